This is an optimization exercise on Yosys and OpenROAD, whose aim is small area, a short achievable clock period and few clock cycles per item, not a production implementation. At most, simulation tests tie the RTL to the original design; equivalence was not proved. The runs stand in the order in which they began. Some may have run side by side, so a run need not build on the results above it, and the first need not be the original design. Not every run is shown, and edits may drop behaviour that the tests do not exercise. For run 2, only the layout was checked, not whether the RTL still works. Power and IR drop assume default switching activity.

===== flow/config.mk =====
export PLATFORM = sky130hd
export DESIGN_NAME = idct_top
export DESIGN_NICKNAME = idct_top
export VERILOG_FILES = /design/flow/design.v
export SDC_FILE = /design/flow/constraint.sdc
export NUM_CORES = 4
export LEC_CHECK = 0
export CAP_MARGIN = 20
export CORE_MARGIN = 2
export CORE_UTILIZATION = 40
export PLACE_DENSITY = 0.6
export SLEW_MARGIN = 20

===== flow/constraint.sdc =====
create_clock -name core_clock -period 12.0 [get_ports {clk}]
set_input_delay 2.4000 -clock core_clock [delete_from_list [all_inputs] [get_ports {clk}]]
set_output_delay 2.4000 -clock core_clock [all_outputs]
set_load 0.01 [all_outputs]

===== flow/design.v =====
`timescale 1ns / 1ps
module weight_matrix (
    input wire [2:0] row,
    input wire [2:0] col,
    output reg signed [15:0] weight
);
    always @(*) begin
        case ({row, col})
            6'd0: weight = 16'sd181;
            6'd1: weight = 16'sd181;
            6'd2: weight = 16'sd181;
            6'd3: weight = 16'sd181;
            6'd4: weight = 16'sd181;
            6'd5: weight = 16'sd181;
            6'd6: weight = 16'sd181;
            6'd7: weight = 16'sd181;
            6'd8: weight = 16'sd251;
            6'd9: weight = 16'sd213;
            6'd10: weight = 16'sd142;
            6'd11: weight = 16'sd50;
            6'd12: weight = -16'sd50;
            6'd13: weight = -16'sd142;
            6'd14: weight = -16'sd213;
            6'd15: weight = -16'sd251;
            6'd16: weight = 16'sd236;
            6'd17: weight = 16'sd98;
            6'd18: weight = -16'sd98;
            6'd19: weight = -16'sd236;
            6'd20: weight = -16'sd236;
            6'd21: weight = -16'sd98;
            6'd22: weight = 16'sd98;
            6'd23: weight = 16'sd236;
            6'd24: weight = 16'sd213;
            6'd25: weight = -16'sd50;
            6'd26: weight = -16'sd251;
            6'd27: weight = -16'sd142;
            6'd28: weight = 16'sd142;
            6'd29: weight = 16'sd251;
            6'd30: weight = 16'sd50;
            6'd31: weight = -16'sd213;
            6'd32: weight = 16'sd181;
            6'd33: weight = -16'sd181;
            6'd34: weight = -16'sd181;
            6'd35: weight = 16'sd181;
            6'd36: weight = 16'sd181;
            6'd37: weight = -16'sd181;
            6'd38: weight = -16'sd181;
            6'd39: weight = 16'sd181;
            6'd40: weight = 16'sd142;
            6'd41: weight = -16'sd251;
            6'd42: weight = 16'sd50;
            6'd43: weight = 16'sd213;
            6'd44: weight = -16'sd213;
            6'd45: weight = -16'sd50;
            6'd46: weight = 16'sd251;
            6'd47: weight = -16'sd142;
            6'd48: weight = 16'sd98;
            6'd49: weight = -16'sd236;
            6'd50: weight = 16'sd236;
            6'd51: weight = -16'sd98;
            6'd52: weight = -16'sd98;
            6'd53: weight = 16'sd236;
            6'd54: weight = -16'sd236;
            6'd55: weight = 16'sd98;
            6'd56: weight = 16'sd50;
            6'd57: weight = -16'sd142;
            6'd58: weight = 16'sd213;
            6'd59: weight = -16'sd251;
            6'd60: weight = 16'sd251;
            6'd61: weight = -16'sd213;
            6'd62: weight = 16'sd142;
            6'd63: weight = -16'sd50;
            default: weight = 16'sd0;
        endcase
    end
endmodule
`timescale 1ns / 1ps
module mac_unit (
    input clk,
    input rst,
    input enable,
    input clear,
    input signed [15:0] data,
    input signed [15:0] weight,
    output signed [31:0] sum,
    output reg signed [31:0] mac_out
);
    wire signed [31:0] product = data * weight;
    assign sum = (clear ? 32'sd0 : mac_out) + product;
    always @(posedge clk or posedge rst) begin
        if (rst)
            mac_out <= 0;
        else if (enable)
            mac_out <= sum;
    end
endmodule
`timescale 1ns / 1ps
module row_buffer (
    input clk,
    input write_enable,
    input [5:0] wr_index,
    input signed [15:0] data_in,
    input [5:0] rd_index,
    output signed [15:0] data_out
);
    reg signed [15:0] buffer [0:63];
    always @(posedge clk) begin
        if (write_enable)
            buffer[wr_index] <= data_in;
    end
    assign data_out = buffer[rd_index];
endmodule
`timescale 1ns / 1ps
module output_scaler (
    input signed [31:0] idct_value,
    output reg [7:0] pixel_out
);
    reg signed [22:0] temp;
    always @(*) begin
        temp = {idct_value[31], idct_value[31:10]} + 23'sd128;
        if (temp < 0)
            pixel_out = 8'd0;
        else if (temp > 23'sd255)
            pixel_out = 8'd255;
        else
            pixel_out = temp[7:0];
    end
endmodule
`timescale 1ns / 1ps
module idct_fsm (
    input wire clk, rst, in_valid,
    output wire in_ready,
    output wire load_we,
    output wire row_phase,
    output wire col_phase,
    output wire [2:0] outer,
    output wire [2:0] inner,
    output wire [2:0] k,
    output wire [5:0] load_idx
);
    localparam LOAD = 2'd0,
               ROW  = 2'd1,
               COL  = 2'd2;
    reg [1:0] state;
    reg [8:0] cnt;
    assign in_ready  = (state == LOAD);
    assign load_we   = in_ready & in_valid;
    assign row_phase = (state == ROW);
    assign col_phase = (state == COL);
    assign outer     = cnt[8:6];
    assign inner     = cnt[5:3];
    assign k         = cnt[2:0];
    assign load_idx  = cnt[5:0];
    always @(posedge clk or posedge rst) begin
        if (rst) begin
            state <= LOAD;
            cnt   <= 9'd0;
        end else begin
            case (state)
                LOAD: if (in_valid) begin
                    if (cnt[5:0] == 6'd63) begin
                        state <= ROW;
                        cnt   <= 9'd0;
                    end else
                        cnt <= cnt + 9'd1;
                end
                ROW: begin
                    if (cnt == 9'd511) state <= COL;
                    cnt <= cnt + 9'd1;
                end
                COL: begin
                    if (cnt == 9'd511) state <= LOAD;
                    cnt <= cnt + 9'd1;
                end
                default: begin
                    state <= LOAD;
                    cnt   <= 9'd0;
                end
            endcase
        end
    end
endmodule
`timescale 1ns / 1ps
module idct_top (
    input clk,
    input rst,
    input in_valid,
    input signed [15:0] F_in,
    output in_ready,
    output reg [7:0] idct_out,
    output reg out_valid
);
    wire load_we, row_phase, col_phase;
    wire [2:0] outer, inner, k;
    wire [5:0] load_idx;
    wire signed [15:0] weight;
    wire signed [15:0] coef_data;
    wire signed [15:0] row_buffer_data;
    wire signed [31:0] mac_sum;
    wire signed [31:0] mac_result;
    wire [7:0] pixel;
    idct_fsm fsm (
        .clk(clk),
        .rst(rst),
        .in_valid(in_valid),
        .in_ready(in_ready),
        .load_we(load_we),
        .row_phase(row_phase),
        .col_phase(col_phase),
        .outer(outer),
        .inner(inner),
        .k(k),
        .load_idx(load_idx)
    );
    row_buffer coef_buf (
        .clk(clk),
        .write_enable(load_we),
        .wr_index(load_idx),
        .data_in(F_in),
        .rd_index({outer, k}),           
        .data_out(coef_data)
    );
    weight_matrix weight_table (
        .row(k),
        .col(row_phase ? inner : outer),
        .weight(weight)
    );
    mac_unit mac (
        .clk(clk),
        .rst(rst),
        .enable(row_phase | col_phase),
        .clear(k == 3'd0),
        .data(col_phase ? row_buffer_data : coef_data),
        .weight(weight),
        .sum(mac_sum),
        .mac_out(mac_result)
    );
    row_buffer row_buf (
        .clk(clk),
        .write_enable(row_phase && k == 3'd7),
        .wr_index({outer, inner}),       
        .data_in(mac_sum[23:8]),
        .rd_index({k, inner}),           
        .data_out(row_buffer_data)
    );
    output_scaler scaler (
        .idct_value(mac_sum),
        .pixel_out(pixel)
    );
    always @(posedge clk or posedge rst) begin
        if (rst)
            out_valid <= 1'b0;
        else
            out_valid <= col_phase && k == 3'd7;
    end
    always @(posedge clk) begin
        if (col_phase && k == 3'd7)
            idct_out <= pixel;
    end
endmodule

===== flow/run.sh =====
#!/bin/bash
# synth_recipe.tcl (not shown) runs the flow's synth.tcl, then flattens the netlist and writes it again
# the make line also repeats each setting of config.mk as NAME=value (left out here)
make -C /OpenROAD-flow-scripts/flow DESIGN_CONFIG=/design/flow/config.mk WORK_HOME=/design/flow/orfs CLKGATE_MAP_FILE= SYNTH_SCRIPT=/design/flow/synth_recipe.tcl finish

==> summary.txt, run 1 <==
Max clock buf depth - 3
layout net count - 6273
headroom to the max-slew limit - 23.9%
Final Non-Filler Cells - 9001
Die W - 477 um
Vias - 54187
RSZ-0062 raised after global routing - false
routed vias/inst - 6.02
most common flop cell mapped by yosys - edfxtp_1
max layer used - met5
DR DRC count - 0
clock latency (worst-skew pair) - 0.89 ns
synthesized flop and latch total - 2100
Post-Synthesis Cells - 5657
period utilization - 96.7%
Post-CTS Hold Buffers - 0
Synth Area in Compound Gates - 11.4%
Crit. End Element - flip-flop
post-synth cell types - 95
core footprint - 0.222 mm2
Inst Count DP - 8619
status - finished clean
largest net degree at the start of global routing - 71
fin worst setup slack - 0.400 ns
commonest non-fill, non-tap cell in the layout - edfxtp_1
WL final - 272000 um
largest family of logic cells by synthesized area - compound AO/OA/AOI/OAI gates
CP required - 12.56 ns
WP data arrival - 12.16 ns
number of DRC violations after detailed-routing iteration 0 - 7740
htree depth - 4
Worst R2R Setup Slack - 0.40 ns
Area Overhead vs Synth - 13.5%
pin slew with the least headroom to its limit - 1.13 ns
Synth Area in Simple Gates - 4.51%
wire length on met3 - 27200 um
skew final - 0.0702 ns
vias in the first global route - 52662
TritonRoute pass-1 iters - 6
Setup Viol. Count Final - 0
I/O pins - 29
TritonCTS buffer count - 203
Initial Util - 40.3%
CP max stage cell - nor3_4
IO Port Bufs - 28
post-layout min period - 11.60 ns
worst min path class - reg -> reg
post-synthesis mux area share - 2.17%
f_max - 86.2 MHz
Final Hold Fails - 0
die area - 0.228 mm2
met2 WL - 125000 um
Worst-path clk slew - 0.06 ns
WL per Instance - 30.3 um
sequential fraction of the synthesis area - 70.2%
most used cell, CP - fa_1
Post-Place Worst Slack - -0.271 ns
count of pins over their slew limit - 0
Worst setup SP type - flip-flop
Root Buffer - clkbuf_16
CTS tree - built
Net Count, Synth - 6078
asr flop ratio synth - 2.10%
max cap viols - 0
Rows - 173
clock sinks - 2100
Adder-Cell Fraction of Synth Area - 7.97%
max incr delay on CP - 0.82 ns
post-route met1 wirelength - 110000 um
most frequent cells in the layout - edfxtp_1 (2056), a22oi_1 (591), inv_1 (397), nor2_1 (282), fa_1 (279)
CP Class - reg -> reg
DRT antenna net count - 0
Max Fanout on Critical Path - 36
synth warn - 6
mapped cell area - 0.0895 mm2
HPWL after detailed placement - 167000 um
Post-synth EDFFs - 2056
Total GRT Usage - 23.4%
post-synthesis xor/xnor area fraction - 0.531%
antenna violations before repair - 16
final estimated routing congestion in global placement - 0.913
Remaining Overflow, GRT - 0
ratio of cells with drive above 1 in the final layout - 13.7%
average cell area after synthesis - 15.8 um2
die height - 477 um
first-pass GRT wire length - 389000 um
-- worst paths after layout --
kind                       depth (start not counted)                        start                     endpoint
min reg2reg                                        1  mac.mac_out[10]$_DFFE_PP0N_  mac.mac_out[10]$_DFFE_PP0N_
min in group asynchronous                          3                          rst  mac.mac_out[24]$_DFFE_PP0N_
max                                               31       fsm.cnt[5]$_DFFE_PP0N_    idct_out[7]$_SDFFCE_PN0P_
max reg2reg                                       31       fsm.cnt[5]$_DFFE_PP0N_    idct_out[7]$_SDFFCE_PN0P_
max in group asynchronous                          3                          rst       fsm.cnt[0]$_DFFE_PP0N_
min                                                1  mac.mac_out[10]$_DFFE_PP0N_  mac.mac_out[10]$_DFFE_PP0N_
-- logic make-up (layout without fill, tap and decap cells) --
| group | Yosys count | count (layout) |
|---|---|---|
| mux | 159 | 159 |
| fa+ha+maj | 403 | 403 |
| xor+xnor | 49 | 49 |
| buf+inv | 733 | 1097 |
| simple gates | 830 | 831 |
| compound gates | 1383 | 1383 |
| other cells | 0 | 4 |
| flops | 2100 | 2100 |
-- critical path, delay by kind of cell, from the launching register on --
kind	cells	cell delay, ns
fa+ha+maj	7	3.32
compound gates	12	3.70
buf+inv	4	0.81
xor+xnor	1	0.22
simple gates	7	2.47
flops	1	0.69
-- final cells by class --
type	count	area, um2
fill	19081	121000
sequential	2100	62900
multi-input combinational	2825	24300
clock buffer	251	5330
tap	2975	3720
timing repair buffer	315	2730
inverter	407	1530
clock inverter	124	1130
antenna	4	10.0
-- per-stage QoR --
step	hold WS (ns)	utilization [%]	setup TNS, ns	instance area, um2
5_1_grt	0.512	45.7	0	102000
4_1_cts	0.499	45.7	0	102000
6_report	0.498	45.7	0	102000
2_1_floorplan	0.472	-	0	89500
3_5_place_dp	0.487	42.8	-1.98	95100
3_3_place_gp	0.480	42.7	-1.56	94900
-- synthesized netlist by cell type, drive strengths merged (18+ instances only) --
library cell	n	share of area, %
nor2b	18	0.13
mux4	20	0.50
a21oi	140	0.79
o211ai	34	0.30
and2	52	0.36
a22oi	591	5.0
or2	21	0.15
ha	123	1.7
inv	406	1.7
o21ai	90	0.50
xnor2	32	0.31
a22o	123	1.2
buf	140	0.71
nand3	41	0.24
mux2i	67	0.76
nand2b	30	0.21
nor3	29	0.17
clkbuf	186	0.78
nand4	100	0.70
a41oi	18	0.18
nor2	336	1.4
a221oi	168	1.6
fa	279	6.2
a31oi	92	0.64
mux2	72	0.91
dfrtp	44	1.2
nand2	135	0.57
edfxtp	2056	69
-- routing by layer --
layer  global-route usage, %  vias up
met5                       0        -
met1                    33.2    28107
met2                    36.2     3110
met3                    4.27      498
met4                    8.78        2
li1                        -    22470
-- registers in the layout, indices dropped and copies added (netlist names) --
name             flops
coef_buf.buffer   1024
row_buf.buffer    1024
mac.mac_out         32
fsm.cnt              9
idct_out             8
fsm.state            2
out_valid            1
-- repair_timing --
action / in CTS / in global routing
setup endpoints to repair: 8 / 8
resized for setup: 2 / 10
pin swaps: 0 / 1
gates cloned: 0 / 1
setup buffers: 0 / 1
Testbench counts, summed over its fixed seeds: cycles 104,456, blocks 96.
Power of run 1 is left out: the tool's default activity adds up to more than one toggle a clock period on the data nets, which glitch-free logic cannot reach.
==> run 2, diff against run 1 <==
==> flow/design.v (replaced) <==
`timescale 1ns / 1ps
module weight_matrix (
    input  wire [2:0] k,
    output reg  [7:0] neg,       
    output reg  [2:0] sel0, sel1, sel2, sel3
);
    always @(*) begin
        case (k)
            3'd0: begin sel0 = 3'd0; sel1 = 3'd0; sel2 = 3'd0; sel3 = 3'd0; neg = 8'b00000000; end
            3'd1: begin sel0 = 3'd1; sel1 = 3'd2; sel2 = 3'd3; sel3 = 3'd4; neg = 8'b11110000; end
            3'd2: begin sel0 = 3'd5; sel1 = 3'd6; sel2 = 3'd6; sel3 = 3'd5; neg = 8'b00111100; end
            3'd3: begin sel0 = 3'd2; sel1 = 3'd4; sel2 = 3'd1; sel3 = 3'd3; neg = 8'b10001110; end
            3'd4: begin sel0 = 3'd0; sel1 = 3'd0; sel2 = 3'd0; sel3 = 3'd0; neg = 8'b01100110; end
            3'd5: begin sel0 = 3'd3; sel1 = 3'd1; sel2 = 3'd4; sel3 = 3'd2; neg = 8'b10110010; end
            3'd6: begin sel0 = 3'd6; sel1 = 3'd5; sel2 = 3'd5; sel3 = 3'd6; neg = 8'b01011010; end
            default: begin sel0 = 3'd4; sel1 = 3'd3; sel2 = 3'd2; sel3 = 3'd1; neg = 8'b10101010; end
        endcase
    end
endmodule
`timescale 1ns / 1ps
module mac_unit #(
    parameter AW = 24
) (
    input clk,
    input rst,
    input in_v,
    input [2:0] k,
    input signed [15:0] x,
    output reg done,
    output [8*AW-1:0] acc_flat
);
    wire [7:0] neg;
    wire [2:0] sel0, sel1, sel2, sel3;
    weight_matrix wm (.k(k), .neg(neg), .sel0(sel0), .sel1(sel1), .sel2(sel2), .sel3(sel3));
    wire signed [23:0] X   = x;
    wire signed [23:0] x3  = X + (X <<< 1);
    wire signed [23:0] x5  = X + (X <<< 2);
    wire signed [23:0] x9  = X + (X <<< 3);
    wire signed [23:0] x45 = x5 + (x5 <<< 3);
    wire signed [23:0] m50  = (x3 <<< 4) + (X <<< 1);
    wire signed [23:0] m98  = (x3 <<< 5) + (X <<< 1);
    wire signed [23:0] m142 = (x9 <<< 4) - (X <<< 1);
    wire signed [23:0] m181 = (x45 <<< 2) + X;
    wire signed [23:0] m213 = m181 + (X <<< 5);
    wire signed [23:0] m236 = ((X <<< 6) - x5) <<< 2;
    wire signed [23:0] m251 = (X <<< 8) - x5;
    function signed [23:0] pick;
        input [2:0] s;
        begin
            case (s)
                3'd0: pick = m181;
                3'd1: pick = m251;
                3'd2: pick = m213;
                3'd3: pick = m142;
                3'd4: pick = m50;
                3'd5: pick = m236;
                default: pick = m98;
            endcase
        end
    endfunction
    reg signed [23:0] p0, p1, p2, p3;
    reg [7:0] neg1;
    reg clr1, last1, v1;
    always @(posedge clk) begin
        p0 <= pick(sel0);
        p1 <= pick(sel1);
        p2 <= pick(sel2);
        p3 <= pick(sel3);
        neg1  <= neg;
        clr1  <= (k == 3'd0);
        last1 <= (k == 3'd7);
    end
    always @(posedge clk or posedge rst) begin
        if (rst) begin
            v1   <= 1'b0;
            done <= 1'b0;
        end else begin
            v1   <= in_v;
            done <= v1 & last1;
        end
    end
    wire signed [23:0] pl [0:7];
    assign pl[0] = p0; assign pl[1] = p1; assign pl[2] = p2; assign pl[3] = p3;
    assign pl[4] = p3; assign pl[5] = p2; assign pl[6] = p1; assign pl[7] = p0;
    genvar g;
    generate
        for (g = 0; g < 8; g = g + 1) begin : lane
            reg signed [AW-1:0] acc;
            wire signed [AW-1:0] pe = pl[g];
            wire signed [AW-1:0] base = clr1 ? {AW{1'b0}} : acc;
            always @(posedge clk)
                acc <= neg1[g] ? base - pe : base + pe;
            assign acc_flat[AW*g +: AW] = acc;
        end
    endgenerate
endmodule
`timescale 1ns / 1ps
module row_buffer #(
    parameter W = 16
) (
    input clk,
    input write_enable,
    input [5:0] wr_index,
    input [W-1:0] data_in,
    input [5:0] rd_index,
    output [W-1:0] data_out
);
    reg [W-1:0] buffer [0:63];
    always @(posedge clk) begin
        if (write_enable)
            buffer[wr_index] <= data_in;
    end
    assign data_out = buffer[rd_index];
endmodule
`timescale 1ns / 1ps
module output_scaler (
    input signed [26:0] idct_value,
    output [7:0] pixel_out
);
    wire in_range = (idct_value[26:17] == {10{idct_value[17]}});
    assign pixel_out = in_range ? {~idct_value[17], idct_value[16:10]}
                                : {8{~idct_value[26]}};
endmodule
`timescale 1ns / 1ps
module idct_fsm (
    input clk,
    input rst,
    input start,
    output reg busy,
    output reg [5:0] cnt
);
    always @(posedge clk or posedge rst) begin
        if (rst) begin
            busy <= 1'b0;
            cnt  <= 6'd0;
        end else if (start) begin
            busy <= 1'b1;
            cnt  <= 6'd0;
        end else if (busy) begin
            cnt <= cnt + 6'd1;
            if (cnt == 6'd63) busy <= 1'b0;
        end
    end
endmodule
`timescale 1ns / 1ps
module idct_top (
    input clk,
    input rst,
    input in_valid,
    input signed [15:0] F_in,
    output in_ready,
    output reg [7:0] idct_out,
    output reg out_valid
);
    reg rdy, iv;
    reg signed [15:0] fd;
    reg [5:0] idx;                       
    assign in_ready = rdy;
    always @(posedge clk or posedge rst) begin
        if (rst) begin
            rdy <= 1'b0;
            iv  <= 1'b0;
            idx <= 6'd0;
        end else begin
            rdy <= 1'b1;
            iv  <= in_valid & rdy;
            if (iv) idx <= idx + 6'd1;
        end
    end
    always @(posedge clk) fd <= (in_valid & rdy) ? F_in : 16'sd0;
    wire rdone;
    wire [8*24-1:0] racc;
    mac_unit #(.AW(24)) row_mac (
        .clk(clk), .rst(rst), .in_v(iv), .k(idx[2:0]), .x(fd),
        .done(rdone), .acc_flat(racc)
    );
    reg [127:0] gsr;
    reg g_act, gwm;
    reg [2:0] gsc, gsu, rowc;
    integer i;
    always @(posedge clk) begin
        if (rdone) begin
            for (i = 0; i < 8; i = i + 1)
                gsr[16*i +: 16] <= racc[24*i + 8 +: 16];
        end else
            gsr <= gsr >> 16;
    end
    always @(posedge clk or posedge rst) begin
        if (rst) begin
            g_act <= 1'b0;
            gwm   <= 1'b0;
            gsc   <= 3'd0;
            gsu   <= 3'd0;
            rowc  <= 3'd0;
        end else begin
            if (g_act && gsc == 3'd7 && gsu == 3'd7) gwm <= ~gwm;
            if (rdone) begin
                g_act <= 1'b1;
                gsc   <= 3'd0;
                gsu   <= rowc;
                rowc  <= rowc + 3'd1;
            end else if (g_act) begin
                gsc <= gsc + 3'd1;
                if (gsc == 3'd7) g_act <= 1'b0;
            end
        end
    end
    wire r_act;
    wire [5:0] rc;
    reg grm;
    wire [15:0] gdata;
    idct_fsm rseq (.clk(clk), .rst(rst), .start(iv && idx == 6'd63), .busy(r_act), .cnt(rc));
    row_buffer #(.W(16)) gbuf (
        .clk(clk),
        .write_enable(g_act),
        .wr_index(gwm ? {gsc, gsu} : {gsu, gsc}),
        .data_in(gsr[15:0]),
        .rd_index(grm ? {rc[5:3], rc[2:0]} : {rc[2:0], rc[5:3]}),
        .data_out(gdata)
    );
    reg signed [15:0] gr;
    reg [2:0] gk;
    reg gv;
    always @(posedge clk or posedge rst) begin
        if (rst) begin
            grm <= 1'b0;
            gv  <= 1'b0;
        end else begin
            if (iv && idx == 6'd63) grm <= gwm;
            gv <= r_act;
        end
    end
    always @(posedge clk) begin
        gr <= gdata;
        gk <= rc[2:0];
    end
    wire cdone;
    wire [8*27-1:0] cacc;
    mac_unit #(.AW(27)) col_mac (
        .clk(clk), .rst(rst), .in_v(gv), .k(gk), .x(gr),
        .done(cdone), .acc_flat(cacc)
    );
    wire [63:0] pix;
    genvar g;
    generate
        for (g = 0; g < 8; g = g + 1) begin : sc
            output_scaler os (.idct_value(cacc[27*g +: 27]), .pixel_out(pix[8*g +: 8]));
        end
    endgenerate
    reg [63:0] psr;
    reg p_act, pwm;
    reg [2:0] psc, psy, colc;
    always @(posedge clk) begin
        if (cdone) psr <= pix;
        else       psr <= psr >> 8;
    end
    always @(posedge clk or posedge rst) begin
        if (rst) begin
            p_act <= 1'b0;
            pwm   <= 1'b0;
            psc   <= 3'd0;
            psy   <= 3'd0;
            colc  <= 3'd0;
        end else begin
            if (p_act && psc == 3'd7 && psy == 3'd7) pwm <= ~pwm;
            if (cdone) begin
                p_act <= 1'b1;
                psc   <= 3'd0;
                psy   <= colc;
                colc  <= colc + 3'd1;
            end else if (p_act) begin
                psc <= psc + 3'd1;
                if (psc == 3'd7) p_act <= 1'b0;
            end
        end
    end
    wire o_act;
    wire [5:0] oc;
    reg prm;
    wire [7:0] pdata;
    wire ostart = r_act && rc == 6'd60;
    idct_fsm oseq (.clk(clk), .rst(rst), .start(ostart), .busy(o_act), .cnt(oc));
    row_buffer #(.W(8)) pbuf (
        .clk(clk),
        .write_enable(p_act),
        .wr_index(pwm ? {psy, psc} : {psc, psy}),
        .data_in(psr[7:0]),
        .rd_index(prm ? {oc[2:0], oc[5:3]} : oc),
        .data_out(pdata)
    );
    always @(posedge clk or posedge rst) begin
        if (rst) begin
            prm       <= 1'b0;
            out_valid <= 1'b0;
        end else begin
            if (ostart) prm <= pwm;
            out_valid <= o_act;
        end
    end
    always @(posedge clk) idct_out <= pdata;
endmodule
==> summary.txt, run 2 <==
status - finished clean
CTS tree - built
asr flop ratio synth - 2.13%
Final Hold Fails - 0
headroom to the max-slew limit - 17.2%
GR peak layer - met2
count of pins over their slew limit - 0
Worst R2R Setup Slack - 2.88 ns
FF-to-FF End - col_mac.p1[22]$_DFF_P_
Worst setup SP type - flip-flop
Crit. End Element - flip-flop
Max Fanout on Critical Path - 20
post-route cell area - 0.146 mm2
commonest non-fill, non-tap cell in the layout - edfxtp_1
pin slew with the least headroom to its limit - 1.24 ns
WP data arrival - 9.88 ns
most common flop cell mapped by yosys - edfxtp_1
TritonRoute pass-1 iters - 6
Die W - 577 um
final estimated routing congestion in global placement - 0.947
routed vias/inst - 5.75
DRT antenna net count - 0
IO Port Bufs - 28
max cap viols - 0
met3 GRT Util - 3.81%
post-synth top area cell - edfxtp_1
CP max stage cell - dfxtp_1
Post-Place Worst Slack - 2.94 ns
Yosys top cell area share - 35.2%
Total GRT Usage - 22.7%
mapped cell area - 0.131 mm2
Worst-path clk slew - 0.06 ns
r2r startpoint - gr[2]$_DFF_P_
min-delay src - gv$_DFF_PP0_
CP Class - reg -> reg
largest net degree at the start of global routing - 133
Post-CTS Hold Buffers - 0
antenna violations before repair - 23
clock sinks - 2441
die area - 0.333 mm2
cell area after placement - 0.137 mm2
RSZ-0062 raised after global routing - false
WL per Instance - 23.7 um
Post-Synthesis Cells - 11678
fin worst setup slack - 2.88 ns
WL final - 387000 um
Rows - 210
Initial Util - 40.1%
Max clock buf depth - 4
Remaining Overflow, GRT - 0
DR DRC count - 0
CP required - 12.76 ns
Final Non-Filler Cells - 16282
htree depth - 5
Inst Count DP - 15781
I/O pins - 29
r2r worst-path depth - 31
Hold Path Depth - 0
HPWL after detailed placement - 270000 um
postcts setup bufs - 0
Vias - 93600
most frequent cell after synthesis - edfxtp_1
met2 GRT Util - 36.5%
Reg with most FFs - gbuf.buffer
GR Util met1 - 30.9%
layout net count - 12506
TritonCTS buffer count - 273
Largest regs - gbuf.buffer: 1024 flops, pbuf.buffer: 512 flops, col_mac.lane.acc: 216 flops
most frequent cells in the layout - edfxtp_1 (1536), nor2_1 (1134), dfxtp_1 (824), xnor2_1 (812), a21oi_1 (803)
average cell area after synthesis - 11.2 um2
worst min path class - reg -> reg
post-synth cell types - 103
total negative setup slack - 0 ns
top cells by count, synth - edfxtp_1 (1536), nor2_1 (1144), dfxtp_1 (853)
Net Count, Synth - 12472
sequential fraction of the synthesis area - 49.2%
max incr delay on CP - 0.90 ns
number of DRC violations after detailed-routing iteration 0 - 8130
core footprint - 0.327 mm2
first-pass GRT wire length - 579000 um
synthesized flop and latch total - 2441
Post-synth EDFFs - 1536
skew final - 0.0619 ns
synth warn - 7
ratio of cells with drive above 1 in the final layout - 10.9%
die height - 577 um
Area Overhead vs Synth - 11.4%
leading post-synthesis cells by cell area - edfxtp_1 (35%), dfxtp_1 (13%), ha_1 (7.1%)
Setup Viol. Count Final - 0
Hold Path End - col_mac.v1$_DFF_PP0_
period utilization - 76.0%
vias in the first global route - 92263
f_max - 110 MHz
post-CTS sizing - 0
Root Buffer - clkbuf_16
max FFs per register - 1024
clock latency (worst-skew pair) - 0.92 ns
post-layout min period - 9.12 ns
## run 2: cell types whose count changed after synthesis, sizes merged, moves of 320 or more
cell    before   now
dfxtp        0   853
nor2       336  1144
xnor2       32   813
a21oi      140   804
ha         123   745
nand2      135   721
a22oi      591    27
edfxtp    2056  1536
nor2b       18   483
mux4        20   392
o21ai       90   410
## run 2: final cells by class
type / instances / area, um2
clock inverter: 139 / 1570
clock buffer: 354 / 7490
sequential: 2441 / 64600
fill: 29827 / 181000
antenna: 6 / 15.0
tap: 4346 / 5440
timing repair buffer: 232 / 1900
multi-input combinational: 8438 / 63900
inverter: 326 / 1220
## run 2: logic make-up after synthesis
group,after synthesis,share of synthesized area [%]
other,1,0.00286
XOR/XNOR,1022,6.86
flip-flops,2441,49.2
buffers and inverters,799,2.29
adder cells (fa/ha/maj),794,7.71
multiplexers,594,8.40
AND/OR/NAND/NOR,3451,12.7
AO/OA/AOI/OAI,2576,12.9
## run 2: worst max path at each step
stage,startpoint,end,slack (ns),depth (start not counted)
after floorplan,gr[1]$_DFF_P_,col_mac.p0[22]$_DFF_P_,4.33,31
after CTS,gr[2]$_DFF_P_,col_mac.p1[22]$_DFF_P_,2.91,31
after global routing,gr[2]$_DFF_P_,col_mac.p1[22]$_DFF_P_,2.15,31
after detailed placement,gr[2]$_DFF_P_,col_mac.p1[22]$_DFF_P_,2.94,31
after global placement,gr[2]$_DFF_P_,col_mac.p1[22]$_DFF_P_,2.85,32
final,gr[2]$_DFF_P_,col_mac.p1[22]$_DFF_P_,2.88,31
## run 2: metrics by stage
step                      hold WS, ns  util, %
final                           0.348     44.7
after global routing            0.370     44.7
after CTS                       0.350     44.7
after detailed placement        0.336     41.9
after global placement          0.334     41.9
after floorplan                 0.331        -
## run 2: worst max-delay path, delay by kind of cell (launching register included)
kind                     cells  cell delay (ns)
adder cells (fa/ha/maj)      5             1.67
multiplexers                 1             0.47
buffers and inverters        2             0.16
AO/OA/AOI/OAI               14             3.66
XOR/XNOR                     4             1.14
AND/OR/NAND/NOR              5             1.03
flip-flops                   1             0.90
## run 2: per-layer routing
| layer | wire, um | vias up |
|---|---|---|
| li1 | - | 43362 |
| met1 | 169000 | 46395 |
| met2 | 177000 | 3147 |
| met3 | 27000 | 686 |
| met4 | 14200 | 10 |
| met5 | 66 | - |
Power of run 2 is not shown: the default activity estimate is doubtful for this run.
==> run 3, diff against run 2 <==
--- a/flow/design.v
+++ b/flow/design.v
@@ -34,7 +34,17 @@
     weight_matrix wm (.k(k), .neg(neg), .sel0(sel0), .sel1(sel1), .sel2(sel2), .sel3(sel3));
-    wire signed [23:0] X   = x;
-    wire signed [23:0] x3  = X + (X <<< 1);
-    wire signed [23:0] x5  = X + (X <<< 2);
-    wire signed [23:0] x9  = X + (X <<< 3);
-    wire signed [23:0] x45 = x5 + (x5 <<< 3);
+    reg signed [23:0] X, x3, x5, x9, x11, x13;
+    reg [2:0] sel0a, sel1a, sel2a, sel3a, ka;
+    reg [7:0] nega;
+    reg va;
+    always @(posedge clk) begin
+        X   <= x;
+        x3  <= x + (x <<< 1);
+        x5  <= x + (x <<< 2);
+        x9  <= x + (x <<< 3);
+        x11 <= x + (x <<< 1) + (x <<< 3);
+        x13 <= x + (x <<< 2) + (x <<< 3);
+        sel0a <= sel0; sel1a <= sel1; sel2a <= sel2; sel3a <= sel3;
+        nega  <= neg;
+        ka    <= k;
+    end
     wire signed [23:0] m50  = (x3 <<< 4) + (X <<< 1);
@@ -42,5 +52,5 @@
     wire signed [23:0] m142 = (x9 <<< 4) - (X <<< 1);
-    wire signed [23:0] m181 = (x45 <<< 2) + X;
-    wire signed [23:0] m213 = m181 + (X <<< 5);
-    wire signed [23:0] m236 = ((X <<< 6) - x5) <<< 2;
+    wire signed [23:0] m181 = (x11 <<< 4) + x5;
+    wire signed [23:0] m213 = (x13 <<< 4) + x5;
+    wire signed [23:0] m236 = (X <<< 8) - (x5 <<< 2);
     wire signed [23:0] m251 = (X <<< 8) - x5;
@@ -64,9 +74,9 @@
     always @(posedge clk) begin
-        p0 <= pick(sel0);
-        p1 <= pick(sel1);
-        p2 <= pick(sel2);
-        p3 <= pick(sel3);
-        neg1  <= neg;
-        clr1  <= (k == 3'd0);
-        last1 <= (k == 3'd7);
+        p0 <= pick(sel0a);
+        p1 <= pick(sel1a);
+        p2 <= pick(sel2a);
+        p3 <= pick(sel3a);
+        neg1  <= nega;
+        clr1  <= (ka == 3'd0);
+        last1 <= (ka == 3'd7);
     end
@@ -74,2 +84,3 @@
         if (rst) begin
+            va   <= 1'b0;
             v1   <= 1'b0;
@@ -77,3 +88,4 @@
         end else begin
-            v1   <= in_v;
+            va   <= in_v;
+            v1   <= va;
             done <= v1 & last1;
@@ -280,3 +292,3 @@
     wire [7:0] pdata;
-    wire ostart = r_act && rc == 6'd60;
+    wire ostart = r_act && rc == 6'd61;
     idct_fsm oseq (.clk(clk), .rst(rst), .start(ostart), .busy(o_act), .cnt(oc));
==> summary.txt, run 3 <==
status - finished clean
Root Buffer - clkbuf_16
Rows - 217
Largest regs - gbuf.buffer: 1024 flops, pbuf.buffer: 512 flops, col_mac.lane.acc: 216 flops
average cell area after synthesis - 11.3 um2
leading post-synthesis cells by cell area - edfxtp_1 (33%), dfxtp_1 (16%), mux4_2 (7.1%)
post-synth top area cell - edfxtp_1
die area - 0.354 mm2
most common flop cell mapped by yosys - edfxtp_1
post-layout min period - 5.44 ns
antenna violations before repair - 22
routed vias/inst - 5.63
Initial Util - 40.1%
FF+latch area - 0.0693 mm2
Yosys top cell area share - 33.0%
Crit. End Element - flip-flop
Worst setup SP type - flip-flop
Reg with most FFs - gbuf.buffer
clock network power share - 21.0%
HPWL after detailed placement - 260000 um
total negative setup slack - 0 ns
Vias - 97088
number of DRC violations after detailed-routing iteration 0 - 9171
max cap viols - 0
most frequent cell after synthesis - edfxtp_1
TritonCTS buffer count - 295
f_max - 184 MHz
Area Overhead vs Synth - 11.1%
htree depth - 5
Post-Synthesis Cells - 12413
Max Fanout on Critical Path - 6
Total GRT Usage - 20.9%
Final Hold Fails - 0
most frequent cells in the layout - edfxtp_1 (1536), nor2_1 (1121), dfxtp_1 (1042), a21oi_1 (885), xnor2_1 (813)
Post-CTS Hold Buffers - 0
period utilization - 45.4%
postcts setup bufs - 0
ratio of cells with drive above 1 in the final layout - 11.1%
Die W - 595 um
RSZ-0062 raised after global routing - false
Max clock buf depth - 4
layout net count - 13240
Sequential Power Share - 30.9%
final core area utilization - 44.6%
mapped cell area - 0.140 mm2
PwrDens - 280 mW/mm2
switching part of the total - 40.6%
Setup Viol. Count Final - 0
WP data arrival - 6.17 ns
worst vdd ir - 144 uV
max FFs per register - 1024
commonest non-fill, non-tap cell in the layout - edfxtp_1
total design power - 43.4 mW
Comb pwr share - 48.0%
largest net degree at the start of global routing - 98
first-pass GRT wire length - 575000 um
post-synth cell types - 105
sequential fraction of the synthesis area - 49.5%
CP Class - reg -> reg
vias in the first global route - 93898
Worst-path clk slew - 0.06 ns
asr flop ratio synth - 2.02%
IO Port Bufs - 28
Net Count, Synth - 13248
TritonRoute pass-1 iters - 6
CTS tree - built
Internal Dissipation - 25.8 mW
core footprint - 0.349 mm2
post-CTS sizing - 0
DRT antenna net count - 0
WL per Instance - 22.1 um
Inst Count DP - 16704
synth warn - 7
skew final - 0.0909 ns
clock latency (worst-skew pair) - 0.92 ns
DR DRC count - 0
worst min path class - reg -> reg
Post-synth EDFFs - 1536
Remaining Overflow, GRT - 0
Multi-input gate area - 0.0676 mm2
pin slew with the least headroom to its limit - 1.10 ns
final estimated routing congestion in global placement - 0.943
count of pins over their slew limit - 0
Static Leakage - 59.9 nW
cell area after placement - 0.146 mm2
I/O pins - 29
Switch Pwr - 17.6 mW
clock sinks - 2675
CP required - 12.73 ns
post-route cell area - 0.155 mm2
# fillers - 32193
Final Non-Filler Cells - 17259
die height - 595 um
headroom to the max-slew limit - 26.7%
synthesized flop and latch total - 2675
WL final - 381000 um
top cells by count, synth - edfxtp_1 (1536), nor2_1 (1121), dfxtp_1 (1085)
==> run 3: logic make-up after synthesis <==
logic type,synth area share [%]
buffers and inverters,2.36
adders and majority gates,7.48
xor gates and xnor gates,6.62
and+or+nand+nor,12.0
AOI/OAI and AO/OA,12.8
DFF,49.5
other,0.00268
muxes,9.27
==> run 3: power groups by stage <==
| stage | Clock [mW] | Sequential [mW] | Combinational [mW] |
|---|---|---|---|
| after CTS | 9.34 | 13.4 | 20.6 |
| after detailed placement | 0 | 13.6 | 20.4 |
| after floorplan | 0 | 13.1 | 15.1 |
| final | 9.13 | 13.4 | 20.9 |
| after global routing | 9.68 | 13.6 | 22.9 |
| after global placement | 0 | 13.6 | 20.3 |
==> run 3: area by class of cell <==
class | count | area share [%]
Sequential cell | 2675 | 44.6
Multi-Input combinational cell | 8878 | 43.5
Clock buffer | 385 | 5.18
Tap cell | 4599 | 3.70
Timing Repair Buffer | 219 | 1.16
Clock inverter | 155 | 1.08
Inverter | 336 | 0.812
Antenna cell | 12 | 0.0193
==> run 3: path summary, 6_finish.rpt <==
kind                                         startpoint                               to  slack, ns  depth (start not counted)
worst max-delay path              col_mac.p1[0]$_DFF_P_  col_mac.lane[6].acc[26]$_DFF_P_       6.56                         20
worst min-delay path            row_mac.nega[3]$_DFF_P_          row_mac.neg1[3]$_DFF_P_       0.32                          0
worst max register to register    col_mac.p1[0]$_DFF_P_  col_mac.lane[6].acc[26]$_DFF_P_       6.56                         20
worst min register to register  row_mac.nega[3]$_DFF_P_          row_mac.neg1[3]$_DFF_P_       0.32                          0
max in group asynchronous                           rst           col_mac.done$_DFF_PP0_       9.09                          3
min in group asynchronous                           rst               psy[2]$_DFFE_PP0P_       1.72                          2
==> run 3: worst max-delay path, cell delays in order, from the launching register on <==
cell,delay [ns]
dfxtp_1,0.36
inv_1,0.08
ha_1,0.23
nand2_1,0.07
nor3_1,0.29
nor3b_1,0.57
nand2_1,0.18
nor2_1,0.24
nor2_1,0.09
xnor2_1,0.18
ha_1,0.32
and3_1,0.20
nand4_1,0.19
or3_1,0.38
o21ai_0,0.29
nor4b_1,0.10
nor3_1,0.38
a41oi_1,0.21
a2111oi_0,0.60
a311oi_1,0.21
xnor2_1,0.16
==> run 3: through the flow <==
stage,worst slack [ns],hold slack [ns]
4_1_cts,6.53,0.324
5_1_grt,6.03,0.331
3_3_place_gp,6.62,0.310
3_5_place_dp,6.58,0.313
6_report,6.56,0.322
2_1_floorplan,7.60,0.310
==> run 3: routing by layer <==
| metal | track usage, % | up-vias | share of wire, % |
|---|---|---|---|
| met3 | 2.71 | 682 | 6.3 |
| li1 | - | 45971 | - |
| met1 | 29.0 | 47310 | 44 |
| met5 | 0 | - | 0.016 |
| met4 | 8.17 | 8 | 4.1 |
| met2 | 33.2 | 3117 | 45 |
Testbench counts for the RTL of run 3, summed over its fixed seeds: cycles 7,168, blocks 96.
==> run 4, diff against run 3 <==
--- a/flow/design.v
+++ b/flow/design.v
@@ -101,5 +101,5 @@
             wire signed [AW-1:0] pe = pl[g];
-            wire signed [AW-1:0] base = clr1 ? {AW{1'b0}} : acc;
+            wire signed [AW-1:0] pn = pe ^ {AW{neg1[g]}};
             always @(posedge clk)
-                acc <= neg1[g] ? base - pe : base + pe;
+                acc <= clr1 ? pe : acc + pn + neg1[g];
             assign acc_flat[AW*g +: AW] = acc;
@@ -135,2 +135,24 @@
 endmodule
+module perm_stage #(
+    parameter W = 8,
+    parameter A = 3,
+    parameter B = 0
+) (
+    input clk,
+    input [5:0] pos,
+    input [W-1:0] din,
+    output [W-1:0] dout
+);
+    localparam L = (1 << A) - (1 << B);
+    reg [W-1:0] dl [0:L-1];
+    wire s = pos[A] & ~pos[B];
+    wire [W-1:0] tail = dl[L-1];
+    integer i;
+    assign dout = s ? din : tail;
+    always @(posedge clk) begin
+        dl[0] <= s ? tail : din;
+        for (i = 1; i < L; i = i + 1)
+            dl[i] <= dl[i-1];
+    end
+endmodule
 `timescale 1ns / 1ps
@@ -166,6 +188,12 @@
 );
-    reg rdy, iv;
+    reg rdy, iv, t63;
     reg signed [15:0] fd;
-    reg [5:0] idx;                       
+    reg [2:0] idx;                       
+    reg [5:0] cnt;
+    reg [6:0] age;
     assign in_ready = rdy;
+    wire take = in_valid & rdy;
+    wire [5:0] cnt_n = take ? cnt + 6'd1 : cnt;
+    wire [6:0] age_n = (take && cnt == 6'd63) ? 7'd1 : (age == 7'd127 ? age : age + 7'd1);
+    wire last_ok = (age_n == 7'd64) || (age_n >= 7'd114);
     always @(posedge clk or posedge rst) begin
@@ -174,10 +202,17 @@
             iv  <= 1'b0;
-            idx <= 6'd0;
+            t63 <= 1'b0;
+            cnt <= 6'd0;
+            age <= 7'd127;
         end else begin
-            rdy <= 1'b1;
-            iv  <= in_valid & rdy;
-            if (iv) idx <= idx + 6'd1;
+            rdy <= ~(cnt_n == 6'd63 && !last_ok);
+            iv  <= take;
+            t63 <= take && cnt == 6'd63;
+            cnt <= cnt_n;
+            age <= age_n;
         end
     end
-    always @(posedge clk) fd <= (in_valid & rdy) ? F_in : 16'sd0;
+    always @(posedge clk) begin
+        fd  <= take ? F_in : 16'sd0;
+        idx <= cnt[2:0];
+    end
     wire rdone;
@@ -185,3 +220,3 @@
     mac_unit #(.AW(24)) row_mac (
-        .clk(clk), .rst(rst), .in_v(iv), .k(idx[2:0]), .x(fd),
+        .clk(clk), .rst(rst), .in_v(iv), .k(idx), .x(fd),
         .done(rdone), .acc_flat(racc)
@@ -223,3 +258,3 @@
     wire [15:0] gdata;
-    idct_fsm rseq (.clk(clk), .rst(rst), .start(iv && idx == 6'd63), .busy(r_act), .cnt(rc));
+    idct_fsm rseq (.clk(clk), .rst(rst), .start(t63), .busy(r_act), .cnt(rc));
     row_buffer #(.W(16)) gbuf (
@@ -240,3 +275,3 @@
         end else begin
-            if (iv && idx == 6'd63) grm <= gwm;
+            if (t63) grm <= gwm;
             gv <= r_act;
@@ -262,4 +297,3 @@
     reg [63:0] psr;
-    reg p_act, pwm;
-    reg [2:0] psc, psy, colc;
+    reg [2:0] colc;
     always @(posedge clk) begin
@@ -268,42 +302,24 @@
     end
+    reg [5:0] pc;
+    reg pend, o_act;
+    wire load0 = cdone && colc == 3'd0;
+    wire [5:0] pc2 = pc - 6'd7;
+    wire [5:0] pc3 = pc - 6'd21;
+    wire [7:0] q1, q2, q3;
+    perm_stage #(.W(8), .A(3), .B(0)) ps1 (.clk(clk), .pos(pc),  .din(psr[7:0]), .dout(q1));
+    perm_stage #(.W(8), .A(4), .B(1)) ps2 (.clk(clk), .pos(pc2), .din(q1),       .dout(q2));
+    perm_stage #(.W(8), .A(5), .B(2)) ps3 (.clk(clk), .pos(pc3), .din(q2),       .dout(q3));
     always @(posedge clk or posedge rst) begin
         if (rst) begin
-            p_act <= 1'b0;
-            pwm   <= 1'b0;
-            psc   <= 3'd0;
-            psy   <= 3'd0;
-            colc  <= 3'd0;
-        end else begin
-            if (p_act && psc == 3'd7 && psy == 3'd7) pwm <= ~pwm;
-            if (cdone) begin
-                p_act <= 1'b1;
-                psc   <= 3'd0;
-                psy   <= colc;
-                colc  <= colc + 3'd1;
-            end else if (p_act) begin
-                psc <= psc + 3'd1;
-                if (psc == 3'd7) p_act <= 1'b0;
-            end
-        end
-    end
-    wire o_act;
-    wire [5:0] oc;
-    reg prm;
-    wire [7:0] pdata;
-    wire ostart = r_act && rc == 6'd61;
-    idct_fsm oseq (.clk(clk), .rst(rst), .start(ostart), .busy(o_act), .cnt(oc));
-    row_buffer #(.W(8)) pbuf (
-        .clk(clk),
-        .write_enable(p_act),
-        .wr_index(pwm ? {psy, psc} : {psc, psy}),
-        .data_in(psr[7:0]),
-        .rd_index(prm ? {oc[2:0], oc[5:3]} : oc),
-        .data_out(pdata)
-    );
-    always @(posedge clk or posedge rst) begin
-        if (rst) begin
-            prm       <= 1'b0;
+            colc      <= 3'd0;
+            pc        <= 6'd0;
+            pend      <= 1'b0;
+            o_act     <= 1'b0;
             out_valid <= 1'b0;
         end else begin
-            if (ostart) prm <= pwm;
+            if (cdone) colc <= colc + 3'd1;
+            pc <= load0 ? 6'd0 : pc + 6'd1;
+            if (pc == 6'd48) o_act <= pend;
+            if (load0) pend <= 1'b1;
+            else if (pc == 6'd48) pend <= 1'b0;
             out_valid <= o_act;
@@ -311,3 +327,3 @@
     end
-    always @(posedge clk) idct_out <= pdata;
+    always @(posedge clk) idct_out <= q3;
 endmodule
==> summary.txt, run 4 <==
max cap viols - 0
Initial Util - 40.1%
Setup Viol. Count Final - 0
vias in the first global route - 92960
htree depth - 5
synth warn - 12
ratio of cells with drive above 1 in the final layout - 11.0%
DRT antenna net count - 0
most used cell, CP - o21ai_0
Vias - 94933
r2r startpoint - gr[1]$_DFF_P_
Post-Synthesis Cells - 11920
Worst R2R Setup Slack - 7.02 ns
TritonCTS buffer count - 290
max incr delay on CP - 0.68 ns
average cell area after synthesis - 10.8 um2
Hold Path End - ps3.dl[20][6]$_DFF_P_
sequential fraction of the synthesis area - 48.0%
Area Overhead vs Synth - 11.6%
Hold Path Depth - 0
final estimated routing congestion in global placement - 0.964
TritonRoute pass-1 iters - 7
Yosys top cell area share - 23.9%
Remaining Overflow, GRT - 0
period utilization - 41.5%
max FFs per register - 1024
Die W - 571 um
I/O pins - 29
worst min path class - reg -> reg
leading post-synthesis cells by cell area - edfxtp_1 (24%), dfxtp_1 (23%), ha_1 (7.4%)
min-delay src - ps3.dl[19][6]$_DFF_P_
f_max - 201 MHz
WP data arrival - 5.73 ns
Net Count, Synth - 12730
Max Fanout on Critical Path - 11
post-layout min period - 4.98 ns
routed vias/inst - 5.78
Crit path max-delay family - compound AO/OA/AOI/OAI gates
most common flop cell mapped by yosys - dfxtp_1
top cells by count, synth - dfxtp_1 (1480), edfxtp_1 (1024), nand2_1 (904)
skew final - 0.0908 ns
count of pins over their slew limit - 0
number of DRC violations after detailed-routing iteration 0 - 8801
Worst setup SP type - flip-flop
clock sinks - 2558
IO Port Bufs - 28
ordered list of cells on the worst path - ha_1 -> inv_1 -> fa_1 -> nor2b_1 -> o21ai_0 -> a21boi_0 -> o21ai_0 -> a21boi_0 -> nor2_1 -> ha_1 -> inv_1 -> o21bai_1 -> a21oi_1 -> o21ai_0 -> a211o_1 -> a2111oi_0 -> or3_1 -> o311ai_0
CP required - 12.75 ns
Largest regs - gbuf.buffer: 1024 flops, ps3.dl: 224 flops, col_mac.lane.acc: 216 flops
CTS tree - built
Reg with most FFs - gbuf.buffer
Multi-input gate area - 0.0637 mm2
first-pass GRT wire length - 567000 um
post-synth top area cell - edfxtp_1
most frequent cell after synthesis - dfxtp_1
headroom to the max-slew limit - 17.6%
Root Buffer - clkbuf_16
post-CTS sizing - 0
antenna violations before repair - 18
commonest non-fill, non-tap cell in the layout - dfxtp_1
post-synth cell types - 112
asr flop ratio synth - 2.11%
HPWL after detailed placement - 263000 um
FF-to-FF End - col_mac.x11[17]$_DFF_P_
final hold slack - 0.317 ns
WL per Instance - 22.9 um
Crit. End Element - flip-flop
WL final - 377000 um
RSZ-0062 raised after global routing - false
largest net degree at the start of global routing - 179
CP max stage cell - dfxtp_1
Total GRT Usage - 22.5%
clock latency (worst-skew pair) - 0.93 ns
status - finished clean
Post-synth EDFFs - 1024
synthesized flop and latch total - 2558
layout net count - 12702
total negative setup slack - 0 ns
Max clock buf depth - 4
worst path bufs/invs - 2
Worst-path clk slew - 0.06 ns
# fillers - 29734
DR DRC count - 0
pin slew with the least headroom to its limit - 1.22 ns
postcts setup bufs - 0
Post-CTS Hold Buffers - 0
r2r worst-path depth - 18
die area - 0.326 mm2
Final Hold Fails - 0
most frequent cells in the layout - dfxtp_1 (1448), edfxtp_1 (1024), nand2_1 (904), o21ai_0 (852), a21oi_1 (814)
die height - 571 um
CP Class - reg -> reg
mapped cell area - 0.129 mm2
core footprint - 0.321 mm2
Rows - 208
FF+latch area - 0.0618 mm2
run 4: stage by stage:
step	utilization (%)	cells	worst slack, ns	instance area, um2
2_1_floorplan	-	11920	8.01	129000
3_3_place_gp	41.7	15904	6.83	134000
3_5_place_dp	41.7	15904	6.78	134000
4_1_cts	44.8	16427	7.05	143000
5_1_grt	44.8	16431	6.66	144000
6_report	44.8	16434	7.02	144000
run 4: cell type report:
type,instances,share of cell area [%]
antenna,6,0.0105
sequential,2558,43.1
tap,4305,3.75
multi-input combinational,8502,44.4
clock inverter,129,1.04
inverter,343,0.898
clock buffer,394,5.72
timing repair buffer,197,1.13
run 4: routing by layer:
layer	GRT usage [%]	vias up	wire, um
met5	0	-	49
met4	9.51	8	16900
met3	3.29	700	24500
met2	36.1	3276	171000
met1	30.3	46566	164000
li1	-	44383	-
run 4: logic make-up after synthesis:
logic type               Yosys count  synth area share, %
adder cells (fa/ha/maj)          791                 7.89
flip-flops                      2558                 48.0
AO/OA/AOI/OAI                   3277                 16.4
buffers and inverters            860                 2.57
AND/OR/NAND/NOR                 2821                 10.3
multiplexers                     649                 8.31
XOR/XNOR                         964                 6.56
run 4: worst max path at each step:
stage | startpoint | endpoint | slack (ns) | cells after the start
detailed placement | in_valid | rdy$_DFF_PP0_ | 6.78 | 10
finish | gr[1]$_DFF_P_ | col_mac.x11[17]$_DFF_P_ | 7.02 | 18
global placement | in_valid | rdy$_DFF_PP0_ | 6.83 | 10
CTS | gr[1]$_DFF_P_ | col_mac.x11[17]$_DFF_P_ | 7.05 | 18
floorplan | in_valid | rdy$_DFF_PP0_ | 8.01 | 10
global route | gr[1]$_DFF_P_ | col_mac.x11[17]$_DFF_P_ | 6.66 | 18
run 4: worst register-to-register path, stage by stage, from the launching register on:
cell and delay [ns]:
dfxtp_1 0.68, ha_1 0.29, inv_1 0.07, fa_1 0.42, nor2b_1 0.13, o21ai_0 0.12, a21boi_0 0.28, o21ai_0 0.17
a21boi_0 0.42, nor2_1 0.14, ha_1 0.34, inv_1 0.07, o21bai_1 0.10, a21oi_1 0.25, o21ai_0 0.16, a211o_1 0.34
a2111oi_0 0.53, or3_1 0.23, o311ai_0 0.13
Testbench counts for the RTL of run 4, summed over its fixed seeds: cycles 7,160, blocks 96.
Power of run 4 is not shown: the default activity estimate is doubtful for this run.
==> run 5, diff against run 4 <==
--- a/flow/design.v
+++ b/flow/design.v
@@ -197,3 +197,4 @@
     wire [6:0] age_n = (take && cnt == 6'd63) ? 7'd1 : (age == 7'd127 ? age : age + 7'd1);
-    wire last_ok = (age_n == 7'd64) || (age_n >= 7'd114);
+    wire next_last = take ? (cnt == 6'd62) : (cnt == 6'd63);
+    wire last_ok = (age == 7'd63) || (age >= 7'd113);
     always @(posedge clk or posedge rst) begin
@@ -206,3 +207,3 @@
         end else begin
-            rdy <= ~(cnt_n == 6'd63 && !last_ok);
+            rdy <= ~(next_last && !last_ok);
             iv  <= take;
==> summary.txt, run 5 <==
post-synth top area cell - edfxtp_1
die area - 0.318 mm2
final core area utilization - 44.8%
antenna violations before repair - 15
postcts setup bufs - 0
commonest non-fill, non-tap cell in the layout - dfxtp_1
most frequent cell after synthesis - dfxtp_1
max incr delay on CP - 1.04 ns
Worst-path clk slew - 0.06 ns
Die W - 564 um
layout net count - 12245
asr flop ratio synth - 2.11%
CP max stage cell - a211oi_1
Vias - 89966
Final Hold Fails - 0
Total GRT Usage - 22.0%
r2r startpoint - grm$_DFFE_PP0P_
CP required - 12.74 ns
synth warn - 12
mapped cell area - 0.125 mm2
most common flop cell mapped by yosys - dfxtp_1
die height - 564 um
htree depth - 5
critical path depth in cells - 9
core footprint - 0.312 mm2
pin slew with the least headroom to its limit - 1.26 ns
source of the critical timing path - grm$_DFFE_PP0P_
WL per Instance - 22.7 um
CP Class - reg -> reg
largest net degree at the start of global routing - 203
final estimated routing congestion in global placement - 0.975
IO Port Bufs - 28
top cells by count, synth - dfxtp_1 (1480), edfxtp_1 (1024), o21ai_0 (867)
Largest regs - gbuf.buffer: 1024 flops, ps3.dl: 224 flops, col_mac.lane.acc: 216 flops
TritonCTS buffer count - 284
number of DRC violations after detailed-routing iteration 0 - 8294
Remaining Overflow, GRT - 0
Area Overhead vs Synth - 11.6%
WL final - 359000 um
vias in the first global route - 88180
Hold Path Depth - 0
r2r worst-path depth - 9
Reg with most FFs - gbuf.buffer
# fillers - 28736
Crit path max-delay family - compound AO/OA/AOI/OAI gates
CP Capture Point - gr[8]$_DFF_P_
TritonRoute pass-1 iters - 7
Crit. End Element - flip-flop
clock sinks - 2558
period utilization - 42.8%
CTS tree - built
post-CTS sizing - 0
Post-Synthesis Cells - 11434
Net Count, Synth - 12246
I/O pins - 29
DR DRC count - 0
post-synth cell types - 109
Initial Util - 40.2%
Worst R2R Setup Slack - 6.87 ns
Max clock buf depth - 4
average cell area after synthesis - 11.0 um2
final hold slack - 0.302 ns
ordered list of cells on the worst path - mux2i_4 -> buf_12 -> buf_4 -> mux4_2 -> and2_1 -> a211oi_1 -> a31oi_1 -> a211oi_1 -> a21oi_1
HPWL after detailed placement - 248000 um
count of pins over their slew limit - 0
max cap viols - 0
total negative setup slack - 0 ns
RSZ-0062 raised after global routing - false
routed vias/inst - 5.69
Post-Place Worst Slack - 6.89 ns
Post-CTS Hold Buffers - 0
Max Fanout on Critical Path - 83
max FFs per register - 1024
post-layout min period - 5.13 ns
most used cell, CP - a211oi_1
status - finished clean
clock latency (worst-skew pair) - 0.92 ns
synthesized flop and latch total - 2558
Post-synth EDFFs - 1024
DRT antenna net count - 0
ratio of cells with drive above 1 in the final layout - 10.9%
worst path bufs/invs - 2
f_max - 195 MHz
Root Buffer - clkbuf_16
most frequent cells in the layout - dfxtp_1 (1444), edfxtp_1 (1024), o21ai_0 (867), nand2_1 (861), a21oi_1 (838)
first-pass GRT wire length - 541000 um
leading post-synthesis cells by cell area - edfxtp_1 (25%), dfxtp_1 (24%), ha_1 (7.6%)
fin worst setup slack - 6.87 ns
skew final - 0.0834 ns
WP data arrival - 5.87 ns
worst min path class - reg -> reg
headroom to the max-slew limit - 15.6%
Worst setup SP type - flip-flop
FF-to-FF End - gr[8]$_DFF_P_
Setup Viol. Count Final - 0
Rows - 205
Yosys top cell area share - 24.5%
sequential fraction of the synthesis area - 49.3%
==> run 5: area by class of cell <==
class	instances	area (um2)	share of cell area, %
Antenna cell	8	20.0	0.0143
Clock buffer	367	7830	5.60
Clock inverter	146	1640	1.17
Inverter	312	1170	0.838
Multi-Input combinational cell	8073	60600	43.3
Sequential cell	2558	61800	44.2
Tap cell	4140	5180	3.70
Timing Repair Buffer	204	1650	1.18
==> run 5: through the flow <==
step | cells | area [um2]
floorplan | 11434 | 125000
global placement | 15286 | 130000
detailed placement | 15286 | 130000
CTS | 15799 | 140000
global route | 15802 | 140000
finish | 15808 | 140000
==> run 5: logic make-up (layout without fill, tap and decap cells) <==
logic type / after synthesis / after routing / synth area share, %
multiplexers: 579 / 579 / 7.73
AND/OR/NAND/NOR: 2475 / 2475 / 9.06
buffers and inverters: 803 / 1029 / 2.50
AO/OA/AOI/OAI: 3165 / 3165 / 15.9
XOR/XNOR: 1061 / 1061 / 7.43
other: 0 / 8 / 0
flip-flops: 2558 / 2558 / 49.3
adder cells (fa/ha/maj): 793 / 793 / 8.12
==> run 5: how the worst min path moves through the flow <==
stage	start	to	slack (ns)
6_report	ps1.dl[0][5]$_DFF_P_	ps1.dl[1][5]$_DFF_P_	0.30
5_1_grt	ps1.dl[0][5]$_DFF_P_	ps1.dl[1][5]$_DFF_P_	0.30
4_1_cts	ps1.dl[0][5]$_DFF_P_	ps1.dl[1][5]$_DFF_P_	0.30
3_5_place_dp	ps1.dl[5][0]$_DFF_P_	ps1.dl[6][0]$_DFF_P_	0.31
3_3_place_gp	ps2.dl[8][1]$_DFF_P_	ps2.dl[9][1]$_DFF_P_	0.31
2_1_floorplan	col_mac.nega[1]$_DFF_P_	col_mac.neg1[1]$_DFF_P_	0.31
==> run 5: layer usage <==
layer,GRT usage (%),share of wire (%),vias to the layer above
met3,3.78,6.9,636
met5,0,0.025,-
met4,8.69,4.2,8
met2,34.8,45,3035
li1,-,-,42172
met1,29.9,44,44115
==> run 5: worst reg2reg max path: cells and delay by family (launching register included) <==
family                 cells  cell delay (ns)
and+or+nand+nor            1             0.17
muxes                      2             0.99
DFF                        1             0.80
buffers and inverters      2             1.53
AOI/OAI and AO/OA          4             1.52
Testbench counts for the RTL of run 5, summed over its fixed seeds: cycles 7,160, blocks 96.
Power of run 5 is left out: the tool's default activity adds up to more than one toggle a clock period on the data nets, which glitch-free logic cannot reach.
==> run 6, diff against run 5 <==
--- a/flow/config.mk
+++ b/flow/config.mk
@@ -9,4 +9,6 @@
 export CORE_MARGIN = 2
-export CORE_UTILIZATION = 40
-export PLACE_DENSITY = 0.6
+export CORE_UTILIZATION = 55
+export CTS_CLUSTER_DIAMETER = 60
+export CTS_CLUSTER_SIZE = 24
+export PLACE_DENSITY = 0.75
 export SLEW_MARGIN = 20
==> summary.txt, run 6 <==
status - finished clean
asr flop ratio synth - 2.11%
largest net degree at the start of global routing - 245
I/O pins - 29
post-synth cell types - 109
die area - 0.232 mm2
WL final - 345000 um
TritonCTS buffer count - 174
Initial Util - 55.2%
ratio of cells with drive above 1 in the final layout - 9.62%
Largest regs - gbuf.buffer: 1024 flops, ps3.dl: 224 flops, col_mac.lane.acc: 216 flops
RSZ-0062 raised after global routing - false
Post-Synthesis Cells - 11434
antenna violations before repair - 13
top cells by count, synth - dfxtp_1 (1480), edfxtp_1 (1024), o21ai_0 (867)
WL per Instance - 23.9 um
Worst R2R Setup Slack - 7.19 ns
synthesized flop and latch total - 2558
sequential fraction of the synthesis area - 49.3%
headroom to the max-slew limit - 17.8%
max FFs per register - 1024
CP required - 12.80 ns
Post-CTS Hold Buffers - 0
period utilization - 40.1%
Setup Viol. Count Final - 0
Yosys top cell area share - 24.5%
Multi-input gate area - 0.0607 mm2
mapped cell area - 0.125 mm2
Die W - 481 um
commonest non-fill, non-tap cell in the layout - dfxtp_1
leading post-synthesis cells by cell area - edfxtp_1 (25%), dfxtp_1 (24%), ha_1 (7.6%)
most used cell, CP - a21oi_1
number of DRC violations after detailed-routing iteration 0 - 10059
Worst-path clk slew - 0.09 ns
most frequent cell after synthesis - dfxtp_1
Crit. End Element - flip-flop
skew final - 0.0708 ns
vias in the first global route - 87089
most common flop cell mapped by yosys - dfxtp_1
Rows - 175
r2r worst-path depth - 9
WP data arrival - 5.62 ns
max cap viols - 0
Remaining Overflow, GRT - 0
synth warn - 12
r2r startpoint - grm$_DFFE_PP0P_
critical path depth in cells - 9
Post-synth EDFFs - 1024
CP Capture Point - gr[12]$_DFF_P_
worst min path class - reg -> reg
FF-to-FF End - gr[12]$_DFF_P_
final estimated routing congestion in global placement - 1.00
ordered list of cells on the worst path - mux2i_4 -> buf_4 -> buf_12 -> mux4_2 -> and2_1 -> a211oi_1 -> a311oi_1 -> a21oi_1 -> a21oi_1
Vias - 90348
postcts setup bufs - 0
FF+latch area - 0.0618 mm2
CP max stage cell - a311oi_1
post-synth top area cell - edfxtp_1
first-pass GRT wire length - 523000 um
clock sinks - 2558
post-layout min period - 4.81 ns
die height - 481 um
IO Port Bufs - 28
most frequent cells in the layout - dfxtp_1 (1445), edfxtp_1 (1024), o21ai_0 (867), nand2_1 (861), a21oi_1 (838)
count of pins over their slew limit - 0
CTS tree - built
pin slew with the least headroom to its limit - 1.22 ns
Max Fanout on Critical Path - 156
DR DRC count - 0
DRT antenna net count - 0
post-CTS sizing - 0
layout net count - 12110
core footprint - 0.227 mm2
Area Overhead vs Synth - 7.84%
Reg with most FFs - gbuf.buffer
Crit path max-delay family - compound AO/OA/AOI/OAI gates
# fillers - 17844
source of the critical timing path - grm$_DFFE_PP0P_
Total GRT Usage - 29.2%
worst path bufs/invs - 2
Final Hold Fails - 0
routed vias/inst - 6.26
Net Count, Synth - 12246
clock latency (worst-skew pair) - 0.88 ns
Root Buffer - clkbuf_16
f_max - 208 MHz
htree depth - 4
Worst setup SP type - flip-flop
TritonRoute pass-1 iters - 7
CP Class - reg -> reg
max incr delay on CP - 0.99 ns
Max clock buf depth - 3
average cell area after synthesis - 11.0 um2
total negative setup slack - 0 ns
HPWL after detailed placement - 242000 um
## run 6: cell count changes in the layout (fill, tap and decap cells not counted), sizes merged
cell | before | now
clkinv | 95 | 45
inv | 335 | 365
diode | 8 | 5
clkinvlp | 10 | 9
bufinv | 18 | 10
clkbuf | 368 | 190
buf | 175 | 151
## run 6: kinds of logic after synthesis
group	count (synthesis)	synth area share, %
compound gates	3165	15.9
mux	579	7.73
flops	2558	49.3
buf+inv	803	2.50
xor+xnor	1061	7.43
simple gates	2475	9.06
fa+ha+maj	793	8.12
## run 6: layout make-up
class / count / area share [%]
Antenna cell: 5 / 0.00926
Clock buffer: 190 / 3.27
Clock inverter: 117 / 1.36
Inverter: 312 / 0.866
Multi-Input combinational cell: 8073 / 44.9
Sequential cell: 2558 / 45.7
Tap cell: 3009 / 2.79
Timing Repair Buffer: 179 / 1.09
## run 6: worst register-to-register path, delay by kind of cell, from the launching register on
kind / cells / cell delay, ns
AOI/OAI and AO/OA: 4 / 1.61
buffers and inverters: 2 / 1.30
and+or+nand+nor: 1 / 0.14
DFF: 1 / 0.84
muxes: 2 / 0.85
## run 6: worst min-delay path by stage
stage	to	slack (ns)	cells after the start	from
global placement	ps3.dl[21][6]$_DFF_P_	0.31	0	ps3.dl[20][6]$_DFF_P_
detailed placement	col_mac.neg1[1]$_DFF_P_	0.31	0	col_mac.nega[1]$_DFF_P_
global route	ps3.dl[19][4]$_DFF_P_	0.32	0	ps3.dl[18][4]$_DFF_P_
floorplan	col_mac.neg1[1]$_DFF_P_	0.31	0	col_mac.nega[1]$_DFF_P_
CTS	ps3.dl[18][3]$_DFF_P_	0.32	0	ps3.dl[17][3]$_DFF_P_
finish	ps3.dl[18][3]$_DFF_P_	0.31	0	ps3.dl[17][3]$_DFF_P_
## run 6: layer usage
metal / vias up / global-route usage [%] / wire (um)
met5: - / 0 / 48
met2: 3983 / 46.1 / 155000
met1: 43881 / 40.2 / 144000
li1: 41781 / - / -
met4: 8 / 12.4 / 16500
met3: 695 / 4.49 / 28900
## run 6: metrics by stage
step	instances	utilization, %	hold slack [ns]	setup WS, ns	area [um2]
6_report	14443	59.5	0.306	7.19	135000
5_1_grt	14440	59.5	0.318	6.98	135000
4_1_cts	14438	59.5	0.321	7.24	135000
3_5_place_dp	14131	56.8	0.312	7.24	129000
3_3_place_gp	14130	56.7	0.310	7.18	129000
2_1_floorplan	11434	-	0.310	7.97	125000
Power of run 6 is left out for the same reason.
==> run 7, diff against run 6 <==
==> flow/flow/run.sh (new file) <==
#!/bin/bash
# The standard layout (standard.sh: standard synthesis, floorplan, place, CTS, route),
# with ORFS's timing repair asked for setup slack of at least SETUP_MARGIN ns against the
# 12 ns clock, so that it sizes and buffers the design for a shorter achieved period.
# The clock, the I/O delays and every other constraint are the standard flow's own.
set -euo pipefail
SETUP_MARGIN=7.5
bash standard.sh SETUP_SLACK_MARGIN=$SETUP_MARGIN finish > standard.log 2>&1
==> flow/standard.sh (new file) <==
#!/bin/bash
# synth_recipe.tcl (not shown) runs the flow's synth.tcl, then flattens the netlist and writes it again
# the make line also repeats each setting of config.mk as NAME=value (left out here)
make -C /OpenROAD-flow-scripts/flow DESIGN_CONFIG=/design/flow/config.mk WORK_HOME=/design/flow/orfs CLKGATE_MAP_FILE= SYNTH_SCRIPT=/design/flow/synth_recipe.tcl "${@:-finish}"
--- a/flow/config.mk
+++ b/flow/config.mk
@@ -9,6 +9,4 @@
 export CORE_MARGIN = 2
-export CORE_UTILIZATION = 55
-export CTS_CLUSTER_DIAMETER = 60
-export CTS_CLUSTER_SIZE = 24
-export PLACE_DENSITY = 0.75
+export CORE_UTILIZATION = 40
+export PLACE_DENSITY = 0.6
 export SLEW_MARGIN = 20
removed: flow/run.sh
==> summary.txt, run 7 <==
count of pins over their slew limit - 0
Root Buffer - clkbuf_16
CTS tree - built
WL per Instance - 22.7 um
Multi-input gate area - 0.0607 mm2
Total GRT Usage - 22.0%
Post-synth EDFFs - 1024
clock sinks - 2558
Reg with most FFs - gbuf.buffer
Post-Synthesis Cells - 11434
sequential fraction of the synthesis area - 49.3%
max cap viols - 0
Worst-path clk slew - 0.06 ns
met3 GRT Util - 3.78%
Largest regs - gbuf.buffer: 1024 flops, ps3.dl: 224 flops, col_mac.lane.acc: 216 flops
Net Count, Synth - 12246
Crit path max-delay family - compound AO/OA/AOI/OAI gates
Die W - 564 um
synthesized flop and latch total - 2558
commonest non-fill, non-tap cell in the layout - dfxtp_1
Rows - 205
antenna violations before repair - 15
IO Port Bufs - 28
CP Class - reg -> reg
htree depth - 5
WL final - 360000 um
headroom to the max-slew limit - 15.2%
post-synth cell types - 109
post-synth top area cell - edfxtp_1
ratio of cells with drive above 1 in the final layout - 11.3%
f_max - 228 MHz
TritonRoute pass-1 iters - 9
Remaining Overflow, GRT - 0
Crit. End Element - flip-flop
CP required - 12.75 ns
pin slew with the least headroom to its limit - 1.27 ns
Initial Util - 40.2%
synth warn - 12
status - finished clean
core footprint - 0.312 mm2
number of DRC violations after detailed-routing iteration 0 - 8412
final hold slack - 0.301 ns
Area Overhead vs Synth - 11.8%
RSZ-0062 raised after global routing - false
final estimated routing congestion in global placement - 0.975
Worst setup SP type - flip-flop
DR DRC count - 0
mapped cell area - 0.125 mm2
worst min path class - reg -> reg
Max clock buf depth - 4
layout net count - 12250
HPWL after detailed placement - 248000 um
Final Hold Fails - 0
I/O pins - 29
leading post-synthesis cells by cell area - edfxtp_1 (25%), dfxtp_1 (24%), ha_1 (7.6%)
vias in the first global route - 88200
die height - 564 um
Vias - 90014
max FFs per register - 1024
worst path bufs/invs - 2
routed vias/inst - 5.69
CP max stage cell - o211ai_1
clock latency (worst-skew pair) - 0.92 ns
max incr delay on CP - 0.59 ns
most common flop cell mapped by yosys - dfxtp_1
GR peak layer - met2
average cell area after synthesis - 11.0 um2
Setup Viol. Count Final - 0
asr flop ratio synth - 2.11%
period utilization - 36.5%
# fillers - 28702
Yosys top cell area share - 24.5%
DRT antenna net count - 0
Max Fanout on Critical Path - 7
ordered list of cells on the worst path - buf_4 -> inv_1 -> ha_1 -> nor4b_2 -> o22ai_1 -> o211ai_1 -> nand2_1 -> o31ai_1 -> a221oi_1 -> xnor2_1 -> a21oi_1 -> a2bb2oi_1 -> a311oi_1
most frequent cell after synthesis - dfxtp_1
TritonCTS buffer count - 284
die area - 0.318 mm2
WP data arrival - 5.13 ns
Post-CTS Hold Buffers - 0
most frequent cells in the layout - dfxtp_1 (1433), edfxtp_1 (1024), o21ai_0 (864), nand2_1 (861), a21oi_1 (826)
total negative setup slack - 0 ns
post-layout min period - 4.38 ns
top cells by count, synth - dfxtp_1 (1480), edfxtp_1 (1024), o21ai_0 (867)
met2 GRT Util - 34.9%
FF+latch area - 0.0618 mm2
first-pass GRT wire length - 541000 um
largest net degree at the start of global routing - 203
skew final - 0.0820 ns
GR Util met1 - 30.0%
## run 7: cell counts after synthesis
No cell type changed its count.
## run 7: cells by family (layout without fill, tap and decap cells)
logic type | after synthesis | count (layout) | share of synthesized area [%]
buffers and inverters | 803 | 1034 | 2.50
adder cells (fa/ha/maj) | 793 | 793 | 8.12
flip-flops | 2558 | 2558 | 49.3
XOR/XNOR | 1061 | 1061 | 7.43
AO/OA/AOI/OAI | 3165 | 3165 | 15.9
AND/OR/NAND/NOR | 2475 | 2475 | 9.06
other | 0 | 6 | 0
multiplexers | 579 | 579 | 7.73
## run 7: per-stage QoR
step	cells	util, %	setup WS [ns]	instance area, um2
after global placement	15286	41.8	6.93	130000
after global routing	15807	44.9	7.48	140000
final	15811	44.9	7.62	140000
after floorplan	11434	-	7.97	125000
after CTS	15799	44.9	7.44	140000
after detailed placement	15286	41.8	6.89	130000
## run 7: layout make-up
| class | instances | area share [%] |
|---|---|---|
| Antenna cell | 6 | 0.0107 |
| Clock buffer | 367 | 5.59 |
| Clock inverter | 146 | 1.17 |
| Inverter | 312 | 0.837 |
| Multi-Input combinational cell | 8073 | 43.3 |
| Sequential cell | 2558 | 44.1 |
| Tap cell | 4140 | 3.70 |
| Timing Repair Buffer | 209 | 1.23 |
## run 7: final timing paths
kind | startpoint | slack (ns) | depth (start not counted) | to
max | col_mac.X[3]$_DFF_P_ | 7.62 | 13 | col_mac.p1[22]$_DFF_P_
max reg2reg | col_mac.X[3]$_DFF_P_ | 7.62 | 13 | col_mac.p1[22]$_DFF_P_
max in group asynchronous | rst | 8.80 | 3 | col_mac.done$_DFF_PP0_
min in group asynchronous | rst | 2.40 | 3 | rowc[1]$_DFFE_PP0P_
min reg2reg | ps1.dl[2][7]$_DFF_P_ | 0.30 | 0 | ps1.dl[3][7]$_DFF_P_
min | ps1.dl[2][7]$_DFF_P_ | 0.30 | 0 | ps1.dl[3][7]$_DFF_P_
## run 7: what timing repair did
| item | in CTS | in global routing |
|---|---|---|
| pin swaps | 0 | 1 |
| buffers inserted | 0 | 5 |
| gates cloned | 0 | 0 |
| resized for setup | 21 | 39 |
| endpoints found under the setup margin | 25 | 39 |
## run 7: layer usage
metal  up-vias  wire length, um
li1      42213                -
met1     44024           157000
met2      3144           162000
met3       625            25800
met4         8            14800
met5         -              117
Power of run 7 is left out for the same reason.
==> run 8, diff against run 7 <==
==> flow/run.sh (new file) <==
#!/bin/bash
# synth_recipe.tcl (not shown) runs the flow's synth.tcl, then flattens the netlist and writes it again
# the make line also repeats each setting of config.mk as NAME=value (left out here)
make -C /OpenROAD-flow-scripts/flow DESIGN_CONFIG=/design/flow/config.mk WORK_HOME=/design/flow/orfs CLKGATE_MAP_FILE= SYNTH_SCRIPT=/design/flow/synth_recipe.tcl finish
--- a/flow/config.mk
+++ b/flow/config.mk
@@ -9,4 +9,6 @@
 export CORE_MARGIN = 2
-export CORE_UTILIZATION = 40
-export PLACE_DENSITY = 0.6
+export CORE_UTILIZATION = 65
+export CTS_CLUSTER_DIAMETER = 60
+export CTS_CLUSTER_SIZE = 30
+export PLACE_DENSITY = 0.85
 export SLEW_MARGIN = 20
removed: flow/flow/run.sh
removed: flow/standard.sh
==> summary.txt, run 8 <==
ratio of cells with drive above 1 in the final layout - 9.34%
most used cell, CP - a21oi_1
antenna violations before repair - 24
WP data arrival - 5.99 ns
mapped cell area - 0.125 mm2
synth warn - 12
IO Port Bufs - 28
synthesized flop and latch total - 2558
status - finished clean
Net Count, Synth - 12246
number of DRC violations after detailed-routing iteration 0 - 11236
CP Class - reg -> reg
DRT antenna net count - 0
ordered list of cells on the worst path - mux2i_4 -> buf_12 -> mux4_2 -> and2_1 -> a211oi_1 -> a31oi_1 -> a21oi_1 -> a21oi_1
Reg with most FFs - gbuf.buffer
total negative setup slack - 0 ns
post-route cell area - 0.134 mm2
r2r startpoint - grm$_DFFE_PP0P_
core footprint - 0.192 mm2
CP max stage cell - mux2i_4
top cells by count, synth - dfxtp_1 (1480), edfxtp_1 (1024), o21ai_0 (867)
Inst Count DP - 13643
headroom to the max-slew limit - 19.3%
Setup Viol. Count Final - 0
f_max - 191 MHz
die height - 443 um
Worst setup SP type - flip-flop
most frequent cell after synthesis - dfxtp_1
WL per Instance - 26.1 um
postcts setup bufs - 0
Final Non-Filler Cells - 13935
vias in the first global route - 91207
leading post-synthesis cells by cell area - edfxtp_1 (25%), dfxtp_1 (24%), ha_1 (7.6%)
Area Overhead vs Synth - 6.85%
Initial Util - 65.2%
clock sinks - 2558
cell area after placement - 0.128 mm2
average cell area after synthesis - 11.0 um2
post-layout min period - 5.24 ns
Max Fanout on Critical Path - 90
post-synth top area cell - edfxtp_1
# fillers - 13130
TritonCTS buffer count - 151
Crit. End Element - flip-flop
layout net count - 12085
count of pins over their slew limit - 0
DR DRC count - 0
FF-to-FF End - gr[3]$_DFF_P_
Final Hold Fails - 0
TritonRoute pass-1 iters - 11
die area - 0.196 mm2
Die W - 443 um
asr flop ratio synth - 2.11%
post-synth cell types - 109
post-CTS sizing - 0
period utilization - 43.7%
htree depth - 4
I/O pins - 29
final estimated routing congestion in global placement - 1.05
clock latency (worst-skew pair) - 0.89 ns
first-pass GRT wire length - 546000 um
CP Capture Point - gr[3]$_DFF_P_
RSZ-0062 raised after global routing - false
max cap viols - 0
commonest non-fill, non-tap cell in the layout - dfxtp_1
Rows - 161
WL final - 363000 um
Largest regs - gbuf.buffer: 1024 flops, ps3.dl: 224 flops, col_mac.lane.acc: 216 flops
max incr delay on CP - 0.98 ns
routed vias/inst - 6.66
FF+latch area - 0.0618 mm2
Post-CTS Hold Buffers - 0
Post-Synthesis Cells - 11434
pin slew with the least headroom to its limit - 1.20 ns
Remaining Overflow, GRT - 0
max FFs per register - 1024
most common flop cell mapped by yosys - dfxtp_1
worst min path class - reg -> reg
skew final - 0.0655 ns
CP required - 12.74 ns
Multi-input gate area - 0.0607 mm2
sequential fraction of the synthesis area - 49.3%
most frequent cells in the layout - dfxtp_1 (1446), edfxtp_1 (1024), o21ai_0 (867), nand2_1 (861), a21oi_1 (838)
Total GRT Usage - 36.2%
Root Buffer - clkbuf_16
Post-synth EDFFs - 1024
Worst-path clk slew - 0.11 ns
HPWL after detailed placement - 245000 um
critical path depth in cells - 8
worst path bufs/invs - 1
Yosys top cell area share - 24.5%
largest net degree at the start of global routing - 197
r2r worst-path depth - 8
Max clock buf depth - 3
Worst R2R Setup Slack - 6.76 ns
Vias - 92874
source of the critical timing path - grm$_DFFE_PP0P_
CTS tree - built
Crit path max-delay family - compound AO/OA/AOI/OAI gates
run 8: cell counts after synthesis:
No cell type changed its count.
run 8: worst min-delay path by stage:
stage	start	end	slack, ns	depth (start not counted)
detailed placement	ps3.dl[2][3]$_DFF_P_	ps3.dl[3][3]$_DFF_P_	0.31	0
finish	ps3.dl[12][2]$_DFF_P_	ps3.dl[13][2]$_DFF_P_	0.31	0
global placement	ps3.dl[11][5]$_DFF_P_	ps3.dl[12][5]$_DFF_P_	0.31	0
global route	ps3.dl[9][0]$_DFF_P_	ps3.dl[10][0]$_DFF_P_	0.32	0
floorplan	col_mac.nega[1]$_DFF_P_	col_mac.neg1[1]$_DFF_P_	0.31	0
CTS	ps3.dl[12][4]$_DFF_P_	ps3.dl[13][4]$_DFF_P_	0.31	0
run 8: cells by family (layout without fill, tap and decap cells):
logic type / count (synthesis) / count (layout) / share of synthesized area, %
AOI/OAI and AO/OA: 3165 / 3165 / 15.9
DFF: 2558 / 2558 / 49.3
and+or+nand+nor: 2475 / 2475 / 9.06
xor gates and xnor gates: 1061 / 1061 / 7.43
buffers and inverters: 803 / 764 / 2.50
adders and majority gates: 793 / 793 / 8.12
muxes: 579 / 579 / 7.73
other: 0 / 14 / 0
run 8: cell type report:
| cell class | count | share of cell area (%) |
|---|---|---|
| sequential | 2558 | 46.2 |
| multi-input combinational | 8073 | 45.3 |
| clock buffer | 168 | 2.95 |
| tap | 2526 | 2.36 |
| clock inverter | 107 | 1.22 |
| timing repair buffer | 177 | 1.12 |
| inverter | 312 | 0.874 |
| antenna | 14 | 0.0262 |
run 8: routing by layer:
| metal | global-route usage [%] | wire length, um | vias up |
|---|---|---|---|
| li1 | - | - | 41645 |
| met1 | 45.8 | 136000 | 44630 |
| met2 | 58.1 | 166000 | 5323 |
| met3 | 6.79 | 35400 | 1272 |
| met4 | 21.8 | 25600 | 4 |
| met5 | 0 | 27 | - |
run 8: metrics by stage:
step | setup WS, ns | util, % | hold slack [ns]
after floorplan | 7.97 | - | 0.310
after global placement | 7.00 | 66.7 | 0.310
after detailed placement | 6.87 | 66.7 | 0.312
after CTS | 6.70 | 69.6 | 0.314
after global routing | 6.56 | 69.7 | 0.321
final | 6.76 | 69.7 | 0.312
Power of run 8 is left out for the same reason.
==> run 9, diff against run 8 <==
--- a/flow/design.v
+++ b/flow/design.v
@@ -265,5 +265,8 @@
         .data_in(gsr[15:0]),
-        .rd_index(grm ? {rc[5:3], rc[2:0]} : {rc[2:0], rc[5:3]}),
+        .rd_index(ra),
         .data_out(gdata)
     );
+    reg [5:0] ra;
+    reg [2:0] rak;
+    reg rav;
     reg signed [15:0] gr;
@@ -274,2 +277,3 @@
             grm <= 1'b0;
+            rav <= 1'b0;
             gv  <= 1'b0;
@@ -277,3 +281,4 @@
             if (t63) grm <= gwm;
-            gv <= r_act;
+            rav <= r_act;
+            gv  <= rav;
         end
@@ -281,4 +286,6 @@
     always @(posedge clk) begin
-        gr <= gdata;
-        gk <= rc[2:0];
+        ra  <= grm ? {rc[5:3], rc[2:0]} : {rc[2:0], rc[5:3]};
+        rak <= rc[2:0];
+        gr  <= gdata;
+        gk  <= rak;
     end
==> flow/flow/run.sh (new file) <==
#!/bin/bash
# The standard layout (standard.sh: standard synthesis, floorplan, place, CTS, route),
# with ORFS's timing repair asked for setup slack of at least SETUP_MARGIN ns against the
# 12 ns clock, so that it sizes and buffers the design for a shorter achieved period.
# The clock, the I/O delays and every other constraint are the standard flow's own.
set -euo pipefail
SETUP_MARGIN=8.0
bash standard.sh SETUP_SLACK_MARGIN=$SETUP_MARGIN finish > standard.log 2>&1
==> flow/standard.sh (new file) <==
#!/bin/bash
# synth_recipe.tcl (not shown) runs the flow's synth.tcl, then flattens the netlist and writes it again
# the make line also repeats each setting of config.mk as NAME=value (left out here)
make -C /OpenROAD-flow-scripts/flow DESIGN_CONFIG=/design/flow/config.mk WORK_HOME=/design/flow/orfs CLKGATE_MAP_FILE= SYNTH_SCRIPT=/design/flow/synth_recipe.tcl "${@:-finish}"
--- a/flow/config.mk
+++ b/flow/config.mk
@@ -9,6 +9,6 @@
 export CORE_MARGIN = 2
-export CORE_UTILIZATION = 65
+export CORE_UTILIZATION = 55
 export CTS_CLUSTER_DIAMETER = 60
-export CTS_CLUSTER_SIZE = 30
-export PLACE_DENSITY = 0.85
+export CTS_CLUSTER_SIZE = 24
+export PLACE_DENSITY = 0.75
 export SLEW_MARGIN = 20
removed: flow/run.sh
==> summary.txt, run 9 <==
post-layout min period - 3.96 ns
Final Hold Fails - 0
Synth Area in Compound Gates - 15.4%
max incr delay on CP - 0.43 ns
Net Count, Synth - 12105
worst min path class - reg -> reg
status - finished clean
core footprint - 0.228 mm2
TritonRoute pass-1 iters - 9
CTS tree - built
CP required - 12.71 ns
f_max - 252 MHz
ratio of cells with drive above 1 in the final layout - 11.2%
Vias - 91994
Max clock buf depth - 3
Post-Place Worst Slack - 7.26 ns
top cells by count, synth - dfxtp_1 (1489), edfxtp_1 (1024), o21ai_0 (846)
HPWL after detailed placement - 247000 um
number of DRC violations after detailed-routing iteration 0 - 10853
Adder-Cell Fraction of Synth Area - 8.07%
most common flop cell mapped by yosys - dfxtp_1
Crit path max-delay family - compound AO/OA/AOI/OAI gates
layout net count - 12014
max FFs per register - 1024
largest net degree at the start of global routing - 122
most frequent cell after synthesis - dfxtp_1
most frequent cells in the layout - dfxtp_1 (1437), edfxtp_1 (1024), o21ai_0 (839), nand2_1 (794), a21oi_1 (772)
pin slew with the least headroom to its limit - 1.26 ns
Die W - 483 um
Post-CTS Hold Buffers - 0
RSZ-0062 raised after global routing - true
Post-synth EDFFs - 1024
ordered list of cells on the worst path - ha_1 -> fa_1 -> xor2_1 -> ha_1 -> fa_1 -> a21o_1 -> a21oi_1 -> o21bai_1 -> a21oi_1 -> o21bai_1 -> a21oi_2 -> o211ai_1 -> a31o_2 -> a21oi_1 -> xnor2_1
Rows - 175
Remaining Overflow, GRT - 0
Area Overhead vs Synth - 8.26%
Setup Viol. Count Final - 0
skew final - 0.0839 ns
htree depth - 4
WL final - 358000 um
count of pins over their slew limit - 0
post-synthesis mux area share - 9.17%
clock sinks - 2568
DRT antenna net count - 0
TritonCTS buffer count - 169
Crit. End Element - flip-flop
Largest regs - gbuf.buffer: 1024 flops, ps3.dl: 224 flops, col_mac.lane.acc: 216 flops
post-synth top area cell - edfxtp_1
vias in the first global route - 88239
period utilization - 33.0%
total negative setup slack - 0 ns
max cap viols - 0
die area - 0.233 mm2
first-pass GRT wire length - 536000 um
CP Class - reg -> reg
Total GRT Usage - 30.0%
post-synthesis xor/xnor area fraction - 7.07%
WL per Instance - 25.0 um
DR DRC count - 0
Post-Synthesis Cells - 11293
leading post-synthesis cells by cell area - edfxtp_1 (24%), dfxtp_1 (24%), ha_1 (7.5%)
synthesized flop and latch total - 2568
clock latency (worst-skew pair) - 0.88 ns
worst path bufs/invs - 0
most used cell, CP - a21oi_1
Reg with most FFs - gbuf.buffer
Worst setup SP type - flip-flop
Worst-path clk slew - 0.09 ns
IO Port Bufs - 28
Synth Area in Simple Gates - 8.91%
sequential fraction of the synthesis area - 49.1%
largest family of logic cells by synthesized area - compound AO/OA/AOI/OAI gates
post-synth cell types - 98
fin worst setup slack - 8.04 ns
Max Fanout on Critical Path - 6
synth warn - 12
headroom to the max-slew limit - 15.6%
final estimated routing congestion in global placement - 0.994
asr flop ratio synth - 2.14%
average cell area after synthesis - 11.2 um2
die height - 483 um
WP data arrival - 4.67 ns
antenna violations before repair - 17
Initial Util - 55.4%
Root Buffer - clkbuf_16
commonest non-fill, non-tap cell in the layout - dfxtp_1
routed vias/inst - 6.41
Yosys top cell area share - 24.4%
CP max stage cell - fa_1
mapped cell area - 0.126 mm2
I/O pins - 29
==> run 9: layout make-up <==
cell class              instances  area [um2]
repair buffers                204        1690
flip-flops and latches       2568       62100
clock buffers                 199        4420
inverters                     301        1130
fillers                     17885       91200
well taps                    3009        3760
diodes                          5        12.5
clock inverters               106        1610
multi-input cells            7958       61800
==> run 9: logic make-up after synthesis <==
| kind of cell | Yosys count |
|---|---|
| fa+ha+maj | 793 |
| flops | 2568 |
| xor+xnor | 1018 |
| buf+inv | 767 |
| simple gates | 2430 |
| mux | 663 |
| compound gates | 3054 |
==> run 9: stage by stage <==
stage / utilization, % / instance area [um2] / std cells / hold slack, ns
floorplan: - / 126000 / 11293 / 0.310
global placement: 57.0 / 130000 / 14025 / 0.310
detailed placement: 57.0 / 130000 / 14026 / 0.312
CTS: 59.7 / 136000 / 14332 / 0.309
global route: 59.9 / 137000 / 14346 / 0.315
finish: 60.0 / 137000 / 14350 / 0.296
==> run 9: worst paths after layout <==
check	end	slack (ns)	startpoint	cells past startpoint
worst min register to register	ps3.dl[21][4]$_DFF_P_	0.30	ps3.dl[20][4]$_DFF_P_	0
max in group asynchronous	row_mac.done$_DFF_PP0_	9.09	rst	3
min in group asynchronous	pc[0]$_DFF_PP0_	2.11	rst	3
worst min-delay path	ps3.dl[21][4]$_DFF_P_	0.30	ps3.dl[20][4]$_DFF_P_	0
worst max-delay path	col_mac.x11[17]$_DFF_P_	8.04	gr[0]$_DFF_P_	15
worst max register to register	col_mac.x11[17]$_DFF_P_	8.04	gr[0]$_DFF_P_	15
==> run 9: worst register-to-register path, delay by kind of cell, from the launching register on <==
kind / cells / cell delay [ns]
flip-flops: 1 / 0.38
AO/OA/AOI/OAI: 9 / 1.81
XOR/XNOR: 2 / 0.29
adder cells (fa/ha/maj): 4 / 1.35
==> run 9: what timing repair did <==
action | 4_1_cts | 5_1_grt
pin swaps | 0 | 16
hold endpoints to repair | 0 | 0
gates resized for setup | 52 | 97
endpoints found under the setup margin | 79 | 91
setup buffers | 1 | 11
cloned | 0 | 0
==> run 9: per-layer routing <==
metal,global-route usage (%),vias to the layer above,share of wire (%)
met2,47.1,4665,45
met4,14.2,10,5.6
met1,40.1,44488,40
li1,-,41813,-
met3,5.89,1018,9.8
met5,0,-,0.018
Testbench counts for the RTL of run 9, summed over its fixed seeds: cycles 7,168, blocks 96.
Power of run 9 is not shown: the default activity estimate is doubtful for this run.
==> run 10, diff against run 9 <==
--- a/flow/flow/run.sh
+++ b/flow/flow/run.sh
@@ -6,3 +6,3 @@
 set -euo pipefail
-SETUP_MARGIN=8.0
+SETUP_MARGIN=8.5
 bash standard.sh SETUP_SLACK_MARGIN=$SETUP_MARGIN finish > standard.log 2>&1
==> summary.txt, run 10 <==
status - finished clean
synthesized flop and latch total - 2568
Root Buffer - clkbuf_16
sequential fraction of the synthesis area - 49.1%
commonest non-fill, non-tap cell in the layout - dfxtp_1
post-synthesis xor/xnor area fraction - 7.07%
worst min path class - reg -> reg
IO Port Bufs - 28
# fillers - 17087
Initial Util - 55.4%
Yosys top cell area share - 24.4%
Net Count, Synth - 12105
first-pass GRT wire length - 545000 um
DRT antenna net count - 0
leading post-synthesis cells by cell area - edfxtp_1 (24%), dfxtp_1 (24%), ha_1 (7.5%)
average cell area after synthesis - 11.2 um2
clock sinks - 2568
Area Overhead vs Synth - 12.3%
routed vias/inst - 6.42
Post-synth EDFFs - 1024
synth warn - 12
mapped cell area - 0.126 mm2
layout net count - 12260
CP Class - reg -> out
HPWL after detailed placement - 244000 um
WP data arrival - 1.42 ns
TritonCTS buffer count - 169
skew final - 0.0804 ns
number of DRC violations after detailed-routing iteration 0 - 10825
Largest regs - gbuf.buffer: 1024 flops, ps3.dl: 224 flops, col_mac.lane.acc: 216 flops
RSZ-0062 raised after global routing - true
total negative setup slack - 0 ns
Total GRT Usage - 30.5%
ratio of cells with drive above 1 in the final layout - 16.5%
TritonRoute pass-1 iters - 8
Worst setup SP type - flip-flop
CP required - 9.60 ns
DR DRC count - 0
Worst-path clk slew - 0.09 ns
FF+latch area - 0.0622 mm2
most frequent cells in the layout - dfxtp_1 (1389), edfxtp_1 (1024), o21ai_0 (790), nand2_1 (788), a21oi_1 (726)
Rows - 175
I/O pins - 29
die height - 483 um
Remaining Overflow, GRT - 0
period utilization - 31.8%
die area - 0.233 mm2
Reg with most FFs - gbuf.buffer
post-synth top area cell - edfxtp_1
vias in the first global route - 90157
post-synthesis mux area share - 9.17%
antenna violations before repair - 22
asr flop ratio synth - 2.14%
largest net degree at the start of global routing - 117
CP max stage cell - dfrtp_1
most common flop cell mapped by yosys - dfxtp_1
clock latency (worst-skew pair) - 0.90 ns
WL final - 371000 um
pin slew with the least headroom to its limit - 1.21 ns
Synth Area in Compound Gates - 15.4%
fin worst setup slack - 8.18 ns
max incr delay on CP - 0.44 ns
core footprint - 0.228 mm2
max FFs per register - 1024
top cells by count, synth - dfxtp_1 (1489), edfxtp_1 (1024), o21ai_0 (846)
most frequent cell after synthesis - dfxtp_1
WL per Instance - 25.4 um
ordered list of cells on the worst path - buf_6
Crit path max-delay family - flip-flops
Vias - 93743
post-synth cell types - 98
Post-Synthesis Cells - 11293
cell area after placement - 0.130 mm2
Crit. End Element - output pin
CTS tree - built
htree depth - 4
Post-CTS Hold Buffers - 0
post-route cell area - 0.142 mm2
Adder-Cell Fraction of Synth Area - 8.07%
f_max - 262 MHz
count of pins over their slew limit - 0
largest family of logic cells by synthesized area - compound AO/OA/AOI/OAI gates
Final Hold Fails - 0
final estimated routing congestion in global placement - 1.06
Synth Area in Simple Gates - 8.91%
headroom to the max-slew limit - 19.3%
worst path bufs/invs - 1
Max clock buf depth - 3
Max Fanout on Critical Path - 1
max cap viols - 0
Multi-input gate area - 0.0643 mm2
Die W - 483 um
Setup Viol. Count Final - 0
Post-Place Worst Slack - 7.49 ns
post-layout min period - 3.82 ns
run 10: cell count changes in the layout (fill, tap and decap cells not counted), moves of 44 or more:
cell,before,now
o21ai_0,839,790
buf_4,161,362
dfxtp_1,1437,1389
xnor2_1,434,390
a21oi_1,772,726
ha_1,755,708
run 10: final timing paths:
check | from | end | slack (ns) | cells after the start
worst min-delay path | ps1.dl[4][2]$_DFF_P_ | ps1.dl[5][2]$_DFF_P_ | 0.29 | 0
worst max register to register | gr[2]$_DFF_P_ | col_mac.x11[17]$_DFF_P_ | 8.19 | 18
min in group asynchronous | rst | iv$_DFF_PP0_ | 2.13 | 3
worst max-delay path | out_valid$_DFF_PP0_ | out_valid | 8.18 | 1
max in group asynchronous | rst | col_mac.done$_DFF_PP0_ | 9.12 | 3
worst min register to register | ps1.dl[4][2]$_DFF_P_ | ps1.dl[5][2]$_DFF_P_ | 0.29 | 0
run 10: stage by stage:
| stage | hold WS (ns) | utilization (%) | std cells |
|---|---|---|---|
| detailed placement | 0.312 | 57.0 | 14012 |
| global route | 0.279 | 62.2 | 14589 |
| finish | 0.288 | 62.2 | 14593 |
| global placement | 0.310 | 56.9 | 14009 |
| CTS | 0.278 | 61.0 | 14464 |
| floorplan | 0.310 | - | 11293 |
run 10: layout make-up:
type | instances | share of cell area (%)
diodes | 5 | 0.00884
clock buffers | 197 | 3.12
clock inverters | 105 | 1.14
inverters | 301 | 0.809
multi-input cells | 7958 | 45.4
flip-flops and latches | 2568 | 43.9
well taps | 3009 | 2.66
repair buffers | 450 | 2.93
run 10: per-layer routing:
| layer | global-route usage (%) | vias to the layer above | part of all wire [%] |
|---|---|---|---|
| li1 | - | 42310 | - |
| met1 | 40.4 | 45557 | 39 |
| met2 | 48.5 | 4816 | 46 |
| met3 | 5.59 | 1040 | 9.4 |
| met4 | 14.6 | 20 | 5.6 |
| met5 | 0 | - | 0.036 |
run 10: repair_timing:
item / 4_1_cts / 5_1_grt
gates resized for setup: 460 / 343
pin swaps: 167 / 229
cloned: 7 / 7
buffers inserted: 143 / 115
endpoints found under the setup margin: 247 / 235
run 10: cells by family after synthesis:
logic type	count (synthesis)
flip-flops	2568
adder cells (fa/ha/maj)	793
AND/OR/NAND/NOR	2430
XOR/XNOR	1018
multiplexers	663
AO/OA/AOI/OAI	3054
buffers and inverters	767
Power of run 10 is not shown: the default activity estimate is doubtful for this run.
==> run 11, diff against run 10 <==
--- a/flow/config.mk
+++ b/flow/config.mk
@@ -9,6 +9,6 @@
 export CORE_MARGIN = 2
-export CORE_UTILIZATION = 55
+export CORE_UTILIZATION = 62
 export CTS_CLUSTER_DIAMETER = 60
 export CTS_CLUSTER_SIZE = 24
-export PLACE_DENSITY = 0.75
+export PLACE_DENSITY = 0.8
 export SLEW_MARGIN = 20
==> summary.txt, run 11 <==
DRT antenna net count - 0
WL final - 392000 um
status - finished clean
post-layout min period - 3.90 ns
post-synthesis mux area share - 9.17%
CP max stage cell - dfxtp_4
leading post-synthesis cells by cell area - edfxtp_1 (24%), dfxtp_1 (24%), ha_1 (7.5%)
HPWL after detailed placement - 250000 um
Worst setup SP type - flip-flop
Setup Viol. Count Final - 0
ordered list of cells on the worst path - buf_6 -> ha_4 -> a21o_1 -> a21oi_4 -> o21bai_1 -> a21oi_2 -> xnor2_1 -> ha_2 -> inv_1 -> o21bai_1 -> a21oi_2 -> o21bai_1 -> a21oi_4 -> o211ai_1 -> a31o_2 -> a21oi_2 -> xnor2_1
Synth Area in Compound Gates - 15.4%
clock sinks - 2568
Post-Synthesis Cells - 11293
headroom to the max-slew limit - 14.0%
average cell area after synthesis - 11.2 um2
Total GRT Usage - 36.3%
Vias - 96178
RSZ-0062 raised after global routing - true
f_max - 256 MHz
Rows - 165
WL per Instance - 27.5 um
count of pins over their slew limit - 0
Initial Util - 62.4%
Final Hold Fails - 0
Remaining Overflow, GRT - 0
Max Fanout on Critical Path - 4
max incr delay on CP - 0.48 ns
post-synth top area cell - edfxtp_1
core footprint - 0.202 mm2
Largest regs - gbuf.buffer: 1024 flops, ps3.dl: 224 flops, col_mac.lane.acc: 216 flops
synth warn - 12
final estimated routing congestion in global placement - 1.03
asr flop ratio synth - 2.14%
Crit. End Element - flip-flop
CTS tree - built
Worst-path clk slew - 0.11 ns
max FFs per register - 1024
total negative setup slack - 0 ns
pin slew with the least headroom to its limit - 1.28 ns
Die W - 455 um
post-synthesis xor/xnor area fraction - 7.07%
mapped cell area - 0.126 mm2
Yosys top cell area share - 24.4%
Synth Area in Simple Gates - 8.91%
Post-synth EDFFs - 1024
commonest non-fill, non-tap cell in the layout - dfxtp_1
routed vias/inst - 6.75
largest net degree at the start of global routing - 242
sequential fraction of the synthesis area - 49.1%
most frequent cell after synthesis - dfxtp_1
DR DRC count - 0
first-pass GRT wire length - 569000 um
CP required - 12.78 ns
Adder-Cell Fraction of Synth Area - 8.07%
synthesized flop and latch total - 2568
die height - 455 um
vias in the first global route - 92222
ratio of cells with drive above 1 in the final layout - 16.5%
number of DRC violations after detailed-routing iteration 0 - 12826
Area Overhead vs Synth - 11.9%
IO Port Bufs - 28
Root Buffer - clkbuf_16
TritonCTS buffer count - 168
die area - 0.207 mm2
most common flop cell mapped by yosys - dfxtp_1
top cells by count, synth - dfxtp_1 (1489), edfxtp_1 (1024), o21ai_0 (846)
post-synth cell types - 98
worst min path class - reg -> reg
clock latency (worst-skew pair) - 0.91 ns
largest family of logic cells by synthesized area - compound AO/OA/AOI/OAI gates
layout net count - 12236
Max clock buf depth - 3
max cap viols - 0
I/O pins - 29
WP data arrival - 4.68 ns
htree depth - 4
period utilization - 32.5%
antenna violations before repair - 39
Net Count, Synth - 12105
most frequent cells in the layout - dfxtp_1 (1392), edfxtp_1 (1024), nand2_1 (789), o21ai_0 (775), a21oi_1 (721)
TritonRoute pass-1 iters - 11
CP Class - reg -> reg
Reg with most FFs - gbuf.buffer
skew final - 0.0972 ns
[run 11: cell types whose count changed in the layout (fill, tap and decap cells not counted), sizes merged]
cell / delta
buf: -20
bufbuf: -2
bufinv: -2
clkbuf: -2
clkdlybuf4s18: +1
clkinv: -5
clkinvlp: +2
diode: +12
inv: +6
[run 11: final timing paths]
kind,startpoint,endpoint,slack (ns),cells after the start
min reg2reg,ps2.dl[6][2]$_DFF_P_,ps2.dl[7][2]$_DFF_P_,0.32,0
min,ps2.dl[6][2]$_DFF_P_,ps2.dl[7][2]$_DFF_P_,0.32,0
max,gr[3]$_DFF_P_,col_mac.x13[17]$_DFF_P_,8.10,17
min in group asynchronous,rst,pend$_DFFE_PP0P_,2.21,3
max reg2reg,gr[3]$_DFF_P_,col_mac.x13[17]$_DFF_P_,8.10,17
max in group asynchronous,rst,row_mac.done$_DFF_PP0_,8.87,3
[run 11: repair_timing]
| item | in CTS | in global routing |
|---|---|---|
| gates resized for setup | 448 | 400 |
| endpoints found under the hold margin | 0 | 0 |
| setup buffers | 124 | 135 |
| hold buffers | 0 | 0 |
| setup endpoints to repair | 323 | 387 |
| pin swaps | 157 | 219 |
| gates cloned | 4 | 6 |
[run 11: routing by layer]
layer,GRT usage (%),vias to the layer above,share of wire (%)
met5,0,-,0.088
met4,21.9,38,7.5
met3,8.18,1611,11
met2,56.8,6038,45
met1,46.1,46229,37
li1,-,42262,-
[run 11: metrics by stage]
step	std cells	cell area (um2)	hold WS (ns)	setup WS [ns]	util (%)
final	14246	141000	0.321	8.10	69.8
after global routing	14231	141000	0.307	8.03	69.8
after CTS	14085	138000	0.307	8.15	68.2
after detailed placement	13654	129000	0.312	7.49	63.9
after global placement	13654	129000	0.310	7.48	63.9
after floorplan	11293	126000	0.310	8.42	-
[run 11: kinds of logic after synthesis]
kind of cell             Yosys count
AO/OA/AOI/OAI                   3054
flip-flops                      2568
AND/OR/NAND/NOR                 2430
XOR/XNOR                        1018
adder cells (fa/ha/maj)          793
buffers and inverters            767
multiplexers                     663
[run 11: final cells by class]
| cell class | instances | area, um2 |
|---|---|---|
| well taps | 2672 | 3340 |
| flip-flops and latches | 2568 | 62200 |
| multi-input cells | 7958 | 64500 |
| fillers | 13436 | 61100 |
| inverters | 301 | 1140 |
| diodes | 17 | 42.5 |
| clock inverters | 106 | 1420 |
| clock buffers | 197 | 4420 |
| repair buffers | 427 | 4000 |
[run 11: critical path: cells and delay by family (launching register included)]
family	cells	cell delay (ns)
buffers and inverters	2	0.20
DFF	1	0.48
xor gates and xnor gates	2	0.29
AOI/OAI and AO/OA	11	2.20
adders and majority gates	2	0.60
Power of run 11 is not shown: the default activity estimate is doubtful for this run.
==> run 12, diff against run 11 <==
--- a/flow/flow/run.sh
+++ b/flow/flow/run.sh
@@ -6,3 +6,3 @@
 set -euo pipefail
-SETUP_MARGIN=8.5
+SETUP_MARGIN=9.0
 bash standard.sh SETUP_SLACK_MARGIN=$SETUP_MARGIN finish > standard.log 2>&1
--- a/flow/config.mk
+++ b/flow/config.mk
@@ -9,6 +9,6 @@
 export CORE_MARGIN = 2
-export CORE_UTILIZATION = 62
+export CORE_UTILIZATION = 55
 export CTS_CLUSTER_DIAMETER = 60
 export CTS_CLUSTER_SIZE = 24
-export PLACE_DENSITY = 0.8
+export PLACE_DENSITY = 0.75
 export SLEW_MARGIN = 20
==> summary.txt, run 12 <==
most common flop cell mapped by yosys - dfxtp_1
clock latency (worst-skew pair) - 0.91 ns
Remaining Overflow, GRT - 0
TritonRoute pass-1 iters - 9
worst min path class - reg -> reg
post-layout min period - 3.89 ns
f_max - 257 MHz
mapped cell area - 0.126 mm2
Crit. End Element - output pin
HPWL after detailed placement - 253000 um
worst path bufs/invs - 1
post-synth cell types - 98
RSZ-0062 raised after global routing - true
Final Hold Fails - 0
period utilization - 32.4%
Worst-path clk slew - 0.08 ns
count of pins over their slew limit - 0
Net Count, Synth - 12105
largest net degree at the start of global routing - 88
WP data arrival - 1.49 ns
total negative setup slack - 0 ns
Crit path max-delay family - flip-flops
final estimated routing congestion in global placement - 1.04
Area Overhead vs Synth - 20.1%
Max Fanout on Critical Path - 1
# fillers - 16048
first-pass GRT wire length - 577000 um
Largest regs - gbuf.buffer: 1024 flops, ps3.dl: 224 flops, col_mac.lane.acc: 216 flops
vias in the first global route - 93386
Setup Viol. Count Final - 0
Rows - 175
Initial Util - 55.4%
top cells by count, synth - dfxtp_1 (1489), edfxtp_1 (1024), o21ai_0 (846)
ratio of cells with drive above 1 in the final layout - 25.8%
DRT antenna net count - 0
skew final - 0.0620 ns
Die W - 483 um
antenna violations before repair - 20
die area - 0.233 mm2
Post-Synthesis Cells - 11293
IO Port Bufs - 28
Vias - 96874
CTS tree - built
sequential fraction of the synthesis area - 49.1%
CP max stage cell - dfrtp_2
headroom to the max-slew limit - 22.1%
most frequent cells in the layout - dfxtp_1 (1358), edfxtp_1 (1024), nand2_1 (773), buf_4 (692), nor2_1 (642)
Post-synth EDFFs - 1024
I/O pins - 29
Max clock buf depth - 3
asr flop ratio synth - 2.14%
synth warn - 12
Reg with most FFs - gbuf.buffer
DR DRC count - 0
max FFs per register - 1024
max incr delay on CP - 0.47 ns
synthesized flop and latch total - 2568
routed vias/inst - 6.42
clock sinks - 2568
commonest non-fill, non-tap cell in the layout - dfxtp_1
pin slew with the least headroom to its limit - 1.16 ns
Worst setup SP type - flip-flop
post-synth top area cell - edfxtp_1
status - finished clean
TritonCTS buffer count - 175
die height - 483 um
leading post-synthesis cells by cell area - edfxtp_1 (24%), dfxtp_1 (24%), ha_1 (7.5%)
Root Buffer - clkbuf_16
core footprint - 0.228 mm2
htree depth - 4
max cap viols - 0
Yosys top cell area share - 24.4%
layout net count - 12739
CP required - 9.60 ns
ordered list of cells on the worst path - buf_6
WL per Instance - 26.2 um
average cell area after synthesis - 11.2 um2
CP Class - reg -> out
number of DRC violations after detailed-routing iteration 0 - 10786
Total GRT Usage - 32.5%
most frequent cell after synthesis - dfxtp_1
WL final - 396000 um
-- run 12: cell counts after synthesis --
No cell type changed its count.
-- run 12: kinds of logic (layout without fill, tap and decap cells) --
logic type | count (synthesis) | after routing | share of synthesized area [%]
AOI/OAI and AO/OA | 3054 | 3054 | 15.4
xor gates and xnor gates | 1018 | 1018 | 7.07
adders and majority gates | 793 | 793 | 8.07
other | 0 | 8 | 0
muxes | 663 | 663 | 9.17
buffers and inverters | 767 | 1540 | 2.29
DFF | 2568 | 2568 | 49.1
and+or+nand+nor | 2430 | 2430 | 8.91
-- run 12: cell type report --
cell class / instances / area, um2 / share of cell area (%)
sequential: 2568 / 62300 / 41.1
inverter: 301 / 1150 / 0.757
multi-input combinational: 7958 / 69500 / 45.8
tap: 3009 / 3760 / 2.49
timing repair buffer: 923 / 8620 / 5.69
clock buffer: 207 / 4680 / 3.09
antenna: 8 / 20.0 / 0.0132
clock inverter: 109 / 1500 / 0.992
-- run 12: what timing repair did --
action | in CTS | in global routing
hold buffers | 0 | 0
cloned | 20 | 3
resized for setup | 1134 | 866
endpoints found under the setup margin | 460 | 382
buffers inserted | 436 | 280
pin swaps | 573 | 700
-- run 12: layer usage --
layer,GRT usage [%],part of all wire (%)
met5,0,0.022
met4,15.3,5.6
met3,5.66,9.2
met2,52.6,47
met1,42.4,39
-- run 12: path summary, 6_finish.rpt --
| kind | cells after the start | slack (ns) | to | start |
|---|---|---|---|---|
| min in group asynchronous | 3 | 2.06 | iv$_DFF_PP0_ | rst |
| max in group asynchronous | 3 | 9.32 | col_mac.done$_DFF_PP0_ | rst |
| setup / recovery | 1 | 8.11 | out_valid | out_valid$_DFF_PP0_ |
| hold / removal | 0 | 0.31 | col_mac.neg1[7]$_DFF_P_ | col_mac.nega[7]$_DFF_P_ |
| setup reg to reg | 17 | 8.22 | col_mac.x13[16]$_DFF_P_ | gr[2]$_DFF_P_ |
| hold reg to reg | 0 | 0.31 | col_mac.neg1[7]$_DFF_P_ | col_mac.nega[7]$_DFF_P_ |
-- run 12: metrics by stage --
step | worst slack, ns | util (%) | hold slack, ns | cell area (um2) | cells
detailed placement | 7.35 | 57.2 | 0.312 | 130000 | 14020
CTS | 8.04 | 63.8 | 0.297 | 145000 | 14792
global route | 8.06 | 66.5 | 0.309 | 151000 | 15076
global placement | 7.48 | 57.2 | 0.310 | 130000 | 14020
floorplan | 8.61 | - | 0.310 | 127000 | 11293
finish | 8.11 | 66.5 | 0.308 | 151000 | 15083
Power of run 12 is not shown: the default activity estimate is doubtful for this run.
==> run 13, diff against run 12 <==
--- a/flow/flow/run.sh
+++ b/flow/flow/run.sh
@@ -6,3 +6,3 @@
 set -euo pipefail
-SETUP_MARGIN=9.0
+SETUP_MARGIN=8.5
 bash standard.sh SETUP_SLACK_MARGIN=$SETUP_MARGIN finish > standard.log 2>&1
--- a/flow/config.mk
+++ b/flow/config.mk
@@ -14 +14,2 @@
 export SLEW_MARGIN = 20
+export TNS_END_PERCENT = 20
==> summary.txt, run 13 <==
Post-CTS Hold Buffers - 0
mapped cell area - 0.126 mm2
WL per Instance - 25.3 um
largest net degree at the start of global routing - 219
Area Overhead vs Synth - 11.0%
DRT antenna net count - 0
Root Buffer - clkbuf_16
antenna violations before repair - 17
Max Fanout on Critical Path - 1
post-synth top area cell - edfxtp_1
WP data arrival - 1.42 ns
most frequent cells in the layout - dfxtp_1 (1399), edfxtp_1 (1024), o21ai_0 (803), nand2_1 (792), a21oi_1 (732)
Rows - 175
Setup Viol. Count Final - 0
Synth Area in Simple Gates - 8.91%
CP Class - reg -> out
status - finished clean
f_max - 262 MHz
Worst-path clk slew - 0.09 ns
max cap viols - 0
vias in the first global route - 89783
average cell area after synthesis - 11.2 um2
HPWL after detailed placement - 250000 um
RSZ-0062 raised after global routing - true
core footprint - 0.228 mm2
sequential fraction of the synthesis area - 49.1%
Crit path max-delay family - flip-flops
headroom to the max-slew limit - 11.9%
max FFs per register - 1024
Worst setup SP type - flip-flop
TritonRoute pass-1 iters - 9
IO Port Bufs - 28
I/O pins - 29
clock latency (worst-skew pair) - 0.87 ns
most common flop cell mapped by yosys - dfxtp_1
worst path bufs/invs - 1
DR DRC count - 0
Net Count, Synth - 12105
max incr delay on CP - 0.42 ns
Remaining Overflow, GRT - 0
commonest non-fill, non-tap cell in the layout - dfxtp_1
post-synthesis xor/xnor area fraction - 7.07%
period utilization - 31.9%
Reg with most FFs - gbuf.buffer
post-route met1 wirelength - 147000 um
skew final - 0.0654 ns
Total GRT Usage - 30.5%
ordered list of cells on the worst path - buf_6
leading post-synthesis cells by cell area - edfxtp_1 (24%), dfxtp_1 (24%), ha_1 (7.5%)
CP required - 9.60 ns
die area - 0.233 mm2
WL final - 367000 um
Post-Synthesis Cells - 11293
post-synth cell types - 98
first-pass GRT wire length - 544000 um
layout net count - 12167
Synth Area in Compound Gates - 15.4%
TritonCTS buffer count - 170
Initial Util - 55.4%
Post-synth EDFFs - 1024
met2 WL - 169000 um
Max clock buf depth - 3
CP max stage cell - dfrtp_1
top cells by count, synth - dfxtp_1 (1489), edfxtp_1 (1024), o21ai_0 (846)
Crit. End Element - output pin
post-synthesis mux area share - 9.17%
clock sinks - 2568
ratio of cells with drive above 1 in the final layout - 14.9%
max layer used - met5
Final Hold Fails - 0
Adder-Cell Fraction of Synth Area - 8.07%
number of DRC violations after detailed-routing iteration 0 - 10465
largest family of logic cells by synthesized area - compound AO/OA/AOI/OAI gates
total negative setup slack - 0 ns
Inst Count DP - 14012
synthesized flop and latch total - 2568
asr flop ratio synth - 2.14%
Final Non-Filler Cells - 14503
routed vias/inst - 6.39
final estimated routing congestion in global placement - 0.992
most frequent cell after synthesis - dfxtp_1
die height - 483 um
Yosys top cell area share - 24.4%
Largest regs - gbuf.buffer: 1024 flops, ps3.dl: 224 flops, col_mac.lane.acc: 216 flops
Vias - 92745
synth warn - 12
count of pins over their slew limit - 0
post-layout min period - 3.82 ns
htree depth - 4
worst min path class - reg -> reg
Die W - 483 um
wire length on met3 - 32000 um
pin slew with the least headroom to its limit - 1.31 ns
CTS tree - built
run 13: changes by cell type in the layout (fill, tap and decap cells not counted), sizes merged:
cell / before / now
diode: 8 / 6
buf: 887 / 330
clkbuf: 211 / 205
bufbuf: 15 / 2
clkdlybuf4s50: 17 / 18
inv: 334 / 341
clkinv: 61 / 51
run 13: kinds of logic after synthesis:
logic type	count (synthesis)
buffers and inverters	767
flip-flops	2568
adder cells (fa/ha/maj)	793
multiplexers	663
AO/OA/AOI/OAI	3054
AND/OR/NAND/NOR	2430
XOR/XNOR	1018
run 13: cell type report:
type	instances	area, um2
multi-input combinational	7958	63700
tap	3009	3760
clock buffer	199	4400
clock inverter	106	1550
timing repair buffer	356	3220
inverter	301	1140
fill	17442	87800
sequential	2568	62200
antenna	6	15.0
run 13: per-layer routing:
| layer | vias up | GRT usage, % |
|---|---|---|
| met1 | 45270 | 40.6 |
| met3 | 897 | 5.12 |
| met4 | 6 | 14.1 |
| met2 | 4463 | 48.7 |
| met5 | - | 0 |
| li1 | 42109 | - |
run 13: path summary, 6_finish.rpt:
check                                       from                       to  cells past startpoint  slack [ns]
hold / removal             ps3.dl[23][3]$_DFF_P_    ps3.dl[24][3]$_DFF_P_                      0        0.31
min in group asynchronous                    rst       cnt[1]$_DFFE_PP0P_                      3        2.14
setup / recovery             out_valid$_DFF_PP0_                out_valid                      1        8.18
max in group asynchronous                    rst   col_mac.done$_DFF_PP0_                      3        9.12
hold reg to reg            ps3.dl[23][3]$_DFF_P_    ps3.dl[24][3]$_DFF_P_                      0        0.31
setup reg to reg                   gr[0]$_DFF_P_  col_mac.x13[17]$_DFF_P_                     18        8.24
run 13: stage by stage:
stage               hold slack, ns  util, %  cell area (um2)  setup WS [ns]
finish                       0.315     61.5           140000           8.18
global route                 0.322     61.5           140000           8.09
CTS                          0.320     60.4           138000           8.12
detailed placement           0.312     56.9           130000           7.40
global placement             0.310     56.9           130000           7.40
floorplan                    0.310        -           126000           8.29
run 13: what timing repair did:
action	4_1_cts	5_1_grt
pin swaps	124	123
endpoints found under the setup margin	303	337
setup buffers	94	77
resized for setup	322	341
cloned	2	6
Power of run 13 is not shown: the default activity estimate is doubtful for this run.
==> run 14, diff against run 13 <==
--- a/flow/config.mk
+++ b/flow/config.mk
@@ -14,2 +14,2 @@
 export SLEW_MARGIN = 20
-export TNS_END_PERCENT = 20
+export TNS_END_PERCENT = 5
==> summary.txt, run 14 <==
CP required - 9.60 ns
clock latency (worst-skew pair) - 0.87 ns
max cap viols - 0
Yosys top cell area share - 24.4%
Post-Synthesis Cells - 11293
htree depth - 4
Net Count, Synth - 12105
Max Fanout on Critical Path - 1
number of DRC violations after detailed-routing iteration 0 - 10789
WP data arrival - 1.42 ns
Largest regs - gbuf.buffer: 1024 flops, ps3.dl: 224 flops, col_mac.lane.acc: 216 flops
TritonCTS buffer count - 170
DRT antenna net count - 0
top cells by count, synth - dfxtp_1 (1489), edfxtp_1 (1024), o21ai_0 (846)
total negative setup slack - 0 ns
Post-synth EDFFs - 1024
CTS tree - built
WL per Instance - 25.4 um
layout net count - 12074
f_max - 262 MHz
worst min path class - reg -> reg
post-layout min period - 3.82 ns
ratio of cells with drive above 1 in the final layout - 13.2%
Post-CTS Hold Buffers - 0
most frequent cell after synthesis - dfxtp_1
Worst-path clk slew - 0.09 ns
headroom to the max-slew limit - 7.82%
clock sinks - 2568
skew final - 0.0599 ns
leading post-synthesis cells by cell area - edfxtp_1 (24%), dfxtp_1 (24%), ha_1 (7.5%)
routed vias/inst - 6.41
asr flop ratio synth - 2.14%
Vias - 92338
sequential fraction of the synthesis area - 49.1%
Initial Util - 55.4%
status - finished clean
synth warn - 12
Area Overhead vs Synth - 9.58%
RSZ-0062 raised after global routing - true
period utilization - 31.9%
die height - 483 um
most frequent cells in the layout - dfxtp_1 (1418), edfxtp_1 (1024), o21ai_0 (820), nand2_1 (794), a21oi_1 (743)
max incr delay on CP - 0.42 ns
HPWL after detailed placement - 250000 um
Crit path max-delay family - flip-flops
Reg with most FFs - gbuf.buffer
first-pass GRT wire length - 539000 um
Setup Viol. Count Final - 0
CP max stage cell - dfrtp_1
IO Port Bufs - 28
worst path bufs/invs - 1
Max clock buf depth - 3
final estimated routing congestion in global placement - 0.992
Rows - 175
count of pins over their slew limit - 0
Crit. End Element - output pin
DR DRC count - 0
vias in the first global route - 88728
core footprint - 0.228 mm2
largest net degree at the start of global routing - 219
most common flop cell mapped by yosys - dfxtp_1
commonest non-fill, non-tap cell in the layout - dfxtp_1
Die W - 483 um
Total GRT Usage - 30.1%
Worst R2R Setup Slack - 8.22 ns
pin slew with the least headroom to its limit - 1.37 ns
mapped cell area - 0.126 mm2
post-synth top area cell - edfxtp_1
Worst setup SP type - flip-flop
antenna violations before repair - 18
die area - 0.233 mm2
WL final - 366000 um
I/O pins - 29
post-synth cell types - 98
CP Class - reg -> out
max FFs per register - 1024
synthesized flop and latch total - 2568
ordered list of cells on the worst path - buf_6
Final Hold Fails - 0
TritonRoute pass-1 iters - 7
Root Buffer - clkbuf_16
Remaining Overflow, GRT - 0
average cell area after synthesis - 11.2 um2
==> run 14: cell families (layout without fill, tap and decap cells) <==
group	count (synthesis)	in the layout	synth area share [%]
XOR/XNOR	1018	1018	7.07
multiplexers	663	663	9.17
AO/OA/AOI/OAI	3054	3054	15.4
AND/OR/NAND/NOR	2430	2430	8.91
buffers and inverters	767	869	2.29
flip-flops	2568	2568	49.1
adder cells (fa/ha/maj)	793	793	8.07
other	0	6	0
==> run 14: worst paths after layout <==
check,startpoint,endpoint,cells after the start
setup / recovery,out_valid$_DFF_PP0_,out_valid,1
hold / removal,ps3.dl[23][3]$_DFF_P_,ps3.dl[24][3]$_DFF_P_,0
setup reg to reg,gwm$_DFFE_PP0P_,gbuf.buffer[49][1]$_DFFE_PP_,4
hold reg to reg,ps3.dl[23][3]$_DFF_P_,ps3.dl[24][3]$_DFF_P_,0
max in group asynchronous,rst,col_mac.done$_DFF_PP0_,3
min in group asynchronous,rst,cnt[1]$_DFFE_PP0P_,3
==> run 14: per-layer routing <==
metal / up-vias / part of all wire, % / global-route usage (%)
met5: - / 0.026 / 0
met4: 12 / 5.2 / 13.5
met3: 916 / 8.8 / 4.86
li1: 41902 / - / -
met2: 4545 / 46 / 48.0
met1: 44963 / 40 / 40.7
==> run 14: metrics by stage <==
step / setup WS (ns) / util, % / area (um2) / std cells / hold slack [ns]
finish: 8.18 / 60.7 / 138000 / 14410 / 0.313
global route: 8.10 / 60.7 / 138000 / 14407 / 0.322
CTS: 8.12 / 59.8 / 136000 / 14330 / 0.320
detailed placement: 7.40 / 56.9 / 130000 / 14012 / 0.312
global placement: 7.40 / 56.9 / 130000 / 14012 / 0.310
floorplan: 8.29 / - / 126000 / 11293 / 0.310
==> run 14: final cells by class <==
| type | instances | area [um2] |
|---|---|---|
| Antenna cell | 6 | 15.0 |
| Multi-Input combinational cell | 7958 | 62900 |
| Inverter | 301 | 1140 |
| Clock buffer | 199 | 4400 |
| Clock inverter | 106 | 1550 |
| Tap cell | 3009 | 3760 |
| Sequential cell | 2568 | 62100 |
| Fill cell | 17662 | 89500 |
| Timing Repair Buffer | 263 | 2270 |
==> run 14: what timing repair did <==
action,in CTS,in global routing
resized for setup,146,293
buffers inserted,12,71
cloned,1,2
endpoints found under the setup margin,303,357
pin swaps,8,113
Power of run 14 is not shown: the default activity estimate is doubtful for this run.
==> run 15, diff against run 14 <==
--- a/flow/flow/run.sh
+++ b/flow/flow/run.sh
@@ -6,3 +6,3 @@
 set -euo pipefail
-SETUP_MARGIN=8.5
+SETUP_MARGIN=8.7
 bash standard.sh SETUP_SLACK_MARGIN=$SETUP_MARGIN finish > standard.log 2>&1
--- a/flow/config.mk
+++ b/flow/config.mk
@@ -14,2 +14,2 @@
 export SLEW_MARGIN = 20
-export TNS_END_PERCENT = 5
+export TNS_END_PERCENT = 20
==> summary.txt, run 15 <==
status - finished clean
Setup Viol. Count Final - 0
commonest non-fill, non-tap cell in the layout - dfxtp_1
CP required - 9.60 ns
max FFs per register - 1024
Area Overhead vs Synth - 12.2%
most frequent cells in the layout - dfxtp_1 (1388), edfxtp_1 (1024), nand2_1 (792), o21ai_0 (786)
Remaining Overflow, GRT - 0
worst min path class - reg -> reg
critical path depth in cells - 1
post-layout min period - 3.88 ns
# fillers - 17140
Net Count, Synth - 12105
Reg with most FFs - gbuf.buffer
TritonRoute pass-1 iters - 9
die area - 0.233 mm2
Root Buffer - clkbuf_16
layout net count - 12251
htree depth - 4
max cap viols - 0
headroom to the max-slew limit - 12.9%
first-pass GRT wire length - 548000 um
DRT antenna net count - 0
DR DRC count - 0
most common flop cell mapped by yosys - dfxtp_1
Post-Synthesis Cells - 11293
ratio of cells with drive above 1 in the final layout - 16.3%
number of DRC violations after detailed-routing iteration 0 - 10485
I/O pins - 29
die height - 483 um
Die W - 483 um
total negative setup slack - 0 ns
r2r worst-path depth - 19
CTS tree - built
CP max stage cell - dfrtp_1
synthesized flop and latch total - 2568
routed vias/inst - 6.42
Total GRT Usage - 30.8%
ordered list of cells on the worst path - buf_6
mapped cell area - 0.126 mm2
Final Hold Fails - 0
Worst-path clk slew - 0.09 ns
Crit path max-delay family - flip-flops
pin slew with the least headroom to its limit - 1.30 ns
Yosys top cell area share - 24.4%
largest net degree at the start of global routing - 202
asr flop ratio synth - 2.14%
top cells by count, synth - dfxtp_1 (1489), edfxtp_1 (1024), o21ai_0 (846)
WL per Instance - 25.7 um
most frequent cell after synthesis - dfxtp_1
RSZ-0062 raised after global routing - true
clock sinks - 2568
max incr delay on CP - 0.45 ns
Worst setup SP type - flip-flop
core footprint - 0.228 mm2
Crit. End Element - output pin
sequential fraction of the synthesis area - 49.1%
average cell area after synthesis - 11.2 um2
WL final - 375000 um
Post-synth EDFFs - 1024
CP Class - reg -> out
Largest regs - gbuf.buffer: 1024 flops, ps3.dl: 224 flops, col_mac.lane.acc: 216 flops
Vias - 93572
Hold Path Depth - 0
Initial Util - 55.4%
post-synth top area cell - edfxtp_1
clock latency (worst-skew pair) - 0.90 ns
HPWL after detailed placement - 249000 um
vias in the first global route - 89060
Worst R2R Setup Slack - 8.16 ns
count of pins over their slew limit - 0
Max clock buf depth - 3
Post-CTS Hold Buffers - 0
final estimated routing congestion in global placement - 1.02
Max Fanout on Critical Path - 1
post-synth cell types - 98
antenna violations before repair - 15
period utilization - 32.4%
Rows - 175
IO Port Bufs - 28
worst path bufs/invs - 1
skew final - 0.0831 ns
synth warn - 12
TritonCTS buffer count - 169
WP data arrival - 1.48 ns
f_max - 257 MHz
leading post-synthesis cells by cell area - edfxtp_1 (24%), dfxtp_1 (24%), ha_1 (7.5%)
-- run 15: final timing paths --
kind | end | startpoint
hold / removal | ps2.dl[10][0]$_DFF_P_ | ps2.dl[9][0]$_DFF_P_
setup reg to reg | col_mac.x11[17]$_DFF_P_ | gr[1]$_DFF_P_
min in group asynchronous | gsu[0]$_DFFE_PP0P_ | rst
max in group asynchronous | col_mac.done$_DFF_PP0_ | rst
setup / recovery | out_valid | out_valid$_DFF_PP0_
hold reg to reg | ps2.dl[10][0]$_DFF_P_ | ps2.dl[9][0]$_DFF_P_
-- run 15: stage by stage --
step	util (%)	setup WS [ns]	area [um2]	instances	hold WS [ns]
global placement	56.9	7.58	130000	14005	0.310
floorplan	-	8.29	126000	11293	0.310
global route	62.1	8.01	141000	14577	0.305
detailed placement	57.0	7.58	130000	14006	0.312
finish	62.1	8.12	141000	14584	0.307
CTS	60.5	8.08	138000	14408	0.304
-- run 15: cell type report --
class / count / area [um2] / area share [%]
multi-input combinational: 7958 / 64200 / 45.4
sequential: 2568 / 62200 / 44.0
clock buffer: 191 / 4400 / 3.11
timing repair buffer: 441 / 4070 / 2.88
tap: 3009 / 3760 / 2.66
clock inverter: 107 / 1600 / 1.13
inverter: 301 / 1150 / 0.810
antenna: 9 / 22.5 / 0.0159
-- run 15: repair_timing --
action	4_1_cts	5_1_grt
cloned	2	15
endpoints found under the setup margin	319	349
setup buffers	102	151
gates resized for setup	357	442
endpoints found under the hold margin	0	0
pin swaps	118	210
-- run 15: logic make-up after synthesis --
logic type                 after synthesis  share of synthesized area (%)
AOI/OAI and AO/OA                     3054                           15.4
DFF                                   2568                           49.1
and+or+nand+nor                       2430                           8.91
xor gates and xnor gates              1018                           7.07
adders and majority gates              793                           8.07
buffers and inverters                  767                           2.29
muxes                                  663                           9.17
-- run 15: layer usage --
| layer | part of all wire [%] | vias to the layer above | global-route usage [%] |
|---|---|---|---|
| li1 | - | 42256 | - |
| met1 | 40 | 45536 | 40.7 |
| met2 | 46 | 4785 | 49.1 |
| met3 | 9.2 | 989 | 5.67 |
| met4 | 5.5 | 6 | 14.8 |
| met5 | 0.0083 | - | 0 |
-- run 15: worst register-to-register path, delay by kind of cell, from the launching register on --
family	cells	cell delay (ns)
compound gates	11	1.81
fa+ha+maj	2	0.77
buf+inv	4	0.47
flops	1	0.44
xor+xnor	2	0.19
Power of run 15 is not shown: the default activity estimate is doubtful for this run.
==> run 16, diff against run 15 <==
--- a/flow/flow/run.sh
+++ b/flow/flow/run.sh
@@ -6,3 +6,3 @@
 set -euo pipefail
-SETUP_MARGIN=8.7
+SETUP_MARGIN=8.3
 bash standard.sh SETUP_SLACK_MARGIN=$SETUP_MARGIN finish > standard.log 2>&1
--- a/flow/config.mk
+++ b/flow/config.mk
@@ -14,2 +14,2 @@
 export SLEW_MARGIN = 20
-export TNS_END_PERCENT = 20
+export TNS_END_PERCENT = 5
==> summary.txt, run 16 <==
die height - 483 um
critical path depth in cells - 10
most used cell, CP - a21oi_1
leading post-synthesis cells by cell area - edfxtp_1 (24%), dfxtp_1 (24%), ha_1 (7.5%)
fin worst setup slack - 8.07 ns
core footprint - 0.228 mm2
max incr delay on CP - 0.86 ns
CP required - 12.68 ns
Root Buffer - clkbuf_16
WL final - 367000 um
# fillers - 17866
post-layout min period - 3.93 ns
Rows - 175
Post-synth EDFFs - 1024
asr flop ratio synth - 2.14%
Largest regs - gbuf.buffer: 1024 flops, ps3.dl: 224 flops, col_mac.lane.acc: 216 flops
CP Class - reg -> reg
max cap viols - 0
Reg with most FFs - gbuf.buffer
Post-CTS Hold Buffers - 0
Post-Place Worst Slack - 7.55 ns
r2r worst-path depth - 10
post-synthesis xor/xnor area fraction - 7.07%
skew final - 0.0605 ns
Net Count, Synth - 12105
post-synth top area cell - edfxtp_1
mapped cell area - 0.126 mm2
status - finished clean
RSZ-0062 raised after global routing - true
ratio of cells with drive above 1 in the final layout - 12.6%
IO Port Bufs - 28
final core area utilization - 60.4%
CTS tree - built
DRT antenna net count - 0
Synth Area in Compound Gates - 15.4%
Synth Area in Simple Gates - 8.91%
TritonCTS buffer count - 170
headroom to the max-slew limit - 17.9%
Vias - 91970
number of DRC violations after detailed-routing iteration 0 - 9408
most common flop cell mapped by yosys - dfxtp_1
Worst setup SP type - flip-flop
Remaining Overflow, GRT - 0
pin slew with the least headroom to its limit - 1.22 ns
antenna violations before repair - 18
post-synth cell types - 98
clock latency (worst-skew pair) - 0.87 ns
Hold Path Depth - 0
HPWL after detailed placement - 254000 um
Yosys top cell area share - 24.4%
worst min path class - reg -> reg
synthesized flop and latch total - 2568
layout net count - 12060
largest net degree at the start of global routing - 219
vias in the first global route - 89227
synth warn - 12
f_max - 254 MHz
Adder-Cell Fraction of Synth Area - 8.07%
Initial Util - 55.4%
first-pass GRT wire length - 547000 um
TritonRoute pass-1 iters - 9
Max Fanout on Critical Path - 6
Die W - 483 um
top cells by count, synth - dfxtp_1 (1489), edfxtp_1 (1024), o21ai_0 (846)
Area Overhead vs Synth - 9.09%
sequential fraction of the synthesis area - 49.1%
DR DRC count - 0
CP max stage cell - a21boi_0
most frequent cell after synthesis - dfxtp_1
max FFs per register - 1024
Worst-path clk slew - 0.08 ns
commonest non-fill, non-tap cell in the layout - dfxtp_1
WL per Instance - 25.5 um
largest family of logic cells by synthesized area - compound AO/OA/AOI/OAI gates
WP data arrival - 4.62 ns
total negative setup slack - 0 ns
htree depth - 4
worst path bufs/invs - 0
count of pins over their slew limit - 0
most frequent cells in the layout - dfxtp_1 (1430), edfxtp_1 (1024), o21ai_0 (832), nand2_1 (793), a21oi_1 (750)
period utilization - 32.8%
clock sinks - 2568
average cell area after synthesis - 11.2 um2
Setup Viol. Count Final - 0
die area - 0.233 mm2
Total GRT Usage - 30.8%
final estimated routing congestion in global placement - 1.00
Post-Synthesis Cells - 11293
post-synthesis mux area share - 9.17%
Final Hold Fails - 0
I/O pins - 29
Crit. End Element - flip-flop
Crit path max-delay family - compound AO/OA/AOI/OAI gates
routed vias/inst - 6.39
ordered list of cells on the worst path - ha_1 -> a21oi_1 -> nor2_1 -> o311a_1 -> o2111ai_1 -> a21oi_1 -> a21boi_0 -> o22ai_1 -> a311oi_1 -> a32oi_1
Max clock buf depth - 3
==> run 16: cell families (layout without fill, tap and decap cells) <==
kind of cell             after synthesis  count (layout)
flip-flops                          2568            2568
adder cells (fa/ha/maj)              793             793
AO/OA/AOI/OAI                       3054            3054
multiplexers                         663             663
other                                  0               7
buffers and inverters                767             857
XOR/XNOR                            1018            1018
AND/OR/NAND/NOR                     2430            2430
==> run 16: worst paths after layout <==
check,startpoint,end,slack (ns)
max reg2reg,col_mac.X[4]$_DFF_P_,col_mac.p2[21]$_DFF_P_,8.07
min in group asynchronous,rst,pc[1]$_DFF_PP0_,2.15
max,col_mac.X[4]$_DFF_P_,col_mac.p2[21]$_DFF_P_,8.07
max in group asynchronous,rst,row_mac.done$_DFF_PP0_,9.11
min,col_mac.nega[3]$_DFF_P_,col_mac.neg1[3]$_DFF_P_,0.30
min reg2reg,col_mac.nega[3]$_DFF_P_,col_mac.neg1[3]$_DFF_P_,0.30
==> run 16: stage by stage <==
stage	instance area [um2]	cells	hold slack, ns
floorplan	126000	11293	0.310
global placement	130000	14026	0.310
detailed placement	130000	14026	0.312
CTS	136000	14346	0.298
global route	138000	14392	0.301
finish	138000	14399	0.304
==> run 16: cell type report <==
class | instances | area (um2) | share of cell area [%]
Multi-Input combinational cell | 7958 | 62600 | 45.5
Sequential cell | 2568 | 62100 | 45.1
Clock buffer | 202 | 4460 | 3.24
Tap cell | 3009 | 3760 | 2.74
Timing Repair Buffer | 249 | 2050 | 1.49
Clock inverter | 105 | 1500 | 1.09
Inverter | 301 | 1130 | 0.821
Antenna cell | 7 | 17.5 | 0.0127
==> run 16: repair_timing <==
action,4_1_cts,5_1_grt
setup endpoints to repair,178,206
pin swaps,12,87
buffers inserted,13,46
gates resized for setup,101,218
==> run 16: worst register-to-register path, stage by stage (launching register included) <==
cell and delay (ns):
dfxtp_1 0.58, ha_1 0.32, a21oi_1 0.17, nor2_1 0.11
o311a_1 0.39, o2111ai_1 0.27, a21oi_1 0.20, a21boi_0 0.86
o22ai_1 0.25, a311oi_1 0.49, a32oi_1 0.17
==> run 16: metal layers <==
layer,part of all wire [%],up-vias,track usage [%]
li1,-,41864,-
met1,41,44777,41.4
met2,45,4389,48.1
met3,9.1,930,5.74
met4,5.6,10,15.1
met5,0.017,-,0
Power of run 16 is not shown: the default activity estimate is doubtful for this run.
==> run 17, diff against run 16 <==
--- a/flow/flow/run.sh
+++ b/flow/flow/run.sh
@@ -6,3 +6,3 @@
 set -euo pipefail
-SETUP_MARGIN=8.3
+SETUP_MARGIN=8.5
 bash standard.sh SETUP_SLACK_MARGIN=$SETUP_MARGIN finish > standard.log 2>&1
--- a/flow/config.mk
+++ b/flow/config.mk
@@ -9,6 +9,6 @@
 export CORE_MARGIN = 2
-export CORE_UTILIZATION = 55
+export CORE_UTILIZATION = 50
 export CTS_CLUSTER_DIAMETER = 60
 export CTS_CLUSTER_SIZE = 24
-export PLACE_DENSITY = 0.75
+export PLACE_DENSITY = 0.7
 export SLEW_MARGIN = 20
==> summary.txt, run 17 <==
Reg with most FFs - gbuf.buffer
routed vias/inst - 6.18
IO Port Bufs - 28
CP required - 9.60 ns
most common flop cell mapped by yosys - dfxtp_1
Die W - 506 um
first-pass GRT wire length - 531000 um
commonest non-fill, non-tap cell in the layout - dfxtp_1
RSZ-0062 raised after global routing - true
max cap viols - 0
mapped cell area - 0.126 mm2
CTS tree - built
Post-synth EDFFs - 1024
number of DRC violations after detailed-routing iteration 0 - 9551
f_max - 257 MHz
post-synth top area cell - edfxtp_1
Rows - 184
die height - 506 um
worst min path class - reg -> reg
Initial Util - 50.2%
count of pins over their slew limit - 0
post-route cell area - 0.139 mm2
final estimated routing congestion in global placement - 1.01
most frequent cells in the layout - dfxtp_1 (1417), edfxtp_1 (1024), o21ai_0 (827), nand2_1 (792), a21oi_1 (747)
headroom to the max-slew limit - 18.1%
most frequent cell after synthesis - dfxtp_1
synthesized flop and latch total - 2568
total negative setup slack - 0 ns
clock latency (worst-skew pair) - 0.90 ns
Crit path max-delay family - flip-flops
average cell area after synthesis - 11.2 um2
CP Class - reg -> out
Multi-input gate area - 0.0628 mm2
top cells by count, synth - dfxtp_1 (1489), edfxtp_1 (1024), o21ai_0 (846)
WL per Instance - 24.0 um
skew final - 0.0923 ns
Post-Synthesis Cells - 11293
Worst-path clk slew - 0.09 ns
Remaining Overflow, GRT - 0
ordered list of cells on the worst path - buf_6
synth warn - 12
vias in the first global route - 87712
leading post-synthesis cells by cell area - edfxtp_1 (24%), dfxtp_1 (24%), ha_1 (7.5%)
core footprint - 0.251 mm2
TritonCTS buffer count - 176
Vias - 91221
largest net degree at the start of global routing - 252
I/O pins - 29
Root Buffer - clkbuf_16
Max clock buf depth - 3
Net Count, Synth - 12105
WP data arrival - 1.49 ns
WL final - 355000 um
TritonRoute pass-1 iters - 9
post-synth cell types - 98
pin slew with the least headroom to its limit - 1.23 ns
DR DRC count - 0
antenna violations before repair - 15
Total GRT Usage - 26.8%
worst path bufs/invs - 1
DRT antenna net count - 0
post-layout min period - 3.89 ns
max FFs per register - 1024
cell area after placement - 0.130 mm2
Crit. End Element - output pin
htree depth - 4
Largest regs - gbuf.buffer: 1024 flops, ps3.dl: 224 flops, col_mac.lane.acc: 216 flops
Max Fanout on Critical Path - 1
die area - 0.256 mm2
ratio of cells with drive above 1 in the final layout - 13.1%
sequential fraction of the synthesis area - 49.1%
asr flop ratio synth - 2.14%
max incr delay on CP - 0.46 ns
Worst setup SP type - flip-flop
Setup Viol. Count Final - 0
clock sinks - 2568
Yosys top cell area share - 24.4%
HPWL after detailed placement - 248000 um
# fillers - 20659
Area Overhead vs Synth - 10.1%
layout net count - 12077
CP max stage cell - dfrtp_2
status - finished clean
Post-CTS Hold Buffers - 0
Worst R2R Setup Slack - 8.17 ns
Final Hold Fails - 0
period utilization - 32.4%
FF+latch area - 0.0621 mm2
[run 17: cell counts after synthesis]
Identical to the previous run, type by type.
[run 17: path summary, 6_finish.rpt]
path	start	end	depth (start not counted)
setup / recovery	out_valid$_DFF_PP0_	out_valid	1
hold / removal	ps3.dl[19][3]$_DFF_P_	ps3.dl[20][3]$_DFF_P_	0
setup reg to reg	col_mac.neg1[2]$_DFF_P_	col_mac.lane[2].acc[24]$_DFF_P_	14
hold reg to reg	ps3.dl[19][3]$_DFF_P_	ps3.dl[20][3]$_DFF_P_	0
max in group asynchronous	rst	row_mac.done$_DFF_PP0_	3
min in group asynchronous	rst	rav$_DFF_PP0_	3
[run 17: timing repair]
| action | 4_1_cts | 5_1_grt |
|---|---|---|
| pin swaps | 2 | 112 |
| endpoints found under the setup margin | 238 | 313 |
| setup buffers | 6 | 78 |
| resized for setup | 88 | 301 |
| gates cloned | 1 | 3 |
[run 17: kinds of logic after synthesis]
group,count (synthesis),share of synthesized area [%]
fa+ha+maj,793,8.07
mux,663,9.17
simple gates,2430,8.91
buf+inv,767,2.29
flops,2568,49.1
compound gates,3054,15.4
xor+xnor,1018,7.07
[run 17: cell type report]
type / count / share of cell area (%)
clock inverters: 110 / 1.22
clock buffers: 211 / 3.35
repair inverters: 1 / 0.00360
multi-input cells: 7958 / 45.2
diodes: 11 / 0.0198
well taps: 3348 / 3.02
flip-flops and latches: 2568 / 44.7
repair buffers: 259 / 1.63
inverters: 301 / 0.822
[run 17: per-stage QoR]
| step | util (%) | hold slack, ns | cells | setup WS [ns] |
|---|---|---|---|---|
| 6_report | 55.3 | 0.308 | 14767 | 8.11 |
| 2_1_floorplan | - | 0.310 | 11293 | 8.29 |
| 3_5_place_dp | 51.8 | 0.312 | 14347 | 7.40 |
| 4_1_cts | 54.5 | 0.305 | 14675 | 8.04 |
| 3_3_place_gp | 51.8 | 0.310 | 14341 | 7.32 |
| 5_1_grt | 55.3 | 0.317 | 14757 | 8.03 |
[run 17: routing by layer]
layer  global-route usage (%)  part of all wire [%]  wire length, um  vias to the layer above
li1                         -                     -                -                    41916
met1                     36.5                    41           147000                    44628
met2                     42.1                    45           160000                     3937
met3                     4.58                   8.5            30100                      736
met4                     11.7                   4.9            17400                        4
met5                        0                0.0093               33                        -
Power of run 17 is not shown: the default activity estimate is doubtful for this run.

==> separate check: timing with driven ports <==
Ports are ideal in the flow. The routed layouts listed here were re-timed in OpenROAD.
Step 1 sets driving cells, clkbuf_16 on the clock port and buf_2 on the other inputs (assumed; they add their load-dependent delay and slew).
Step 2, shift: input delay + t, output delay - t, t = (earliest + latest rising clock arrival at the registers) / 2. This alone moves slack from input paths to output paths.
Slacks: ideal ports / drivers / drivers and shift; pairs: ideal ports / drivers.
| run | shift t [ns] | slack for setup (ns) | worst setup path at the end | slew at the worst register clock pin (ns) |
|---|---|---|---|---|
| run 1 | 0.941 | 0.400 / 0.400 / 0.400 | register to register | 0.07 / 0.07 |
| run 2 | 0.985 | 2.878 / 2.878 / 2.878 | register to register | 0.07 / 0.07 |
| run 3 | 0.987 | 6.557 / 6.557 / 6.557 | register to register | 0.07 / 0.07 |
| run 4 | 0.982 | 7.017 / 7.017 / 6.795 | input to register | 0.08 / 0.08 |
| run 5 | 0.965 | 6.870 / 6.870 / 6.870 | register to register | 0.07 / 0.07 |
| run 6 | 0.933 | 7.186 / 7.186 / 7.186 | register to register | 0.10 / 0.10 |
| run 7 | 0.961 | 7.618 / 7.574 / 7.570 | input to register | 0.07 / 0.07 |
| run 8 | 0.962 | 6.757 / 6.757 / 6.757 | register to register | 0.11 / 0.11 |
| run 9 | 0.926 | 8.037 / 8.006 / 7.631 | input to register | 0.10 / 0.10 |
| run 10 | 0.952 | 8.179 / 8.088 / 7.899 | input to register | 0.10 / 0.10 |
| run 11 | 0.950 | 8.099 / 8.099 / 7.914 | input to register | 0.12 / 0.12 |
| run 12 | 0.953 | 8.112 / 8.028 / 8.224 | register to register | 0.11 / 0.11 |
| run 13 | 0.946 | 8.178 / 8.084 / 7.680 | input to register | 0.12 / 0.12 |
| run 14 | 0.941 | 8.177 / 8.082 / 7.651 | input to register | 0.11 / 0.11 |
| run 15 | 0.953 | 8.116 / 8.028 / 7.610 | input to register | 0.11 / 0.11 |
| run 16 | 0.943 | 8.067 / 8.051 / 7.603 | input to register | 0.10 / 0.10 |
| run 17 | 0.941 | 8.109 / 8.021 / 7.581 | input to register | 0.10 / 0.10 |
After both steps setup and hold are still met in every run listed. For run 17, which loses most, drivers alone change the setup slack by -0.088 ns; drivers and shift together by -0.528 ns.
